From an optimization exercise on the open Yosys and OpenROAD flow, aimed at small area, a short achievable clock period and few clock cycles; shortcuts taken in it are not production practice.
RTL that was checked went through simulation tests only; none was proved equivalent to the original.
Runs are listed by start time; runs that overlapped did not see each other's results, and the first one shown may already differ from the original design.
The series may have gaps, and a smaller design here may also do less where the tests do not look.
No functional check of the RTL was part of runs 6, 7, 14 and 17 to 19.
No activity file was given, so power comes from the tool's default toggle rates.

===== flow/config.mk =====
export PLATFORM = sky130hd
export DESIGN_NAME = SD
export DESIGN_NICKNAME = SD
export VERILOG_FILES = /design/flow/design.v
export SDC_FILE = /design/flow/constraint.sdc
export NUM_CORES = 4
export LEC_CHECK = 0
export CAP_MARGIN = 20
export CORE_MARGIN = 2
export CORE_UTILIZATION = 40
export SLEW_MARGIN = 20

===== flow/constraint.sdc =====
create_clock -name core_clock -period 8.5 [get_ports {clk}]
set_input_delay 1.7000 -clock core_clock [delete_from_list [all_inputs] [get_ports {clk}]]
set_output_delay 1.7000 -clock core_clock [all_outputs]
set_load 0.01 [all_outputs]

===== flow/design.v =====
module SD(
    clk,
    rst_n,
	in_valid,
	in,
    out_valid,
    out
    );
input            clk, rst_n, in_valid;
input [3:0]		 in;
output reg		 out_valid;
output reg [3:0] out;
parameter INPUT  = 2'd0;
parameter SOLVE  = 2'd1;
parameter BACK   = 2'd2;
parameter OUTPUT = 2'd3;
reg [1:0] current_state, next_state;
reg [3:0] cnt_input_x, cnt_input_y;
reg [3:0] cnt_blank;
reg [3:0] cnt_output;
reg [3:0] blank_x[0:8], blank_y[0:8];
reg [8:0] row_check[0:8], col_check[0:8], squ_check[0:2][0:2];
wire [8:0] check;
reg [3:0] current;
wire [8:0] cdn;
reg back_tracking;
reg [3:0] value[0:8];
integer x, y, z;
always @(posedge clk or negedge rst_n) begin
    if(!rst_n)
        current_state <= INPUT;
    else
        current_state <= next_state;
end
always @(*) begin
    case(current_state)
		INPUT:
			if(cnt_input_x==8 & cnt_input_y==8) next_state = SOLVE;
			else next_state = INPUT;
		SOLVE:
			if(value[8]) next_state = OUTPUT;
			else if(back_tracking) next_state = BACK;
			else next_state = SOLVE;
		BACK:
			next_state = SOLVE;
		OUTPUT:
			if(cnt_output==8) next_state = INPUT;
			else next_state = OUTPUT;
		default: next_state = current_state;
    endcase
end
always @(posedge clk or negedge rst_n) begin
	if(!rst_n) begin
		cnt_input_x <= 0;
	end
	else if(in_valid) begin
		if(cnt_input_x==8) begin
			cnt_input_x <= 0;
		end
		else begin
			cnt_input_x <= cnt_input_x + 1;
		end
	end
	else if(out_valid) begin
		cnt_input_x <= 0;
	end
end
always @(posedge clk or negedge rst_n) begin
	if(!rst_n) begin
		cnt_input_y <= 0;
	end
	else if(in_valid) begin
		if(cnt_input_x==8) begin
			cnt_input_y <= cnt_input_y + 1;
		end
	end
	else if(out_valid) begin
		cnt_input_y <= 0;
	end
end
always @(posedge clk or negedge rst_n) begin
	if(!rst_n) begin
		cnt_blank <= 0;
	end
	else if(in_valid & in==0) begin
		cnt_blank <= cnt_blank + 1;
	end
	else if(out_valid) begin
		cnt_blank <= 0;
	end
end
always @(posedge clk or negedge rst_n) begin
	if(!rst_n) begin
		for(x=0; x<9; x=x+1) begin
			blank_x[x] <= 0;
		end
	end
	else if(in_valid & in==0) begin
		blank_x[8] <= cnt_input_x;
		for(x=0; x<8; x=x+1) begin
			blank_x[x] <= blank_x[x+1];
		end	
	end
end
always @(posedge clk or negedge rst_n) begin
	if(!rst_n) begin
		for(y=0; y<9; y=y+1) begin
			blank_y[y] <= 0;
		end
	end
	else if(in_valid & in==0) begin
		blank_y[8] <= cnt_input_y;
		for(y=0; y<8; y=y+1) begin
			blank_y[y] <= blank_y[y+1];
		end
	end
end
always @(posedge clk or negedge rst_n) begin
	if(!rst_n) begin
		for(y=0; y<9; y=y+1) begin
			row_check[y] <= 0;
		end
	end
	else if(in_valid) begin
		case(in)
			4'd1: row_check[cnt_input_y][0] <= 1;
			4'd2: row_check[cnt_input_y][1] <= 1;
			4'd3: row_check[cnt_input_y][2] <= 1;
			4'd4: row_check[cnt_input_y][3] <= 1;
			4'd5: row_check[cnt_input_y][4] <= 1;
			4'd6: row_check[cnt_input_y][5] <= 1;
			4'd7: row_check[cnt_input_y][6] <= 1;
			4'd8: row_check[cnt_input_y][7] <= 1;
			4'd9: row_check[cnt_input_y][8] <= 1;
		endcase
	end
	else if(current_state==SOLVE) begin
		if     (cdn[0]) row_check[blank_y[current]][0] <= 1;
		else if(cdn[1]) row_check[blank_y[current]][1] <= 1;
		else if(cdn[2]) row_check[blank_y[current]][2] <= 1;
		else if(cdn[3]) row_check[blank_y[current]][3] <= 1;
		else if(cdn[4]) row_check[blank_y[current]][4] <= 1;
		else if(cdn[5]) row_check[blank_y[current]][5] <= 1;
		else if(cdn[6]) row_check[blank_y[current]][6] <= 1;
		else if(cdn[7]) row_check[blank_y[current]][7] <= 1;
		else if(cdn[8]) row_check[blank_y[current]][8] <= 1;
	end
	else if(current_state==BACK) begin
		row_check[blank_y[current]][value[current]-1] <= 0;
	end
	else if(out_valid) begin
		for(y=0; y<9; y=y+1) begin
			row_check[y] <= 0;
		end
	end
end
always @(posedge clk or negedge rst_n) begin
	if(!rst_n) begin
		for(x=0; x<9; x=x+1) begin
			col_check[x] <= 0;
		end
	end
	else if(in_valid) begin
		case(in)
			4'd1: col_check[cnt_input_x][0] <= 1;
			4'd2: col_check[cnt_input_x][1] <= 1;
			4'd3: col_check[cnt_input_x][2] <= 1;
			4'd4: col_check[cnt_input_x][3] <= 1;
			4'd5: col_check[cnt_input_x][4] <= 1;
			4'd6: col_check[cnt_input_x][5] <= 1;
			4'd7: col_check[cnt_input_x][6] <= 1;
			4'd8: col_check[cnt_input_x][7] <= 1;
			4'd9: col_check[cnt_input_x][8] <= 1;
		endcase
	end
	else if(current_state==SOLVE) begin
		if     (cdn[0]) col_check[blank_x[current]][0] <= 1;
		else if(cdn[1]) col_check[blank_x[current]][1] <= 1;
		else if(cdn[2]) col_check[blank_x[current]][2] <= 1;
		else if(cdn[3]) col_check[blank_x[current]][3] <= 1;
		else if(cdn[4]) col_check[blank_x[current]][4] <= 1;
		else if(cdn[5]) col_check[blank_x[current]][5] <= 1;
		else if(cdn[6]) col_check[blank_x[current]][6] <= 1;
		else if(cdn[7]) col_check[blank_x[current]][7] <= 1;
		else if(cdn[8]) col_check[blank_x[current]][8] <= 1;
	end
	else if(current_state==BACK) begin
		col_check[blank_x[current]][value[current]-1] <= 0;
	end
	else if(out_valid) begin
		for(x=0; x<9; x=x+1) begin
			col_check[x] <= 0;
		end
	end
end
wire [3:0] squ_x, squ_y;
assign squ_x = ( (current_state==INPUT | current>=9) ? cnt_input_x : blank_x[current] )/3;
assign squ_y = ( (current_state==INPUT | current>=9) ? cnt_input_y : blank_y[current] )/3;
always @(posedge clk or negedge rst_n) begin
	if(!rst_n) begin
		for(y=0;y<3; y=y+1) begin
			for(x=0; x<3; x=x+1) begin
				squ_check[y][x] <= 0;
			end
		end
	end
	else if(in_valid) begin
		case(in)
			4'd1: squ_check[squ_y][squ_x][0] <= 1;
			4'd2: squ_check[squ_y][squ_x][1] <= 1;
			4'd3: squ_check[squ_y][squ_x][2] <= 1;
			4'd4: squ_check[squ_y][squ_x][3] <= 1;
			4'd5: squ_check[squ_y][squ_x][4] <= 1;
			4'd6: squ_check[squ_y][squ_x][5] <= 1;
			4'd7: squ_check[squ_y][squ_x][6] <= 1;
			4'd8: squ_check[squ_y][squ_x][7] <= 1;
			4'd9: squ_check[squ_y][squ_x][8] <= 1;
		endcase
	end
	else if(current_state==SOLVE) begin
		if     (cdn[0]) squ_check[squ_y][squ_x][0] <= 1;
		else if(cdn[1]) squ_check[squ_y][squ_x][1] <= 1;
		else if(cdn[2]) squ_check[squ_y][squ_x][2] <= 1;
		else if(cdn[3]) squ_check[squ_y][squ_x][3] <= 1;
		else if(cdn[4]) squ_check[squ_y][squ_x][4] <= 1;
		else if(cdn[5]) squ_check[squ_y][squ_x][5] <= 1;
		else if(cdn[6]) squ_check[squ_y][squ_x][6] <= 1;
		else if(cdn[7]) squ_check[squ_y][squ_x][7] <= 1;
		else if(cdn[8]) squ_check[squ_y][squ_x][8] <= 1;
	end
	else if(current_state==BACK) begin
		squ_check[squ_y][squ_x][value[current]-1] <= 0;
end
	else if(out_valid) begin
		for(y=0;y<3; y=y+1) begin
			for(x=0; x<3; x=x+1) begin
				squ_check[y][x] <= 0;
			end
		end
	end
end
assign check = (current<9) ? row_check[blank_y[current]] | col_check[blank_x[current]] | squ_check[squ_y][squ_x] : 0;
always @(posedge clk or negedge rst_n) begin
	if(!rst_n) current <= 0;
	else if(current_state==SOLVE & !back_tracking) current <= current + 1;
	else if(current_state==SOLVE & current!=0) current <= current - 1;
	else if(in_valid) current <= 0;
end
assign cdn[0] = (current<9) ? (check[0]==0 & value[current]==0) : 0;
assign cdn[1] = (current<9) ? (check[1]==0 & value[current]<2)  : 0;
assign cdn[2] = (current<9) ? (check[2]==0 & value[current]<3)  : 0;
assign cdn[3] = (current<9) ? (check[3]==0 & value[current]<4)  : 0;
assign cdn[4] = (current<9) ? (check[4]==0 & value[current]<5)  : 0;
assign cdn[5] = (current<9) ? (check[5]==0 & value[current]<6)  : 0;
assign cdn[6] = (current<9) ? (check[6]==0 & value[current]<7)  : 0;
assign cdn[7] = (current<9) ? (check[7]==0 & value[current]<8)  : 0;
assign cdn[8] = (current<9) ? (check[8]==0 & value[current]<9)  : 0;
always @(posedge clk or negedge rst_n) begin
	if(!rst_n) begin
		for(z=0; z<9; z=z+1) begin
			value[z] <= 0;
		end
	end
	else if(current_state==SOLVE) begin
		if     (cdn[0])	value[current] <= 1;
		else if(cdn[1]) value[current] <= 2;
		else if(cdn[2]) value[current] <= 3;
		else if(cdn[3]) value[current] <= 4;
		else if(cdn[4]) value[current] <= 5;
		else if(cdn[5]) value[current] <= 6;
		else if(cdn[6]) value[current] <= 7;
		else if(cdn[7]) value[current] <= 8;
		else if(cdn[8]) value[current] <= 9;
		else            value[current] <= 0;
	end
	else if(in_valid) begin
		for(z=0; z<9; z=z+1) begin
			value[z] <= 0;
		end
	end
end
always @(*) begin
	if     (cdn[0]) back_tracking = 0;
	else if(cdn[1]) back_tracking = 0;
	else if(cdn[2]) back_tracking = 0;
	else if(cdn[3]) back_tracking = 0;
	else if(cdn[4]) back_tracking = 0;
	else if(cdn[5]) back_tracking = 0;
	else if(cdn[6]) back_tracking = 0;
	else if(cdn[7]) back_tracking = 0;
	else if(cdn[8]) back_tracking = 0;
	else            back_tracking = 1;
end
wire cdn_output;
assign cdn_output = (current_state==SOLVE&current==9) | current_state==OUTPUT;
always @(posedge clk or negedge rst_n) begin
	if(!rst_n) begin
		cnt_output <= 0;
	end
	else if(cdn_output) begin
		cnt_output <= cnt_output + 1;
	end
	else if(in_valid) begin
		cnt_output <= 0;
	end
end
always @(posedge clk or negedge rst_n) begin
	if(!rst_n) begin
		out_valid <= 0;
	end
	else if(cdn_output) begin
		out_valid <= 1;
	end
	else begin
		out_valid <= 0;
	end
end
always @(posedge clk or negedge rst_n) begin
	if(!rst_n) begin
		out <= 0;
	end
	else if(cdn_output) begin
		case(cnt_output)
			4'd0: out <= value[0];
			4'd1: out <= value[1];
			4'd2: out <= value[2];
			4'd3: out <= value[3];
			4'd4: out <= value[4];
			4'd5: out <= value[5];
			4'd6: out <= value[6];
			4'd7: out <= value[7];
			4'd8: out <= value[8];
		endcase
	end
	else begin
		out <= 0;
	end
end
endmodule

===== flow/run.sh =====
#!/bin/bash
# synth_recipe.tcl (not shown) runs the flow's synth.tcl, then flattens the netlist and writes it again
# the make line also repeats each setting of config.mk as NAME=value (left out here)
make -C /OpenROAD-flow-scripts/flow DESIGN_CONFIG=/design/flow/config.mk WORK_HOME=/design/flow/orfs CLKGATE_MAP_FILE= SYNTH_SCRIPT=/design/flow/synth_recipe.tcl finish

==> notes.md, run 1 <==
Mapped Area 21600 sq um; vias in the first global route 18700; DR pass1 iterations 6; Post-DP HPWL 57500 um; Layout area overhead 12.5%; DR iter-0 viols 2336; Port Buffer Count 11; GR peak layer met2; Root Driver clkbuf_16; RD Place Congestion 1.02; Worst Setup End Kind register; TritonCTS clock tree built; Slew headroom 27.4%; HP Class reg -> reg; Routed wire per std cell ~26 um; largest net degree at the start of global routing 169; Slew Limit Fails 0; setup TNS 0 ns; Max stage delay on crit path 0.61 ns; Setup-failing EPs final 0; vias per cell 6.46; die area 56000 sq um; worst-case clock buffer depth 3; post-route ant nets 0; Starting Density 40.3%; register bit total from synthesis 374; Die Height 237 um; yosys warns 7; clock sink count 374; Top FF cell, synth dfrtp_1; count of flip-flops with a built-in enable after synthesis 0; via count slightly below 20000; crit path kind reg -> reg; Fillers 5095; drt drc 0; worst slew pin tran between 1 and 1.5 ns; FMAX 0.124 GHz; Overflow after GRT 0; layout cells sized above 1 14.3%; Ports 12; crit-path leading delay family compound AO/OA/AOI/OAI gates; Cells after Synth 2365; initial antenna violation count 2; met1 Use GR 40.5%; WP data arrival 8.53 ns; Synth Net Count 2414; RSZ-0062 raised after global routing false; first-pass GRT wire length 122000 um; n_diodes 0; DP Worst Slack -0.115 ns; most repeated library cell on the critical path ha_1; leak pwr just over 0.01 uW; min Tclk post-route 8.07 ns; Die W 237 um; Post-DP Area roughly 23000 sq um; total CTS buffers 43; maxcap violations 0; Std-Cell Core Area 53700 sq um; VDD IR max 0.000205 V; endpoints failing hold 0; outcome complete, no violations; register area share after synthesis 43.2%; Non-Filler Instances 3080; final instance area ~24000 sq um; CP startpoint kind register; Placed Instances 2996; Cell variety after synth 103; Post-Syn Area per Cell approximately 9.2 sq um; Slowest-stage cell, CP or4b_2; H-tree Lvls 2; WP data required 8.96 ns; P per Cell Area 326 nW/um^2; Worst Path Buf+Inv 7; GR Util met3 5.41%; Tcrit/Tclk final 95.0%; total wire length about 82000 um; Tot GR Track Use 28.6%; Worst Setup Slack, final between 0.4 and 0.5 ns; Post-CTS Hold Buffers 0; M2 GR Usage between 40% and 50%; crit-path max FO 20; clk_skew 0.0211 ns; insertion delay to the later sink of the worst-skew pair between 0.5 and 0.6 ns; clk slew on worst S/H paths 0.06 ns; std cell rows 85; Post-synth ARST share between 90% and 100%; fin nets ~2400
## cells in the final DEF, fill, tap and decap left out, types with 12 or more instances in the layout
cell and n:
a21o_1 19, a21oi_1 89, a221oi_1 12, a22o_1 15, a22oi_1 30, a2bb2oi_1 12
a31oi_1 34, a32oi_1 13, and2_1 12, and3_1 14, buf_4 98, clkbuf_16 44
clkbuf_8 12, dfrtp_1 374, ha_1 38, inv_1 59, mux2_2 91, mux2i_1 39
nand2_1 240, nand2b_1 40, nand3_1 81, nand3b_1 13, nand4_1 17, nor2_1 104
nor3_1 44, o211ai_1 18, o21ai_0 430, o21ai_1 23, o22ai_1 13, o2bb2ai_1 24
o31ai_1 31, xnor2_1 12
## registers in the layout (all words and copies together) (netlist names), 36 cells and up
register   cells
blank_x       36
blank_y       36
col_check     81
row_check     81
squ_check     81
value         36
## report_power, final
group / internal, uW / total [uW] / leakage (uW) / switching, uW
Clock: 1150 / 1930 / 0.000711 / 784
Combinational: 1160 / 3500 / 0.00468 / 2340
Sequential: 2200 / 2510 / 0.00491 / 304
## cell usage after synthesis, drive strengths merged (13+ instances only)
cell type,n,area (sq um)
nor2,107,404
a22oi,31,238
nor3,46,240
dfrtp,374,9360
a22o,15,131
o31ai,36,308
mux2i,39,390
nand4,17,106
inv,59,221
a31oi,38,257
mux2,91,1020
and3,14,87.6
buf,61,310
a221oi,13,114
o21ai,453,2270
o22ai,13,81.3
ha,39,488
nand2b,40,250
o211ai,18,135
nand3b,13,97.6
clkbuf,116,437
nand2,244,918
a21o,19,143
a21oi,94,500
nand3,82,410
a32oi,14,123
o2bb2ai,24,210
## area by class of cell
cell class                      count  area [sq um]  area share, %
Timing Repair Buffer              119           995           4.08
Clock inverter                     11           154          0.632
Inverter                           62           233          0.956
Tap cell                          696           871           3.58
Clock buffer                       66          1300           5.35
Multi-Input combinational cell   1752         11400           47.0
Sequential cell                   374          9360           38.4
## per-stage QoR
stage / hold slack (ns) / util, % / power, uW
floorplan: 0.441 / - / 4520
global placement: 0.457 / 42.3 / 5790
detailed placement: 0.467 / 42.3 / 5830
CTS: 0.486 / 45.1 / 7780
global route: 0.505 / 45.3 / 8280
finish: 0.480 / 45.3 / 7940
## worst reg2reg max path, delay by kind of cell (launching register included)
| kind | cells | cell delay (ns) |
|---|---|---|
| and+or+nand+nor | 6 | 1.61 |
| DFF | 1 | 0.46 |
| adders and majority gates | 6 | 1.59 |
| AOI/OAI and AO/OA | 9 | 2.32 |
| buffers and inverters | 7 | 1.32 |
| muxes | 2 | 0.65 |
## worst paths after layout
kind	slack, ns	cells past startpoint	startpoint	end
max in group asynchronous	5.94	2	rst_n	squ_check[4][1]
setup / recovery	0.43	30	current[0]	col_check[7][6]
setup reg to reg	0.43	30	current[0]	col_check[7][6]
hold / removal	0.48	2	squ_check[3][1]	squ_check[3][1]
hold reg to reg	0.48	2	squ_check[3][1]	squ_check[3][1]
min in group asynchronous	1.12	1	rst_n	cnt_input_y[3]
## what timing repair did
item	in CTS	in global routing
pin swaps	0	8
setup endpoints to repair	20	228
setup buffers	0	5
cloned	0	0
hold endpoints to repair	0	0
gates resized for setup	3	16
## cell families (layout without fill, tap and decap cells)
group	Yosys count	after routing	share of synthesized area (%)
adders and majority gates	42	42	2.53
and+or+nand+nor	646	646	14.5
xor gates and xnor gates	15	15	0.607
AOI/OAI and AO/OA	914	914	27.5
DFF	374	374	43.2
muxes	135	135	7.06
buffers and inverters	239	258	4.53
## metal layers
layer	part of all wire (%)	vias up
li1	-	8765
met1	42	9946
met2	44	974
met3	9.5	210
met4	4.5	2
met5	0.015	-
Testbench counts, summed over its fixed seeds: cycles 31,704.
==> run 2: changes to the inputs <==
==> flow/design.v (replaced) <==
module SD(
    clk,
    rst_n,
    in_valid,
    in,
    out_valid,
    out
    );
input            clk, rst_n, in_valid;
input      [3:0] in;
output reg       out_valid;
output reg [3:0] out;
localparam P_IN  = 2'd0;
localparam P_SLV = 2'd1;
localparam P_OUT = 2'd2;
reg [1:0] phase;
reg [1:0] xo, xs, yo, ys;
wire last_x   = (xo == 2'd2) & (xs == 2'd2);
wire last_y   = (yo == 2'd2) & (ys == 2'd2);
wire first_x  = (xo == 2'd0) & (xs == 2'd0);
wire first_y  = (yo == 2'd0) & (ys == 2'd0);
wire start    = in_valid & first_x & first_y;    
wire last_in  = in_valid & last_x & last_y;      
wire is_blank = in_valid & (in == 4'd0);
wire [8:0] din;
genvar g, h;
generate
    for (g = 0; g < 9; g = g + 1) begin : g_din
        assign din[g] = in_valid & (in == g + 1);
    end
endgenerate
reg [8:0] colr [0:8];
wire [8:0] col_old = (first_y ? 9'd0 : colr[8]);
integer i;
always @(posedge clk) begin
    colr[0] <= in_valid ? (col_old | din) : colr[8];
    for (i = 1; i < 9; i = i + 1)
        colr[i] <= colr[i-1];
end
reg [8:0] boxm [0:2];
wire box_new = (yo == 2'd0) & (xo == 2'd0);
generate
    for (g = 0; g < 3; g = g + 1) begin : g_box
        always @(posedge clk)
            if (in_valid & (xs == g))
                boxm[g] <= (box_new ? 9'd0 : boxm[g]) | din;
    end
endgenerate
wire [8:0] box_old = box_new ? 9'd0 : boxm[xs];
reg [8:0] rowm;
wire [8:0] row_old = first_x ? 9'd0 : rowm;
always @(posedge clk)
    if (in_valid) rowm <= row_old | din;
reg  [8:0] ex;               
wire [8:0] ex_base = start ? 9'd0 : ex;
wire [8:0] create  = is_blank ? ({ex_base[7:0], 1'b1} & ~ex_base) : 9'd0;
always @(posedge clk or negedge rst_n)
    if (!rst_n) ex <= 9'd0;
    else if (in_valid) ex <= ex_base | create;
reg [8:0] cand  [0:8];       
reg [1:0] bxs   [0:8];       
reg [1:0] bxo   [0:8];
reg [8:0] inrow;             
reg [8:0] inband;            
wire [8:0] related;          
wire [8:0] new_cand = ~(col_old | box_old | row_old);
generate
    for (g = 0; g < 9; g = g + 1) begin : g_blank
        wire same_stack = (bxs[g] == xs);
        assign related[g] = inrow[g] | (inband[g] & same_stack) | (same_stack & (bxo[g] == xo));
        always @(posedge clk) begin
            if (create[g]) begin
                cand[g] <= new_cand;
                bxs[g]  <= xs;
                bxo[g]  <= xo;
            end
            else if (related[g])
                cand[g] <= cand[g] & ~din;
            if (create[g])
                inrow[g] <= ~last_x;
            else if (in_valid & last_x)
                inrow[g] <= 1'b0;
            if (create[g])
                inband[g] <= ~(last_x & (yo == 2'd2));
            else if (in_valid & last_x & (yo == 2'd2))
                inband[g] <= 1'b0;
        end
    end
endgenerate
reg [8:0] rel [0:8];
generate
    for (g = 1; g < 9; g = g + 1) begin : g_rel
        always @(posedge clk)
            if (create[g]) rel[g] <= related & ((9'd1 << g) - 9'd1);
    end
endgenerate
reg  [3:0] val [0:8];        
reg  [9:0] cur;              
reg        retry;            
wire [8:0] voh [0:8];
generate
    for (g = 0; g < 9; g = g + 1) begin : g_voh
        for (h = 0; h < 9; h = h + 1) begin : g_b
            assign voh[g][h] = (val[g] == h + 1);
        end
    end
endgenerate
wire [8:0] below;
assign below[0] = |cur[9:1];
generate
    for (g = 1; g < 9; g = g + 1) begin : g_below
        assign below[g] = below[g-1] & ~cur[g];
    end
endgenerate
wire [8:0] viol;
wire [8:0] jmp;
generate
    for (g = 0; g < 9; g = g + 1) begin : g_viol
        assign viol[g] = below[g] & ~|(voh[g] & cand[g]);
        if (g == 0) begin : g0
            assign jmp[g] = viol[g];
        end else begin : gn
            assign jmp[g] = viol[g] & ~|viol[g-1:0];
        end
    end
endgenerate
wire any_viol = |viol;
reg  [8:0] cand_c;
reg  [8:0] rel_c;
reg  [3:0] val_c;
always @(*) begin
    cand_c = 9'd0;
    rel_c  = 9'd0;
    val_c  = (cur[9] ? val[0] : 4'd0);
    for (i = 0; i < 9; i = i + 1) begin
        cand_c = cand_c | ({9{cur[i]}} & cand[i]);
        rel_c  = rel_c  | ({9{cur[i]}} & (i == 0 ? 9'd0 : rel[i]));
        val_c  = val_c  | ({4{cur[i]}} & val[i]);
    end
end
reg [8:0] used;
always @(*) begin
    used = 9'd0;
    for (i = 0; i < 9; i = i + 1)
        used = used | ({9{rel_c[i]}} & voh[i]);
end
reg [8:0] above;
always @(*) begin
    for (i = 0; i < 9; i = i + 1)
        above[i] = ~retry | (val_c < i + 1);
end
wire [8:0] avail = cand_c & ~used & above;
reg  [3:0] pick_val;
reg        found;
always @(*) begin
    pick_val = 4'd0;
    found    = 1'b0;
    for (i = 8; i >= 0; i = i - 1)
        if (avail[i]) begin
            pick_val = i + 1;
            found    = 1'b1;
        end
end
wire searching = (phase != P_OUT) & ~start;
wire can_step  = |(cur[8:0] & ex);
always @(posedge clk or negedge rst_n) begin
    if (!rst_n) begin
        cur   <= 10'd1;
        retry <= 1'b0;
    end
    else if (start) begin
        cur   <= 10'd1;
        retry <= 1'b0;
    end
    else if (phase == P_OUT) begin
        cur   <= cur[9] ? 10'd1 : {cur[8:0], 1'b0};
        retry <= 1'b0;
    end
    else if (any_viol) begin
        cur   <= {1'b0, jmp};
        retry <= 1'b1;
    end
    else if (phase == P_SLV & cur[9]) begin
        cur   <= 10'd2;
        retry <= 1'b0;
    end
    else if (can_step) begin
        cur   <= found ? {cur[8:0], 1'b0} : {1'b0, cur[9:1]};
        retry <= ~found;
    end
end
generate
    for (g = 0; g < 9; g = g + 1) begin : g_val
        always @(posedge clk)
            if (searching & ~any_viol & cur[g] & ex[g])
                val[g] <= pick_val;
    end
endgenerate
wire done = (phase == P_SLV) & cur[9] & ~any_viol;
always @(posedge clk or negedge rst_n) begin
    if (!rst_n)
        phase <= P_IN;
    else case (phase)
        P_IN:    if (last_in) phase <= P_SLV;
        P_SLV:   if (done) phase <= P_OUT;
        default: if (cur[9]) phase <= P_IN;
    endcase
end
always @(posedge clk or negedge rst_n) begin
    if (!rst_n) begin
        xo <= 2'd0; xs <= 2'd0; yo <= 2'd0; ys <= 2'd0;
    end
    else if (in_valid) begin
        xo <= (xo == 2'd2) ? 2'd0 : xo + 2'd1;
        if (xo == 2'd2) begin
            xs <= (xs == 2'd2) ? 2'd0 : xs + 2'd1;
            if (xs == 2'd2) begin
                yo <= (yo == 2'd2) ? 2'd0 : yo + 2'd1;
                if (yo == 2'd2)
                    ys <= (ys == 2'd2) ? 2'd0 : ys + 2'd1;
            end
        end
    end
end
wire emit = done | ((phase == P_OUT) & ~cur[9]);
always @(posedge clk or negedge rst_n) begin
    if (!rst_n) begin
        out_valid <= 1'b0;
        out       <= 4'd0;
    end
    else begin
        out_valid <= emit;
        out       <= emit ? val_c : 4'd0;
    end
end
endmodule
==> run 2 against run 1 <==
Combinational power fell by 42%. Global-route usage fell by 4.2 points. Routed wire length down 38%. Highest routed layer is now met4. Clock power is about 10% lower. Clock skew grew 0.012 ns. Cell count down 35%.
==> notes.md, run 2 <==
Hold Path Depth 0; Largest regs cand: 81 flops, colr: 81 flops; Die W 205 um; Yosys top cell by area edfxtp_1; clock sink count 359; Port Buffer Count 11; largest net degree at the start of global routing 37; layout cells sized above 1 7.64%; std cell rows 73; Max stage delay on crit path 0.69 ns; Tot GR Track Use approximately 24%; Mapped Area approximately 16000 sq um; register bit total from synthesis about 360; Post-CTS Hold Buffers 0; Ports 12; post-route ant nets 0; yosys warns 8; Worst Setup End Kind register; register area share after synthesis 60.3%; Routed wire per std cell ~25 um; total CTS buffers 38; Worst Path Buf+Inv 3; Std-Cell Core Area around 40000 sq um; Setup-failing EPs final 0; final core utilization 45.2%; Layout area overhead 11.0%; P per Cell Area 351 nW/um^2; Top FF cell, synth edfxtp_1; first-pass GRT wire length between 70000 and 80000 um; n_diodes 0; total wire length 50500 um; Setup Buffers After CTS 0; crit path kind in -> reg; Die Height 205 um; vias in the first global route 11600; min Tclk post-route 5.20 ns; crit-path max FO 24; Crit. path cell count 8; RSZ-0062 raised after global routing false; crit-path cells clkdlybuf4s50_1, buf_4, nor3b_1, nand2_1, nor2_1, nand3b_1, inv_1, or3_1; CP startpoint kind primary input; Post-Syn Area per Cell 11.0 sq um; via count 12400; Overflow after GRT 0; endpoints failing hold 0; WP data required 8.74 ns; DR pass1 iterations 6; H-tree Lvls 2; count of flip-flops with a built-in enable after synthesis 243; initial antenna violation count 0; vias per cell 6.18; Synth Net Count between 1000 and 1500; share of the synthesized area in the top cell type 44.9%; fin nets approximately 1500; outcome complete, no violations; Resized Gates After CTS 0; Root Driver clkbuf_16; top cells by count, synth edfxtp_1, nand2_1, nand3_1, o21ai_0, dfxtp_1; WP data arrival 5.43 ns; maxcap violations 0; Post-DP HPWL 35100 um; Slew headroom 22.1%; insertion delay to the later sink of the worst-skew pair roughly 0.58 ns; clk_skew 0.0333 ns; worst slew pin tran 1.15 ns; TritonCTS clock tree built; leak pwr 0.00679 uW; most common library cell in the layout ignoring fill and taps edfxtp_1; HP Class reg -> reg; Cell variety after synth 82; setup TNS 0 ns; die area 42200 sq um; Tcrit/Tclk final about 61%; Post-synth ARST share under 10%; most frequent cells in the layout edfxtp_1, nand2_1, nand3_1, o21ai_0, dfxtp_1; worst-case clock buffer depth 3; drt drc 0; Slew Limit Fails 0; DR iter-0 viols 1589; Cells after Synth between 1000 and 1500; crit-path leading delay family simple AND/OR/NAND/NOR gates; r2r worst-path depth 8; clk slew on worst S/H paths 0.06 ns; Starting Density 40.7%; FMAX a little under 0.2 GHz; RD Place Congestion 0.981; VDD IR max 0.000230 V; most common cell in the synthesized netlist edfxtp_1; Synth area leaders edfxtp_1, dfxtp_1, dfrtp_1, nand2_1, nand3_1; Slowest-stage cell, CP nand3b_1
[run 2: cell types whose count changed in the layout (fill, tap and decap cells not counted), moves of 50 or more]
cell	delta
dfxtp_1	+81
a21oi_1	-61
dfrtp_1	-340
nand3_1	+50
o21ai_0	-325
edfxtp_1	+243
buf_4	-79
mux2_2	-82
[run 2: worst paths after layout]
| kind | endpoint | from | slack [ns] |
|---|---|---|---|
| max | cand[8][6] | in_valid | 3.30 |
| min in group asynchronous | phase[1] | rst_n | 1.23 |
| min reg2reg | colr[4][0] | colr[3][0] | 0.32 |
| min | colr[4][0] | colr[3][0] | 0.32 |
| max reg2reg | val[3][0] | val[0][2] | 3.70 |
| max in group asynchronous | xs[1] | rst_n | 6.71 |
[run 2: cells by family (layout without fill, tap and decap cells)]
logic type / after synthesis / after routing / synth area share [%]
compound gates: 321 / 321 / 13.4
xor+xnor: 36 / 36 / 1.94
fa+ha+maj: 5 / 5 / 0.385
buf+inv: 128 / 126 / 3.31
flops: 359 / 359 / 60.3
mux: 25 / 25 / 1.76
simple gates: 608 / 608 / 18.9
[run 2: through the flow]
step	hold WS [ns]	instances	power [uW]	setup WS, ns	area [sq um]
after floorplan	0.310	1482	3790	4.79	16200
after global placement	0.311	1936	4560	3.01	16700
after detailed placement	0.312	1936	4580	2.82	16700
after CTS	0.327	2005	6310	3.42	18000
after global routing	0.330	2005	6610	2.93	18000
final	0.323	2005	6320	3.30	18000
[run 2: power breakdown]
group	switching, uW	internal, uW
clock network	731	1000
registers	264	2310
logic	1390	621
[run 2: per-layer routing]
metal  global-route usage [%]  up-vias  part of all wire [%]
li1                         -     5471                     -
met1                     34.9     6062                    43
met2                     36.4      734                    43
met3                     4.42      125                   9.7
met4                     10.5        0                   4.1
met5                        0        -                     0
[run 2: layout make-up]
| type | count | area, sq um |
|---|---|---|
| clock inverters | 21 | 248 |
| clock buffers | 48 | 1070 |
| well taps | 525 | 657 |
| fillers | 3680 | 21900 |
| multi-input cells | 995 | 5910 |
| inverters | 27 | 101 |
| flip-flops and latches | 359 | 9800 |
| repair buffers | 30 | 248 |
Testbench counts for the RTL of run 2, summed over its fixed seeds: cycles 28,832.
==> run 3: changes to the inputs <==
--- a/flow/design.v
+++ b/flow/design.v
@@ -19,7 +19,6 @@
 wire last_y   = (yo == 2'd2) & (ys == 2'd2);
 wire first_x  = (xo == 2'd0) & (xs == 2'd0);
 wire first_y  = (yo == 2'd0) & (ys == 2'd0);
-wire start    = in_valid & first_x & first_y;    
 wire last_in  = in_valid & last_x & last_y;      
 wire is_blank = in_valid & (in == 4'd0);
 wire [8:0] din;
@@ -52,11 +51,7 @@
 always @(posedge clk)
     if (in_valid) rowm <= row_old | din;
 reg  [8:0] ex;               
-wire [8:0] ex_base = start ? 9'd0 : ex;
-wire [8:0] create  = is_blank ? ({ex_base[7:0], 1'b1} & ~ex_base) : 9'd0;
-always @(posedge clk or negedge rst_n)
-    if (!rst_n) ex <= 9'd0;
-    else if (in_valid) ex <= ex_base | create;
+wire [8:0] slot = {ex[7:0], 1'b1} & ~ex;
 reg [8:0] cand  [0:8];       
 reg [1:0] bxs   [0:8];       
 reg [1:0] bxo   [0:8];
@@ -69,21 +64,21 @@
         wire same_stack = (bxs[g] == xs);
         assign related[g] = inrow[g] | (inband[g] & same_stack) | (same_stack & (bxo[g] == xo));
         always @(posedge clk) begin
-            if (create[g]) begin
-                cand[g] <= new_cand;
-                bxs[g]  <= xs;
-                bxo[g]  <= xo;
+            if (slot[g]) begin
+                cand[g]   <= new_cand;
+                bxs[g]    <= xs;
+                bxo[g]    <= xo;
+                inrow[g]  <= ~last_x;
+                inband[g] <= ~(last_x & (yo == 2'd2));
             end
-            else if (related[g])
-                cand[g] <= cand[g] & ~din;
-            if (create[g])
-                inrow[g] <= ~last_x;
-            else if (in_valid & last_x)
-                inrow[g] <= 1'b0;
-            if (create[g])
-                inband[g] <= ~(last_x & (yo == 2'd2));
-            else if (in_valid & last_x & (yo == 2'd2))
-                inband[g] <= 1'b0;
+            else begin
+                if (related[g])
+                    cand[g] <= cand[g] & ~din;
+                if (in_valid & last_x)
+                    inrow[g] <= 1'b0;
+                if (in_valid & last_x & (yo == 2'd2))
+                    inband[g] <= 1'b0;
+            end
         end
     end
 endgenerate
@@ -91,7 +86,7 @@
 generate
     for (g = 1; g < 9; g = g + 1) begin : g_rel
         always @(posedge clk)
-            if (create[g]) rel[g] <= related & ((9'd1 << g) - 9'd1);
+            if (slot[g]) rel[g] <= related & ((9'd1 << g) - 9'd1);
     end
 endgenerate
 reg  [3:0] val [0:8];        
@@ -161,14 +156,10 @@
             found    = 1'b1;
         end
 end
-wire searching = (phase != P_OUT) & ~start;
+wire searching = (phase != P_OUT);
 wire can_step  = |(cur[8:0] & ex);
 always @(posedge clk or negedge rst_n) begin
     if (!rst_n) begin
-        cur   <= 10'd1;
-        retry <= 1'b0;
-    end
-    else if (start) begin
         cur   <= 10'd1;
         retry <= 1'b0;
     end
@@ -197,6 +188,10 @@
     end
 endgenerate
 wire done = (phase == P_SLV) & cur[9] & ~any_viol;
+always @(posedge clk or negedge rst_n)
+    if (!rst_n) ex <= 9'd0;
+    else if (done) ex <= 9'd0;
+    else if (is_blank) ex <= ex | slot;
 always @(posedge clk or negedge rst_n) begin
     if (!rst_n)
         phase <= P_IN;
==> run 3 against run 2 <==
Register-to-register slack better by 0.88 ns. Power decreased by 13%. Synthesized cell count decreased by 5.6%. Clock skew down 0.015 ns. Critical path type is now reg -> reg. Routed wire length fell by 3.1%. Flip-flop and latch count unchanged. Global-route usage fell by 1.3 points. Non-clock buffer count increased by 4. Clock power is 3% higher. Count of clock-buffer cells in the layout rose by 5. Cell count fell by 3.6%. Critical endpoint is now val[5][1].
==> notes.md, run 3 <==
top cells by count, synth edfxtp_1, nand2_1, nor2_1, o22ai_1, dfxtp_1; clk slew on worst S/H paths 0.06 ns; Post-DP HPWL 34400 um; met3 routed wirelength 4280 um; drt drc 0; DP Worst Slack 4.30 ns; register area share after synthesis 60.1%; Mapped Area 16300 sq um; most common cell in the synthesized netlist edfxtp_1; Post-Syn Area per Cell 11.7 sq um; worst hold endpoint colr[4][3]; Setup Buffers After CTS 0; post-route ant nets 0; outcome complete, no violations; Routed wire per std cell 25.3 um; FF-to-FF Start cur[5]; WP data required 8.76 ns; Top FF cell, synth edfxtp_1; endpoints failing hold 0; std cell rows 73; VDD IR max 0.000216 V; total wire length slightly below 50000 um; initial antenna violation count 1; met2 wire length 22000 um; wl on met1 20700 um; n_diodes 0; WP data arrival 4.19 ns; Die Height 206 um; H-tree Lvls 2; Port Buffer Count 11; DR iter-0 viols about 1700; Starting Density 40.8%; yosys warns 8; RSZ-0062 raised after global routing false; Slew headroom 26.5%; Synth Net Count 1411; via count 11900; first-pass GRT wire length 73000 um; most frequent cells in the layout edfxtp_1, nand2_1, nor2_1, o22ai_1, dfxtp_1; vias per cell 6.17; Worst Setup Slack, final around 4.6 ns; top sig layer met5; RD Place Congestion 1.00; Std-Cell Core Area 40000 sq um; HP Class reg -> reg; count of flip-flops with a built-in enable after synthesis 243; Hold Path Depth 0; Yosys top cell by area edfxtp_1; most common library cell in the layout ignoring fill and taps edfxtp_1; setup TNS 0 ns; Cell variety after synth 94; Slew Limit Fails 0; vias in the first global route 11300; share of the synthesized area in the top cell type 44.8%; clock sink count 359; Tot GR Track Use around 23%; min-delay src colr[3][3]; Post-synth ARST share 9.75%; Root Driver clkbuf_16; clk_skew approximately 0.019 ns; Largest regs cand: 81 flops, colr: 81 flops; worst-case clock buffer depth 3; crit path kind reg -> reg; Cells after Synth ~1400; R2R setup slack 4.58 ns; leak pwr 0.00682 uW; maxcap violations 0; worst slew pin tran 1.10 ns; Ports 12; Setup-failing EPs final 0; largest net degree at the start of global routing 36; Worst Setup End Kind register; r2r worst-path depth 9; insertion delay to the later sink of the worst-skew pair about 0.56 ns; total CTS buffers 39; TritonCTS clock tree built; crit-path max FO 23; Resized Gates After CTS 0; Overflow after GRT 0; CP startpoint kind register; Synth area leaders edfxtp_1, dfxtp_1, dfrtp_1, nand2_1, o22ai_1; Post-CTS Hold Buffers 0; DR pass1 iterations 6; fin nets 1390; layout cells sized above 1 roughly a tenth; final instance area 18100 sq um; FMAX 0.255 GHz; FF-to-FF End val[5][1]; Tcrit/Tclk final 46.2%; register bit total from synthesis between 300 and 400; Layout area overhead 11.2%; die area 42400 sq um; Die W 206 um; Post-DP Area 16700 sq um; min Tclk post-route 3.92 ns; P per Cell Area 304 nW/um^2
run 3: changes by cell type after synthesis, sizes merged, moves of 12 or more:
cell	previous run	this run
nand4	21	9
o21ai	111	41
buf	30	43
o22ai	4	82
a21o	2	47
nor2	72	85
nand2	222	166
nand2b	24	42
clkbuf	71	53
nand3	131	29
a21oi	28	40
run 3: report_power, final:
| part | leakage [uW] | internal (uW) | switching, uW | total, uW |
|---|---|---|---|---|
| clock network | 0.000682 | 1080 | 702 | 1790 |
| registers | 0.00337 | 2350 | 313 | 2670 |
| logic | 0.00277 | 356 | 706 | 1060 |
| total | 0.00682 | 3790 | 1720 | 5510 |
run 3: worst max path at each step:
stage                        start          to  slack [ns]  depth (start not counted)
after floorplan              in[2]  cand[0][1]        5.40                          4
final                       cur[5]   val[5][1]        4.58                          9
after global routing        cur[5]   val[1][1]        4.35                          9
after global placement    in_valid  cand[0][1]        4.31                          5
after CTS                   cur[5]   val[5][1]        4.64                          9
after detailed placement  in_valid       ex[6]        4.30                          6
run 3: area by class of cell:
type	instances	area (sq um)
well taps	525	657
flip-flops and latches	359	9800
multi-input cells	918	5920
repair buffers	34	278
clock buffers	53	1150
inverters	26	97.6
fillers	3752	21900
clock inverters	18	223
run 3: cell families after synthesis:
group | synth area share (%)
AO/OA/AOI/OAI | 17.8
XOR/XNOR | 1.93
adder cells (fa/ha/maj) | 0.384
buffers and inverters | 3.67
flip-flops | 60.1
multiplexers | 1.93
AND/OR/NAND/NOR | 14.2
run 3: critical path, stage by stage (launching register included):
cell	delay, ns
dfrtp_1	0.78
a22oi_2	0.46
a21oi_1	0.20
a221oi_1	0.62
o2111ai_1	0.20
nor3_1	0.51
a21oi_1	0.08
nor3_1	0.15
nor3_1	0.08
nor2_1	0.55
run 3: metal layers:
layer  up-vias  track usage, %
met3       144            4.64
met4         2            10.0
li1       5298               -
met2       601            35.7
met1      5879            31.9
met5         -               0
run 3: per-stage QoR:
stage	util [%]	hold slack (ns)	instances	power, uW
after floorplan	-	0.310	1399	3260
after global placement	41.9	0.311	1862	3700
after detailed placement	41.9	0.312	1862	3740
after CTS	45.3	0.326	1933	5520
after global routing	45.3	0.330	1933	5740
final	45.3	0.324	1933	5510
Testbench counts for the RTL of run 3, summed over its fixed seeds: cycles 28,832.
==> run 4: changes to the inputs <==
--- a/flow/config.mk
+++ b/flow/config.mk
@@ -5,7 +5,9 @@
 export SDC_FILE = /design/flow/constraint.sdc
 export NUM_CORES = 4
 export LEC_CHECK = 0
+export ABC_CLOCK_PERIOD_IN_PS = 3000
 export CAP_MARGIN = 20
 export CORE_MARGIN = 2
-export CORE_UTILIZATION = 40
+export CORE_UTILIZATION = 60
+export SETUP_SLACK_MARGIN = 5
 export SLEW_MARGIN = 20
==> run 4 against run 3 <==
Synthesized cell count did not move. Worst setup slack gained 0.42 ns. Sequential share of layout area grew 0.80 points. Power down 3.5%. Critical path type is now in -> reg. Critical endpoint is now cand[0][4]. Largest cell class unchanged.
==> notes.md, run 4 <==
outcome complete, no violations; DR pass1 iterations 8; Starting Density 60.8%; vias per cell 7.01; Fillers 1953; setup TNS 0 ns; initial antenna violation count 0; area occupied by multi-input gates ~6000 sq um; crit path kind in -> reg; VDD IR max around 0.00026 V; fin nets ~1400; Worst Setup End Kind register; total wire length roughly 49000 um; top cells by count, synth edfxtp_1, nand2_1, nor2_1, o22ai_1, dfxtp_1; yosys warns 8; Tcrit/Tclk final between 40% and 50%; Ports 12; Tot GR Track Use roughly a third; share of the synthesized area in the top cell type between 40 and 50%; Post-DP HPWL 34200 um; Mapped Area 16300 sq um; std cell rows 60; layout cells sized above 1 around 11%; Non-Filler Instances ~1800; Post-Syn Area per Cell 11.7 sq um; RD Place Congestion approximately 1.0; Post-synth ARST share 9.75%; WP data arrival 3.73 ns; Cells after Synth 1399; vias in the first global route 11700; Synth Net Count ~1400; leak pwr 0.00677 uW; WP data required 8.72 ns; min Tclk post-route 3.51 ns; Std-Cell Core Area 26800 sq um; Hold Path Depth 0; most frequent cells in the layout edfxtp_1, nand2_1, o22ai_1, dfxtp_1, nor2_1; die area 28500 sq um; first-pass GRT wire length about 73000 um; Slew headroom around 22%; worst slew pin tran ~1.2 ns; Overflow after GRT 0; HP Class reg -> reg; clock sink count around 360; via count 12300; Layout area overhead 9.58%; r2r worst-path depth 7; worst-case clock buffer depth 3; most common cell in the synthesized netlist edfxtp_1; Setup-failing EPs final 0; Die W between 150 and 200 um; largest net degree at the start of global routing 36; register bit total from synthesis 359; maxcap violations 0; H-tree Lvls 2; Largest regs cand: 81 flops, colr: 81 flops; Die Height 169 um; Port Buffer Count 11; clk slew on worst S/H paths 0.06 ns; DR iter-0 viols 1926; CP startpoint kind primary input; Yosys top cell by area edfxtp_1; FMAX 0.285 GHz; Synth area leaders edfxtp_1, dfxtp_1, dfrtp_1, nand2_1, o22ai_1; Pwr Total around 5300 uW; Register Area 9800 sq um; Root Driver clkbuf_16; RSZ-0062 raised after global routing true; Slew Limit Fails 0; post-route ant nets 0; endpoints failing hold 0; clk_skew approximately 0.024 ns; R2R setup slack 5.12 ns; min-delay src colr[2][1]; TritonCTS clock tree built; insertion delay to the later sink of the worst-skew pair ~0.53 ns; drt drc 0; P per Cell Area 298 nW/um^2; FF-to-FF End val[1][3]; crit-path max FO 22; total CTS buffers 36; count of flip-flops with a built-in enable after synthesis 243; most common library cell in the layout ignoring fill and taps edfxtp_1; FF-to-FF Start val[0][0]; Top FF cell, synth edfxtp_1; worst hold endpoint colr[3][1]; register area share after synthesis around 60%; Cell variety after synth 94; Routed wire per std cell 27.8 um; Placed Instances roughly 1700
==> run 4: cell count changes in the layout (fill, tap and decap cells not counted), sizes merged <==
cell and delta:
clkinv -4, buf +5, bufinv -3, clkbuf +1
clkinvlp +1, diode +1
==> run 4: where the power goes <==
part	switching, uW	leakage (uW)	internal (uW)	total [uW]
logic	694	0.00282	350	1040
clock network	654	0.000590	926	1580
registers	343	0.00337	2350	2700
total	1690	0.00677	3630	5320
==> run 4: logic make-up (layout without fill, tap and decap cells) <==
kind of cell             count (synthesis)  in the layout  share of synthesized area [%]
flip-flops                             359            359                           60.1
buffers and inverters                  122            131                           3.67
adder cells (fa/ha/maj)                  5              5                          0.384
AO/OA/AOI/OAI                          401            401                           17.8
XOR/XNOR                                36             36                           1.93
other                                    0              1                              0
AND/OR/NAND/NOR                        449            449                           14.2
multiplexers                            27             27                           1.93
==> run 4: final cells by class <==
type | instances | share of cell area, %
timing repair buffer | 39 | 1.76
clock buffer | 54 | 6.08
multi-input combinational | 918 | 33.7
sequential | 359 | 54.8
clock inverter | 12 | 0.693
tap | 341 | 2.39
antenna | 1 | 0.0140
inverter | 26 | 0.546
==> run 4: how the worst max path moves through the flow <==
stage | from | end
floorplan | in[2] | cand[0][1]
global placement | in_valid | cand[8][0]
detailed placement | in_valid | cand[8][0]
CTS | in_valid | cand[8][0]
global route | in_valid | cand[0][4]
finish | in_valid | cand[0][4]
==> run 4: critical path, stage by stage <==
cell and delay [ns]:
clkdlybuf4s50_1 0.46, buf_4 0.26, nand3b_1 0.20, nor2_1 0.88, o22ai_1 0.21
==> run 4: per-layer routing <==
metal / track usage (%) / up-vias / part of all wire (%)
li1: - / 5288 / -
met1: 46.4 / 6039 / 39
met2: 53.8 / 769 / 46
met3: 6.34 / 173 / 9.4
met4: 15.7 / 0 / 4.8
met5: 0 / - / 0
==> run 4: metrics by stage <==
stage,util [%],instance area (sq um),setup WS (ns),hold slack (ns)
6_report,66.7,17900,4.99,0.322
3_5_place_dp,61.6,16500,4.20,0.312
2_1_floorplan,-,16300,5.40,0.310
4_1_cts,66.2,17700,4.99,0.325
3_3_place_gp,61.6,16500,4.32,0.310
5_1_grt,66.6,17900,4.91,0.329
==> run 4: repair_timing <==
| item | in CTS | in global routing |
|---|---|---|
| resized for setup | 6 | 20 |
| hold buffers | 0 | 0 |
| setup endpoints to repair | 107 | 115 |
| buffers inserted | 2 | 5 |
| cloned | 0 | 0 |
| pin swaps | 1 | 3 |
==> run 5: changes to the inputs <==
==> flow/flow/run.sh (new file) <==
#!/bin/bash
# The standard layout, with two changes to how it is made:
#  - port buffers are buf_2 cells (buffer_ports would otherwise pick a delay cell)
#  - timing repair aims past the target period (the clock period is unchanged)
set -euo pipefail
MARGIN=$(cat flow/margin.txt)
bash standard.sh finish \
  "BUFFER_PORTS_ARGS=-buffer_cell sky130_fd_sc_hd__buf_2" \
  "SETUP_SLACK_MARGIN=${MARGIN}" > standard.log 2>&1
==> flow/flow/margin.txt (new file) <==
5.5
==> flow/standard.sh (new file) <==
#!/bin/bash
# synth_recipe.tcl (not shown) runs the flow's synth.tcl, then flattens the netlist and writes it again
# the make line also repeats each setting of config.mk as NAME=value (left out here)
make -C /OpenROAD-flow-scripts/flow DESIGN_CONFIG=/design/flow/config.mk WORK_HOME=/design/flow/orfs CLKGATE_MAP_FILE= SYNTH_SCRIPT=/design/flow/synth_recipe.tcl "${@:-finish}"
--- a/flow/config.mk
+++ b/flow/config.mk
@@ -9,5 +9,4 @@
 export CAP_MARGIN = 20
 export CORE_MARGIN = 2
 export CORE_UTILIZATION = 60
-export SETUP_SLACK_MARGIN = 5
 export SLEW_MARGIN = 20
removed: flow/run.sh
==> run 5 against run 4 <==
Via count grew 5.2%. Power grew 2.4%. Register-to-register slack gained 0.19 ns. Die area is the same. Area after synthesis is the same. Critical path type is now reg -> reg. Critical endpoint is now cur[2]. Largest power group unchanged.
==> notes.md, run 5 <==
Synth area leaders edfxtp_1, dfxtp_1, dfrtp_1, nand2_1, o22ai_1; Max stage delay on crit path around 0.53 ns; Fillers between 1500 and 2000; FF-to-FF End cur[2]; post-route ant nets 0; clk slew on worst S/H paths 0.06 ns; Reg power frac about 49%; Die Height 169 um; vias in the first global route about 12000; Routed wire per std cell 28.3 um; min-delay src colr[6][6]; Tot GR Track Use 34.8%; Top FF cell, synth edfxtp_1; largest net degree at the start of global routing 36; R2R setup slack 5.31 ns; wl on met1 20200 um; clk_skew between 0.02 and 0.025 ns; Root Driver clkbuf_16; most common cell in the synthesized netlist edfxtp_1; Comb pwr share 19.9%; Non-Filler Instances 1839; setup TNS 0 ns; std cell rows 60; Hold Path Depth 0; via count 12900; Post-DP HPWL between 30000 and 40000 um; Slew headroom ~19%; vias per cell 7.02; WP data required roughly 9 ns; count of flip-flops with a built-in enable after synthesis 243; DR iter-0 viols 2058; Tcrit/Tclk final 37.5%; worst-case clock buffer depth 3; maxcap violations 0; top sig layer met5; total wire length 52100 um; final core utilization 72.0%; min Tclk post-route between 3 and 4 ns; Mapped Area around 16000 sq um; clock share of power 30.8%; first-pass GRT wire length 73800 um; leak pwr 0.00742 uW; Layout area overhead 18.4%; r2r worst-path depth 14; met2 wire length around 24000 um; outcome complete, no violations; layout cells sized above 1 between 20% and 30%; clock sink count 359; Worst Setup End Kind register; Cell variety after synth 94; Port Buffer Count 11; Post-synth ARST share 9.75%; met3 routed wirelength 5410 um; top cells by count, synth edfxtp_1, nand2_1, nor2_1, o22ai_1, dfxtp_1; Slowest-stage cell, CP or4_1; Cells after Synth 1399; FMAX 0.314 GHz; endpoints failing hold 0; hold_ws approximately 0.32 ns; Post-Syn Area per Cell 11.7 sq um; share of the synthesized area in the top cell type between 40 and 50%; Synth Net Count 1411; TritonCTS clock tree built; Slew Limit Fails 0; crit path kind reg -> reg; Setup-failing EPs final 0; FF-to-FF Start cur[7]; Overflow after GRT 0; Std-Cell Core Area 26800 sq um; most frequent cells in the layout edfxtp_1, nand2_1, buf_4, o22ai_1, dfxtp_1; crit-path cells buf_12, clkbuf_16, nand2_1, and3_4, or4_1, o2111ai_2, nor4bb_2, buf_4, nor3_4, buf_4, and3_4, buf_4, a31oi_4, a21oi_2; Ports 12; initial antenna violation count 2; register area share after synthesis 60.1%; switching share of total power 31.9%; RSZ-0062 raised after global routing true; CP startpoint kind register; worst hold endpoint colr[7][6]; RD Place Congestion 1.05; Largest regs cand: 81 flops, colr: 81 flops; HP Class reg -> reg; Post-CTS Hold Buffers 0; Starting Density 60.8%; Yosys top cell by area edfxtp_1; DR pass1 iterations 6; crit-path max FO 13; Placed Instances between 1500 and 2000; H-tree Lvls 2; NetSw 1740 uW; Die W ~170 um; die area 28500 sq um; register bit total from synthesis 359; VDD IR max 0.000255 V; drt drc 0; WP data arrival 3.63 ns; fin nets ~1500; yosys warns 8; most common library cell in the layout ignoring fill and taps edfxtp_1; crit-path leading delay family simple AND/OR/NAND/NOR gates; worst slew pin tran 1.21 ns; most repeated library cell on the critical path buf_4; total CTS buffers 37; P per Cell Area between 200 and 300 nW/um^2; insertion delay to the later sink of the worst-skew pair approximately 0.54 ns; Internal Pwr Total 3710 uW; Worst Path Buf+Inv 5
[run 5: cell counts after synthesis]
No cell type changed its count.
[run 5: power by group through the flow]
| stage | sequential, uW | combinational (uW) | clock (uW) |
|---|---|---|---|
| final | 2680 | 1090 | 1680 |
| after global placement | 2680 | 1010 | 0 |
| after detailed placement | 2690 | 1040 | 0 |
| after floorplan | 2510 | 750 | 0 |
| after CTS | 2660 | 1050 | 1690 |
| after global routing | 2700 | 1180 | 1760 |
[run 5: cell type report]
| type | instances | area [sq um] | share of cell area [%] |
|---|---|---|---|
| diodes | 1 | 2.50 | 0.0130 |
| clock buffers | 48 | 1070 | 5.56 |
| clock inverters | 20 | 216 | 1.12 |
| inverters | 26 | 97.6 | 0.506 |
| multi-input cells | 919 | 6490 | 33.6 |
| flip-flops and latches | 359 | 9820 | 50.9 |
| well taps | 341 | 427 | 2.21 |
| repair buffers | 125 | 1170 | 6.09 |
[run 5: what timing repair did]
| action | CTS | global route |
|---|---|---|
| setup endpoints to repair | 213 | 168 |
| buffers inserted | 26 | 61 |
| pin swaps | 17 | 37 |
| resized for setup | 58 | 98 |
| gates cloned | 1 | 5 |
[run 5: stage by stage]
stage                     power [uW]  setup slack (ns)  instance area [sq um]
after global placement          3690              4.71                  16500
final                           5450              5.31                  19300
after global routing            5640              5.27                  19300
after floorplan                 3260              5.49                  16300
after detailed placement        3730              4.62                  16500
after CTS                       5400              5.42                  18200
[run 5: worst max path at each step]
stage / to / depth (start not counted) / startpoint
after floorplan: ex[1] / 4 / in[2]
after global placement: ex[5] / 5 / in_valid
after detailed placement: ex[4] / 5 / in_valid
after CTS: cand[0][6] / 4 / in_valid
after global routing: cur[0] / 12 / cur[7]
final: cur[2] / 14 / cur[7]
[run 5: logic make-up after synthesis]
kind of cell	Yosys count	synth area share (%)
AND/OR/NAND/NOR	449	14.2
AO/OA/AOI/OAI	401	17.8
flip-flops	359	60.1
buffers and inverters	122	3.67
XOR/XNOR	36	1.93
multiplexers	27	1.93
adder cells (fa/ha/maj)	5	0.384
[run 5: worst register-to-register path, stage by stage, from the launching register on]
cell and delay, ns:
dfrtp_2 0.46, buf_12 0.14, clkbuf_16 0.18, nand2_1 0.07, and3_4 0.21, or4_1 0.54, o2111ai_2 0.14, nor4bb_2 0.08
buf_4 0.16, nor3_4 0.38, buf_4 0.19, and3_4 0.23, buf_4 0.14, a31oi_4 0.07, a21oi_2 0.13
[run 5: metal layers]
metal / vias up / global-route usage (%)
met2: 889 / 54.5
met1: 6303 / 47.7
li1: 5489 / -
met3: 220 / 7.04
met4: 2 / 15.3
met5: - / 0
==> run 6: changes to the inputs <==
--- a/flow/design.v
+++ b/flow/design.v
@@ -89,17 +89,9 @@
             if (slot[g]) rel[g] <= related & ((9'd1 << g) - 9'd1);
     end
 endgenerate
-reg  [3:0] val [0:8];        
+reg  [8:0] val [0:8];        
 reg  [9:0] cur;              
 reg        retry;            
-wire [8:0] voh [0:8];
-generate
-    for (g = 0; g < 9; g = g + 1) begin : g_voh
-        for (h = 0; h < 9; h = h + 1) begin : g_b
-            assign voh[g][h] = (val[g] == h + 1);
-        end
-    end
-endgenerate
 wire [8:0] below;
 assign below[0] = |cur[9:1];
 generate
@@ -111,7 +103,7 @@
 wire [8:0] jmp;
 generate
     for (g = 0; g < 9; g = g + 1) begin : g_viol
-        assign viol[g] = below[g] & ~|(voh[g] & cand[g]);
+        assign viol[g] = below[g] & ~|(val[g] & cand[g]);
         if (g == 0) begin : g0
             assign jmp[g] = viol[g];
         end else begin : gn
@@ -122,42 +114,40 @@
 wire any_viol = |viol;
 reg  [8:0] cand_c;
 reg  [8:0] rel_c;
-reg  [3:0] val_c;
+reg  [8:0] val_c;
 always @(*) begin
     cand_c = 9'd0;
     rel_c  = 9'd0;
-    val_c  = (cur[9] ? val[0] : 4'd0);
+    val_c  = (cur[9] ? val[0] : 9'd0);
     for (i = 0; i < 9; i = i + 1) begin
         cand_c = cand_c | ({9{cur[i]}} & cand[i]);
         rel_c  = rel_c  | ({9{cur[i]}} & (i == 0 ? 9'd0 : rel[i]));
-        val_c  = val_c  | ({4{cur[i]}} & val[i]);
+        val_c  = val_c  | ({9{cur[i]}} & val[i]);
     end
 end
 reg [8:0] used;
 always @(*) begin
     used = 9'd0;
-    for (i = 0; i < 9; i = i + 1)
-        used = used | ({9{rel_c[i]}} & voh[i]);
-end
-reg [8:0] above;
-always @(*) begin
-    for (i = 0; i < 9; i = i + 1)
-        above[i] = ~retry | (val_c < i + 1);
-end
+    for (i = 0; i < 8; i = i + 1)
+        used = used | ({9{rel_c[i]}} & val[i]);
+end
+wire [8:0] above;
+assign above[0] = ~retry;
+generate
+    for (g = 1; g < 9; g = g + 1) begin : g_above
+        assign above[g] = ~retry | (|val_c[g-1:0]);
+    end
+endgenerate
 wire [8:0] avail = cand_c & ~used & above;
-reg  [3:0] pick_val;
-reg        found;
-always @(*) begin
-    pick_val = 4'd0;
-    found    = 1'b0;
-    for (i = 8; i >= 0; i = i - 1)
-        if (avail[i]) begin
-            pick_val = i + 1;
-            found    = 1'b1;
-        end
-end
-wire searching = (phase != P_OUT);
-wire can_step  = |(cur[8:0] & ex);
+wire [8:0] pick;              
+assign pick[0] = avail[0];
+generate
+    for (g = 1; g < 9; g = g + 1) begin : g_pick
+        assign pick[g] = avail[g] & ~|avail[g-1:0];
+    end
+endgenerate
+wire found = |avail;
+wire can_step = |(cur[8:0] & ex);
 always @(posedge clk or negedge rst_n) begin
     if (!rst_n) begin
         cur   <= 10'd1;
@@ -183,8 +173,8 @@
 generate
     for (g = 0; g < 9; g = g + 1) begin : g_val
         always @(posedge clk)
-            if (searching & ~any_viol & cur[g] & ex[g])
-                val[g] <= pick_val;
+            if (cur[g] & (phase != P_OUT))
+                val[g] <= pick;
     end
 endgenerate
 wire done = (phase == P_SLV) & cur[9] & ~any_viol;
@@ -225,7 +215,10 @@
     end
     else begin
         out_valid <= emit;
-        out       <= emit ? val_c : 4'd0;
+        out       <= emit ? {val_c[7] | val_c[8],
+                                 val_c[3] | val_c[4] | val_c[5] | val_c[6],
+                                 val_c[1] | val_c[2] | val_c[5] | val_c[6],
+                                 val_c[0] | val_c[2] | val_c[4] | val_c[6] | val_c[8]} : 4'd0;
     end
 end
 endmodule
==> run 6 against run 5 <==
Highest routed layer unchanged. Worst hold slack lost 0.00084 ns. Count of clock-buffer cells in the layout grew 8. Worst setup slack gained 0.077 ns. Via count shrank 2.6%. Still clean on timing, DRC and antenna. Non-clock buffer count shrank 63. Critical path depth shrank 3. Sequential power grew 12%. Routed wire length grew 0.41%. Cell count shrank 3.4%. First-iteration DRC count grew 16%. Register-to-register slack gained 0.08 ns. Maximum frequency grew 2.5%.
==> notes.md, run 6 <==
outcome complete, no violations; insertion delay to the later sink of the worst-skew pair 0.56 ns; Root Driver clkbuf_16; Synth Net Count 1355; fin nets 1378; drt drc 0; via count ~13000; initial antenna violation count 2; register bit total from synthesis 404; Die Height 172 um; Fillers 2026; DP Worst Slack 4.53 ns; P per Cell Area between 300 and 400 nW/um^2; Post-DP HPWL 34500 um; worst slew pin tran 1.07 ns; Tcrit/Tclk final 36.6%; most frequent cells in the layout edfxtp_1, nand2_1, o22ai_1, dfxtp_1, a22oi_1; Top FF cell, synth edfxtp_1; top cells by count, synth edfxtp_1, nand2_1, a22oi_1, o22ai_1, dfxtp_1; Cell variety after synth 70; CP startpoint kind register; min Tclk post-route 3.11 ns; Critical path origin cur[8]; register area share after synthesis about two thirds; TritonCTS clock tree built; Layout area overhead 14.1%; setup TNS 0 ns; RD Place Congestion between 1 and 1.5; worst-case clock buffer depth 3; largest net degree at the start of global routing 38; critical path endpoint cur[0]; HP Class reg -> reg; Overflow after GRT 0; Die W 172 um; die area 29500 sq um; layout cells sized above 1 15.0%; share of the synthesized area in the top cell type between 50% and 60%; Routed wire per std cell 29.4 um; Slew Limit Fails 0; vias per cell a little over 7; VDD IR max 0.000246 V; Cells after Synth 1343; R2R setup slack 5.39 ns; Post-CTS Hold Buffers 0; std cell rows 61; Slew headroom 28.6%; Synth area leaders edfxtp_1, dfxtp_1, dfrtp_1, a22oi_1, nand2_1; clk slew on worst S/H paths ~0.060 ns; FMAX 0.321 GHz; Worst Setup Slack, final 5.39 ns; clock sink count 404; Ports 12; hold_ws 0.322 ns; FF-to-FF End cur[0]; post-route ant nets 0; vias in the first global route 11500; count of flip-flops with a built-in enable after synthesis ~290; Port Buffer Count 11; leak pwr 0.00725 uW; crit-path max FO 10; yosys warns 8; Std-Cell Core Area approximately 28000 sq um; total wire length 52300 um; maxcap violations 0; total CTS buffers 40; Largest regs cand: 81 flops, colr: 81 flops, val: 81 flops; final core utilization 69.5%; FF-to-FF Start cur[8]; RSZ-0062 raised after global routing true; first-pass GRT wire length 76600 um; Yosys top cell by area edfxtp_1; endpoints failing hold 0; Starting Density roughly three fifths; Mapped Area 16900 sq um; area occupied by multi-input gates 5600 sq um; DR iter-0 viols between 2000 and 2500; Post-synth ARST share approximately 8.7%; clk_skew 0.0213 ns; H-tree Lvls 2; Worst Setup End Kind register; WP data arrival 3.55 ns; WP data required 8.94 ns; Post-Syn Area per Cell roughly 13 sq um; crit path kind reg -> reg; Tot GR Track Use 35.7%; most common cell in the synthesized netlist edfxtp_1; Setup-failing EPs final 0; r2r worst-path depth 11; most common library cell in the layout ignoring fill and taps edfxtp_1; Register Area approximately 11000 sq um; DR pass1 iterations 10
-- run 6: cell count changes in the layout (fill, tap and decap cells not counted), moves of 16 or more --
cell,previous run,this run
edfxtp_1,243,288
buf_4,91,37
nand2b_1,42,19
a22o_1,14,30
a22oi_1,48,80
-- run 6: cell type report --
type                            instances  share of cell area, %
Clock buffer                           56                   6.15
Multi-Input combinational cell        832                   29.1
Clock inverter                         18                  0.689
Antenna cell                            1                 0.0130
Inverter                               26                  0.507
Tap cell                              378                   2.46
Timing Repair Buffer                   62                   3.17
Sequential cell                       404                   57.9
-- run 6: cell families (layout without fill, tap and decap cells) --
group	after synthesis	after routing	synth area share [%]
XOR/XNOR	36	36	1.87
AO/OA/AOI/OAI	416	416	18.2
AND/OR/NAND/NOR	363	364	10.1
adder cells (fa/ha/maj)	5	5	0.371
multiplexers	11	11	0.690
buffers and inverters	108	162	2.77
other	0	1	0
flip-flops	404	404	66.1
-- run 6: metrics by stage --
step	area, sq um	total power (uW)	instances
6_report	19200	5910	1777
5_1_grt	19200	6110	1776
4_1_cts	18900	5870	1762
3_5_place_dp	17200	4130	1669
3_3_place_gp	17200	4100	1669
2_1_floorplan	16900	3630	1343
-- run 6: per-layer routing --
metal / wire (um) / share of wire, % / GRT usage [%] / vias up
met5: 50 / 0.096 / 0 / -
met4: 2230 / 4.3 / 11.5 / 2
met3: 6930 / 13 / 10.4 / 202
met2: 22800 / 44 / 52.6 / 949
met1: 20300 / 39 / 51.2 / 6127
li1: - / - / - / 5282
-- run 6: worst min-delay path by stage --
stage               cells past startpoint  startpoint          to
floorplan                               0  colr[0][0]  colr[1][0]
global placement                        0  colr[3][1]  colr[4][1]
detailed placement                      0  colr[5][2]  colr[6][2]
CTS                                     0  colr[5][2]  colr[6][2]
global route                            0  colr[4][6]  colr[5][6]
finish                                  0  colr[5][2]  colr[6][2]
-- run 6: repair_timing --
| item | 4_1_cts | 5_1_grt |
|---|---|---|
| setup endpoints to repair | 178 | 161 |
| gates resized for setup | 53 | 40 |
| pin swaps | 15 | 31 |
| buffers inserted | 16 | 12 |
| cloned | 3 | 2 |
-- run 6: power breakdown --
group          total (uW)  internal (uW)  switching (uW)
Combinational        1150            394             759
Clock                1750            984             763
Sequential           3010           2630             382
Total                5910           4010            1900
-- run 6: critical path, stage by stage, from the launching register on --
cell and delay (ns):
dfrtp_2 0.49, clkbuf_16 0.22, and2_2 0.27, a221o_1 0.31, a221o_1 0.28, a2111o_1 0.41
o2111ai_1 0.11, and4bb_4 0.25, and2_4 0.20, buf_4 0.14, a311oi_2 0.25, nor3_1 0.07
==> run 7: changes to the inputs <==
==> flow/run.sh (new file) <==
#!/bin/bash
# synth_recipe.tcl (not shown) runs the flow's synth.tcl, then flattens the netlist and writes it again
# the make line also repeats each setting of config.mk as NAME=value (left out here)
make -C /OpenROAD-flow-scripts/flow DESIGN_CONFIG=/design/flow/config.mk WORK_HOME=/design/flow/orfs CLKGATE_MAP_FILE= SYNTH_SCRIPT=/design/flow/synth_recipe.tcl finish
--- a/flow/config.mk
+++ b/flow/config.mk
@@ -9,4 +9,5 @@
 export CAP_MARGIN = 20
 export CORE_MARGIN = 2
 export CORE_UTILIZATION = 60
+export SETUP_SLACK_MARGIN = 5
 export SLEW_MARGIN = 20
removed: flow/flow/run.sh
removed: flow/flow/margin.txt
removed: flow/standard.sh
==> run 7 against run 6 <==
Sequential power hardly changed. Via count is 1.7% lower. Largest cell class unchanged. Global-route usage is 0.49 points lower. Critical path depth shrank 6. Synthesized cell count stayed put. Routed wire length down 2.5%. Still clean on timing, DRC and antenna. Final area is 2.9% lower. Utilization shrank 2.0 points.
==> notes.md, run 7 <==
outcome complete, no violations; RD Place Congestion approximately 1.0; crit-path cells clkdlybuf4s50_1, buf_4, or3b_2, nor2_2, o22ai_1; total CTS buffers 41; Largest regs cand: 81 flops, colr: 81 flops, val: 81 flops; Layout area overhead 10.8%; HP Class reg -> reg; top cells by count, synth edfxtp_1, nand2_1, a22oi_1, o22ai_1, dfxtp_1; first-pass GRT wire length 75500 um; Slowest-stage cell, CP or3b_2; FMAX 0.290 GHz; Die Height 172 um; Tot GR Track Use 35.2%; count of flip-flops with a built-in enable after synthesis 288; WP data required 8.76 ns; Post-Syn Area per Cell 12.6 sq um; Synth Net Count 1355; post-route ant nets 0; r2r worst-path depth 10; Post-synth ARST share between 8 and 9%; DR iter-0 viols 2216; Root Driver clkbuf_16; setup TNS 0 ns; layout cells sized above 1 between 8 and 9%; worst slew pin tran 1.16 ns; vias per cell 7.07; endpoints failing hold 0; Worst Setup End Kind register; initial antenna violation count 0; H-tree Lvls 2; share of the synthesized area in the top cell type between 50% and 60%; final core utilization 67.5%; Overflow after GRT 0; maxcap violations 0; clk_skew 0.0233 ns; CP startpoint kind primary input; insertion delay to the later sink of the worst-skew pair 0.56 ns; Max stage delay on crit path 0.59 ns; most common cell in the synthesized netlist edfxtp_1; leak pwr 0.00701 uW; via count 12300; crit-path max FO 21; Crit. path cell count 5; most frequent cells in the layout edfxtp_1, nand2_1, a22oi_1, o22ai_1, dfxtp_1; register bit total from synthesis 404; Setup-failing EPs final 0; area occupied by multi-input gates 5340 sq um; Register Area about 11000 sq um; Slew headroom 22.8%; Tcrit/Tclk final 40.6%; drt drc 0; Post-DP Area approximately 17000 sq um; Port Buffer Count 11; Ports 12; Cell variety after synth 70; VDD IR max 0.000192 V; Slew Limit Fails 0; Synth area leaders edfxtp_1, dfxtp_1, dfrtp_1, a22oi_1, nand2_1; P per Cell Area 320 nW/um^2; crit path kind in -> reg; Hold Path Depth 0; WP data arrival 3.71 ns; Starting Density 60.9%; Die W 172 um; Top FF cell, synth edfxtp_1; largest net degree at the start of global routing 40; clock sink count ~400; fin nets ~1300; final instance area 18700 sq um; yosys warns 8; Fillers 2087; DR pass1 iterations 10; min Tclk post-route 3.45 ns; Routed wire per std cell 29.2 um; die area 29500 sq um; n_diodes 0; Worst Path Buf+Inv 2; Mapped Area 16900 sq um; worst-case clock buffer depth 3; register area share after synthesis 66.1%; total wire length 51000 um; crit-path leading delay family simple AND/OR/NAND/NOR gates; vias in the first global route 11700; std cell rows 61; TritonCTS clock tree built; Cells after Synth 1343; Yosys top cell by area edfxtp_1; Std-Cell Core Area around 28000 sq um; most common library cell in the layout ignoring fill and taps edfxtp_1; clk slew on worst S/H paths roughly 0.07 ns; Post-DP HPWL 34200 um; Post-CTS Hold Buffers 0; RSZ-0062 raised after global routing true
[run 7: cell count changes in the layout (fill, tap and decap cells not counted), sizes merged]
cell           change
diode              -1
bufinv             +2
bufbuf             -2
clkinv             -7
buf               -37
and2               -1
clkbuf             +4
clkdlybuf4s50     +10
[run 7: worst reg2reg max path, cell delays in order (launching register included)]
cell	delay, ns
dfrtp_1	0.33
buf_4	0.43
nor3_1	0.30
a221o_1	0.41
nor3_1	0.47
nor2_1	0.16
and4_1	0.27
and3_1	0.27
a211oi_1	0.35
a2bb2oi_1	0.19
o22ai_1	0.09
[run 7: report_power, final]
| group | switching [uW] | total (uW) | internal [uW] | leakage [uW] |
|---|---|---|---|---|
| combinational | 754 | 1140 | 388 | 0.00264 |
| sequential | 367 | 3000 | 2630 | 0.00368 |
| clock | 761 | 1840 | 1080 | 0.000691 |
| total | 1880 | 5980 | 4100 | 0.00701 |
[run 7: stage by stage]
step / instances / setup WS [ns] / hold WS, ns / total power, uW
floorplan: 1343 / 5.39 / 0.310 / 3630
global placement: 1664 / 4.30 / 0.309 / 4090
detailed placement: 1664 / 4.22 / 0.312 / 4130
CTS: 1742 / 4.96 / 0.324 / 5950
global route: 1745 / 4.97 / 0.333 / 6190
finish: 1745 / 5.05 / 0.324 / 5980
[run 7: layout make-up]
class	instances	share of cell area [%]
sequential	404	59.6
clock inverter	13	0.776
inverter	26	0.522
tap	378	2.53
multi-input combinational	831	28.5
clock buffer	63	6.67
timing repair buffer	30	1.33
[run 7: metal layers]
layer | GRT usage [%] | part of all wire, %
met3 | 8.79 | 12
met1 | 50.7 | 40
met5 | 0 | 0
met2 | 52.8 | 44
met4 | 11.5 | 4.0
[run 7: timing repair]
item | 4_1_cts | 5_1_grt
endpoints found under the hold margin | 0 | 0
endpoints found under the setup margin | 59 | 41
pin swaps | 2 | 3
resized for setup | 8 | 7
setup buffers | 2 | 3
[run 7: cell families after synthesis]
family,count (synthesis),share of synthesized area [%]
buf+inv,108,2.77
simple gates,363,10.1
xor+xnor,36,1.87
fa+ha+maj,5,0.371
mux,11,0.690
compound gates,416,18.2
flops,404,66.1
[run 7: worst paths after layout]
check	startpoint	to	slack (ns)
setup / recovery	in_valid	cand[0][1]	5.05
hold / removal	colr[7][5]	colr[8][5]	0.32
setup reg to reg	cur[7]	cur[1]	5.11
hold reg to reg	colr[7][5]	colr[8][5]	0.32
max in group asynchronous	rst_n	xs[1]	6.61
min in group asynchronous	rst_n	xs[0]	1.27
==> run 8: changes to the inputs <==
--- a/flow/design.v
+++ b/flow/design.v
@@ -10,10 +10,12 @@
 input      [3:0] in;
 output reg       out_valid;
 output reg [3:0] out;
-localparam P_IN  = 2'd0;
-localparam P_SLV = 2'd1;
-localparam P_OUT = 2'd2;
-reg [1:0] phase;
+localparam P_IN  = 2'd0;     
+localparam P_SLV = 2'd1;     
+localparam P_OUT = 2'd2;     
+reg  [1:0] phase;
+wire       ph_in  = (phase == P_IN);
+wire       ph_out = (phase == P_OUT);
 reg [1:0] xo, xs, yo, ys;
 wire last_x   = (xo == 2'd2) & (xs == 2'd2);
 wire last_y   = (yo == 2'd2) & (ys == 2'd2);
@@ -22,17 +24,17 @@
 wire last_in  = in_valid & last_x & last_y;      
 wire is_blank = in_valid & (in == 4'd0);
 wire [8:0] din;
-genvar g, h;
+genvar g;
 generate
     for (g = 0; g < 9; g = g + 1) begin : g_din
-        assign din[g] = in_valid & (in == g + 1);
+        assign din[g] = (in == g + 1);
     end
 endgenerate
 reg [8:0] colr [0:8];
-wire [8:0] col_old = (first_y ? 9'd0 : colr[8]);
+wire [8:0] col_old = first_y ? 9'd0 : colr[8];
 integer i;
 always @(posedge clk) begin
-    colr[0] <= in_valid ? (col_old | din) : colr[8];
+    colr[0] <= col_old | din;
     for (i = 1; i < 9; i = i + 1)
         colr[i] <= colr[i-1];
 end
@@ -41,7 +43,7 @@
 generate
     for (g = 0; g < 3; g = g + 1) begin : g_box
         always @(posedge clk)
-            if (in_valid & (xs == g))
+            if (xs == g)
                 boxm[g] <= (box_new ? 9'd0 : boxm[g]) | din;
     end
 endgenerate
@@ -49,7 +51,7 @@
 reg [8:0] rowm;
 wire [8:0] row_old = first_x ? 9'd0 : rowm;
 always @(posedge clk)
-    if (in_valid) rowm <= row_old | din;
+    rowm <= row_old | din;
 reg  [8:0] ex;               
 wire [8:0] slot = {ex[7:0], 1'b1} & ~ex;
 reg [8:0] cand  [0:8];       
@@ -72,26 +74,28 @@
                 inband[g] <= ~(last_x & (yo == 2'd2));
             end
             else begin
-                if (related[g])
+                if (related[g] & ph_in)
                     cand[g] <= cand[g] & ~din;
-                if (in_valid & last_x)
+                if (last_x)
                     inrow[g] <= 1'b0;
-                if (in_valid & last_x & (yo == 2'd2))
+                if (last_x & (yo == 2'd2))
                     inband[g] <= 1'b0;
             end
         end
     end
 endgenerate
-reg [8:0] rel [0:8];
+reg [35:0] relt;
 generate
     for (g = 1; g < 9; g = g + 1) begin : g_rel
         always @(posedge clk)
-            if (slot[g]) rel[g] <= related & ((9'd1 << g) - 9'd1);
+            if (slot[g]) relt[g*(g-1)/2 +: g] <= related[g-1:0];
     end
 endgenerate
 reg  [8:0] val [0:8];        
 reg  [9:0] cur;              
 reg        retry;            
+reg        fail_r;           
+reg  [8:0] jmp_r;            
 wire [8:0] below;
 assign below[0] = |cur[9:1];
 generate
@@ -112,6 +116,8 @@
     end
 endgenerate
 wire any_viol = |viol;
+wire [8:0] jmp_now = jmp_r & (below | cur[8:0]);
+wire       do_jmp  = |jmp_now;
 reg  [8:0] cand_c;
 reg  [8:0] rel_c;
 reg  [8:0] val_c;
@@ -121,9 +127,10 @@
     val_c  = (cur[9] ? val[0] : 9'd0);
     for (i = 0; i < 9; i = i + 1) begin
         cand_c = cand_c | ({9{cur[i]}} & cand[i]);
-        rel_c  = rel_c  | ({9{cur[i]}} & (i == 0 ? 9'd0 : rel[i]));
         val_c  = val_c  | ({9{cur[i]}} & val[i]);
     end
+    for (i = 1; i < 9; i = i + 1)
+        rel_c  = rel_c  | ({9{cur[i]}} & ({9'd0, relt} >> (i*(i-1)/2)) & ((9'd1 << i) - 9'd1));
 end
 reg [8:0] used;
 always @(*) begin
@@ -148,36 +155,47 @@
 endgenerate
 wire found = |avail;
 wire can_step = |(cur[8:0] & ex);
+wire stepped  = ~ph_out & ~do_jmp & ~fail_r & can_step;
+wire done = (phase == P_SLV) & cur[9] & ~fail_r & ~any_viol;
 always @(posedge clk or negedge rst_n) begin
     if (!rst_n) begin
-        cur   <= 10'd1;
-        retry <= 1'b0;
-    end
-    else if (phase == P_OUT) begin
-        cur   <= cur[9] ? 10'd1 : {cur[8:0], 1'b0};
-        retry <= 1'b0;
-    end
-    else if (any_viol) begin
-        cur   <= {1'b0, jmp};
-        retry <= 1'b1;
-    end
-    else if (phase == P_SLV & cur[9]) begin
-        cur   <= 10'd2;
-        retry <= 1'b0;
-    end
-    else if (can_step) begin
-        cur   <= found ? {cur[8:0], 1'b0} : {1'b0, cur[9:1]};
-        retry <= ~found;
+        cur    <= 10'd1;
+        retry  <= 1'b0;
+        fail_r <= 1'b0;
+        jmp_r  <= 9'd0;
+    end
+    else begin
+        fail_r <= stepped & ~found;
+        jmp_r  <= ph_out ? 9'd0 : jmp;
+        if (ph_out) begin
+            cur   <= cur[9] ? 10'd1 : {cur[8:0], 1'b0};
+            retry <= 1'b0;
+        end
+        else if (done) begin
+            cur   <= 10'd2;
+            retry <= 1'b0;
+        end
+        else if (do_jmp) begin
+            cur   <= {1'b0, jmp_now};
+            retry <= 1'b1;
+        end
+        else if (fail_r) begin
+            cur   <= {2'b0, cur[9:2]};
+            retry <= 1'b1;
+        end
+        else if (can_step) begin
+            cur   <= {cur[8:0], 1'b0};
+            retry <= 1'b0;
+        end
     end
 end
 generate
     for (g = 0; g < 9; g = g + 1) begin : g_val
         always @(posedge clk)
-            if (cur[g] & (phase != P_OUT))
+            if (cur[g] & stepped)
                 val[g] <= pick;
     end
 endgenerate
-wire done = (phase == P_SLV) & cur[9] & ~any_viol;
 always @(posedge clk or negedge rst_n)
     if (!rst_n) ex <= 9'd0;
     else if (done) ex <= 9'd0;
@@ -207,7 +225,7 @@
         end
     end
 end
-wire emit = done | ((phase == P_OUT) & ~cur[9]);
+wire emit = done | (ph_out & ~cur[9]);
 always @(posedge clk or negedge rst_n) begin
     if (!rst_n) begin
         out_valid <= 1'b0;
@@ -216,9 +234,9 @@
     else begin
         out_valid <= emit;
         out       <= emit ? {val_c[7] | val_c[8],
-                                 val_c[3] | val_c[4] | val_c[5] | val_c[6],
-                                 val_c[1] | val_c[2] | val_c[5] | val_c[6],
-                                 val_c[0] | val_c[2] | val_c[4] | val_c[6] | val_c[8]} : 4'd0;
+                             val_c[3] | val_c[4] | val_c[5] | val_c[6],
+                             val_c[1] | val_c[2] | val_c[5] | val_c[6],
+                             val_c[0] | val_c[2] | val_c[4] | val_c[6] | val_c[8]} : 4'd0;
     end
 end
 endmodule
==> flow/flow/run.sh (new file) <==
#!/bin/bash
# The standard layout, with two changes to how it is made:
#  - port buffers are buf_2 cells (buffer_ports would otherwise pick a delay cell)
#  - timing repair aims past the target period (the clock period is unchanged)
set -euo pipefail
MARGIN=$(cat flow/margin.txt)
bash standard.sh finish \
  "BUFFER_PORTS_ARGS=-buffer_cell sky130_fd_sc_hd__buf_2" \
  "SETUP_SLACK_MARGIN=${MARGIN}" > standard.log 2>&1
==> flow/flow/margin.txt (new file) <==
6.0
==> flow/standard.sh (new file) <==
#!/bin/bash
# synth_recipe.tcl (not shown) runs the flow's synth.tcl, then flattens the netlist and writes it again
# the make line also repeats each setting of config.mk as NAME=value (left out here)
make -C /OpenROAD-flow-scripts/flow DESIGN_CONFIG=/design/flow/config.mk WORK_HOME=/design/flow/orfs CLKGATE_MAP_FILE= SYNTH_SCRIPT=/design/flow/synth_recipe.tcl "${@:-finish}"
--- a/flow/config.mk
+++ b/flow/config.mk
@@ -9,5 +9,5 @@
 export CAP_MARGIN = 20
 export CORE_MARGIN = 2
 export CORE_UTILIZATION = 60
-export SETUP_SLACK_MARGIN = 5
 export SLEW_MARGIN = 20
+export TNS_END_PERCENT = 10
removed: flow/run.sh
==> run 8 against run 7 <==
Via count grew 7.7%. Largest power group unchanged. Highest routed layer is now met5. Critical endpoint is now val[6][8]. Maximum frequency rose by 20%. Still clean. Largest cell class unchanged. Combinational power about the same.
==> notes.md, run 8 <==
Worst Setup Slack, final 5.62 ns; count of flip-flops with a built-in enable after synthesis 279; clk slew on worst S/H paths ~0.07 ns; DP Worst Slack roughly 5 ns; setup TNS 0 ns; Ports 12; Max stage delay on crit path between 0.5 and 0.6 ns; Synth area leaders edfxtp_1, dfxtp_1, dfrtp_1, nand2_1, a22oi_1; Placed Instances 1679; TritonCTS clock tree built; Layout area overhead 19.0%; largest net degree at the start of global routing 46; clk_skew 0.0227 ns; Cells after Synth 1370; WP data required 8.95 ns; most frequent cells in the layout edfxtp_1, nand2_1, dfxtp_1, buf_4, o22ai_1; FMAX ~0.35 GHz; Overflow after GRT 0; Slowest-stage cell, CP dfstp_4; Die Height 173 um; crit-path leading delay family simple AND/OR/NAND/NOR gates; crit-path cells o21ai_0, nand4_1, nor3_4, buf_4, nand3_4, o31ai_4, nand2_2, nor4_4, buf_4, clkbuf_16; die area between 20000 and 30000 sq um; most common library cell in the layout ignoring fill and taps edfxtp_1; Post-DP Area 17500 sq um; Routed wire per std cell 31.0 um; Synth Net Count between 1000 and 1500; HP Class reg -> reg; total CTS buffers 40; DR pass1 iterations 10; maxcap violations 0; Post-synth ARST share 10.9%; leak pwr 0.00769 uW; vias in the first global route 12100; H-tree Lvls 2; Std-Cell Core Area 27900 sq um; total wire length 57000 um; Post-Syn Area per Cell 12.4 sq um; std cell rows 61; Tot GR Track Use a little over a third; yosys warns 7; RSZ-0062 raised after global routing true; n_diodes 0; Worst Path Buf+Inv 3; endpoints failing hold 0; via count 13300; CP startpoint kind register; Cell variety after synth 71; most repeated library cell on the critical path buf_4; Non-Filler Instances 1842; DR iter-0 viols 2750; RD Place Congestion 1.01; Worst Setup End Kind register; Yosys top cell by area edfxtp_1; most common cell in the synthesized netlist edfxtp_1; min Tclk post-route 2.88 ns; Port Buffer Count 11; Slew headroom between 20% and 30%; fin nets around 1400; clock sink count slightly above 400; worst slew pin tran 1.09 ns; crit-path max FO 17; register area share after synthesis 66.3%; Starting Density between 60% and 70%; drt drc 0; insertion delay to the later sink of the worst-skew pair 0.57 ns; Setup-failing EPs final 0; top cells by count, synth edfxtp_1, nand2_1, dfxtp_1, clkbuf_1, a22oi_1; initial antenna violation count 1; outcome complete, no violations; Die W 173 um; layout cells sized above 1 20.8%; crit path kind reg -> reg; Fillers 1863; Hold Path Depth 0; Mapped Area 17100 sq um; r2r worst-path depth 10; first-pass GRT wire length 80300 um; P per Cell Area 281 nW/um^2; share of the synthesized area in the top cell type roughly 49%; WP data arrival 3.33 ns; worst-case clock buffer depth 3; register bit total from synthesis 414; Largest regs cand: 81 flops, colr: 81 flops, val: 81 flops; Post-CTS Hold Buffers 0; final instance area between 20000 and 25000 sq um; Post-DP HPWL 35700 um; VDD IR max 0.000249 V; post-route ant nets 0; Top FF cell, synth edfxtp_1; Root Driver clkbuf_16; Tcrit/Tclk final 33.9%; Crit. path cell count 10; vias per cell between 7 and 8; Slew Limit Fails 0; final core utilization ~73%
[run 8: repair_timing]
| action | 4_1_cts | 5_1_grt |
|---|---|---|
| resized for setup | 73 | 90 |
| pin swaps | 21 | 39 |
| cloned | 1 | 10 |
| buffers inserted | 30 | 49 |
| setup endpoints to repair | 379 | 341 |
[run 8: power breakdown]
group	internal [uW]	total [uW]	switching, uW
Sequential	2590	2830	240
Clock	975	1750	773
Combinational	362	1110	749
Total	3930	5690	1760
[run 8: final timing paths]
check / from / end / slack [ns]
max in group asynchronous: rst_n / cur[8] / 6.85
hold / removal: colr[3][1] / colr[4][1] / 0.32
setup / recovery: cur[0] / val[6][8] / 5.62
hold reg to reg: colr[3][1] / colr[4][1] / 0.32
min in group asynchronous: rst_n / yo[1] / 1.16
setup reg to reg: cur[0] / val[6][8] / 5.62
[run 8: area by class of cell]
cell class	instances	area, sq um	share of cell area, %
tap	378	473	2.33
clock inverter	12	118	0.580
timing repair buffer	112	1120	5.53
inverter	24	90.1	0.444
multi-input combinational	841	5970	29.4
sequential	414	11300	55.8
clock buffer	61	1180	5.84
[run 8: kinds of logic (layout without fill, tap and decap cells)]
group	after synthesis	in the layout	share of synthesized area, %
buf+inv	120	209	2.65
simple gates	397	402	11.2
xor+xnor	36	36	1.85
flops	414	414	66.3
compound gates	390	390	17.2
mux	8	8	0.506
fa+ha+maj	5	5	0.367
[run 8: layer usage]
layer	vias up	global-route usage [%]	routed length, um
li1	5423	-	-
met1	6491	52.0	21600
met2	1095	54.8	24700
met3	279	8.58	7600
met4	2	11.7	3100
met5	-	0	37
[run 8: per-stage QoR]
step,total power (uW),hold WS [ns]
3_5_place_dp,3930,0.312
2_1_floorplan,3530,0.310
5_1_grt,5900,0.328
4_1_cts,5670,0.325
6_report,5690,0.323
3_3_place_gp,3880,0.310
Testbench counts for the RTL of run 8, summed over its fixed seeds: cycles 28,838.
==> run 9: changes to the inputs <==
==> flow/config.mk (replaced) <==
export PLATFORM = sky130hd
export DESIGN_NAME = SD
export DESIGN_NICKNAME = SD
export VERILOG_FILES = /design/flow/design.v
export SDC_FILE = /design/flow/constraint.sdc
export NUM_CORES = 4
export LEC_CHECK = 0
export ABC_AREA = 1
export CAP_MARGIN = 20
export CORE_MARGIN = 2
export CORE_UTILIZATION = 70
export SLEW_MARGIN = 20
export TNS_END_PERCENT = 10
==> run 9 against run 8 <==
Clock skew is 0.0048 ns higher. Largest cell class unchanged. Non-clock buffer count is 31 lower. Via count rose by 11%. Combinational power grew 26%. Still clean on timing, DRC and antenna. Critical path depth grew 7. Flip-flop and latch count unchanged.
==> notes.md, run 9 <==
share of the synthesized area in the top cell type 47.8%; Tot GR Track Use 40.7%; fin nets 1790; Die W approximately 160 um; first-pass GRT wire length 79300 um; top cells by count, synth nand2_1, edfxtp_1, nand3_1, o21ai_0, nor2_1; endpoints failing hold 0; Post-Syn Area per Cell about 10 sq um; WP data arrival between 3 and 4 ns; total wire length slightly below 60000 um; std cell rows 57; DR pass1 iterations 11; most frequent cells in the layout nand2_1, edfxtp_1, nand3_1, o21ai_0, dfxtp_1; Ports 12; Slew headroom 28.3%; Die Height 162 um; Synth area leaders edfxtp_1, nand2_1, dfxtp_1, dfrtp_1, nand3_1; setup TNS 0 ns; Largest regs cand: 81 flops, colr: 81 flops, val: 81 flops; P per Cell Area 317 nW/um^2; layout cells sized above 1 16.5%; register area share after synthesis 64.6%; Starting Density 71.6%; outcome complete, no violations; M2 GR Usage 65.6%; Cells after Synth 1714; largest net degree at the start of global routing 46; maxcap violations 0; vias in the first global route 13500; Tcrit/Tclk final 34.2%; Top FF cell, synth edfxtp_1; HP Class reg -> reg; min Tclk post-route 2.90 ns; post-route ant nets 0; FMAX around 0.34 GHz; vias per cell 6.92; drt drc 0; Post-CTS Hold Buffers 0; Fillers between 1000 and 1500; Post-DP HPWL around 34000 um; most common cell in the synthesized netlist nand2_1; Placed Instances 1993; WP data required 8.76 ns; Port Buffer Count 11; Mapped Area 17500 sq um; Worst Setup End Kind register; GR Util met3 8.84%; die area 26300 sq um; crit-path max FO 17; Non-Filler Instances 2134; Root Driver clkbuf_16; worst-case clock buffer depth 3; met1 Use GR a little over half; CP startpoint kind register; via count about 15000; total CTS buffers 40; Layout area overhead 18.0%; leak pwr between 0.008 and 0.009 uW; initial antenna violation count 1; Slew Limit Fails 0; hold_ws 0.327 ns; register bit total from synthesis 414; Setup-failing EPs final 0; insertion delay to the later sink of the worst-skew pair 0.56 ns; worst slew pin tran 1.07 ns; most common library cell in the layout ignoring fill and taps nand2_1; Yosys top cell by area edfxtp_1; RSZ-0062 raised after global routing true; H-tree Lvls 2; yosys warns 7; TritonCTS clock tree built; DR iter-0 viols 2945; Cell variety after synth 52; clk slew on worst S/H paths approximately 0.070 ns; clk_skew 0.0275 ns; count of flip-flops with a built-in enable after synthesis 279; Routed wire per std cell 27.1 um; Overflow after GRT 0; n_diodes 0; Post-synth ARST share 10.9%; crit path kind reg -> reg; RD Place Congestion 0.977; clock sink count slightly above 400; Std-Cell Core Area 24500 sq um; Synth Net Count 1726; VDD IR max approximately 0.00025 V; GR peak layer met2
-- run 9: layer usage --
metal	up-vias	share of wire, %
met1	6916	33
met5	-	0.022
met4	2	6.7
met2	1421	45
met3	379	15
li1	6048	-
-- run 9: final cells by class --
class / instances / area [sq um] / area share (%)
flip-flops and latches: 414 / 11300 / 54.9
multi-input cells: 1126 / 5960 / 28.8
repair buffers: 81 / 1030 / 4.99
well taps: 324 / 405 / 1.96
repair inverters: 6 / 35.0 / 0.169
clock buffers: 54 / 1150 / 5.54
inverters: 109 / 482 / 2.33
clock inverters: 20 / 275 / 1.33
-- run 9: cell families after synthesis --
logic type | count (synthesis) | synth area share, %
flops | 414 | 64.6
xor+xnor | 36 | 1.80
buf+inv | 176 | 3.99
simple gates | 829 | 20.6
compound gates | 253 | 8.62
fa+ha+maj | 5 | 0.357
mux | 1 | 0.0643
-- run 9: per-stage QoR --
step           util [%]  worst slack [ns]  area, sq um  total power [uW]
5_1_grt            84.5              5.58        20700              6740
3_5_place_dp       72.9              4.69        17800              4400
6_report           84.5              5.60        20700              6550
2_1_floorplan         -              5.92        17600              3880
3_3_place_gp       72.9              4.91        17800              4310
4_1_cts            81.7              5.74        20000              6320
-- run 9: repair_timing --
action	in CTS	in global routing
pin swaps	17	23
cloned	6	12
endpoints found under the setup margin	335	330
gates resized for setup	91	73
setup buffers	23	26
-- run 9: critical path, cell delays in order, from the launching register on --
cell and delay (ns):
dfrtp_2 0.43, buf_12 0.17, inv_4 0.11, nand3_2 0.10, nor2_2 0.16, nand2_1 0.13, a21oi_2 0.20, nand2_2 0.09
nor2_4 0.12, nand3_2 0.08, nor2_2 0.14, nand2_2 0.10, nor2_4 0.13, buf_6 0.14, nand2_8 0.09, nor2_4 0.13
buf_4 0.13, buf_12 0.12
-- run 9: path summary, 6_finish.rpt --
kind | from | to | slack (ns) | depth (start not counted)
setup / recovery | cur[8] | val[8][0] | 5.60 | 17
hold / removal | colr[6][8] | colr[7][8] | 0.33 | 0
setup reg to reg | cur[8] | val[8][0] | 5.60 | 17
hold reg to reg | colr[6][8] | colr[7][8] | 0.33 | 0
max in group asynchronous | rst_n | cur[1] | 6.80 | 1
min in group asynchronous | rst_n | yo[0] | 1.16 | 1
-- run 9: report_power, final --
group	switching, uW	internal [uW]
clock	819	1090
combinational	990	412
sequential	405	2830
==> run 10: changes to the inputs <==
==> flow/flow/margin.txt (replaced) <==
5.5
==> flow/config.mk (replaced) <==
export PLATFORM = sky130hd
export DESIGN_NAME = SD
export DESIGN_NICKNAME = SD
export VERILOG_FILES = /design/flow/design.v
export SDC_FILE = /design/flow/constraint.sdc
export NUM_CORES = 4
export LEC_CHECK = 0
export ABC_CLOCK_PERIOD_IN_PS = 3000
export CAP_MARGIN = 20
export CORE_MARGIN = 2
export CORE_UTILIZATION = 60
export SLEW_MARGIN = 20
==> run 10 against run 9 <==
Still clean on timing, DRC and antenna. Critical path depth is 8 lower. Maximum frequency fell by 1.7%. Register-to-register slack got worse by 0.05 ns. Count of clock-buffer cells in the layout is 10 higher. Critical endpoint is now val[7][7]. Largest power group unchanged. Highest routed layer unchanged.
==> notes.md, run 10 <==
Std-Cell Core Area 27900 sq um; Mapped Area between 15000 and 20000 sq um; DP Worst Slack slightly below 5 ns; clock sink count 414; Post-Syn Area per Cell between 10 and 15 sq um; Overflow after GRT 0; via count 12500; leak pwr around 0.0072 uW; layout cells sized above 1 between 10% and 20%; DR iter-0 viols 2183; TritonCTS clock tree built; VDD IR max about 0.00026 V; Slew headroom between 30% and 40%; Reg power frac 49.4%; crit-path cells buf_6, a222oi_1, nand3_2, a22o_1, nor4_4, buf_4, a211oi_2, nand3_2, and4b_4; FF-to-FF End val[7][7]; Largest regs cand: 81 flops, colr: 81 flops, val: 81 flops; most frequent cells in the layout edfxtp_1, nand2_1, dfxtp_1, a22oi_1, o22ai_1; n_diodes 0; min Tclk post-route 2.96 ns; Root Driver clkbuf_16; Cells after Synth approximately 1400; clk_skew 0.0350 ns; Worst Setup End Kind register; maxcap violations 0; FF-to-FF Start cur[5]; initial antenna violation count 1; Routed wire per std cell approximately 28 um; Yosys top cell by area edfxtp_1; worst hold endpoint colr[4][7]; NetSw 1720 uW; largest net degree at the start of global routing 46; Port Buffer Count 11; vias in the first global route 11700; Post-CTS Hold Buffers 0; Die Height between 150 and 200 um; post-route ant nets 0; worst slew pin tran 1.04 ns; register area share after synthesis 66.3%; worst-case clock buffer depth 3; insertion delay to the later sink of the worst-skew pair 0.57 ns; R2R setup slack 5.54 ns; HP Class reg -> reg; FMAX 0.338 GHz; setup TNS 0 ns; count of flip-flops with a built-in enable after synthesis 279; most repeated library cell on the critical path nand3_2; fin nets roughly 1400; Comb pwr share 18.8%; Tcrit/Tclk final 34.8%; top cells by count, synth edfxtp_1, nand2_1, dfxtp_1, clkbuf_1, a22oi_1; switching share of total power 30.2%; Cell variety after synth slightly above 70; Slew Limit Fails 0; Hold Path Depth 0; Die W 173 um; yosys warns 7; RD Place Congestion 1.01; r2r worst-path depth 9; hold_ws between 0.3 and 0.4 ns; Post-synth ARST share 10.9%; register bit total from synthesis 414; share of the synthesized area in the top cell type 49.1%; most common library cell in the layout ignoring fill and taps edfxtp_1; drt drc 0; H-tree Lvls 2; Starting Density about three fifths; Internal Pwr Total 3980 uW; min-delay src colr[3][7]; Post-DP Area between 15000 and 20000 sq um; P per Cell Area 296 nW/um^2; CP startpoint kind register; Layout area overhead 13.1%; total CTS buffers 42; Top FF cell, synth edfxtp_1; Synth Net Count 1382; endpoints failing hold 0; crit path kind reg -> reg; crit-path max FO 33; RSZ-0062 raised after global routing true; Post-DP HPWL between 30000 and 40000 um; clock share of power 31.9%; Tot GR Track Use 33.7%; Setup-failing EPs final 0; vias per cell around 7; DR pass1 iterations 9; std cell rows 61; WP data required 8.78 ns; Worst Setup Slack, final 5.54 ns; outcome complete, no violations; Placed Instances 1682; Ports 12; clk slew on worst S/H paths 0.06 ns; Slowest-stage cell, CP a222oi_1; total wire length 50600 um; die area between 20000 and 30000 sq um; Max stage delay on crit path 0.44 ns; most common cell in the synthesized netlist edfxtp_1; first-pass GRT wire length about 75000 um; final instance area around 19000 sq um; Synth area leaders edfxtp_1, dfxtp_1, dfrtp_1, nand2_1, a22oi_1; WP data arrival around 3.2 ns; Non-Filler Instances 1780
-- run 10: changes by cell type in the layout (fill, tap and decap cells not counted), sizes merged, moves of 22 or more --
cell	previous run	this run
nand2	493	172
o21ai	137	36
nand3	151	51
inv	96	25
a22oi	5	66
o22ai	10	64
nor2	115	63
nand4	47	10
a221oi	11	44
a21o	0	32
a222oi	0	24
a22o	15	37
nand2b	0	22
-- run 10: power by group through the flow --
| stage | sequential [uW] | clock, uW | combinational [uW] |
|---|---|---|---|
| floorplan | 2740 | 0 | 787 |
| global route | 2840 | 1910 | 1190 |
| finish | 2820 | 1820 | 1070 |
| detailed placement | 2840 | 0 | 1050 |
| CTS | 2810 | 1830 | 1060 |
| global placement | 2830 | 0 | 1020 |
-- run 10: layer usage --
layer  up-vias  wire length [um]  global-route usage [%]
met3       197              5330                    7.78
met1      6152             20000                    47.2
li1       5297                 -                       -
met2       852             22700                    51.0
met5         -                13                       0
met4         2              2530                    14.4
-- run 10: how the worst max path moves through the flow --
stage          startpoint          to  slack [ns]
2_1_floorplan       in[3]  cand[0][3]        5.57
3_3_place_gp       cur[2]   val[0][6]        4.93
3_5_place_dp       cur[8]   val[2][6]        4.87
4_1_cts            cur[1]      fail_r        5.36
5_1_grt             xs[1]  cand[8][2]        5.48
6_report           cur[5]   val[7][7]        5.54
-- run 10: repair_timing --
action,4_1_cts,5_1_grt
endpoints found under the setup margin,162,222
buffers inserted,6,15
gates resized for setup,43,45
cloned,0,1
pin swaps,5,12
hold endpoints to repair,0,0
-- run 10: kinds of logic (layout without fill, tap and decap cells) --
logic type,after synthesis,after routing,share of synthesized area (%)
buffers and inverters,120,152,2.65
adder cells (fa/ha/maj),5,5,0.367
flip-flops,414,414,66.3
multiplexers,8,8,0.506
AO/OA/AOI/OAI,390,390,17.2
AND/OR/NAND/NOR,397,397,11.2
XOR/XNOR,36,36,1.85
-- run 10: through the flow --
step	util, %	total power, uW
6_report	69.2	5700
4_1_cts	68.0	5700
3_3_place_gp	62.4	3850
3_5_place_dp	62.4	3890
2_1_floorplan	-	3530
5_1_grt	69.2	5940
-- run 10: cell type report --
cell class,count,area (sq um)
clock buffers,64,1260
flip-flops and latches,414,11300
multi-input cells,836,5620
inverters,24,90.1
clock inverters,12,123
fillers,1998,8570
well taps,378,473
repair buffers,52,412
-- run 10: worst max-delay path: cells and delay by family, from the launching register on --
family          cells  cell delay, ns
compound gates      3            0.87
buf+inv             2            0.45
simple gates        4            0.99
flops               1            0.37
==> run 11: changes to the inputs <==
--- a/flow/config.mk
+++ b/flow/config.mk
@@ -9,4 +9,5 @@
 export CAP_MARGIN = 20
 export CORE_MARGIN = 2
 export CORE_UTILIZATION = 60
+export CTS_BUF_LIST = sky130_fd_sc_hd__clkbuf_4 sky130_fd_sc_hd__clkbuf_8
 export SLEW_MARGIN = 20
==> run 11 against run 10 <==
Synthesized cell count unchanged. Utilization rose by 0.44 points. Power increased by 1.6%. Sequential share of layout area is 0.36 points lower. Routed wire length increased by 0.78%. Clock skew grew 0.0070 ns. Sequential power hardly changed. Worst setup slack got worse by 0.0044 ns. Maximum frequency down 0.15%. Worst hold slack got worse by 0.0064 ns. Critical path type unchanged. Area after synthesis is the same. Clock power is 5% higher.
==> notes.md, run 11 <==
R2R setup slack 5.54 ns; H-tree Lvls 3; Ports 12; Mapped Area 17100 sq um; Synth area leaders edfxtp_1, dfxtp_1, dfrtp_1, nand2_1, a22oi_1; Starting Density between 60% and 70%; via count 12700; Std-Cell Core Area 27900 sq um; most common library cell in the layout ignoring fill and taps edfxtp_1; Tcrit/Tclk final 34.8%; r2r worst-path depth 10; register bit total from synthesis ~410; Register Area 11300 sq um; worst-case clock buffer depth 3; clk slew on worst S/H paths 0.06 ns; DR pass1 iterations 9; FF-to-FF Start cur[5]; WP data required 8.83 ns; DR iter-0 viols about 2200; most common cell in the synthesized netlist edfxtp_1; clock sink count 414; FF-to-FF End val[3][8]; Worst Setup End Kind register; largest net degree at the start of global routing 46; worst slew pin tran approximately 1.1 ns; switching share of total power 30.5%; vias per cell 6.93; WP data arrival about 3.3 ns; total CTS buffers 67; Yosys top cell by area edfxtp_1; Post-synth ARST share 10.9%; P per Cell Area 299 nW/um^2; area occupied by multi-input gates 5590 sq um; Slew Limit Fails 0; crit path kind reg -> reg; Largest regs cand: 81 flops, colr: 81 flops, val: 81 flops; FMAX 0.338 GHz; Cells after Synth 1370; outcome complete, no violations; NetSw 1770 uW; VDD IR max 0.000220 V; std cell rows between 60 and 70; total wire length 51000 um; first-pass GRT wire length 76200 um; maxcap violations 0; Root Driver clkbuf_8; vias in the first global route 12000; yosys warns 7; Slew headroom 29.8%; Routed wire per std cell around 28 um; crit-path max FO 33; endpoints failing hold 0; top cells by count, synth edfxtp_1, nand2_1, dfxtp_1, clkbuf_1, a22oi_1; drt drc 0; HP Class reg -> reg; CP startpoint kind register; Post-DP HPWL 33800 um; Top FF cell, synth edfxtp_1; Die Height 173 um; Overflow after GRT 0; die area 29800 sq um; TritonCTS clock tree built; Synth Net Count 1382; Post-DP Area between 15000 and 20000 sq um; clk_skew between 0.04 and 0.05 ns; count of flip-flops with a built-in enable after synthesis about 280; Cell variety after synth 71; layout cells sized above 1 16.9%; share of the synthesized area in the top cell type 49.1%; RSZ-0062 raised after global routing true; post-route ant nets 0; Tot GR Track Use 34.1%; fin nets approximately 1400; Port Buffer Count 11; leak pwr 0.00736 uW; min Tclk post-route 2.96 ns; Fillers 2002; Reg power frac 48.6%; clock share of power 33.0%; Die W approximately 170 um; critical path endpoint val[3][8]; Post-CTS Hold Buffers 0; Layout area overhead 13.8%; RD Place Congestion 1.01; Setup-failing EPs final 0; register area share after synthesis 66.3%; Internal Pwr Total 4030 uW; Post-Syn Area per Cell 12.4 sq um; initial antenna violation count 2; most frequent cells in the layout edfxtp_1, nand2_1, dfxtp_1, clkbuf_8, a22oi_1; Critical path origin cur[5]; final instance area 19400 sq um; setup TNS 0 ns; Comb pwr share between 15 and 20%; insertion delay to the later sink of the worst-skew pair 0.62 ns
## run 11: layout make-up
cell class / count / share of cell area (%)
diodes: 1 / 0.0129
clock buffers: 98 / 6.18
clock inverters: 24 / 1.62
inverters: 24 / 0.464
multi-input cells: 836 / 28.8
flip-flops and latches: 414 / 58.3
well taps: 378 / 2.44
repair buffers: 52 / 2.20
## run 11: what timing repair did
item | in CTS | in global routing
hold endpoints to repair | 0 | 0
pin swaps | 5 | 10
cloned | 0 | 1
gates resized for setup | 48 | 37
buffers inserted | 7 | 13
setup endpoints to repair | 163 | 218
## run 11: worst min-delay path by stage
| stage | end | slack [ns] | start | cells past startpoint |
|---|---|---|---|---|
| 4_1_cts | colr[2][0] | 0.32 | colr[1][0] | 0 |
| 3_5_place_dp | colr[3][8] | 0.31 | colr[2][8] | 0 |
| 3_3_place_gp | colr[3][5] | 0.31 | colr[2][5] | 0 |
| 5_1_grt | colr[2][0] | 0.33 | colr[1][0] | 0 |
| 6_report | colr[4][5] | 0.32 | colr[3][5] | 0 |
| 2_1_floorplan | colr[1][0] | 0.31 | colr[0][0] | 0 |
## run 11: per-stage QoR
stage | instances | utilization, % | hold WS (ns) | power (uW) | worst slack [ns]
3_3_place_gp | 1682 | 62.4 | 0.310 | 3850 | 4.93
3_5_place_dp | 1682 | 62.4 | 0.312 | 3890 | 4.87
5_1_grt | 1826 | 69.7 | 0.326 | 6040 | 5.46
2_1_floorplan | 1370 | - | 0.310 | 3530 | 5.57
6_report | 1827 | 69.7 | 0.317 | 5800 | 5.54
4_1_cts | 1811 | 68.6 | 0.318 | 5790 | 5.36
## run 11: routing by layer
metal  GRT usage, %  part of all wire, %  up-vias
met3           7.30                   11      218
met4           15.8                  5.1        4
li1               -                    -     5349
met1           47.7                   39     6236
met2           51.4                   45      853
met5              0                 0.15        -
## run 11: critical path, cell delays in order (launching register included)
cell	delay, ns
dfrtp_1	0.38
buf_6	0.23
a222oi_1	0.41
nand3_2	0.21
buf_12	0.20
a222oi_1	0.43
and3_1	0.31
o31ai_4	0.11
nand2_1	0.17
nor4_4	0.07
buf_4	0.17
## run 11: cells by family after synthesis
kind of cell / after synthesis / synth area share, %
AO/OA/AOI/OAI: 390 / 17.2
XOR/XNOR: 36 / 1.85
buffers and inverters: 120 / 2.65
multiplexers: 8 / 0.506
flip-flops: 414 / 66.3
adder cells (fa/ha/maj): 5 / 0.367
AND/OR/NAND/NOR: 397 / 11.2
## run 11: power by group through the flow
stage	clock (uW)	sequential (uW)	combinational (uW)
3_3_place_gp	0	2830	1020
4_1_cts	1920	2810	1060
5_1_grt	2010	2840	1180
3_5_place_dp	0	2840	1050
2_1_floorplan	0	2740	787
6_report	1910	2810	1070
==> run 12: changes to the inputs <==
--- a/flow/config.mk
+++ b/flow/config.mk
@@ -9,5 +9,7 @@
 export CAP_MARGIN = 20
 export CORE_MARGIN = 2
 export CORE_UTILIZATION = 60
-export CTS_BUF_LIST = sky130_fd_sc_hd__clkbuf_4 sky130_fd_sc_hd__clkbuf_8
+export CTS_BUF_LIST = sky130_fd_sc_hd__clkbuf_8 sky130_fd_sc_hd__clkbuf_16
+export CTS_CLUSTER_DIAMETER = 80
+export CTS_CLUSTER_SIZE = 20
 export SLEW_MARGIN = 20
==> run 12 against run 11 <==
Still clean on timing, DRC and antenna. Combinational power hardly changed. Cell count is 4.2% lower. Clock power is 35% lower. Utilization shrank 2.8 points. First-iteration DRC count decreased by 6.4%. Flip-flop and latch count is the same. Area after synthesis did not move. Register-to-register slack got worse by 0.03 ns. Final area shrank 4.0%. Worst hold slack improved by 0.0026 ns. Sequential share of layout area up 2.4 points.
==> notes.md, run 12 <==
Overflow after GRT 0; FF-to-FF End val[0][8]; most common library cell in the layout ignoring fill and taps edfxtp_1; Slew headroom 30.9%; yosys warns 7; WP data arrival 3.31 ns; n_diodes 0; clk slew on worst S/H paths 0.09 ns; maxcap violations 0; Synth area leaders edfxtp_1, dfxtp_1, dfrtp_1, nand2_1, a22oi_1; RSZ-0062 raised after global routing true; vias in the first global route 11400; leak pwr about 0.007 uW; Top FF cell, synth edfxtp_1; HP Class reg -> reg; die area 29800 sq um; post-route ant nets 0; most frequent cells in the layout edfxtp_1, nand2_1, dfxtp_1, a22oi_1, o22ai_1; Ports 12; min-delay src colr[1][6]; Post-Syn Area per Cell 12.4 sq um; min Tclk post-route 2.99 ns; Port Buffer Count 11; Fillers between 2000 and 2500; Largest regs cand: 81 flops, colr: 81 flops, val: 81 flops; FMAX 0.335 GHz; drt drc 0; Cell variety after synth ~70; WP data required 8.83 ns; total wire length 50300 um; vias per cell 7.03; Post-DP Area approximately 17000 sq um; crit-path max FO 33; area occupied by multi-input gates 5580 sq um; Worst Setup End Kind register; r2r worst-path depth 10; R2R setup slack 5.51 ns; Tcrit/Tclk final a little over a third; FF-to-FF Start cur[5]; Die W around 170 um; RD Place Congestion 1.01; Std-Cell Core Area between 20000 and 30000 sq um; largest net degree at the start of global routing 46; Register Area 11300 sq um; hold_ws 0.320 ns; Starting Density 61.2%; final instance area 18600 sq um; count of flip-flops with a built-in enable after synthesis 279; share of the synthesized area in the top cell type 49.1%; outcome complete, no violations; layout cells sized above 1 11.2%; Post-synth ARST share between 10% and 20%; Die Height approximately 170 um; worst hold endpoint colr[2][6]; endpoints failing hold 0; Slew Limit Fails 0; CP startpoint kind register; Hold Path Depth 0; Synth Net Count 1382; Post-DP HPWL around 34000 um; TritonCTS clock tree built; total CTS buffers 25; DR iter-0 viols 2053; fin nets 1365; Yosys top cell by area edfxtp_1; via count 12300; P per Cell Area 274 nW/um^2; Layout area overhead 9.30%; Tot GR Track Use 33.3%; register area share after synthesis 66.3%; worst slew pin tran 1.04 ns; DR pass1 iterations 8; insertion delay to the later sink of the worst-skew pair 0.58 ns; VDD IR max between 0.0002 and 0.0003 V; crit path kind reg -> reg; Setup-failing EPs final 0; std cell rows 61; H-tree Lvls 1; clock sink count 414; Root Driver clkbuf_16; first-pass GRT wire length 74800 um; most common cell in the synthesized netlist edfxtp_1; initial antenna violation count 1; worst-case clock buffer depth 3; setup TNS 0 ns; Mapped Area roughly 17000 sq um; top cells by count, synth edfxtp_1, nand2_1, dfxtp_1, clkbuf_1, a22oi_1; register bit total from synthesis between 400 and 500; Cells after Synth around 1400; Post-CTS Hold Buffers 0; clk_skew 0.0349 ns; Routed wire per std cell 28.7 um
run 12: worst max path at each step:
stage | end | depth (start not counted) | from
2_1_floorplan | cand[0][3] | 4 | in[3]
3_3_place_gp | val[0][6] | 9 | cur[2]
3_5_place_dp | val[2][6] | 9 | cur[8]
4_1_cts | fail_r | 9 | cur[1]
5_1_grt | val[0][8] | 10 | cur[5]
6_report | val[0][8] | 10 | cur[5]
run 12: layout make-up:
| class | instances | share of cell area (%) |
|---|---|---|
| Sequential cell | 414 | 60.7 |
| Multi-Input combinational cell | 836 | 30.0 |
| Clock buffer | 25 | 3.36 |
| Tap cell | 378 | 2.54 |
| Timing Repair Buffer | 52 | 2.28 |
| Clock inverter | 21 | 0.692 |
| Inverter | 24 | 0.483 |
run 12: worst max-delay path: stages, from the launching register on:
cell and delay, ns:
dfrtp_1 0.41, buf_12 0.20, a222oi_1 0.44, nand3_2 0.30, buf_6 0.22, a222oi_1 0.42, and3_1 0.30, o31ai_4 0.11
nand2_2 0.12, nor4_4 0.05, buf_4 0.18
run 12: what timing repair did:
action | 4_1_cts | 5_1_grt
setup endpoints to repair | 159 | 229
buffers inserted | 7 | 14
gates cloned | 0 | 1
hold endpoints to repair | 0 | 0
pin swaps | 5 | 8
resized for setup | 47 | 39
run 12: kinds of logic after synthesis:
group,count (synthesis),synth area share (%)
compound gates,390,17.2
xor+xnor,36,1.85
fa+ha+maj,5,0.367
buf+inv,120,2.65
flops,414,66.3
mux,8,0.506
simple gates,397,11.2
run 12: metrics by stage:
step           std cells  setup WS, ns  util, %  total power (uW)
2_1_floorplan       1370          5.57        -              3530
3_3_place_gp        1682          4.93     62.4              3850
3_5_place_dp        1682          4.87     62.4              3890
4_1_cts             1735          5.36     65.9              5110
5_1_grt             1750          5.45     66.9              5340
6_report            1750          5.51     66.9              5110
run 12: power by group:
group	internal, uW	switching (uW)	leakage (uW)	total (uW)
registers	2590	224	0.00375	2810
clock network	574	662	0.000432	1240
logic	355	714	0.00280	1070
run 12: metal layers:
layer	share of wire (%)	global-route usage (%)	vias to the layer above
li1	-	-	5238
met1	39	47.7	6114
met2	46	51.9	792
met3	10	5.98	153
met4	4.6	11.6	2
met5	0.050	0	-
==> run 13: changes to the inputs <==
--- a/flow/config.mk
+++ b/flow/config.mk
@@ -9,7 +9,7 @@
 export CAP_MARGIN = 20
 export CORE_MARGIN = 2
 export CORE_UTILIZATION = 60
-export CTS_BUF_LIST = sky130_fd_sc_hd__clkbuf_8 sky130_fd_sc_hd__clkbuf_16
-export CTS_CLUSTER_DIAMETER = 80
-export CTS_CLUSTER_SIZE = 20
+export CTS_BUF_LIST = sky130_fd_sc_hd__clkbuf_16
+export CTS_CLUSTER_DIAMETER = 100
+export CTS_CLUSTER_SIZE = 24
 export SLEW_MARGIN = 20
==> run 13 against run 12 <==
Still clean on timing, DRC and antenna. Register-to-register slack gained 0.03 ns. Clock power is 12% lower. Largest power group unchanged. Combinational power barely moved. Largest cell class unchanged.
==> notes.md, run 13 <==
endpoints failing hold 0; most common library cell in the layout ignoring fill and taps edfxtp_1; H-tree Lvls 1; Port Buffer Count 11; register bit total from synthesis 414; DR pass1 iterations 10; Slew Limit Fails 0; Post-synth ARST share between 10% and 20%; maxcap violations 0; CP startpoint kind register; Setup-failing EPs final 0; first-pass GRT wire length 74500 um; insertion delay to the later sink of the worst-skew pair ~0.56 ns; clock sink count between 400 and 500; n_diodes 0; Post-Syn Area per Cell ~12 sq um; Max stage delay on crit path just under 0.4 ns; setup TNS 0 ns; P per Cell Area 268 nW/um^2; total CTS buffers 21; Layout area overhead 8.67%; most frequent cells in the layout edfxtp_1, nand2_1, dfxtp_1, a22oi_1, o22ai_1; Die Height 173 um; Die W 173 um; die area 29800 sq um; Pwr Total 4970 uW; Top FF cell, synth edfxtp_1; std cell rows 61; clk slew on worst S/H paths 0.10 ns; Worst Setup End Kind register; most common cell in the synthesized netlist edfxtp_1; count of flip-flops with a built-in enable after synthesis 279; Slew headroom about a quarter; fin nets 1365; post-route ant nets 0; register area share after synthesis 66.3%; top cells by count, synth edfxtp_1, nand2_1, dfxtp_1, clkbuf_1, a22oi_1; vias per cell approximately 7; share of the synthesized area in the top cell type 49.1%; worst-case clock buffer depth 3; Largest regs cand: 81 flops, colr: 81 flops, val: 81 flops; final core utilization about two thirds; Root Driver clkbuf_16; via count 12300; Yosys top cell by area edfxtp_1; crit path kind reg -> reg; Post-DP HPWL 33800 um; most repeated library cell on the critical path a221o_1; FMAX around 0.34 GHz; RSZ-0062 raised after global routing false; clk_skew between 0.02 and 0.025 ns; drt drc 0; Mapped Area 17100 sq um; crit-path max FO 31; Synth Net Count around 1400; Post-CTS Hold Buffers 0; Starting Density 61.2%; VDD IR max around 0.00022 V; total wire length 50000 um; Cells after Synth 1370; Cell variety after synth 71; initial antenna violation count 1; DR iter-0 viols 2335; yosys warns 7; min Tclk post-route 2.96 ns; Routed wire per std cell between 20 and 30 um; leak pwr 0.00692 uW; HP Class reg -> reg; Synth area leaders edfxtp_1, dfxtp_1, dfrtp_1, nand2_1, a22oi_1; Overflow after GRT 0; Ports 12; Tot GR Track Use 33.1%; layout cells sized above 1 11.3%; Slowest-stage cell, CP dfrtp_1; WP data arrival between 3 and 4 ns; crit-path cells buf_6, a22o_4, a221o_1, a221o_1, nor4_4, buf_4, a211oi_2, nand3_2, and4b_4; WP data required 8.79 ns; vias in the first global route 11400; Std-Cell Core Area 27900 sq um; outcome complete, no violations; TritonCTS clock tree built; Fillers around 2100; largest net degree at the start of global routing 46; worst slew pin tran 1.11 ns; RD Place Congestion slightly above 1; Tcrit/Tclk final 34.8%
run 13: power by group:
| group | internal (uW) | switching, uW |
|---|---|---|
| sequential | 2590 | 224 |
| clock | 460 | 630 |
| combinational | 358 | 712 |
run 13: kinds of logic (layout without fill, tap and decap cells):
kind of cell	Yosys count	in the layout	synth area share (%)
flops	414	414	66.3
fa+ha+maj	5	5	0.367
simple gates	397	397	11.2
xor+xnor	36	36	1.85
buf+inv	120	118	2.65
mux	8	8	0.506
compound gates	390	390	17.2
run 13: path summary, 6_finish.rpt:
kind / from / endpoint / slack, ns / depth (start not counted)
worst max-delay path: cur[7] / val[7][7] / 5.54 / 9
worst min-delay path: colr[5][3] / colr[6][3] / 0.31 / 0
worst max register to register: cur[7] / val[7][7] / 5.54 / 9
worst min register to register: colr[5][3] / colr[6][3] / 0.31 / 0
max in group asynchronous: rst_n / cur[9] / 6.87 / 1
min in group asynchronous: rst_n / xs[1] / 1.17 / 1
run 13: through the flow:
step | instance area, sq um | hold slack (ns) | instances | worst slack (ns)
floorplan | 17100 | 0.310 | 1370 | 5.57
global placement | 17400 | 0.310 | 1682 | 4.93
detailed placement | 17400 | 0.312 | 1682 | 4.87
CTS | 18200 | 0.310 | 1728 | 5.33
global route | 18500 | 0.305 | 1746 | 5.46
finish | 18500 | 0.309 | 1746 | 5.54
run 13: area by class of cell:
| class | count | area [sq um] | share of cell area (%) |
|---|---|---|---|
| Timing Repair Buffer | 56 | 450 | 2.43 |
| Multi-Input combinational cell | 836 | 5600 | 30.2 |
| Clock buffer | 21 | 526 | 2.84 |
| Tap cell | 378 | 473 | 2.55 |
| Sequential cell | 414 | 11300 | 61.0 |
| Inverter | 24 | 90.1 | 0.486 |
| Clock inverter | 17 | 81.3 | 0.439 |
run 13: repair_timing:
| action | in CTS | in global routing |
|---|---|---|
| pin swaps | 5 | 12 |
| cloned | 0 | 1 |
| endpoints found under the setup margin | 175 | 225 |
| buffers inserted | 8 | 17 |
| endpoints found under the hold margin | 0 | 0 |
| gates resized for setup | 44 | 42 |
run 13: worst max-delay path, delay by kind of cell (launching register included):
family | cells | cell delay [ns]
compound gates | 4 | 1.04
buf+inv | 2 | 0.44
flops | 1 | 0.39
simple gates | 3 | 0.81
run 13: metal layers:
metal  vias up  global-route usage [%]  share of wire (%)
met3       203                    6.86                 10
met1      6039                    47.2                 40
met5         -                       0              0.026
met4         2                    13.1                5.2
li1       5240                       -                  -
met2       769                    50.5                 44
==> run 14: changes to the inputs <==
--- a/flow/design.v
+++ b/flow/design.v
@@ -91,7 +91,13 @@
             if (slot[g]) relt[g*(g-1)/2 +: g] <= related[g-1:0];
     end
 endgenerate
-reg  [8:0] val [0:8];        
+reg  [8:1] vt [0:8];
+wire [8:0] val [0:8];        
+generate
+    for (g = 0; g < 9; g = g + 1) begin : g_val1
+        assign val[g] = {vt[g], 1'b1} & ~{1'b0, vt[g]};
+    end
+endgenerate
 reg  [9:0] cur;              
 reg        retry;            
 reg        fail_r;           
@@ -120,14 +126,11 @@
 wire       do_jmp  = |jmp_now;
 reg  [8:0] cand_c;
 reg  [8:0] rel_c;
-reg  [8:0] val_c;
 always @(*) begin
     cand_c = 9'd0;
     rel_c  = 9'd0;
-    val_c  = (cur[9] ? val[0] : 9'd0);
     for (i = 0; i < 9; i = i + 1) begin
         cand_c = cand_c | ({9{cur[i]}} & cand[i]);
-        val_c  = val_c  | ({9{cur[i]}} & val[i]);
     end
     for (i = 1; i < 9; i = i + 1)
         rel_c  = rel_c  | ({9{cur[i]}} & ({9'd0, relt} >> (i*(i-1)/2)) & ((9'd1 << i) - 9'd1));
@@ -138,19 +141,18 @@
     for (i = 0; i < 8; i = i + 1)
         used = used | ({9{rel_c[i]}} & val[i]);
 end
-wire [8:0] above;
-assign above[0] = ~retry;
-generate
-    for (g = 1; g < 9; g = g + 1) begin : g_above
-        assign above[g] = ~retry | (|val_c[g-1:0]);
-    end
-endgenerate
+reg [8:1] vt_c;
+always @(*) begin
+    vt_c = cur[9] ? vt[0] : 8'd0;
+    for (i = 0; i < 9; i = i + 1)
+        vt_c = vt_c | ({8{cur[i]}} & vt[i]);
+end
+wire [8:0] above = ~({vt_c, 1'b1} & {9{retry}});
 wire [8:0] avail = cand_c & ~used & above;
-wire [8:0] pick;              
-assign pick[0] = avail[0];
+wire [8:1] pick_t;            
 generate
     for (g = 1; g < 9; g = g + 1) begin : g_pick
-        assign pick[g] = avail[g] & ~|avail[g-1:0];
+        assign pick_t[g] = ~|avail[g-1:0];
     end
 endgenerate
 wire found = |avail;
@@ -193,7 +195,7 @@
     for (g = 0; g < 9; g = g + 1) begin : g_val
         always @(posedge clk)
             if (cur[g] & stepped)
-                val[g] <= pick;
+                vt[g] <= pick_t;
     end
 endgenerate
 always @(posedge clk or negedge rst_n)
@@ -233,10 +235,10 @@
     end
     else begin
         out_valid <= emit;
-        out       <= emit ? {val_c[7] | val_c[8],
-                             val_c[3] | val_c[4] | val_c[5] | val_c[6],
-                             val_c[1] | val_c[2] | val_c[5] | val_c[6],
-                             val_c[0] | val_c[2] | val_c[4] | val_c[6] | val_c[8]} : 4'd0;
+        out       <= emit ? {vt_c[7],
+                             vt_c[3] & ~vt_c[7],
+                             vt_c[1] & ~vt_c[3] | vt_c[5] & ~vt_c[7],
+                             ~vt_c[1] | vt_c[2] & ~vt_c[3] | vt_c[4] & ~vt_c[5] | vt_c[6] & ~vt_c[7] | vt_c[8]} : 4'd0;
     end
 end
 endmodule
==> run 14 against run 13 <==
Sequential power rose by 8.9%. Still clean on timing, DRC and antenna. Routed wire length rose by 7.3%. Sequential share of layout area fell by 2.8 points. Critical endpoint is now vt[0][2]. Maximum frequency fell by 3.8%. Power rose by 8.5%. Critical path depth fell by 1.
==> notes.md, run 14 <==
Synth Net Count 1473; post-synthesis compound-gate area fraction 15.9%; RD Place Congestion 1.09; Tot GR Track Use 34.4%; Die Height 174 um; WP data arrival 3.34 ns; Post-DP HPWL 36500 um; TritonCTS clock tree built; clk slew on worst S/H paths 0.10 ns; Post-DP Area about 18000 sq um; setup TNS 0 ns; final instance area 19000 sq um; Register Area 11000 sq um; total CTS buffers 20; Port Buffer Count 11; initial antenna violation count 0; Setup-failing EPs final 0; outcome complete, no violations; Ports 12; area occupied by multi-input gates between 5000 and 6000 sq um; top sig layer met4; Post-synth ARST share 11.1%; endpoints failing hold 0; Pwr Total 5390 uW; Std-Cell Core Area about 29000 sq um; RSZ-0062 raised after global routing true; Starting Density 60.6%; Tcrit/Tclk final a little over a third; Cell variety after synth 72; std cell rows 62; main combinational cell family by area after synthesis compound AO/OA/AOI/OAI gates; total wire length 53700 um; Root Driver clkbuf_16; most common cell in the synthesized netlist edfxtp_1; Mapped Area 17300 sq um; met2 wire length 23200 um; vias in the first global route about 12000; CP startpoint kind register; clock sink count 405; count of flip-flops with a built-in enable after synthesis between 200 and 300; Top FF cell, synth edfxtp_1; maxcap violations 0; XOR/XNOR Fraction of Synth Area 1.82%; WP data required 8.76 ns; most frequent cells in the layout edfxtp_1, nand2_1, dfxtp_1, o22ai_1, inv_1; Fillers roughly 2200; share of the synthesized area in the top cell type 46.9%; crit-path max FO 8; Slew headroom 30.5%; first-pass GRT wire length between 70000 and 80000 um; insertion delay to the later sink of the worst-skew pair 0.55 ns; n_diodes 0; crit path kind reg -> reg; post-route ant nets 0; clk_skew 0.0220 ns; fin nets around 1500; Post-Synth Simple-Gate Area between 10 and 15%; Die W 174 um; leak pwr 0.00731 uW; HP Class reg -> reg; register bit total from synthesis 405; yosys warns 7; via count 13000; die area between 30000 and 40000 sq um; Layout area overhead 9.61%; Cells after Synth between 1000 and 1500; Synth Area in Adders 0.362%; DR iter-0 viols between 2000 and 2500; vias per cell 6.97; most common library cell in the layout ignoring fill and taps edfxtp_1; min Tclk post-route 3.08 ns; Routed wire per std cell approximately 29 um; met3 routed wirelength 6670 um; largest net degree at the start of global routing 46; H-tree Lvls 1; Synth area leaders edfxtp_1, dfxtp_1, dfrtp_1, nand2_1, a22oi_1; P per Cell Area about 280 nW/um^2; register area share after synthesis 63.8%; Largest regs cand: 81 flops, colr: 81 flops, vt: 72 flops; DR pass1 iterations 9; Post-Syn Area per Cell 11.8 sq um; post-synthesis mux area share 0.846%; VDD IR max 0.000238 V; Worst Setup End Kind register; worst slew pin tran 1.04 ns; worst-case clock buffer depth 3; Yosys top cell by area edfxtp_1; layout cells sized above 1 between 10% and 20%; top cells by count, synth edfxtp_1, nand2_1, dfxtp_1, clkbuf_1, o22ai_1; wl on met1 approximately 21000 um; drt drc 0; Overflow after GRT 0; Slew Limit Fails 0; FMAX 0.325 GHz
run 14: final cells by class:
| class | count | share of cell area (%) |
|---|---|---|
| inverters | 52 | 1.03 |
| flip-flops and latches | 405 | 58.3 |
| clock inverters | 15 | 0.370 |
| repair buffers | 76 | 3.68 |
| well taps | 384 | 2.53 |
| clock buffers | 20 | 2.64 |
| multi-input cells | 909 | 31.5 |
run 14: worst paths after layout:
path / endpoint / depth (start not counted) / slack, ns / startpoint
worst min-delay path: colr[8][5] / 0 / 0.32 / colr[7][5]
worst max register to register: vt[0][2] / 8 / 5.42 / cur[8]
worst min register to register: colr[8][5] / 0 / 0.32 / colr[7][5]
worst max-delay path: vt[0][2] / 8 / 5.42 / cur[8]
min in group asynchronous: ex[6] / 2 / 1.26 / rst_n
max in group asynchronous: cur[3] / 2 / 6.79 / rst_n
run 14: power by group:
part	total [uW]	switching [uW]	internal (uW)	leakage (uW)
clock network	1030	599	435	0.000327
registers	3060	369	2690	0.00411
logic	1300	886	412	0.00288
run 14: timing repair:
item | CTS | global route
resized for setup | 39 | 42
buffers inserted | 14 | 19
hold buffers | 0 | 0
endpoints found under the hold margin | 0 | 0
pin swaps | 12 | 13
endpoints found under the setup margin | 245 | 194
cloned | 0 | 5
run 14: cell families after synthesis:
| logic type | count (synthesis) |
|---|---|
| AO/OA/AOI/OAI | 377 |
| XOR/XNOR | 36 |
| adder cells (fa/ha/maj) | 5 |
| buffers and inverters | 147 |
| flip-flops | 405 |
| multiplexers | 14 |
| AND/OR/NAND/NOR | 477 |
run 14: layer usage:
| metal | track usage [%] | vias to the layer above |
|---|---|---|
| li1 | - | 5525 |
| met1 | 50.7 | 6348 |
| met2 | 51.7 | 929 |
| met3 | 8.20 | 177 |
| met4 | 8.89 | 0 |
| met5 | 0 | - |
run 14: per-stage QoR:
| step | instances | hold slack [ns] | worst slack (ns) | util, % |
|---|---|---|---|---|
| after floorplan | 1461 | 0.310 | 5.50 | - |
| after global placement | 1788 | 0.310 | 4.58 | 62.0 |
| after detailed placement | 1788 | 0.312 | 4.42 | 62.0 |
| after CTS | 1837 | 0.325 | 5.35 | 64.9 |
| after global routing | 1861 | 0.329 | 5.34 | 66.4 |
| final | 1861 | 0.322 | 5.42 | 66.4 |
run 14: critical path, cell delays in order (launching register included):
cell and delay, ns:
dfrtp_2 0.44, buf_12 0.13, or4_4 0.52, o41a_1 0.44, a2111oi_4 0.36, nand4_4 0.17, nor4_4 0.29, buf_4 0.23
and2_4 0.23
==> run 15: changes to the inputs <==
==> flow/design.v: back to that of run 8 <==
==> flow/flow/margin.txt (replaced) <==
5.7
==> run 15 against run 14 <==
Area after synthesis is 1.4% lower. Routed wire length is 2.2% higher. Critical path depth is 3 higher. Final area is 1.5% higher. Worst hold slack worse by 0.0033 ns. Synthesized cell count is 6.2% lower. Utilization is 2.7 points higher. Largest power group unchanged.
==> notes.md, run 15 <==
RSZ-0062 raised after global routing true; DP Worst Slack 4.74 ns; Post-synth ARST share 10.9%; Port Buffer Count 11; Synth Net Count 1382; Slew headroom 29.2%; n_diodes 0; std cell rows 61; most frequent cells in the layout edfxtp_1, nand2_1, dfxtp_1, o22ai_1, buf_4; Slowest-stage cell, CP a222oi_1; via count 12900; clk slew on worst S/H paths 0.10 ns; Slew Limit Fails 0; Cells after Synth 1370; R2R setup slack ~5.6 ns; insertion delay to the later sink of the worst-skew pair 0.57 ns; maxcap violations 0; Root Driver clkbuf_16; Layout area overhead 12.9%; Ports 12; Tot GR Track Use 35.4%; fin nets 1404; TritonCTS clock tree built; H-tree Lvls 1; crit-path max FO 9; drt drc 0; die area 29800 sq um; Setup-failing EPs final 0; Std-Cell Core Area 27900 sq um; Yosys top cell by area edfxtp_1; count of flip-flops with a built-in enable after synthesis 279; yosys warns 7; most common cell in the synthesized netlist edfxtp_1; endpoints failing hold 0; Die Height 173 um; first-pass GRT wire length 79000 um; WP data required 8.81 ns; layout cells sized above 1 16.2%; total wire length 54900 um; Synth area leaders edfxtp_1, dfxtp_1, dfrtp_1, nand2_1, a22oi_1; Die W 173 um; share of the synthesized area in the top cell type between 40 and 50%; Post-DP HPWL 35700 um; Top FF cell, synth edfxtp_1; Post-CTS Hold Buffers 0; HP Class reg -> reg; crit-path cells buf_12, buf_4, a22oi_2, nand2_4, a222oi_1, and3_1, nand3_1, nand3_4, nor3b_4, buf_6, clkbuf_16; VDD IR max 0.000199 V; setup TNS 0 ns; worst-case clock buffer depth 3; clock sink count 414; Cell variety after synth around 70; register bit total from synthesis 414; initial antenna violation count 2; crit path kind reg -> reg; RD Place Congestion 1.04; leak pwr just over 0.007 uW; P per Cell Area 259 nW/um^2; FF-to-FF Start cur[5]; DR pass1 iterations 14; min Tclk post-route around 2.9 ns; most common library cell in the layout ignoring fill and taps edfxtp_1; FF-to-FF End val[6][6]; FMAX 0.343 GHz; Max stage delay on crit path 0.51 ns; register area share after synthesis 66.3%; critical path endpoint val[6][6]; Largest regs cand: 81 flops, colr: 81 flops, val: 81 flops; Overflow after GRT 0; top cells by count, synth edfxtp_1, nand2_1, dfxtp_1, clkbuf_1, a22oi_1; outcome complete, no violations; largest net degree at the start of global routing 46; CP startpoint kind register; DR iter-0 viols roughly 2800; Pwr Total 4990 uW; post-route ant nets 0; r2r worst-path depth 11; Post-Syn Area per Cell 12.4 sq um; vias in the first global route around 12000; clk_skew around 0.032 ns; worst slew pin tran 1.06 ns; Critical path origin cur[5]; total CTS buffers 21; Starting Density roughly three fifths; WP data arrival 3.23 ns; Tcrit/Tclk final about 34%; Routed wire per std cell 30.7 um; Worst Setup Slack, final 5.58 ns; vias per cell 7.24; Mapped Area 17100 sq um; Worst Setup End Kind register
run 15: how the worst min path moves through the flow:
stage / from / slack (ns) / endpoint / cells after the start
after CTS: colr[1][2] / 0.33 / colr[2][2] / 0
after detailed placement: colr[6][3] / 0.31 / colr[7][3] / 0
after floorplan: colr[0][0] / 0.31 / colr[1][0] / 0
after global placement: colr[4][0] / 0.31 / colr[5][0] / 0
final: colr[1][2] / 0.32 / colr[2][2] / 0
after global routing: colr[1][2] / 0.33 / colr[2][2] / 0
run 15: cell families after synthesis:
family	share of synthesized area (%)
multiplexers	0.506
XOR/XNOR	1.85
buffers and inverters	2.65
AND/OR/NAND/NOR	11.2
flip-flops	66.3
adder cells (fa/ha/maj)	0.367
AO/OA/AOI/OAI	17.2
run 15: where the power goes:
group | leakage (uW) | internal, uW | switching [uW]
Sequential | 0.00374 | 2590 | 219
Combinational | 0.00313 | 356 | 736
Clock | 0.000349 | 460 | 632
run 15: area by class of cell:
type	instances	area, sq um
sequential	414	11300
fill	2011	8610
clock buffer	21	526
tap	378	473
timing repair buffer	91	885
multi-input combinational	840	5880
inverter	24	90.1
clock inverter	17	86.3
run 15: worst max-delay path: cells and delay by family (launching register included):
kind            cells  cell delay [ns]
simple gates        5             0.94
compound gates      2             0.73
flops               1             0.44
buf+inv             4             0.59
run 15: timing repair:
| item | 4_1_cts | 5_1_grt |
|---|---|---|
| pin swaps | 22 | 21 |
| setup endpoints to repair | 262 | 233 |
| cloned | 4 | 4 |
| endpoints found under the hold margin | 0 | 0 |
| resized for setup | 101 | 65 |
| setup buffers | 25 | 32 |
run 15: routing by layer:
| layer | routed length, um | up-vias | track usage, % |
|---|---|---|---|
| li1 | - | 5325 | - |
| met1 | 20700 | 6332 | 50.6 |
| met2 | 23800 | 1004 | 52.8 |
| met3 | 7400 | 250 | 10.2 |
| met4 | 2990 | 6 | 11.1 |
| met5 | 51 | - | 0 |
run 15: metrics by stage:
| stage | hold slack, ns | utilization [%] | area, sq um | cells |
|---|---|---|---|---|
| finish | 0.319 | 69.1 | 19200 | 1785 |
| CTS | 0.326 | 67.0 | 18700 | 1749 |
| global placement | 0.310 | 62.5 | 17400 | 1682 |
| floorplan | 0.310 | - | 17100 | 1370 |
| global route | 0.329 | 69.1 | 19200 | 1785 |
| detailed placement | 0.312 | 62.5 | 17400 | 1682 |
Testbench counts for the RTL of run 15, summed over its fixed seeds: cycles 28,838.
==> run 16: changes to the inputs <==
==> flow/flow/margin.txt (replaced) <==
5.5
--- a/flow/config.mk
+++ b/flow/config.mk
@@ -8,7 +8,7 @@
 export ABC_CLOCK_PERIOD_IN_PS = 3000
 export CAP_MARGIN = 20
 export CORE_MARGIN = 2
-export CORE_UTILIZATION = 60
+export CORE_UTILIZATION = 70
 export CTS_BUF_LIST = sky130_fd_sc_hd__clkbuf_16
 export CTS_CLUSTER_DIAMETER = 100
 export CTS_CLUSTER_SIZE = 24
==> run 16 against run 15 <==
Cell count down 5.7%. Critical endpoint is now cur[5]. Final area is 4.8% lower. Worst hold slack better by 0.0072 ns. Maximum frequency fell by 3.7%. First-iteration DRC count down 4.1%. Critical path depth shrank 4. Sequential share of layout area up 3.0 points. Routed wire length decreased by 12%. Count of clock-buffer cells in the layout unchanged. Synthesized cell count is the same. Combinational power about the same. Sequential power hardly changed. Critical path type unchanged. Still clean on timing, DRC and antenna.
==> notes.md, run 16 <==
clock sink count 414; maxcap violations 0; most common cell in the synthesized netlist edfxtp_1; most frequent cells in the layout edfxtp_1, nand2_1, dfxtp_1, a22oi_1, o22ai_1; leak pwr approximately 0.0069 uW; Port Buffer Count 11; Cells after Synth 1370; outcome complete, no violations; Post-Syn Area per Cell 12.4 sq um; Tcrit/Tclk final around 36%; FMAX about 0.33 GHz; VDD IR max 0.000243 V; worst hold endpoint colr[8][8]; DR iter-0 viols 2666; crit-path max FO 20; Overflow after GRT 0; TritonCTS clock tree built; H-tree Lvls 1; n_diodes 0; largest net degree at the start of global routing 46; register area share after synthesis approximately two thirds; layout cells sized above 1 10.4%; Top FF cell, synth edfxtp_1; WP data arrival 3.46 ns; Slew headroom 23.2%; via count 12400; total CTS buffers 21; FF-to-FF End cur[5]; crit path kind reg -> reg; Synth Net Count 1382; min-delay src colr[7][8]; Largest regs cand: 81 flops, colr: 81 flops, val: 81 flops; WP data required between 8 and 9 ns; area occupied by multi-input gates about 5600 sq um; count of flip-flops with a built-in enable after synthesis 279; Die W 160 um; worst-case clock buffer depth 3; most common library cell in the layout ignoring fill and taps edfxtp_1; Root Driver clkbuf_16; Starting Density 70.7%; Layout area overhead 7.48%; Post-CTS Hold Buffers 0; r2r worst-path depth 7; top cells by count, synth edfxtp_1, nand2_1, dfxtp_1, clkbuf_1, a22oi_1; RSZ-0062 raised after global routing true; drt drc 0; Setup-failing EPs final 0; Post-DP HPWL approximately 33000 um; final core utilization 76.0%; Critical path origin cand[5][3]; Routed wire per std cell 28.6 um; initial antenna violation count 1; Ports 12; P per Cell Area 272 nW/um^2; RD Place Congestion 1.04; worst slew pin tran 1.15 ns; Worst Setup End Kind register; post-route ant nets 0; Fillers 1522; Slew Limit Fails 0; Register Area 11300 sq um; clk slew on worst S/H paths 0.10 ns; Cell variety after synth 71; first-pass GRT wire length 72100 um; share of the synthesized area in the top cell type between 40 and 50%; min Tclk post-route 3.03 ns; FF-to-FF Start cand[5][3]; setup TNS 0 ns; total wire length just under 50000 um; R2R setup slack ~5.5 ns; Tot GR Track Use 37.4%; Post-synth ARST share about 11%; Std-Cell Core Area 24100 sq um; die area 25600 sq um; CP startpoint kind register; insertion delay to the later sink of the worst-skew pair 0.56 ns; vias in the first global route 11400; yosys warns 7; clk_skew 0.0251 ns; fin nets 1357; Hold Path Depth 0; vias per cell 7.36; Synth area leaders edfxtp_1, dfxtp_1, dfrtp_1, nand2_1, a22oi_1; HP Class reg -> reg; Yosys top cell by area edfxtp_1; std cell rows 57; endpoints failing hold 0; Die Height 160 um; register bit total from synthesis 414; Mapped Area 17100 sq um; DR pass1 iterations 10
==> run 16: where the power goes <==
part | leakage [uW] | internal, uW | switching, uW | total [uW]
combinational | 0.00278 | 354 | 721 | 1080
clock | 0.000353 | 462 | 624 | 1090
sequential | 0.00375 | 2590 | 238 | 2820
==> run 16: worst max path at each step <==
stage                      end  depth (start not counted)
floorplan           cand[0][3]                          4
global placement     val[7][6]                          9
detailed placement   val[3][6]                          9
CTS                  val[6][8]                          9
global route            cur[5]                          8
finish                  cur[5]                          7
==> run 16: timing repair <==
| action | 4_1_cts | 5_1_grt |
|---|---|---|
| pin swaps | 6 | 3 |
| gates cloned | 0 | 0 |
| endpoints found under the hold margin | 0 | 0 |
| gates resized for setup | 42 | 33 |
| buffers inserted | 12 | 10 |
| setup endpoints to repair | 169 | 275 |
==> run 16: kinds of logic after synthesis <==
logic type               Yosys count  share of synthesized area, %
AO/OA/AOI/OAI                    390                          17.2
XOR/XNOR                          36                          1.85
adder cells (fa/ha/maj)            5                         0.367
buffers and inverters            120                          2.65
flip-flops                       414                          66.3
multiplexers                       8                         0.506
AND/OR/NAND/NOR                  397                          11.2
==> run 16: metrics by stage <==
step	setup slack (ns)	hold WS, ns	power [uW]	area, sq um	cells
after floorplan	5.57	0.310	3530	17100	1370
after global placement	4.87	0.310	3850	17300	1624
after detailed placement	4.73	0.312	3910	17300	1624
after CTS	5.48	0.329	4960	18100	1674
after global routing	5.43	0.333	5180	18300	1684
final	5.47	0.326	4990	18300	1684
==> run 16: layout make-up <==
type                       instances  share of cell area [%]
multi-input combinational        836                    30.3
sequential                       414                    61.7
inverter                          24                   0.492
timing repair buffer              48                    1.93
tap                              324                    2.21
clock buffer                      21                    2.87
clock inverter                    17                   0.464
==> run 16: metal layers <==
metal	up-vias	share of wire (%)	track usage, %
li1	5224	-	-
met1	5932	37	54.7
met2	1025	44	56.5
met3	208	13	8.05
met4	2	5.4	13.1
met5	-	0.048	0
==> run 16: critical path, cell delays in order (launching register included) <==
cell      delay, ns
edfxtp_1       0.50
a22oi_1        0.38
nand3_1        0.13
a221oi_1       0.66
o211ai_1       0.26
and3_4         0.31
or3_4          0.44
o22a_1         0.22
==> run 17: changes to the inputs <==
--- a/flow/design.v
+++ b/flow/design.v
@@ -94,7 +94,8 @@
 reg  [8:0] val [0:8];        
 reg  [9:0] cur;              
 reg        retry;            
-reg        fail_r;           
+reg        ph_b;             
+reg  [8:0] avail_r;          
 reg  [8:0] jmp_r;            
 wire [8:0] below;
 assign below[0] = |cur[9:1];
@@ -146,27 +147,29 @@
     end
 endgenerate
 wire [8:0] avail = cand_c & ~used & above;
+always @(posedge clk)
+    avail_r <= avail;
 wire [8:0] pick;              
-assign pick[0] = avail[0];
+assign pick[0] = avail_r[0];
 generate
     for (g = 1; g < 9; g = g + 1) begin : g_pick
-        assign pick[g] = avail[g] & ~|avail[g-1:0];
-    end
-endgenerate
-wire found = |avail;
+        assign pick[g] = avail_r[g] & ~|avail_r[g-1:0];
+    end
+endgenerate
+wire found = |avail_r;
 wire can_step = |(cur[8:0] & ex);
-wire stepped  = ~ph_out & ~do_jmp & ~fail_r & can_step;
-wire done = (phase == P_SLV) & cur[9] & ~fail_r & ~any_viol;
+wire stepped  = ~ph_out & ~do_jmp & ph_b;
+wire done = (phase == P_SLV) & cur[9] & ~any_viol;
 always @(posedge clk or negedge rst_n) begin
     if (!rst_n) begin
         cur    <= 10'd1;
         retry  <= 1'b0;
-        fail_r <= 1'b0;
+        ph_b   <= 1'b0;
         jmp_r  <= 9'd0;
     end
     else begin
-        fail_r <= stepped & ~found;
         jmp_r  <= ph_out ? 9'd0 : jmp;
+        ph_b   <= ~ph_out & ~do_jmp & ~ph_b & can_step;
         if (ph_out) begin
             cur   <= cur[9] ? 10'd1 : {cur[8:0], 1'b0};
             retry <= 1'b0;
@@ -179,13 +182,9 @@
             cur   <= {1'b0, jmp_now};
             retry <= 1'b1;
         end
-        else if (fail_r) begin
-            cur   <= {2'b0, cur[9:2]};
-            retry <= 1'b1;
-        end
-        else if (can_step) begin
-            cur   <= {cur[8:0], 1'b0};
-            retry <= 1'b0;
+        else if (ph_b) begin
+            cur   <= found ? {cur[8:0], 1'b0} : {1'b0, cur[9:1]};
+            retry <= ~found;
         end
     end
 end
--- a/flow/config.mk
+++ b/flow/config.mk
@@ -8,7 +8,7 @@
 export ABC_CLOCK_PERIOD_IN_PS = 3000
 export CAP_MARGIN = 20
 export CORE_MARGIN = 2
-export CORE_UTILIZATION = 70
+export CORE_UTILIZATION = 60
 export CTS_BUF_LIST = sky130_fd_sc_hd__clkbuf_16
 export CTS_CLUSTER_DIAMETER = 100
 export CTS_CLUSTER_SIZE = 24
==> run 17 against run 16 <==
Die area rose by 18%. Critical endpoint is now val[3][0]. Cell count rose by 5.8%. Sequential power rose by 2%. Critical path depth rose by 1. Register-to-register slack improved by 0.04 ns. Final area rose by 2.3%. Sequential share of layout area fell by 0.40 points.
==> notes.md, run 17 <==
outcome complete, no violations; top cells by count, synth edfxtp_1, nand2_1, dfxtp_1, clkbuf_1, a22oi_1; WP data required about 9 ns; Post-DP Area 17700 sq um; Non-Filler Instances between 1500 and 2000; Std-Cell Core Area 28600 sq um; die area 30300 sq um; min Tclk post-route 2.99 ns; share of the synthesized area in the top cell type 48.2%; Post-DP HPWL 33800 um; clock sink count 423; fin nets 1395; TritonCTS clock tree built; WP data arrival between 3 and 4 ns; count of flip-flops with a built-in enable after synthesis between 200 and 300; Slew Limit Fails 0; P per Cell Area around 270 nW/um^2; yosys warns 7; clk slew on worst S/H paths roughly 0.10 ns; layout cells sized above 1 roughly a tenth; Yosys top cell by area edfxtp_1; DR pass1 iterations 11; Ports 12; largest net degree at the start of global routing 46; drt drc 0; most frequent cells in the layout edfxtp_1, nand2_1, dfxtp_1, a22oi_1, o22ai_1; final instance area 18700 sq um; post-route ant nets 0; CP startpoint kind register; crit-path max FO 22; maxcap violations 0; worst-case clock buffer depth 3; Starting Density 60.7%; Routed wire per std cell 28.6 um; leak pwr 0.00731 uW; Cell variety after synth 70; Root Driver clkbuf_16; std cell rows 62; FMAX ~0.33 GHz; H-tree Lvls 1; Die Height 174 um; most common library cell in the layout ignoring fill and taps edfxtp_1; DP Worst Slack between 5 and 6 ns; Slew headroom 25.3%; Synth Net Count between 1000 and 1500; n_diodes 0; vias in the first global route 11500; Port Buffer Count 11; Die W 174 um; Top FF cell, synth edfxtp_1; Placed Instances 1716; total CTS buffers 21; total wire length 51000 um; Tcrit/Tclk final 35.2%; endpoints failing hold 0; Worst Setup End Kind register; worst slew pin tran 1.11 ns; Cells after Synth 1400; setup TNS 0 ns; Mapped Area around 17000 sq um; RD Place Congestion 1.07; Largest regs cand: 81 flops, colr: 81 flops, val: 81 flops; via count 12500; Layout area overhead 7.82%; Setup-failing EPs final 0; RSZ-0062 raised after global routing true; first-pass GRT wire length 74300 um; Post-synth ARST share 10.6%; clk_skew 0.0197 ns; Synth area leaders edfxtp_1, dfxtp_1, dfrtp_1, nand2_1, a22oi_1; initial antenna violation count 2; crit path kind reg -> reg; Fillers 2103; DR iter-0 viols 2300; most common cell in the synthesized netlist edfxtp_1; Post-Syn Area per Cell between 10 and 15 sq um; HP Class reg -> reg; VDD IR max approximately 0.0002 V; register bit total from synthesis 423; register area share after synthesis 66.1%; Overflow after GRT 0; Tot GR Track Use 32.6%; Worst Setup Slack, final 5.51 ns; vias per cell between 7 and 8; insertion delay to the later sink of the worst-skew pair 0.55 ns
run 17: timing repair:
action                                  4_1_cts  5_1_grt
gates cloned                                  0       12
endpoints found under the setup margin      203      159
pin swaps                                     1        7
hold buffers                                  0        0
gates resized for setup                      24       37
setup buffers                                 1       15
run 17: path summary, 6_finish.rpt:
path,from,end,slack (ns),depth (start not counted)
min in group asynchronous,rst_n,xo[1],1.15,1
hold / removal,colr[0][1],colr[1][1],0.32,0
hold reg to reg,colr[0][1],colr[1][1],0.32,0
max in group asynchronous,rst_n,cur[5],6.85,1
setup / recovery,cur[1],val[3][0],5.51,8
setup reg to reg,cur[1],val[3][0],5.51,8
run 17: area by class of cell:
type                    count  area [sq um]  share of cell area, %
flip-flops and latches    423         11500                   61.3
multi-input cells         871          5690                   30.4
clock buffers              21           526                   2.80
repair buffers             48           412                   2.20
clock inverters            17          73.8                  0.394
well taps                 384           480                   2.56
inverters                  18          67.6                  0.360
run 17: metal layers:
layer  vias up  track usage, %  wire length, um  share of wire (%)
met5         -               0               24              0.047
met4         4            8.12             1560                3.1
met3       149            7.66             6350                 12
met2       858            50.6            23100                 45
met1      6179            46.9            19900                 39
li1       5353               -                -                  -
run 17: per-stage QoR:
stage | power [uW] | util, % | hold slack (ns)
after floorplan | 3550 | - | 0.310
after global placement | 3890 | 61.9 | 0.310
after detailed placement | 3920 | 61.9 | 0.312
after CTS | 4970 | 64.1 | 0.321
after global routing | 5200 | 65.5 | 0.327
final | 4970 | 65.5 | 0.319
run 17: worst max-delay path: stages (launching register included):
cell	delay, ns
dfrtp_2	0.54
buf_4	0.29
nor3_2	0.31
nand3_2	0.20
o221ai_2	0.17
nand4_4	0.21
nor3_4	0.38
and3_4	0.33
and2_2	0.26
run 17: kinds of logic after synthesis:
kind of cell               share of synthesized area [%]
adders and majority gates                          0.360
muxes                                               1.07
xor gates and xnor gates                            1.81
buffers and inverters                               2.57
AOI/OAI and AO/OA                                   16.6
and+or+nand+nor                                     11.5
DFF                                                 66.1
run 17: power breakdown:
group	leakage (uW)	switching, uW	internal [uW]
clock	0.000348	628	457
sequential	0.00420	238	2630
combinational	0.00276	680	342
==> run 18: changes to the inputs <==
==> flow/flow/margin.txt (replaced) <==
5.7
==> run 18 against run 17 <==
Still clean on timing, DRC and antenna. Register-to-register slack gained 0.17 ns. Maximum frequency grew 6.0%. Utilization grew 1.2 points. Flip-flop and latch count is the same. Die area is the same. Combinational power is essentially flat. Area after synthesis is the same. Routed wire length grew 2.9%. Clock power is essentially flat. Sequential power is essentially flat. Highest routed layer is now met4.
==> notes.md, run 18 <==
Starting Density 60.7%; die area 30300 sq um; r2r worst-path depth 10; via count 12800; Routed wire per std cell about 29 um; Comb pwr share 20.9%; top cells by count, synth edfxtp_1, nand2_1, dfxtp_1, clkbuf_1, a22oi_1; first-pass GRT wire length 77400 um; Tcrit/Tclk final between 30% and 40%; register area share after synthesis 66.1%; Non-Filler Instances about 1800; std cell rows 62; Port Buffer Count 11; VDD IR max 0.000204 V; leak pwr 0.00745 uW; Ports 12; H-tree Lvls 1; most common cell in the synthesized netlist edfxtp_1; outcome complete, no violations; share of the synthesized area in the top cell type 48.2%; largest net degree at the start of global routing 46; Yosys top cell by area edfxtp_1; vias in the first global route 12000; Reg power frac 57.4%; Post-synth ARST share 10.6%; Slew Limit Fails 0; Die W 174 um; Synth Net Count roughly 1400; crit-path max FO 7; Internal Pwr Total between 3000 and 4000 uW; Post-DP HPWL 34000 um; Root Driver clkbuf_16; TritonCTS clock tree built; WP data arrival 3.25 ns; clock sink count 423; WP data required approximately 8.9 ns; count of flip-flops with a built-in enable after synthesis 279; area occupied by multi-input gates 5840 sq um; Register Area ~11000 sq um; Std-Cell Core Area about 29000 sq um; Post-DP Area 17800 sq um; DR iter-0 viols 2483; fin nets 1413; layout cells sized above 1 12.6%; most frequent cells in the layout edfxtp_1, nand2_1, dfxtp_1, a22oi_1, o22ai_1; RD Place Congestion 0.983; vias per cell 7.09; Top FF cell, synth edfxtp_1; endpoints failing hold 0; Mapped Area approximately 17000 sq um; drt drc 0; Hold Path Depth 0; Worst Setup End Kind register; clock share of power 21.8%; final core utilization 66.7%; final instance area 19100 sq um; Cell variety after synth 70; maxcap violations 0; most common library cell in the layout ignoring fill and taps edfxtp_1; worst-case clock buffer depth 3; post-route ant nets 0; CP startpoint kind register; Pwr Total 5020 uW; Overflow after GRT 0; yosys warns 7; insertion delay to the later sink of the worst-skew pair 0.55 ns; RSZ-0062 raised after global routing true; Layout area overhead 9.81%; initial antenna violation count 1; Slew headroom ~24%; Tot GR Track Use 34.1%; HP Class reg -> reg; clk slew on worst S/H paths about 0.1 ns; Setup-failing EPs final 0; total CTS buffers 21; crit path kind reg -> reg; Fillers 2167; Placed Instances 1720; min Tclk post-route 2.82 ns; setup TNS 0 ns; Synth area leaders edfxtp_1, dfxtp_1, dfrtp_1, nand2_1, a22oi_1; total wire length 52500 um; register bit total from synthesis approximately 420; switching share of total power 31.5%; worst slew pin tran 1.13 ns; Die Height 174 um; FMAX roughly 0.35 GHz; NetSw ~1600 uW; clk_skew 0.0263 ns; DR pass1 iterations 11; P per Cell Area 263 nW/um^2; Largest regs cand: 81 flops, colr: 81 flops, val: 81 flops; Cells after Synth 1400; Post-Syn Area per Cell 12.4 sq um
## run 18: cell counts after synthesis
Identical to the previous run, type by type.
## run 18: final timing paths
| kind | startpoint | end | slack [ns] |
|---|---|---|---|
| setup / recovery | cur[4] | cur[3] | 5.68 |
| hold / removal | colr[7][7] | colr[8][7] | 0.32 |
| setup reg to reg | cur[4] | cur[3] | 5.68 |
| hold reg to reg | colr[7][7] | colr[8][7] | 0.32 |
| max in group asynchronous | rst_n | cur[6] | 6.84 |
| min in group asynchronous | rst_n | xo[0] | 1.16 |
## run 18: cell families (layout without fill, tap and decap cells)
family                     count (synthesis)  after routing  synth area share, %
DFF                                      423            423                 66.1
AOI/OAI and AO/OA                        396            396                 16.6
muxes                                     17             17                 1.07
xor gates and xnor gates                  36             36                 1.81
and+or+nand+nor                          407            417                 11.5
adders and majority gates                  5              5                0.360
buffers and inverters                    116            122                 2.57
other                                      0              1                    0
## run 18: routing by layer
metal	vias up	part of all wire, %	global-route usage [%]
li1	5383	-	-
met1	6311	39	49.1
met2	897	45	52.2
met3	179	12	7.41
met4	0	4.4	11.3
met5	-	0	0
## run 18: power by group through the flow
stage	registers, uW	clock network, uW	logic [uW]
global route	2910	1170	1160
finish	2880	1090	1050
global placement	2900	0	997
floorplan	2780	0	765
CTS	2870	1100	1040
detailed placement	2910	0	1020
## run 18: cell type report
type | instances | share of cell area [%]
diodes | 1 | 0.0131
multi-input cells | 871 | 30.6
well taps | 384 | 2.52
flip-flops and latches | 423 | 60.2
inverters | 18 | 0.354
repair buffers | 66 | 3.12
clock inverters | 17 | 0.400
clock buffers | 21 | 2.75
## run 18: stage by stage
step           worst slack, ns  hold slack (ns)
3_5_place_dp              5.05            0.312
3_3_place_gp              5.13            0.310
6_report                  5.68            0.319
4_1_cts                   5.66            0.321
5_1_grt                   5.66            0.318
2_1_floorplan             5.69            0.310
## run 18: timing repair
item	4_1_cts	5_1_grt
pin swaps	5	13
setup endpoints to repair	212	204
cloned	10	3
resized for setup	45	43
buffers inserted	6	22
hold buffers	0	0
## run 18: critical path, stage by stage, from the launching register on
cell	delay, ns
dfrtp_2	0.44
buf_12	0.14
buf_4	0.16
buf_12	0.14
nor3_4	0.23
nand4_1	0.28
a211oi_4	0.46
o31ai_4	0.17
nand4_1	0.23
nand2_4	0.11
mux2_1	0.33
==> run 19: changes to the inputs <==
--- a/flow/design.v
+++ b/flow/design.v
@@ -94,16 +94,9 @@
 reg  [8:0] val [0:8];        
 reg  [9:0] cur;              
 reg        retry;            
-reg        ph_b;             
-reg  [8:0] avail_r;          
+reg        fail_r;           
 reg  [8:0] jmp_r;            
-wire [8:0] below;
-assign below[0] = |cur[9:1];
-generate
-    for (g = 1; g < 9; g = g + 1) begin : g_below
-        assign below[g] = below[g-1] & ~cur[g];
-    end
-endgenerate
+reg  [8:0] below;
 wire [8:0] viol;
 wire [8:0] jmp;
 generate
@@ -147,44 +140,59 @@
     end
 endgenerate
 wire [8:0] avail = cand_c & ~used & above;
-always @(posedge clk)
-    avail_r <= avail;
 wire [8:0] pick;              
-assign pick[0] = avail_r[0];
+assign pick[0] = avail[0];
 generate
     for (g = 1; g < 9; g = g + 1) begin : g_pick
-        assign pick[g] = avail_r[g] & ~|avail_r[g-1:0];
-    end
-endgenerate
-wire found = |avail_r;
+        assign pick[g] = avail[g] & ~|avail[g-1:0];
+    end
+endgenerate
+wire found = |avail;
 wire can_step = |(cur[8:0] & ex);
-wire stepped  = ~ph_out & ~do_jmp & ph_b;
-wire done = (phase == P_SLV) & cur[9] & ~any_viol;
+wire stepped  = ~ph_out & ~do_jmp & ~fail_r & can_step;
+wire done = (phase == P_SLV) & cur[9] & ~fail_r & ~any_viol;
+wire [8:0] jmp_below;
+assign jmp_below[8] = 1'b0;
+generate
+    for (g = 0; g < 8; g = g + 1) begin : g_jb
+        assign jmp_below[g] = |jmp_now[8:g+1];
+    end
+endgenerate
 always @(posedge clk or negedge rst_n) begin
     if (!rst_n) begin
         cur    <= 10'd1;
+        below  <= 9'd0;
         retry  <= 1'b0;
-        ph_b   <= 1'b0;
+        fail_r <= 1'b0;
         jmp_r  <= 9'd0;
     end
     else begin
+        fail_r <= stepped & ~found;
         jmp_r  <= ph_out ? 9'd0 : jmp;
-        ph_b   <= ~ph_out & ~do_jmp & ~ph_b & can_step;
         if (ph_out) begin
             cur   <= cur[9] ? 10'd1 : {cur[8:0], 1'b0};
+            below <= 9'd0;
             retry <= 1'b0;
         end
         else if (done) begin
             cur   <= 10'd2;
+            below <= 9'd0;
             retry <= 1'b0;
         end
         else if (do_jmp) begin
             cur   <= {1'b0, jmp_now};
+            below <= jmp_below;
             retry <= 1'b1;
         end
-        else if (ph_b) begin
-            cur   <= found ? {cur[8:0], 1'b0} : {1'b0, cur[9:1]};
-            retry <= ~found;
+        else if (fail_r) begin
+            cur   <= {2'b0, cur[9:2]};
+            below <= below & ~cur[9:1] & ~{1'b0, cur[9:2]};
+            retry <= 1'b1;
+        end
+        else if (can_step) begin
+            cur   <= {cur[8:0], 1'b0};
+            below <= below | cur[8:0];
+            retry <= 1'b0;
         end
     end
 end
==> flow/flow/margin.txt (replaced) <==
5.5
==> run 19 against run 18 <==
Via count shrank 1.2%. Final area shrank 0.48%. Critical path type unchanged. Synthesized cell count grew 2.0%. Still clean on timing, DRC and antenna. Cell count grew 0.17%. Routed wire length shrank 2.9%. Utilization shrank 0.85 points. Largest power group unchanged. Highest routed layer is now met5.
==> notes.md, run 19 <==
outcome complete, no violations; CP startpoint kind register; register area share after synthesis 65.4%; count of flip-flops with a built-in enable after synthesis 279; min Tclk post-route 2.96 ns; Cell variety after synth 76; P per Cell Area roughly 260 nW/um^2; via count between 10000 and 15000; first-pass GRT wire length ~76000 um; Slew Limit Fails 0; WP data required 8.80 ns; Setup-failing EPs final 0; clk slew on worst S/H paths ~0.090 ns; yosys warns 7; share of the synthesized area in the top cell type 47.5%; RSZ-0062 raised after global routing true; post-synthesis compound-gate area fraction 17.5%; Synth area leaders edfxtp_1, dfxtp_1, dfrtp_1, nand2_1, a22oi_1; layout cells sized above 1 10.5%; Post-DP HPWL 35400 um; setup TNS 0 ns; Post-Synth Simple-Gate Area 11.1%; Overflow after GRT 0; Fillers 2199; Die W 175 um; Critical path origin cur[7]; XOR/XNOR Fraction of Synth Area approximately 1.8%; fin nets 1417; most common cell in the synthesized netlist edfxtp_1; Routed wire per std cell 28.2 um; DR iter-0 viols 2376; most frequent cells in the layout edfxtp_1, nand2_1, dfxtp_1, a22oi_1, o22ai_1; insertion delay to the later sink of the worst-skew pair 0.56 ns; TritonCTS clock tree built; vias in the first global route approximately 12000; initial antenna violation count 2; n_diodes 0; Synth Net Count 1440; Slew headroom 25.9%; clk_skew 0.0242 ns; vias per cell 6.99; worst-case clock buffer depth 3; Tot GR Track Use about a third; total CTS buffers 21; Worst Setup End Kind register; Post-CTS Hold Buffers 0; Ports 12; Largest regs cand: 81 flops, colr: 81 flops, val: 81 flops; crit path kind reg -> reg; post-synthesis mux area share less than 1%; Port Buffer Count 11; maxcap violations 0; drt drc 0; Synth Area in Adders less than 1%; die area 30800 sq um; Top FF cell, synth edfxtp_1; DR pass1 iterations 10; post-route ant nets 0; H-tree Lvls 1; VDD IR max 0.000346 V; clock sink count 423; main combinational cell family by area after synthesis compound AO/OA/AOI/OAI gates; Root Driver clkbuf_16; RD Place Congestion between 1 and 1.5; Cells after Synth 1428; Std-Cell Core Area 28900 sq um; hold_ws 0.328 ns; top cells by count, synth edfxtp_1, nand2_1, dfxtp_1, a22oi_1, clkbuf_1; min-delay src colr[3][6]; FF-to-FF Start cur[7]; Mapped Area 17600 sq um; Die Height 175 um; worst slew pin tran 1.11 ns; Layout area overhead 7.73%; endpoints failing hold 0; register bit total from synthesis 423; Tcrit/Tclk final a little over a third; std cell rows 62; Starting Density 61.1%; leak pwr 0.00700 uW; Post-synth ARST share 12.8%; FMAX about 0.34 GHz; total wire length 50900 um; HP Class reg -> reg; Post-Syn Area per Cell 12.3 sq um; WP data arrival 3.26 ns; largest net degree at the start of global routing 55; most common library cell in the layout ignoring fill and taps edfxtp_1; crit-path max FO 35; Yosys top cell by area edfxtp_1
## run 19: changes by cell type in the layout (fill, tap and decap cells not counted), moves of 6 or more
cell / before / now
a22o_1: 22 / 34
dfrtp_1: 38 / 49
a22oi_1: 83 / 72
and2_4: 13 / 4
and2_1: 8 / 2
nor2_1: 52 / 59
a222oi_1: 25 / 16
dfxtp_1: 99 / 90
nand2_1: 164 / 197
a32oi_1: 0 / 8
buf_4: 45 / 37
nand3_1: 54 / 41
o21ai_0: 35 / 45
## run 19: metal layers
layer / wire length, um / share of wire (%) / up-vias / GRT usage, %
met1: 20500 / 40 / 6200 / 48.2
met5: 10 / 0.020 / - / 0
li1: - / - / 5410 / -
met3: 5530 / 11 / 178 / 6.28
met4: 2140 / 4.2 / 2 / 9.75
met2: 22700 / 45 / 824 / 50.7
## run 19: power by group
group	switching, uW	internal (uW)
combinational	670	357
sequential	254	2630
clock	627	487
## run 19: cells by family after synthesis
family / count (synthesis)
multiplexers: 13
adder cells (fa/ha/maj): 5
AO/OA/AOI/OAI: 419
XOR/XNOR: 36
buffers and inverters: 119
AND/OR/NAND/NOR: 413
flip-flops: 423
## run 19: path summary, 6_finish.rpt
path	end	slack [ns]	depth (start not counted)
hold reg to reg	colr[4][6]	0.33	0
setup / recovery	val[4][7]	5.54	9
max in group asynchronous	cur[5]	6.66	2
min in group asynchronous	ys[0]	1.28	2
hold / removal	colr[4][6]	0.33	0
setup reg to reg	val[4][7]	5.54	9
## run 19: cell type report
cell class | instances | area [sq um] | share of cell area, %
clock buffer | 21 | 526 | 2.77
clock inverter | 17 | 97.6 | 0.514
inverter | 20 | 75.1 | 0.395
multi-input combinational | 886 | 5850 | 30.8
sequential | 423 | 11500 | 60.7
tap | 384 | 480 | 2.53
timing repair buffer | 53 | 433 | 2.28
## run 19: metrics by stage
stage	instance area, sq um	utilization [%]	setup WS [ns]	total power (uW)	instances
finish	19000	65.8	5.54	5020	1804
detailed placement	17900	62.1	4.85	3940	1743
global placement	17900	62.0	5.01	3890	1743
global route	19000	65.8	5.45	5250	1804
floorplan	17600	-	5.57	3570	1428
CTS	18700	64.9	5.38	5020	1787
## run 19: repair_timing
item / 4_1_cts / 5_1_grt
setup endpoints to repair: 262 / 222
buffers inserted: 6 / 17
gates resized for setup: 29 / 26
pin swaps: 5 / 14
## run 19: critical path: stages (launching register included)
cell,delay [ns]
dfrtp_1,0.37
buf_4,0.27
a22o_2,0.40
a221o_1,0.38
a221o_1,0.30
nor4_4,0.40
a21oi_2,0.10
nand3_4,0.21
nor4b_4,0.07
buf_4,0.18
==> run 20: changes to the inputs <==
--- a/flow/design.v
+++ b/flow/design.v
@@ -94,7 +94,8 @@
 reg  [8:0] val [0:8];        
 reg  [9:0] cur;              
 reg        retry;            
-reg        fail_r;           
+reg        ph_b;             
+reg  [8:0] avail_r;          
 reg  [8:0] jmp_r;            
 reg  [8:0] below;
 wire [8:0] viol;
@@ -140,17 +141,19 @@
     end
 endgenerate
 wire [8:0] avail = cand_c & ~used & above;
+always @(posedge clk)
+    avail_r <= avail;
 wire [8:0] pick;              
-assign pick[0] = avail[0];
+assign pick[0] = avail_r[0];
 generate
     for (g = 1; g < 9; g = g + 1) begin : g_pick
-        assign pick[g] = avail[g] & ~|avail[g-1:0];
-    end
-endgenerate
-wire found = |avail;
+        assign pick[g] = avail_r[g] & ~|avail_r[g-1:0];
+    end
+endgenerate
+wire found = |avail_r;
 wire can_step = |(cur[8:0] & ex);
-wire stepped  = ~ph_out & ~do_jmp & ~fail_r & can_step;
-wire done = (phase == P_SLV) & cur[9] & ~fail_r & ~any_viol;
+wire stepped  = ~ph_out & ~do_jmp & ph_b;
+wire done = (phase == P_SLV) & cur[9] & ~any_viol;
 wire [8:0] jmp_below;
 assign jmp_below[8] = 1'b0;
 generate
@@ -163,12 +166,12 @@
         cur    <= 10'd1;
         below  <= 9'd0;
         retry  <= 1'b0;
-        fail_r <= 1'b0;
+        ph_b   <= 1'b0;
         jmp_r  <= 9'd0;
     end
     else begin
-        fail_r <= stepped & ~found;
         jmp_r  <= ph_out ? 9'd0 : jmp;
+        ph_b   <= ~ph_out & ~do_jmp & ~ph_b & can_step;
         if (ph_out) begin
             cur   <= cur[9] ? 10'd1 : {cur[8:0], 1'b0};
             below <= 9'd0;
@@ -184,15 +187,10 @@
             below <= jmp_below;
             retry <= 1'b1;
         end
-        else if (fail_r) begin
-            cur   <= {2'b0, cur[9:2]};
-            below <= below & ~cur[9:1] & ~{1'b0, cur[9:2]};
-            retry <= 1'b1;
-        end
-        else if (can_step) begin
-            cur   <= {cur[8:0], 1'b0};
-            below <= below | cur[8:0];
-            retry <= 1'b0;
+        else if (ph_b) begin
+            cur   <= found ? {cur[8:0], 1'b0} : {1'b0, cur[9:1]};
+            below <= found ? (below | cur[8:0]) : (below & ~cur[9:1]);
+            retry <= ~found;
         end
     end
 end
==> flow/flow/margin.txt (replaced) <==
5.7
==> run 20 against run 19 <==
Final area decreased by 0.63%. Combinational power increased by 11%. Sequential power increased by 9.7%. Power increased by 7.4%. Global-route usage decreased by 0.41 points. Critical path depth decreased by 5. Still clean on timing, DRC and antenna. Utilization decreased by 0.24 points. Flip-flop and latch count increased by 9. Register-to-register slack improved by 0.21 ns. Die area about the same. Routed wire length decreased by 1.4%.
==> notes.md, run 20 <==
Synth area leaders edfxtp_1, dfxtp_1, dfrtp_1, nand2_1, a22oi_1; clk_skew 0.0198 ns; first-pass GRT wire length 74600 um; register bit total from synthesis ~430; Fillers 2239; WP data arrival 3.02 ns; area occupied by multi-input gates 5660 sq um; share of the synthesized area in the top cell type 47.6%; Routed wire per std cell 27.6 um; P per Cell Area between 200 and 300 nW/um^2; Port Buffer Count 11; Worst Path Buf+Inv 1; Slowest-stage cell, CP nor3_2; Cells after Synth 1440; Post-Syn Area per Cell 12.2 sq um; Top FF cell, synth edfxtp_1; Slew headroom between 20% and 30%; yosys warns 7; Cell variety after synth 67; worst slew pin tran 1.10 ns; Die Height 175 um; crit path kind in -> reg; outcome complete, no violations; HP Class reg -> reg; crit-path max FO 14; Post-DP HPWL 33600 um; min Tclk post-route between 2 and 3 ns; Max stage delay on crit path 0.72 ns; n_diodes 0; top cells by count, synth edfxtp_1, nand2_1, dfxtp_1, a22oi_1, clkbuf_1; Die W ~180 um; Tot GR Track Use roughly a third; via count 12600; Synth Net Count 1452; Setup-failing EPs final 0; most common cell in the synthesized netlist edfxtp_1; Tcrit/Tclk final 32.5%; most common library cell in the layout ignoring fill and taps edfxtp_1; fin nets 1429; Register Area 11700 sq um; count of flip-flops with a built-in enable after synthesis about 280; Starting Density 61.2%; total CTS buffers 21; crit-path cells buf_2, nand2b_1, nor3_2, o22ai_1; Pwr Total approximately 5400 uW; insertion delay to the later sink of the worst-skew pair 0.55 ns; TritonCTS clock tree built; RSZ-0062 raised after global routing true; FMAX 0.362 GHz; crit-path leading delay family simple AND/OR/NAND/NOR gates; Std-Cell Core Area ~29000 sq um; total wire length ~50000 um; clock sink count ~430; H-tree Lvls 1; layout cells sized above 1 8.59%; endpoints failing hold 0; register area share after synthesis 66.5%; drt drc 0; Root Driver clkbuf_16; Worst Setup End Kind register; Slew Limit Fails 0; worst-case clock buffer depth 3; CP startpoint kind primary input; maxcap violations 0; Ports 12; setup TNS 0 ns; RD Place Congestion approximately 1; WP data required 8.76 ns; Largest regs cand: 81 flops, colr: 81 flops, val: 81 flops; Layout area overhead 7.15%; Post-synth ARST share 12.5%; post-route ant nets 0; Mapped Area 17600 sq um; Overflow after GRT 0; Yosys top cell by area edfxtp_1; largest net degree at the start of global routing 55; most frequent cells in the layout edfxtp_1, nand2_1, dfxtp_1, a22oi_1; R2R setup slack 5.75 ns; DR pass1 iterations 8; DR iter-0 viols 2449; vias in the first global route 11800; clk slew on worst S/H paths 0.10 ns; std cell rows 62; vias per cell 6.94; initial antenna violation count 1; VDD IR max between 0.0002 and 0.00025 V; die area 30800 sq um; leak pwr 0.00741 uW
run 20: cell count changes in the layout (fill, tap and decap cells not counted), sizes merged, moves of 6 or more:
cell	change
a222oi	+6
a22o	-10
a22oi	+13
a32oi	-8
and2	+15
buf	-11
dfxtp	+9
nand3	+7
nor2b	-6
o21a	+6
o21ai	-18
run 20: through the flow:
step	util, %	std cells	setup slack [ns]	hold slack (ns)	instance area, sq um
floorplan	-	1440	5.69	0.310	17600
global placement	62.5	1763	4.77	0.310	18000
detailed placement	62.5	1763	4.71	0.312	18000
CTS	65.2	1812	5.58	0.328	18800
global route	65.6	1816	5.67	0.336	18900
finish	65.6	1816	5.74	0.327	18900
run 20: path summary, 6_finish.rpt:
path                            startpoint         end  cells after the start
worst max register to register   val[0][7]      cur[4]                      8
max in group asynchronous            rst_n       xs[0]                      2
min in group asynchronous            rst_n       xs[1]                      2
worst min register to register  colr[4][0]  colr[5][0]                      0
worst max-delay path                 in[1]  cand[0][0]                      4
worst min-delay path            colr[4][0]  colr[5][0]                      0
run 20: cell families after synthesis:
group	count (synthesis)	share of synthesized area (%)
flops	432	66.5
mux	5	0.312
buf+inv	113	2.48
fa+ha+maj	5	0.355
xor+xnor	36	1.79
compound gates	406	16.6
simple gates	443	12.0
run 20: timing repair:
action                     in CTS  in global routing
hold buffers                    0                  0
setup endpoints to repair     226                174
cloned                          6                  2
pin swaps                       5                  6
resized for setup              35                 26
setup buffers                   5                  2
run 20: metal layers:
metal | global-route usage [%] | vias up | wire length, um
li1 | - | 5440 | -
met5 | 0 | - | 50
met4 | 11.0 | 2 | 1900
met3 | 5.56 | 173 | 5410
met1 | 47.8 | 6176 | 20400
met2 | 49.7 | 815 | 22400
run 20: final cells by class:
cell class                 instances  area share [%]
multi-input combinational        903            30.0
clock inverter                    17           0.365
inverter                          17           0.338
clock buffer                      21            2.78
timing repair buffer              42            1.90
sequential                       432            62.1
tap                              384            2.55
run 20: report_power, final:
group          switching, uW  internal, uW  leakage [uW]
logic                    767           376       0.00267
clock network            638           456      0.000349
registers                352          2810       0.00440
Testbench counts for the RTL of run 20, summed over its fixed seeds: cycles 28,958.
==> run 21: changes to the inputs <==
==> flow/flow/margin.txt (replaced) <==
5.9
==> run 21 against run 20 <==
Power rose by 0.91%. Sequential power about the same. Flip-flop and latch count unchanged. Clock skew is 0.012 ns higher. Routed wire length rose by 3.5%. Sequential share of layout area decreased by 2.3 points. Combinational power is essentially flat. Register-to-register slack gained 0.02 ns. Non-clock buffer count increased by 35. Clock power is essentially flat. Global-route usage rose by 1.0 points. Largest cell class unchanged.
==> notes.md, run 21 <==
CP startpoint kind register; vias per cell 6.99; yosys warns 7; Setup-failing EPs final 0; Mapped Area 17600 sq um; Post-DP HPWL 33800 um; most common library cell in the layout ignoring fill and taps edfxtp_1; layout cells sized above 1 13.4%; clk_skew 0.0321 ns; clock share of power 20.1%; final core utilization 68.2%; main combinational cell family by area after synthesis compound AO/OA/AOI/OAI gates; die area approximately 31000 sq um; Slowest-stage cell, CP dfrtp_1; count of flip-flops with a built-in enable after synthesis 279; Synth Area in Adders 0.355%; switching share of total power 32.6%; WP data required 6.80 ns; Post-synth ARST share 12.5%; NetSw 1780 uW; Routed wire per std cell 28.1 um; via count roughly 13000; crit path kind reg -> out; total CTS buffers 21; post-route ant nets 0; Top FF cell, synth edfxtp_1; Synth area leaders edfxtp_1, dfxtp_1, dfrtp_1, nand2_1, a22oi_1; most frequent cells in the layout edfxtp_1, nand2_1, dfxtp_1, a22oi_1, o22ai_1; FMAX 0.362 GHz; RD Place Congestion 0.985; n_diodes 0; Ports 12; crit-path leading delay family flip-flops; worst slew pin tran 1.13 ns; Yosys top cell by area edfxtp_1; XOR/XNOR Fraction of Synth Area under 10%; H-tree Lvls 1; outcome complete, no violations; most common cell in the synthesized netlist edfxtp_1; clk slew on worst S/H paths 0.10 ns; Worst Setup End Kind output pin; DR iter-0 viols 2284; endpoints failing hold 0; Tcrit/Tclk final 32.5%; largest net degree at the start of global routing 55; vias in the first global route 12000; leak pwr a little under 0.008 uW; RSZ-0062 raised after global routing true; total wire length approximately 52000 um; post-synthesis compound-gate area fraction between 10% and 20%; Max stage delay on crit path 0.38 ns; top cells by count, synth edfxtp_1, nand2_1, dfxtp_1, a22oi_1, clkbuf_1; WP data arrival 1.06 ns; initial antenna violation count 0; Root Driver clkbuf_16; Std-Cell Core Area 28800 sq um; std cell rows 62; fin nets 1465; min Tclk post-route 2.76 ns; Port Buffer Count 11; Overflow after GRT 0; register bit total from synthesis 432; Starting Density 61.2%; share of the synthesized area in the top cell type 47.6%; setup TNS 0 ns; TritonCTS clock tree built; maxcap violations 0; Post-Synth Simple-Gate Area 12.0%; DR pass1 iterations 9; first-pass GRT wire length 77300 um; Post-CTS Hold Buffers 0; Comb pwr share 21.6%; post-synthesis mux area share 0.312%; crit-path max FO 1; Tot GR Track Use 33.5%; Layout area overhead 11.4%; clock sink count 432; VDD IR max between 0.0002 and 0.00025 V; HP Class reg -> reg; Reg power frac just under 60%; register area share after synthesis 66.5%; Worst Path Buf+Inv 1; worst-case clock buffer depth 3; Die Height 175 um; Slew Limit Fails 0; Internal Pwr Total around 3700 uW; Cells after Synth 1440; insertion delay to the later sink of the worst-skew pair 0.56 ns; P per Cell Area around 280 nW/um^2; Post-Syn Area per Cell between 10 and 15 sq um; Synth Net Count 1452; Cell variety after synth 67; drt drc 0; crit-path cells buf_2; Largest regs cand: 81 flops, colr: 81 flops, val: 81 flops; Die W 175 um; Slew headroom 24.9%
==> run 21: cell counts after synthesis <==
No cell type changed its count.
==> run 21: final timing paths <==
kind	slack, ns	startpoint	cells after the start	to
min	0.32	colr[4][8]	0	colr[5][8]
max in group asynchronous	6.69	rst_n	2	cur[5]
min reg2reg	0.32	colr[4][8]	0	colr[5][8]
max reg2reg	5.77	cur[7]	9	val[3][0]
max	5.74	out[0]	1	out[0]
min in group asynchronous	1.28	rst_n	2	xo[0]
==> run 21: kinds of logic after synthesis <==
family | Yosys count
and+or+nand+nor | 443
adders and majority gates | 5
muxes | 5
xor gates and xnor gates | 36
AOI/OAI and AO/OA | 406
DFF | 432
buffers and inverters | 113
==> run 21: repair_timing <==
item                       CTS  global route
setup endpoints to repair  266           211
pin swaps                   14            16
buffers inserted            30            10
cloned                      16             0
resized for setup           79            42
==> run 21: cell type report <==
cell class	count	area (sq um)
Clock inverter	17	68.8
Multi-Input combinational cell	904	5930
Tap cell	384	480
Timing Repair Buffer	77	821
Inverter	17	63.8
Sequential cell	432	11700
Fill cell	2069	9160
Clock buffer	21	526
==> run 21: power groups by stage <==
stage          clock, uW  sequential, uW  combinational [uW]
2_1_floorplan          0            3000                 847
3_3_place_gp           0            3180                1080
3_5_place_dp           0            3200                1100
4_1_cts             1100            3160                1130
5_1_grt             1180            3200                1300
6_report            1100            3180                1170
==> run 21: layer usage <==
| metal | GRT usage (%) | up-vias | part of all wire [%] |
|---|---|---|---|
| li1 | - | 5518 | - |
| met1 | 48.6 | 6324 | 40 |
| met2 | 51.5 | 912 | 45 |
| met3 | 6.80 | 187 | 11 |
| met4 | 10.6 | 0 | 4.1 |
| met5 | 0 | - | 0 |
==> run 21: through the flow <==
stage               hold slack [ns]  total power [uW]  instance area, sq um  std cells  setup WS (ns)
global route                  0.335              5680                 19600       1852           5.71
detailed placement            0.312              4300                 18000       1758           5.22
floorplan                     0.310              3850                 17800       1440           5.88
finish                        0.324              5450                 19600       1852           5.74
global placement              0.310              4260                 18000       1758           5.24
CTS                           0.330              5390                 19300       1842           5.73
==> run 22: changes to the inputs <==
--- a/flow/design.v
+++ b/flow/design.v
@@ -92,12 +92,13 @@
     end
 endgenerate
 reg  [8:0] val [0:8];        
-reg  [9:0] cur;              
+reg  [9:1] le;
+wire [9:0] cur = {le, 1'b1} & ~{1'b0, le};
 reg        retry;            
 reg        ph_b;             
 reg  [8:0] avail_r;          
 reg  [8:0] jmp_r;            
-reg  [8:0] below;
+wire [8:0] below = le[9:1];
 wire [8:0] viol;
 wire [8:0] jmp;
 generate
@@ -154,17 +155,16 @@
 wire can_step = |(cur[8:0] & ex);
 wire stepped  = ~ph_out & ~do_jmp & ph_b;
 wire done = (phase == P_SLV) & cur[9] & ~any_viol;
-wire [8:0] jmp_below;
-assign jmp_below[8] = 1'b0;
-generate
-    for (g = 0; g < 8; g = g + 1) begin : g_jb
-        assign jmp_below[g] = |jmp_now[8:g+1];
+wire [9:1] jmp_le;
+assign jmp_le[9] = 1'b0;
+generate
+    for (g = 1; g < 9; g = g + 1) begin : g_jl
+        assign jmp_le[g] = |jmp_now[8:g];
     end
 endgenerate
 always @(posedge clk or negedge rst_n) begin
     if (!rst_n) begin
-        cur    <= 10'd1;
-        below  <= 9'd0;
+        le     <= 9'd0;
         retry  <= 1'b0;
         ph_b   <= 1'b0;
         jmp_r  <= 9'd0;
@@ -173,23 +173,19 @@
         jmp_r  <= ph_out ? 9'd0 : jmp;
         ph_b   <= ~ph_out & ~do_jmp & ~ph_b & can_step;
         if (ph_out) begin
-            cur   <= cur[9] ? 10'd1 : {cur[8:0], 1'b0};
-            below <= 9'd0;
+            le    <= le[9] ? 9'd0 : {le[8:1], 1'b1};
             retry <= 1'b0;
         end
         else if (done) begin
-            cur   <= 10'd2;
-            below <= 9'd0;
+            le    <= 9'd1;
             retry <= 1'b0;
         end
         else if (do_jmp) begin
-            cur   <= {1'b0, jmp_now};
-            below <= jmp_below;
+            le    <= jmp_le;
             retry <= 1'b1;
         end
         else if (ph_b) begin
-            cur   <= found ? {cur[8:0], 1'b0} : {1'b0, cur[9:1]};
-            below <= found ? (below | cur[8:0]) : (below & ~cur[9:1]);
+            le    <= found ? {le[8:1], 1'b1} : {1'b0, le[9:2]};
             retry <= ~found;
         end
     end
==> flow/flow/margin.txt (replaced) <==
5.5
==> run 22 against run 21 <==
Still clean. Non-clock buffer count fell by 36. Count of clock-buffer cells in the layout unchanged. Clock power barely moved. Routed wire length down 3.9%. Flip-flop and latch count decreased by 10. Sequential share of layout area is 2.5 points higher. Worst setup slack worse by 0.19 ns. Worst hold slack lost 0.019 ns. Power up 37%. Synthesized cell count decreased by 2.6%. Highest routed layer is now met5.
==> notes.md, run 22 <==
outcome complete, no violations; share of the synthesized area in the top cell type 48.6%; Root Driver clkbuf_16; worst-case clock buffer depth 3; most common library cell in the layout ignoring fill and taps edfxtp_1; via count between 10000 and 15000; HP Class reg -> reg; DR pass1 iterations 9; Synth Net Count around 1400; Critical path origin val[3][5]; hold_ws 0.305 ns; Layout area overhead 6.84%; Slew Limit Fails 0; post-route ant nets 0; VDD IR max 0.000251 V; Tcrit/Tclk final 34.7%; Overflow after GRT 0; FF-to-FF Start val[3][5]; H-tree Lvls 1; clock sink count about 420; yosys warns 7; RD Place Congestion 0.992; Largest regs cand: 81 flops, colr: 81 flops, val: 81 flops; FMAX around 0.34 GHz; total wire length 50000 um; most common cell in the synthesized netlist edfxtp_1; std cell rows 62; insertion delay to the later sink of the worst-skew pair around 0.57 ns; top cells by count, synth edfxtp_1, nand2_1, dfxtp_1, nor2_1, clkbuf_1; initial antenna violation count 1; Die W 173 um; Cells after Synth 1403; worst slew pin tran 1.08 ns; register area share after synthesis 66.5%; layout cells sized above 1 between 8 and 9%; Setup-failing EPs final 0; Fillers 2212; DR iter-0 viols 2039; P per Cell Area 405 nW/um^2; setup TNS 0 ns; leak pwr between 0.007 and 0.008 uW; Worst Setup End Kind register; count of flip-flops with a built-in enable after synthesis between 200 and 300; clk slew on worst S/H paths 0.11 ns; Top FF cell, synth edfxtp_1; maxcap violations 0; die area 30100 sq um; RSZ-0062 raised after global routing true; first-pass GRT wire length 74600 um; Post-CTS Hold Buffers 0; register bit total from synthesis approximately 420; TritonCTS clock tree built; Ports 12; min Tclk post-route 2.95 ns; crit-path max FO 13; Slew headroom 28.1%; Synth area leaders edfxtp_1, dfxtp_1, dfrtp_1, nand2_1, a22oi_1; Std-Cell Core Area 28500 sq um; endpoints failing hold 0; Cell variety after synth 64; Yosys top cell by area edfxtp_1; Worst Setup Slack, final 5.55 ns; Pwr Total 7450 uW; Routed wire per std cell 28.2 um; WP data required 8.93 ns; total CTS buffers 21; Tot GR Track Use 33.2%; clk_skew 0.0384 ns; Port Buffer Count 11; Starting Density 60.5%; WP data arrival between 3 and 4 ns; Post-Syn Area per Cell 12.3 sq um; n_diodes 0; Die Height 173 um; Post-synth ARST share about a tenth; CP startpoint kind register; largest net degree at the start of global routing 32; Post-DP HPWL 34300 um; crit path kind reg -> reg; Mapped Area 17200 sq um; vias in the first global route 11500; min-delay src colr[0][1]; most frequent cells in the layout edfxtp_1, nand2_1, dfxtp_1, a22oi_1, nor2_1; DP Worst Slack between 4 and 5 ns; drt drc 0; vias per cell 6.92; fin nets 1383
run 22: repair_timing:
action	CTS	global route
setup endpoints to repair	191	68
pin swaps	2	2
buffers inserted	1	4
gates resized for setup	18	10
hold endpoints to repair	0	0
run 22: layout make-up:
| type | instances | area, sq um | area share [%] |
|---|---|---|---|
| clock buffers | 21 | 526 | 2.85 |
| clock inverters | 17 | 76.3 | 0.415 |
| inverters | 22 | 82.6 | 0.449 |
| multi-input cells | 863 | 5460 | 29.7 |
| flip-flops and latches | 422 | 11500 | 62.3 |
| well taps | 384 | 480 | 2.61 |
| repair buffers | 41 | 313 | 1.70 |
run 22: path summary, 6_finish.rpt:
path | slack, ns | endpoint | cells after the start
min in group asynchronous | 1.17 | ex[3] | 1
max | 5.55 | out[1] | 8
min | 0.30 | colr[1][1] | 0
max reg2reg | 5.55 | out[1] | 8
min reg2reg | 0.30 | colr[1][1] | 0
max in group asynchronous | 6.76 | le[7] | 2
run 22: report_power, final:
group	switching, uW	leakage [uW]	internal [uW]
logic	1830	0.00269	1000
registers	572	0.00404	2940
clock network	647	0.000349	458
total	3050	0.00708	4400
run 22: logic make-up after synthesis:
family	synth area share [%]
AND/OR/NAND/NOR	11.9
flip-flops	66.5
AO/OA/AOI/OAI	15.8
buffers and inverters	2.74
XOR/XNOR	1.83
multiplexers	0.792
adder cells (fa/ha/maj)	0.363
run 22: worst max-delay path, stage by stage (launching register included):
cell and delay, ns:
edfxtp_1 0.49, a22o_1 0.28, a221oi_1 0.63, nand4_1 0.25
nand3_1 0.31, nor3_1 0.08, buf_4 0.20, nor2_1 0.48
nor2_1 0.11
run 22: layer usage:
layer | GRT usage, % | up-vias | routed length [um]
met4 | 12.0 | 2 | 2080
met1 | 48.0 | 6062 | 20600
met5 | 0 | - | 13
li1 | - | 5263 | -
met2 | 49.5 | 753 | 22000
met3 | 7.83 | 170 | 5260
run 22: through the flow:
stage	util [%]	std cells	area (sq um)
floorplan	-	1403	17200
global placement	61.8	1726	17600
detailed placement	62.0	1727	17600
CTS	64.3	1766	18300
global route	64.7	1770	18400
finish	64.7	1770	18400
Testbench counts for the RTL of run 22, summed over its fixed seeds: cycles 28,958.
==> run 23: changes to the inputs <==
==> flow/flow/margin.txt (replaced) <==
5.7
==> run 23 against run 22 <==
Still clean on timing, DRC and antenna. Clock skew shrank 0.011 ns. Clock power barely moved. Global-route usage rose by 0.36 points. Maximum frequency rose by 6.7%. Register-to-register slack gained 0.21 ns. Flip-flop and latch count did not move. Cell count up 0.73%. Area after synthesis unchanged. Synthesized cell count unchanged.
==> notes.md, run 23 <==
outcome complete, no violations; min Tclk post-route about 2.8 ns; Die Height 173 um; FF-to-FF End avail_r[6]; total wire length approximately 50000 um; endpoints failing hold 0; top cells by count, synth edfxtp_1, nand2_1, dfxtp_1, nor2_1, clkbuf_1; vias in the first global route 11600; FMAX roughly 0.36 GHz; Setup-failing EPs final 0; count of flip-flops with a built-in enable after synthesis 279; register area share after synthesis 66.5%; most common cell in the synthesized netlist edfxtp_1; TritonCTS clock tree built; CP startpoint kind register; worst slew pin tran between 1 and 1.5 ns; r2r worst-path depth 8; Synth area leaders edfxtp_1, dfxtp_1, dfrtp_1, nand2_1, a22oi_1; Largest regs cand: 81 flops, colr: 81 flops, val: 81 flops; setup TNS 0 ns; layout cells sized above 1 10.3%; initial antenna violation count 1; Slew headroom 25.0%; Fillers 2177; Non-Filler Instances 1783; hold_ws around 0.32 ns; clock sink count 422; clk slew on worst S/H paths 0.10 ns; Register Area around 11000 sq um; via count 12400; total CTS buffers 21; critical path endpoint out[0]; Worst Setup Slack, final 5.74 ns; Cell variety after synth 64; Tot GR Track Use between 30% and 40%; crit-path leading delay family flip-flops; Routed wire per std cell between 20 and 30 um; crit path kind reg -> out; Top FF cell, synth edfxtp_1; clk_skew 0.0274 ns; n_diodes 0; insertion delay to the later sink of the worst-skew pair 0.56 ns; RSZ-0062 raised after global routing true; DR pass1 iterations 11; Tcrit/Tclk final 32.5%; Mapped Area between 15000 and 20000 sq um; drt drc 0; Post-DP HPWL roughly 35000 um; RD Place Congestion 1.04; first-pass GRT wire length 75100 um; Slowest-stage cell, CP dfrtp_1; crit-path max FO 1; most frequent cells in the layout edfxtp_1, nand2_1, dfxtp_1, a22oi_1, nor2_1; WP data required 6.80 ns; fin nets 1396; H-tree Lvls 1; R2R setup slack 5.76 ns; Yosys top cell by area edfxtp_1; P per Cell Area 404 nW/um^2; maxcap violations 0; yosys warns 7; worst-case clock buffer depth 3; VDD IR max 0.000248 V; area occupied by multi-input gates 5550 sq um; Ports 12; Synth Net Count 1415; largest net degree at the start of global routing 45; Worst Path Buf+Inv 1; Placed Instances 1732; HP Class reg -> reg; Root Driver clkbuf_16; Die W 173 um; Crit. path cell count 1; vias per cell 6.93; Post-synth ARST share 10.4%; share of the synthesized area in the top cell type 48.6%; FF-to-FF Start le[5]; Slew Limit Fails 0; crit-path cells buf_2; std cell rows 62; Overflow after GRT 0; Port Buffer Count 11; most common library cell in the layout ignoring fill and taps edfxtp_1; Std-Cell Core Area 28500 sq um; die area 30100 sq um; Layout area overhead 7.92%; Starting Density 60.5%; Worst Setup End Kind output pin; WP data arrival 1.06 ns; post-route ant nets 0; Post-Syn Area per Cell 12.3 sq um; DR iter-0 viols ~2200; leak pwr around 0.0072 uW; DP Worst Slack 4.40 ns; register bit total from synthesis 422; Cells after Synth 1403; Max stage delay on crit path roughly 0.38 ns; Critical path origin out[0]
run 23: metal layers:
layer | vias up | share of wire (%) | wire [um] | global-route usage [%]
li1 | 5302 | - | - | -
met1 | 6011 | 40 | 20000 | 48.0
met2 | 868 | 44 | 22200 | 50.5
met3 | 176 | 12 | 6070 | 7.98
met4 | 2 | 4.2 | 2120 | 12.4
met5 | - | 0.026 | 13 | 0
run 23: repair_timing:
action,4_1_cts,5_1_grt
pin swaps,2,6
buffers inserted,4,9
gates resized for setup,31,27
endpoints found under the setup margin,206,174
hold buffers,0,0
run 23: cell type report:
| cell class | count | area share [%] |
|---|---|---|
| Multi-Input combinational cell | 863 | 29.8 |
| Clock buffer | 21 | 2.83 |
| Clock inverter | 17 | 0.397 |
| Tap cell | 384 | 2.58 |
| Sequential cell | 422 | 61.8 |
| Timing Repair Buffer | 54 | 2.15 |
| Inverter | 22 | 0.444 |
run 23: kinds of logic after synthesis:
group | count (synthesis) | share of synthesized area, %
AND/OR/NAND/NOR | 437 | 11.9
adder cells (fa/ha/maj) | 5 | 0.363
multiplexers | 13 | 0.792
flip-flops | 422 | 66.5
buffers and inverters | 118 | 2.74
XOR/XNOR | 36 | 1.83
AO/OA/AOI/OAI | 372 | 15.8
run 23: worst register-to-register path, delay by kind of cell, from the launching register on:
family                 cells  cell delay [ns]
AO/OA/AOI/OAI              3             0.93
buffers and inverters      2             0.48
flip-flops                 1             0.60
AND/OR/NAND/NOR            3             0.61
run 23: power by group:
group | total [uW] | switching [uW] | leakage (uW) | internal [uW]
logic | 2900 | 1850 | 0.00278 | 1050
clock network | 1090 | 630 | 0.000344 | 457
registers | 3520 | 571 | 0.00403 | 2950
total | 7510 | 3050 | 0.00715 | 4450
run 23: per-stage QoR:
step	cell area [sq um]	power (uW)	utilization, %
floorplan	17200	5190	-
global placement	17600	6120	61.9
CTS	18400	7330	64.7
global route	18600	7840	65.3
detailed placement	17600	6190	62.0
finish	18600	7510	65.3
run 23: how the worst min path moves through the flow:
stage	start	endpoint	depth (start not counted)
after global routing	colr[2][5]	colr[3][5]	0
after CTS	colr[2][5]	colr[3][5]	0
after floorplan	colr[0][0]	colr[1][0]	0
final	colr[2][5]	colr[3][5]	0
after global placement	colr[7][3]	colr[8][3]	0
after detailed placement	colr[2][6]	colr[3][6]	0
==> run 24: changes to the inputs <==
==> flow/flow/margin.txt (replaced) <==
5.8
==> run 24 against run 23 <==
Final area increased by 0.61%. Worst setup slack improved by 0.0064 ns. Via count increased by 0.48%. Sequential power about the same. Still clean on timing, DRC and antenna. Flip-flop and latch count unchanged. Power increased by 0.12%. Synthesized cell count unchanged. Global-route usage decreased by 0.24 points. Largest cell class unchanged. Clock skew about the same. Critical path depth unchanged.
==> notes.md, run 24 <==
clk slew on worst S/H paths 0.09 ns; Port Buffer Count 11; fin nets 1399; total CTS buffers 21; yosys warns 7; Yosys top cell by area edfxtp_1; Root Driver clkbuf_16; outcome complete, no violations; register bit total from synthesis 422; worst slew pin tran 1.12 ns; Slew Limit Fails 0; Mapped Area 17200 sq um; Die W between 150 and 200 um; DR pass1 iterations 9; Post-DP HPWL 34800 um; TritonCTS clock tree built; vias in the first global route approximately 12000; n_diodes 0; register area share after synthesis 66.5%; most common cell in the synthesized netlist edfxtp_1; Slew headroom around 25%; Tcrit/Tclk final 32.4%; setup TNS 0 ns; hold_ws 0.314 ns; total wire length 50400 um; Largest regs cand: 81 flops, colr: 81 flops, val: 81 flops; VDD IR max 0.000233 V; clock share of power between 10% and 20%; crit-path cells buf_2; HP Class reg -> reg; Synth Net Count around 1400; drt drc 0; count of flip-flops with a built-in enable after synthesis between 200 and 300; Comb pwr share about two fifths; std cell rows 62; NetSw 3050 uW; WP data arrival 1.06 ns; P per Cell Area between 400 and 500 nW/um^2; r2r worst-path depth 7; top cells by count, synth edfxtp_1, nand2_1, dfxtp_1, nor2_1, clkbuf_1; Max stage delay on crit path about 0.38 ns; Std-Cell Core Area 28500 sq um; Worst Setup End Kind output pin; Layout area overhead 8.57%; insertion delay to the later sink of the worst-skew pair 0.56 ns; via count 12400; crit-path max FO 1; Worst Path Buf+Inv 1; FMAX 0.363 GHz; Slowest-stage cell, CP dfrtp_1; Fillers 2137; Post-synth ARST share around a tenth; CP startpoint kind register; WP data required just under 7 ns; Starting Density 60.5%; Tot GR Track Use 33.3%; most frequent cells in the layout edfxtp_1, nand2_1, dfxtp_1, a22oi_1, nor2_1; Setup-failing EPs final 0; worst-case clock buffer depth 3; Overflow after GRT 0; maxcap violations 0; H-tree Lvls 1; share of the synthesized area in the top cell type 48.6%; clock sink count 422; die area 30100 sq um; Routed wire per std cell 28.2 um; DR iter-0 viols 2149; clk_skew 0.0272 ns; crit path kind reg -> out; Die Height around 170 um; switching share of total power between 40% and 50%; Cells after Synth 1403; vias per cell 6.95; Top FF cell, synth edfxtp_1; FF-to-FF Start val[6][2]; FF-to-FF End le[2]; endpoints failing hold 0; initial antenna violation count 0; Internal Pwr Total 4470 uW; layout cells sized above 1 11.7%; Reg power frac between 40% and 50%; most common library cell in the layout ignoring fill and taps edfxtp_1; RSZ-0062 raised after global routing true; Cell variety after synth between 60 and 70; Ports 12; leak pwr ~0.007 uW; largest net degree at the start of global routing 45; post-route ant nets 0; Crit. path cell count 1; Critical path origin out[3]; R2R setup slack 5.76 ns; first-pass GRT wire length 75100 um; Synth area leaders edfxtp_1, dfxtp_1, dfrtp_1, nand2_1, a22oi_1; min Tclk post-route about 2.8 ns; RD Place Congestion about 1; critical path endpoint out[3]; crit-path leading delay family flip-flops; Post-Syn Area per Cell approximately 12 sq um
run 24: cell counts after synthesis:
No cell type changed its count.
run 24: worst min-delay path by stage:
stage | from | end | slack [ns] | cells after the start
after global routing | colr[2][0] | colr[3][0] | 0.33 | 0
final | colr[4][3] | colr[5][3] | 0.31 | 0
after CTS | colr[4][3] | colr[5][3] | 0.32 | 0
after global placement | colr[4][1] | colr[5][1] | 0.31 | 0
after detailed placement | colr[0][4] | colr[1][4] | 0.31 | 0
after floorplan | colr[0][0] | colr[1][0] | 0.31 | 0
run 24: area by class of cell:
cell class,instances,area [sq um],area share (%)
multi-input cells,863,5610,30.0
repair buffers,57,442,2.36
flip-flops and latches,422,11500,61.4
clock inverters,17,76.3,0.408
inverters,22,82.6,0.441
clock buffers,21,526,2.81
well taps,384,480,2.57
run 24: repair_timing:
item                                    CTS  global route
gates resized for setup                  46            34
pin swaps                                 4             6
endpoints found under the setup margin  249           206
buffers inserted                          5            17
hold buffers                              0             0
run 24: kinds of logic after synthesis:
logic type / after synthesis / synth area share (%)
flops: 422 / 66.5
buf+inv: 118 / 2.74
fa+ha+maj: 5 / 0.363
simple gates: 437 / 11.9
xor+xnor: 36 / 1.83
mux: 13 / 0.792
compound gates: 372 / 15.8
run 24: stage by stage:
| stage | cell area [sq um] | util [%] | power (uW) | instances | setup WS [ns] |
|---|---|---|---|---|---|
| 2_1_floorplan | 17300 | - | 5190 | 1403 | 5.64 |
| 3_3_place_gp | 17600 | 61.8 | 6120 | 1726 | 4.47 |
| 3_5_place_dp | 17600 | 61.8 | 6160 | 1726 | 4.26 |
| 4_1_cts | 18400 | 64.7 | 7310 | 1769 | 5.74 |
| 5_1_grt | 18700 | 65.7 | 7850 | 1786 | 5.72 |
| 6_report | 18700 | 65.7 | 7520 | 1786 | 5.74 |
run 24: per-layer routing:
layer / vias to the layer above / GRT usage [%] / share of wire, %
met4: 0 / 10.8 / 4.2
li1: 5301 / - / -
met1: 6118 / 48.7 / 39
met3: 156 / 6.91 / 12
met2: 843 / 50.4 / 44
met5: - / 0 / 0
run 24: power groups by stage:
stage / clock network [uW] / logic, uW / registers [uW]
6_report: 1090 / 2910 / 3520
2_1_floorplan: 0 / 2000 / 3190
3_3_place_gp: 0 / 2590 / 3530
3_5_place_dp: 0 / 2620 / 3540
4_1_cts: 1100 / 2710 / 3500
5_1_grt: 1170 / 3130 / 3560
==> run 25: changes to the inputs <==
==> flow/flow/margin.txt (replaced) <==
5.7
--- a/flow/config.mk
+++ b/flow/config.mk
@@ -5,7 +5,7 @@
 export SDC_FILE = /design/flow/constraint.sdc
 export NUM_CORES = 4
 export LEC_CHECK = 0
-export ABC_CLOCK_PERIOD_IN_PS = 3000
+export ABC_CLOCK_PERIOD_IN_PS = 2500
 export CAP_MARGIN = 20
 export CORE_MARGIN = 2
 export CORE_UTILIZATION = 60
==> run 25 against run 24 <==
Cell count shrank 0.17%. Count of clock-buffer cells in the layout is the same. Routed wire length grew 0.12%. Highest routed layer is now met5.
==> notes.md, run 25 <==
outcome complete, no violations; Synth Net Count between 1000 and 1500; most frequent cells in the layout edfxtp_1, nand2_1, dfxtp_1, a22oi_1, nor2_1; Cell variety after synth 64; Top FF cell, synth edfxtp_1; crit-path max FO 1; clock sink count roughly 420; Routed wire per std cell 28.3 um; Die W 173 um; std cell rows 62; worst-case clock buffer depth 3; Root Driver clkbuf_16; crit path kind reg -> out; Synth area leaders edfxtp_1, dfxtp_1, dfrtp_1, nand2_1, a22oi_1; Post-Synth Simple-Gate Area between 10% and 20%; Slowest-stage cell, CP dfrtp_1; die area 30100 sq um; FF-to-FF End avail_r[6]; Overflow after GRT 0; initial antenna violation count 1; FF-to-FF Start le[5]; Starting Density 60.5%; clk slew on worst S/H paths 0.10 ns; Crit. path cell count 1; register bit total from synthesis 422; crit-path leading delay family flip-flops; H-tree Lvls 1; FMAX about 0.36 GHz; count of flip-flops with a built-in enable after synthesis roughly 280; post-route ant nets 0; vias in the first global route 11600; share of the synthesized area in the top cell type between 40% and 50%; endpoints failing hold 0; Layout area overhead 7.92%; insertion delay to the later sink of the worst-skew pair 0.56 ns; maxcap violations 0; Max stage delay on crit path 0.38 ns; largest net degree at the start of global routing 45; critical path endpoint out[0]; most common cell in the synthesized netlist edfxtp_1; R2R setup slack around 5.8 ns; Cells after Synth 1403; most common library cell in the layout ignoring fill and taps edfxtp_1; Tcrit/Tclk final 32.5%; Hold Path Depth 0; total wire length a little over 50000 um; XOR/XNOR Fraction of Synth Area 1.83%; WP data required 6.80 ns; vias per cell roughly 6.9; total CTS buffers 21; Slew Limit Fails 0; Mapped Area 17200 sq um; CP startpoint kind register; Pwr Total 7510 uW; Post-synth ARST share 10.4%; Std-Cell Core Area 28500 sq um; Die Height between 150 and 200 um; crit-path cells buf_2; r2r worst-path depth 8; min Tclk post-route 2.76 ns; Setup-failing EPs final 0; post-synthesis mux area share less than 1%; Post-Syn Area per Cell roughly 12 sq um; DR pass1 iterations 11; leak pwr between 0.007 and 0.008 uW; post-synthesis compound-gate area fraction 15.8%; Slew headroom 25.0%; top cells by count, synth edfxtp_1, nand2_1, dfxtp_1, nor2_1, clkbuf_1; Ports 12; yosys warns 7; worst slew pin tran 1.12 ns; Synth Area in Adders 0.363%; HP Class reg -> reg; drt drc 0; Tot GR Track Use 33.5%; first-pass GRT wire length 75100 um; via count 12400; Critical path origin out[0]; RSZ-0062 raised after global routing true; Post-DP HPWL 35200 um; layout cells sized above 1 between 10% and 20%; register area share after synthesis 66.5%; clk_skew 0.0274 ns; main combinational cell family by area after synthesis compound AO/OA/AOI/OAI gates; DR iter-0 viols 2206; TritonCTS clock tree built; VDD IR max 0.000248 V; Worst Setup End Kind output pin; fin nets 1396; WP data arrival 1.06 ns; Largest regs cand: 81 flops, colr: 81 flops, val: 81 flops; Yosys top cell by area edfxtp_1; setup TNS 0 ns; Fillers 2177; Port Buffer Count 11; Worst Path Buf+Inv 1; RD Place Congestion 1.04; P per Cell Area 404 nW/um^2; n_diodes 0
-- run 25: cell counts after synthesis --
No cell type changed its count.
-- run 25: cell type report --
| class | count | area, sq um | area share [%] |
|---|---|---|---|
| repair buffers | 54 | 400 | 2.15 |
| multi-input cells | 863 | 5550 | 29.8 |
| clock inverters | 17 | 73.8 | 0.397 |
| clock buffers | 21 | 526 | 2.83 |
| well taps | 384 | 480 | 2.58 |
| inverters | 22 | 82.6 | 0.444 |
| flip-flops and latches | 422 | 11500 | 61.8 |
-- run 25: routing by layer --
metal / global-route usage, % / vias up / part of all wire (%)
met4: 12.4 / 2 / 4.2
met1: 48.0 / 6011 / 40
met5: 0 / - / 0.026
met2: 50.5 / 868 / 44
li1: - / 5302 / -
met3: 7.98 / 176 / 12
-- run 25: cell families after synthesis --
kind of cell / after synthesis
AND/OR/NAND/NOR: 437
multiplexers: 13
buffers and inverters: 118
flip-flops: 422
AO/OA/AOI/OAI: 372
adder cells (fa/ha/maj): 5
XOR/XNOR: 36
-- run 25: per-stage QoR --
stage	cell area [sq um]	std cells	util, %	setup slack [ns]	hold slack, ns
after floorplan	17200	1403	-	5.64	0.310
after global placement	17600	1731	61.9	4.66	0.310
after detailed placement	17600	1732	62.0	4.40	0.312
after CTS	18400	1774	64.7	5.68	0.323
after global routing	18600	1783	65.3	5.69	0.334
final	18600	1783	65.3	5.74	0.317
-- run 25: report_power, final --
group | internal (uW) | switching, uW
Combinational | 1050 | 1850
Sequential | 2950 | 571
Clock | 457 | 630
Total | 4450 | 3050
-- run 25: how the worst min path moves through the flow --
stage,startpoint,endpoint,slack [ns]
finish,colr[2][5],colr[3][5],0.32
global route,colr[2][5],colr[3][5],0.33
CTS,colr[2][5],colr[3][5],0.32
detailed placement,colr[2][6],colr[3][6],0.31
global placement,colr[7][3],colr[8][3],0.31
floorplan,colr[0][0],colr[1][0],0.31
-- run 25: repair_timing --
action,4_1_cts,5_1_grt
pin swaps,2,6
hold buffers,0,0
gates resized for setup,31,27
buffers inserted,4,9
endpoints found under the setup margin,206,174
hold endpoints to repair,0,0
==> run 26: changes to the inputs <==
==> flow/flow/margin.txt (replaced) <==
5.8
--- a/flow/config.mk
+++ b/flow/config.mk
@@ -5,10 +5,10 @@
 export SDC_FILE = /design/flow/constraint.sdc
 export NUM_CORES = 4
 export LEC_CHECK = 0
-export ABC_CLOCK_PERIOD_IN_PS = 2500
+export ABC_CLOCK_PERIOD_IN_PS = 3000
 export CAP_MARGIN = 20
 export CORE_MARGIN = 2
-export CORE_UTILIZATION = 60
+export CORE_UTILIZATION = 65
 export CTS_BUF_LIST = sky130_fd_sc_hd__clkbuf_16
 export CTS_CLUSTER_DIAMETER = 100
 export CTS_CLUSTER_SIZE = 24
==> run 26 against run 25 <==
Global-route usage is 2.3 points higher. Critical path depth is the same. Count of clock-buffer cells in the layout is the same. Power increased by 0.70%. Routed wire length decreased by 0.45%. Via count up 1.2%. Utilization grew 6.2 points. Final area up 0.19%. Register-to-register slack is essentially flat. Synthesized cell count did not move. Non-clock buffer count fell by 1. Critical path type unchanged. Critical endpoint unchanged.
==> notes.md, run 26 <==
Top FF cell, synth edfxtp_1; Overflow after GRT 0; register bit total from synthesis 422; Ports 12; post-route ant nets 0; maxcap violations 0; total CTS buffers 21; WP data required just under 7 ns; first-pass GRT wire length between 70000 and 80000 um; P per Cell Area 406 nW/um^2; clock share of power between 10% and 20%; Worst Path Buf+Inv 1; yosys warns 7; crit-path cells buf_2; Post-DP HPWL 34200 um; initial antenna violation count 2; DR pass1 iterations 10; via count 12500; n_diodes 0; total wire length 50200 um; Routed wire per std cell about 29 um; Post-Syn Area per Cell 12.3 sq um; most common cell in the synthesized netlist edfxtp_1; Synth Net Count 1415; Root Driver clkbuf_16; vias per cell roughly 7.2; register area share after synthesis ~67%; Worst Setup End Kind output pin; leak pwr 0.00717 uW; worst slew pin tran 1.10 ns; Max stage delay on crit path 0.37 ns; insertion delay to the later sink of the worst-skew pair 0.56 ns; Slowest-stage cell, CP dfrtp_1; share of the synthesized area in the top cell type between 40 and 50%; min Tclk post-route 2.75 ns; clk slew on worst S/H paths 0.09 ns; drt drc 0; Largest regs cand: 81 flops, colr: 81 flops, val: 81 flops; most frequent cells in the layout edfxtp_1, nand2_1, dfxtp_1, a22oi_1, nor2_1; Fillers 1784; RSZ-0062 raised after global routing true; FMAX between 0.3 and 0.4 GHz; Mapped Area ~17000 sq um; Comb pwr share 38.9%; RD Place Congestion 1.04; Tcrit/Tclk final 32.4%; Yosys top cell by area edfxtp_1; Std-Cell Core Area 26100 sq um; HP Class reg -> reg; VDD IR max 0.000361 V; final instance area ~19000 sq um; Cell variety after synth 64; Internal Pwr Total 4490 uW; Reg power frac 46.8%; Setup-failing EPs final 0; Starting Density 66.1%; layout cells sized above 1 roughly 11%; fin nets 1395; CP startpoint kind register; crit-path max FO 1; worst-case clock buffer depth 3; most common library cell in the layout ignoring fill and taps edfxtp_1; Die W 167 um; Synth area leaders edfxtp_1, dfxtp_1, dfrtp_1, nand2_1, a22oi_1; top cells by count, synth edfxtp_1, nand2_1, dfxtp_1, nor2_1, clkbuf_1; WP data arrival around 1.1 ns; DR iter-0 viols 2471; endpoints failing hold 0; std cell rows 59; clock sink count around 420; TritonCTS clock tree built; crit-path leading delay family flip-flops; clk_skew around 0.032 ns; setup TNS 0 ns; Cells after Synth between 1000 and 1500; crit path kind reg -> out; Tot GR Track Use between 30% and 40%; outcome complete, no violations; Die Height 167 um; vias in the first global route 11800; count of flip-flops with a built-in enable after synthesis 279; Layout area overhead 8.12%; die area 27800 sq um; Post-synth ARST share between 10% and 20%; Slew headroom 26.4%; NetSw about 3000 uW; Port Buffer Count 11; largest net degree at the start of global routing 45; Post-DP Area 17500 sq um; switching share of total power 40.6%; H-tree Lvls 1; Slew Limit Fails 0
==> run 26: cell counts after synthesis <==
Identical to the previous run, type by type.
==> run 26: area by class of cell <==
type | instances | area, sq um | area share [%]
sequential | 422 | 11500 | 61.7
multi-input combinational | 863 | 5620 | 30.2
clock buffer | 21 | 526 | 2.82
timing repair buffer | 53 | 423 | 2.27
tap | 335 | 419 | 2.25
inverter | 22 | 82.6 | 0.443
clock inverter | 16 | 72.6 | 0.390
==> run 26: per-stage QoR <==
step | hold WS (ns) | power [uW] | worst slack [ns] | instances | util (%)
CTS | 0.319 | 7340 | 5.74 | 1722 | 70.5
detailed placement | 0.312 | 6160 | 4.27 | 1677 | 67.3
global route | 0.319 | 7870 | 5.71 | 1732 | 71.5
floorplan | 0.310 | 5190 | 5.64 | 1403 | -
global placement | 0.310 | 6090 | 4.52 | 1677 | 67.3
finish | 0.315 | 7560 | 5.75 | 1732 | 71.5
==> run 26: timing repair <==
| item | in CTS | in global routing |
|---|---|---|
| resized for setup | 41 | 33 |
| pin swaps | 4 | 7 |
| hold buffers | 0 | 0 |
| setup buffers | 8 | 10 |
| setup endpoints to repair | 218 | 122 |
==> run 26: logic make-up after synthesis <==
| logic type | Yosys count | synth area share, % |
|---|---|---|
| and+or+nand+nor | 437 | 11.9 |
| DFF | 422 | 66.5 |
| AOI/OAI and AO/OA | 372 | 15.8 |
| buffers and inverters | 118 | 2.74 |
| xor gates and xnor gates | 36 | 1.83 |
| muxes | 13 | 0.792 |
| adders and majority gates | 5 | 0.363 |
==> run 26: power groups by stage <==
stage	clock [uW]	sequential [uW]	combinational [uW]
after floorplan	0	3190	2000
after global placement	0	3510	2580
after detailed placement	0	3530	2630
after CTS	1090	3490	2750
after global routing	1170	3560	3140
final	1090	3530	2940
==> run 26: layer usage <==
metal	GRT usage (%)	part of all wire (%)	up-vias	routed length, um
li1	-	-	5296	-
met1	51.7	38	6050	19200
met2	53.1	44	938	22100
met3	8.60	13	225	6370
met4	14.1	5.2	2	2590
met5	0	0.026	-	13
==> run 26: worst reg2reg max path, delay by kind of cell, from the launching register on <==
kind	cells	cell delay, ns
flops	1	0.53
buf+inv	1	0.25
simple gates	3	0.52
compound gates	4	1.41
==> run 26: final timing paths <==
| path | startpoint | endpoint | slack, ns | cells past startpoint |
|---|---|---|---|---|
| worst max-delay path | out[0] | out[0] | 5.75 | 1 |
| worst min-delay path | colr[7][6] | colr[8][6] | 0.31 | 0 |
| worst max register to register | le[8] | avail_r[4] | 5.77 | 8 |
| worst min register to register | colr[7][6] | colr[8][6] | 0.31 | 0 |
| max in group asynchronous | rst_n | le[5] | 6.80 | 1 |
| min in group asynchronous | rst_n | yo[0] | 1.17 | 1 |
==> run 27: changes to the inputs <==
--- a/flow/config.mk
+++ b/flow/config.mk
@@ -8,8 +8,8 @@
 export ABC_CLOCK_PERIOD_IN_PS = 3000
 export CAP_MARGIN = 20
 export CORE_MARGIN = 2
-export CORE_UTILIZATION = 65
+export CORE_UTILIZATION = 60
 export CTS_BUF_LIST = sky130_fd_sc_hd__clkbuf_16
-export CTS_CLUSTER_DIAMETER = 100
-export CTS_CLUSTER_SIZE = 24
+export CTS_CLUSTER_DIAMETER = 80
+export CTS_CLUSTER_SIZE = 20
 export SLEW_MARGIN = 20
==> run 27 against run 26 <==
Utilization is 5.3 points lower. Still clean. Global-route usage down 2.4 points. Flip-flop and latch count unchanged. Synthesized cell count is the same. Largest cell class unchanged. First-iteration DRC count shrank 6.5%. Die area up 8.1%. Worst setup slack worse by 0.035 ns. Cell count rose by 3.7%. Via count shrank 0.16%. Critical path depth stayed put.
==> notes.md, run 27 <==
drt drc 0; most common library cell in the layout ignoring fill and taps edfxtp_1; TritonCTS clock tree built; Post-DP HPWL 34800 um; Internal Pwr Total 4570 uW; switching share of total power 40.3%; Die Height 173 um; vias in the first global route around 12000; P per Cell Area about 410 nW/um^2; first-pass GRT wire length ~75000 um; Post-synth ARST share 10.4%; Slew Limit Fails 0; maxcap violations 0; Post-Syn Area per Cell 12.3 sq um; crit-path cells buf_2; setup TNS 0 ns; most common cell in the synthesized netlist edfxtp_1; initial antenna violation count 0; WP data arrival around 1.1 ns; most frequent cells in the layout edfxtp_1, nand2_1, dfxtp_1, a22oi_1, nor2_1; crit-path max FO 1; crit path kind reg -> out; Tcrit/Tclk final 32.8%; FMAX 0.359 GHz; Tot GR Track Use 33.4%; Setup-failing EPs final 0; n_diodes 0; Slowest-stage cell, CP dfrtp_1; Comb pwr share 38.2%; WP data required 6.80 ns; Root Driver clkbuf_16; VDD IR max 0.000218 V; NetSw between 3000 and 4000 uW; Std-Cell Core Area 28500 sq um; clk slew on worst S/H paths 0.08 ns; Overflow after GRT 0; clock share of power 15.7%; HP Class reg -> reg; RSZ-0062 raised after global routing true; via count 12500; total CTS buffers 25; Max stage delay on crit path around 0.38 ns; Synth area leaders edfxtp_1, dfxtp_1, dfrtp_1, nand2_1, a22oi_1; vias per cell 6.95; Starting Density 60.5%; final core utilization between 60% and 70%; clk_skew 0.0290 ns; Layout area overhead 9.40%; register area share after synthesis 66.5%; Worst Setup End Kind output pin; Routed wire per std cell 28.1 um; total wire length 50400 um; Mapped Area 17200 sq um; Port Buffer Count 11; crit-path leading delay family flip-flops; worst slew pin tran 1.12 ns; insertion delay to the later sink of the worst-skew pair 0.59 ns; largest net degree at the start of global routing 45; Top FF cell, synth edfxtp_1; count of flip-flops with a built-in enable after synthesis approximately 280; Pwr Total 7650 uW; endpoints failing hold 0; std cell rows 62; min Tclk post-route 2.79 ns; leak pwr slightly above 0.007 uW; RD Place Congestion 0.999; Largest regs cand: 81 flops, colr: 81 flops, val: 81 flops; post-route ant nets 0; Cell variety after synth 64; Reg power frac 46.1%; worst-case clock buffer depth 3; yosys warns 7; top cells by count, synth edfxtp_1, nand2_1, dfxtp_1, nor2_1, clkbuf_1; CP startpoint kind register; Worst Path Buf+Inv 1; die area 30100 sq um; outcome complete, no violations; H-tree Lvls 1; Yosys top cell by area edfxtp_1; fin nets 1406; share of the synthesized area in the top cell type around half; Ports 12; layout cells sized above 1 between 10% and 20%; hold_ws roughly 0.32 ns; DR iter-0 viols approximately 2300; clock sink count ~420; Die W roughly 170 um; DR pass1 iterations 10; Synth Net Count around 1400; Cells after Synth 1403; Slew headroom 25.3%; register bit total from synthesis 422
[run 27: cell counts after synthesis]
Identical to the previous run, type by type.
[run 27: power groups by stage]
stage               clock (uW)  sequential [uW]  combinational (uW)
CTS                       1210             3500                2710
detailed placement           0             3540                2620
finish                    1200             3530                2920
global route              1290             3560                3140
floorplan                    0             3190                2000
global placement             0             3530                2590
[run 27: routing by layer]
metal	GRT usage (%)	up-vias	wire [um]
met3	8.00	181	6500
met4	11.0	0	2220
met2	50.3	895	22100
met5	0	-	0
met1	48.4	6095	19600
li1	-	5320	-
[run 27: area by class of cell]
class | count | area, sq um
clock buffers | 25 | 626
clock inverters | 20 | 104
fillers | 2132 | 9620
inverters | 22 | 82.6
multi-input cells | 863 | 5610
flip-flops and latches | 422 | 11500
well taps | 384 | 480
repair buffers | 60 | 459
[run 27: timing repair]
action | 4_1_cts | 5_1_grt
setup endpoints to repair | 245 | 198
hold endpoints to repair | 0 | 0
setup buffers | 5 | 19
hold buffers | 0 | 0
gates resized for setup | 46 | 33
pin swaps | 4 | 5
[run 27: final timing paths]
| kind | start | to | slack, ns | cells past startpoint |
|---|---|---|---|---|
| setup / recovery | out[3] | out[3] | 5.71 | 1 |
| hold / removal | colr[7][6] | colr[8][6] | 0.32 | 0 |
| setup reg to reg | val[7][3] | le[2] | 5.78 | 7 |
| hold reg to reg | colr[7][6] | colr[8][6] | 0.32 | 0 |
| max in group asynchronous | rst_n | le[7] | 6.75 | 2 |
| min in group asynchronous | rst_n | xs[1] | 1.22 | 2 |
[run 27: kinds of logic after synthesis]
family,after synthesis,synth area share [%]
flops,422,66.5
simple gates,437,11.9
compound gates,372,15.8
xor+xnor,36,1.83
buf+inv,118,2.74
fa+ha+maj,5,0.363
mux,13,0.792
[run 27: per-stage QoR]
step / std cells / worst slack (ns) / instance area, sq um
2_1_floorplan: 1403 / 5.64 / 17300
3_3_place_gp: 1726 / 4.47 / 17600
3_5_place_dp: 1726 / 4.26 / 17600
4_1_cts: 1776 / 5.72 / 18600
5_1_grt: 1796 / 5.70 / 18800
6_report: 1796 / 5.71 / 18800
[run 27: worst reg2reg max path: stages, from the launching register on]
cell      delay, ns
edfxtp_1       0.55
a22oi_1        0.16
nand4_1        0.27
nor2_1         0.13
or4_4          0.58
or3_1          0.56
a31oi_1        0.24
mux2i_1        0.09

-- what the ideal ports hide --
In the flow no input, the clock included, has a driving cell. The finished layouts below were timed again as built, in two steps. Step 1, drivers: a clkbuf_16 drives clk and a buf_2 each remaining input, both assumed. Step 2, shift: input delay + t, output delay - t, t = (earliest + latest rising clock arrival at the registers) / 2. This alone moves slack from input paths to output paths. Three values: ideal ports, drivers, drivers and shift; two values: the first two.
| run | shift t [ns] | setup WS [ns] | worst setup path after step 2 | worst slew at a driven data input, ns |
|---|---|---|---|---|
| run 1 | 0.637 | 0.426 / 0.426 / 0.426 | register to register | 0.05 |
| run 2 | 0.617 | 3.304 / 3.333 / 2.717 | input to register | 0.03 |
| run 3 | 0.599 | 4.576 / 4.576 / 4.284 | input to register | 0.04 |
| run 4 | 0.571 | 4.994 / 5.016 / 4.446 | input to register | 0.03 |
| run 5 | 0.581 | 5.312 / 5.312 / 5.023 | input to register | 0.03 |
| run 6 | 0.599 | 5.389 / 5.389 / 5.064 | input to register | 0.03 |
| run 7 | 0.598 | 5.051 / 5.071 / 4.473 | input to register | 0.03 |
| run 8 | 0.609 | 5.619 / 5.619 / 5.191 | input to register | 0.03 |
| run 9 | 0.601 | 5.596 / 5.596 / 5.289 | input to register | 0.04 |
| run 10 | 0.605 | 5.545 / 5.545 / 5.128 | input to register | 0.03 |
| run 11 | 0.649 | 5.541 / 5.541 / 5.112 | input to register | 0.03 |
| run 12 | 0.611 | 5.513 / 5.513 / 5.134 | input to register | 0.03 |
| run 13 | 0.591 | 5.541 / 5.541 / 5.151 | input to register | 0.03 |
| run 14 | 0.593 | 5.423 / 5.423 / 5.037 | input to register | 0.04 |
| run 15 | 0.601 | 5.585 / 5.585 / 5.277 | input to register | 0.03 |
| run 16 | 0.596 | 5.474 / 5.474 / 5.027 | input to register | 0.03 |
| run 17 | 0.594 | 5.509 / 5.510 / 5.102 | input to register | 0.05 |
| run 18 | 0.594 | 5.679 / 5.679 / 5.217 | input to register | 0.03 |
| run 19 | 0.599 | 5.538 / 5.538 / 5.050 | input to register | 0.03 |
| run 20 | 0.599 | 5.739 / 5.699 / 5.174 | input to register | 0.03 |
| run 21 | 0.599 | 5.741 / 5.688 / 5.400 | input to register | 0.03 |
| run 22 | 0.607 | 5.552 / 5.552 / 5.127 | input to register | 0.03 |
| run 23 | 0.595 | 5.738 / 5.687 / 5.201 | input to register | 0.03 |
| run 24 | 0.593 | 5.744 / 5.692 / 5.321 | input to register | 0.03 |
| run 25 | 0.595 | 5.738 / 5.687 / 5.201 | input to register | 0.03 |
| run 26 | 0.593 | 5.747 / 5.697 / 5.331 | input to register | 0.03 |
| run 27 | 0.621 | 5.712 / 5.661 / 5.283 | input to register | 0.03 |
After both steps every run listed still meets setup and hold. For run 2, which loses most, drivers alone change the setup slack by +0.029 ns; drivers and shift together by -0.587 ns.
